Background: an optimization exercise with open tools, aiming at small area. Do not read the settings as production practice.
Where RTL was checked, it was by simulation tests only, not by an equivalence proof against the original.
Runs are listed by start time; runs that overlapped did not see each other's results, and the first one shown may already differ from the original design.
Not every run is shown, and edits may drop behaviour that the tests do not exercise.
The RTL of runs 13 and 14 was laid out without a check of its function.
The clock input has no modelled driver; a real chip could not lean on it and would need a root buffer or a full tree.
Power is estimated from default activity; no workload was simulated.

### run.sh
#!/bin/bash
# synth_recipe.tcl (not shown) runs the flow's synth.tcl, then flattens the netlist and writes it again
# the make line also repeats each setting of config.mk as NAME=value (left out here)
make -C /OpenROAD-flow-scripts/flow DESIGN_CONFIG=/design/flow/config.mk WORK_HOME=/design/flow/orfs CLKGATE_MAP_FILE= SYNTH_SCRIPT=/design/flow/synth_recipe.tcl finish
### config.mk
export PLATFORM = sky130hd
export DESIGN_NAME = top
export DESIGN_NICKNAME = top
export VERILOG_FILES = /design/flow/design.v
export SDC_FILE = /design/flow/constraint.sdc
export NUM_CORES = 4
export LEC_CHECK = 0
export CAP_MARGIN = 20
export CORE_MARGIN = 2
export CORE_UTILIZATION = 40
export SLEW_MARGIN = 20
### constraint.sdc
create_clock -name core_clock -period 10.0 [get_ports {MAX10_CLK1_50}]
set_input_delay 2.0000 -clock core_clock [delete_from_list [all_inputs] [get_ports {MAX10_CLK1_50}]]
set_output_delay 2.0000 -clock core_clock [all_outputs]
set_load 0.01 [all_outputs]
### design.v
module countdown_timer #(parameter CLK_FREQ = 50_000_000) (
    input           clk,
    input           rst_n,   
    input           PB0_flag,
    input           PB1_flag,
    output logic    PB0_read,    
    output logic    PB1_read,    
    output  [7:0]   tmr_out_sec,
    output  [7:0]   tmr_out_min,
    output logic    finish_flag
);
enum logic [3:0] {
    IDLE,
    INCREMENT,
    ACTIVE,
    DECREMENT,
    FINISH
} current_state, next_state;
logic [7:0] tmr_sec;
logic [7:0] tmr_min;
logic [31:0] counter;
logic decrement_flag;
always_ff @( posedge clk or negedge rst_n ) begin
    if (!rst_n) begin
        current_state <= IDLE;   
    end else begin
        current_state <= next_state;
    end
end
always_comb begin : next_state_logic
    PB0_read = 0;  
    PB1_read = 0;
    next_state = current_state;
    unique case (current_state)
        IDLE : begin
            if (PB0_flag) begin  
                next_state = INCREMENT;
                PB0_read = 1;
            end else if (PB1_flag) begin     
                next_state = ACTIVE;
                PB1_read = 1;
            end else begin   
                next_state = IDLE;
            end
        end
        INCREMENT : next_state = IDLE;   
        ACTIVE : begin
            if (PB1_flag) begin
                next_state = IDLE;
                PB1_read = 1;
            end else if (tmr_out_min == 0 && tmr_out_sec == 0) begin
                next_state = FINISH;
            end else if (decrement_flag) begin
                next_state = DECREMENT;
            end else begin
                next_state = ACTIVE;
            end
        end
        DECREMENT : next_state = ACTIVE;
        FINISH : begin
            if (PB0_flag) begin
                next_state = INCREMENT;
                PB0_read = 1;
            end else if (PB1_flag) begin
                next_state = IDLE;
                PB1_read = 1;
            end else begin
                next_state = FINISH;
            end
        end
    endcase
end : next_state_logic
always_ff @( posedge clk or negedge rst_n ) begin : timer_logic
    if (!rst_n) begin
        finish_flag <= 0;
        counter <= 0;
        decrement_flag <= 0;
        tmr_sec <= 0;
        tmr_min <= 0;
    end else
    unique case (current_state)
        IDLE : begin
            finish_flag <= 0;
            counter <= 0;
        end
        INCREMENT : begin
            finish_flag <= 0;
            if(tmr_min == 99) begin
                tmr_min <= 0;
            end else begin
                tmr_min <= tmr_min + 1;
            end
        end
        ACTIVE : begin
            if(counter == (CLK_FREQ-2)) begin   
                decrement_flag <= 1;
                counter <= 1;    
            end else begin
                counter <= counter + 1;
            end
        end
        DECREMENT : begin
            if(tmr_sec == 0) begin   
                tmr_sec <= 59;
                tmr_min <= tmr_min - 1;
            end else begin
                tmr_sec <= tmr_sec - 1;
            end
            decrement_flag <= 0;
        end
        FINISH : begin
            finish_flag <= 1;
        end
    endcase
end : timer_logic
assign tmr_out_min = tmr_min;
assign tmr_out_sec = tmr_sec;
endmodule
module LED_blinker #(parameter MAX_COUNT_1Hz = 25_000_000) (
	input 	clk,
	input 	enable,
	input	rst_n,
	output	led
);
logic [31:0] count;
logic toggle;
always_ff @( posedge clk or negedge rst_n ) begin		
	if(!rst_n) begin
		toggle <= 0;
		count <= 0;
	end else if(count == MAX_COUNT_1Hz-1) begin
		toggle <= !toggle;
		count <= 0;
	end else begin
		count <= count + 1;
	end
end
assign led = toggle & enable;
endmodule
module bin_to_bcd #(
	parameter BIN_WIDTH = 8,
	parameter DEC_DEGITS = 3
)(                                         
	input	[BIN_WIDTH-1:0] 		bin,
	output	[(DEC_DEGITS*4)-1:0]	out
);
logic [(DEC_DEGITS*4)-1:0] bcd;
logic [3:0] bin_index;
logic [2:0] dec_index;
logic [3:0] dec_val;
always_comb begin
	bcd = 0;
	for(bin_index = 0; bin_index < BIN_WIDTH; bin_index = bin_index + 1) begin
		bcd = {bcd[0+:((DEC_DEGITS*4)-1)], bin[BIN_WIDTH-bin_index-1+:1]};
		if(bin_index < BIN_WIDTH-1) begin
			for(dec_index = 0; dec_index < DEC_DEGITS; dec_index = dec_index + 1) begin
				dec_val = bcd[(dec_index*4)+:4];
				if(dec_val > 4) begin
					bcd[(dec_index*4)+:4] = dec_val + 3;
				end
			end
		end
	end
end
assign out = bcd;
endmodule
module PB_state (
	input clk,
	input rst_n,
	input PB0,
	input PB1,
	input PB0_read,
	input PB1_read,
	output logic PB0_flag,
	output logic PB1_flag
);
logic PB0_old, PB1_old;
always_ff @( posedge clk or negedge rst_n ) begin
	if (!rst_n) begin
		PB0_old <= 0;
		PB1_old <= 0;
		PB0_flag <= 0;
		PB1_flag <= 0;
	end else begin
		PB0_old <= PB0;
		PB1_old <= PB1;
		if(PB0_old == 1 && PB0 == 0) begin
			PB0_flag <= 1;
		end else if (PB0_read == 1) begin
			PB0_flag <= 0;
		end
		if(PB1_old == 1 && PB1 == 0) begin
			PB1_flag <= 1;
		end else if (PB1_read == 1) begin
			PB1_flag <= 0;
		end
	end
end
endmodule
module sev_seg_decoder (
	input		 	dp,
	input 	[3:0]	bcd,
	output	[7:0]	sev_seg
);
logic [6:0] val;
always_comb begin
	case(bcd)
		4'b0000 : val = 7'b1000000;
		4'b0001 : val = 7'b1111001;
		4'b0010 : val = 7'b0100100;			 
		4'b0011 : val = 7'b0110000;			 
		4'b0100 : val = 7'b0011001;			 
		4'b0101 : val = 7'b0010010;			 
		4'b0110 : val = 7'b0000010;			 
		4'b0111 : val = 7'b1111000;			 
		4'b1000 : val = 7'b0000000;			 
		4'b1001 : val = 7'b0010000;			 
		4'b1010 : val = 7'b0001000;			 
		4'b1011 : val = 7'b0000000;			 
		4'b1100 : val = 7'b1000110;			
		4'b1101 : val = 7'b1000000;
		4'b1110 : val = 7'b0000110;
		4'b1111 : val = 7'b0001110;
	endcase
end
assign sev_seg = {~dp, val};
endmodule
module top #(parameter CLK_FREQ = 10_000) (
	input 			MAX10_CLK1_50,
	input			SW0,	 
	input	[1:0]	KEY,
	output 	[7:0]	HEX0,
	output 	[7:0]	HEX1,
	output 	[7:0]	HEX2,
	output 	[7:0]	HEX3,
	output	[9:0]	LEDR
);
wire
	PB0_read,	 
	PB1_read,	 
	finish_flag, 
	led,		 
	PB0_flag,	 
	PB1_flag;	 
wire [7:0] tmr_out_min;
wire [7:0] tmr_out_sec;
wire [11:0] tmr_out_min_bcd;
wire [11:0] tmr_out_sec_bcd;
wire rst_n = ~SW0;	 
countdown_timer #(.CLK_FREQ(CLK_FREQ)) timer(
	.*,
	.clk(MAX10_CLK1_50)
);
bin_to_bcd bcd_encoder_sec(
	.bin(tmr_out_sec),
	.out(tmr_out_sec_bcd)
);
bin_to_bcd bcd_encoder_min(
	.bin(tmr_out_min),
	.out(tmr_out_min_bcd)
);
LED_blinker #(.MAX_COUNT_1Hz(CLK_FREQ/2)) blinker(
	.*,
	.clk(MAX10_CLK1_50),
	.enable(finish_flag)
);
sev_seg_decoder sec_0(
	.bcd(tmr_out_sec_bcd[3:0]),
	.sev_seg(HEX0),
	.dp(1'b0)
);
sev_seg_decoder sec_1(
	.bcd(tmr_out_sec_bcd[7:4]),
	.sev_seg(HEX1),
	.dp(1'b0)
);
sev_seg_decoder min_0(
	.bcd(tmr_out_min_bcd[3:0]),
	.sev_seg(HEX2),
	.dp(1'b1)
);
sev_seg_decoder min_1(
	.bcd(tmr_out_min_bcd[7:4]),
	.sev_seg(HEX3),
	.dp(1'b0)
);
PB_state read_PBs(
	.*,
	.clk(MAX10_CLK1_50),
	.PB0(KEY[0]),
	.PB1(KEY[1])
);
assign LEDR = {10{led}};
endmodule
==> results of run 1 <==
area by class of cell:
class                      count  area (um^2)
fill                        1856        10400
multi-input combinational    751         4910
sequential                    90         2250
timing repair buffer          46          448
tap                          234          293
clock buffer                  12          256
inverter                      39          148
clock inverter                 4         26.3
state kept, by name, summed over array words and instances (netlist names):
register / flops
blinker.count: 32
read_PBs.PB1_flag: 1
timer.decrement_flag: 1
read_PBs.PB1_old: 1
read_PBs.PB0_old: 1
timer.tmr_min: 8
timer.counter: 32
timer.tmr_sec: 8
read_PBs.PB0_flag: 1
timer.finish_flag: 1
blinker.toggle: 1
timer.current_state: 3
worst register-to-register path: cells and delay by family (launching register included):
kind	cells	cell delay, ns
compound gates	2	0.37
fa+ha+maj	1	0.24
buf+inv	1	0.47
flops	1	0.62
simple gates	3	1.13
worst max path at each step:
| stage | startpoint | endpoint | slack [ns] |
|---|---|---|---|
| 2_1_floorplan | timer.tmr_sec[5] | HEX1[6] | 3.39 |
| 3_3_place_gp | timer.tmr_sec[5] | HEX1[6] | 1.88 |
| 3_5_place_dp | timer.tmr_sec[5] | HEX1[6] | 1.72 |
| 4_1_cts | timer.tmr_sec[5] | HEX1[6] | 1.34 |
| 5_1_grt | timer.tmr_sec[5] | HEX1[6] | 0.82 |
| 6_report | timer.tmr_sec[5] | HEX1[6] | 1.32 |
per-layer routing:
metal	share of wire [%]	up-vias	global-route usage, %
met5	0	-	0
met4	0.55	0	2.37
met3	2.9	7	3.20
met2	46	79	26.6
met1	51	3188	23.8
li1	-	3422	-
cell usage in the layout, fill, tap and decap left out, drive strengths merged, types with 15 or more instances in the layout:
master,count
inv,36
a31oi,15
a21oi,55
xor2,19
xnor2,32
and3,24
dfrtp,90
o21ai,93
ha,32
o31ai,16
nand3,44
nand2,105
clkdlybuf4s50,41
nor2,68
nand4,15
nor3,25
logic make-up (layout without fill, tap and decap cells):
| logic type | Yosys count | count (layout) |
|---|---|---|
| AO/OA/AOI/OAI | 284 | 284 |
| XOR/XNOR | 52 | 52 |
| adder cells (fa/ha/maj) | 32 | 32 |
| buffers and inverters | 105 | 101 |
| flip-flops | 90 | 90 |
| multiplexers | 12 | 12 |
| other | 2 | 4 |
| AND/OR/NAND/NOR | 367 | 367 |
stage by stage:
stage | worst slack (ns) | instance area (um^2) | total power, mW
2_1_floorplan | 3.39 | 7650 | 2.27
3_3_place_gp | 1.88 | 8050 | 2.99
3_5_place_dp | 1.72 | 8050 | 2.99
4_1_cts | 1.34 | 8340 | 3.32
5_1_grt | 0.818 | 8340 | 3.62
6_report | 1.32 | 8340 | 3.31
where the power goes:
| part | total, mW | switching, mW | internal [mW] |
|---|---|---|---|
| registers | 0.526 | 0.124 | 0.402 |
| logic | 2.46 | 1.35 | 1.11 |
| clock network | 0.321 | 0.140 | 0.182 |
==> results.yml, run 1 <==
place:
  placed_cells: 1160
  numPortBuffers: 41
  gp_congestion: 0.788
  hpwlAfterDp_mm: 11.4
critical_path:
  critical_path_depth: 22
  crit_fanout: 12
  critical_path.reg2reg.endpoint: "timer.tmr_min[5]"
  timing.critical_path.required_ns: 8.00
  crit-reg2reg-launch: "timer.tmr_sec[1]"
  end_kind: "primary output"
  slowest_stage: "sky130_fd_sc_hd__mux2i_1"
  criticalPathCategory: "reg2out"
  rrSetupSlack_ns: 7.05
  critical-path-top-cell-by-count: "sky130_fd_sc_hd__ha_1"
  r2r.worst_path.cells: 7
  crit_family: "adder cells"
  critPathBufInv: 4
  worstSetupStartpointType: "flip-flop"
  crit_path_max_incr_delay_ns: 0.84
  cp_cell_instances: "inv_1 > ha_1 > inv_1 > ha_1 > nor2_2 > nor2_4 > mux2i_1 > o31ai_2 > nand2_1 > nand2_1 > ha_1 > xnor3_1 > ha_1 > o31ai_4 > xnor2_2 > inv_1 > ha_1 > nand2b_1 > a2111oi_0 > a311oi_1 > nand2_1 > clkdlybuf4s50_1"
  worstPathArrival_ns: 6.68
floorplanning:
  core_um2: 18700
  die_width_um: 142
  die_area_um2: 20200
  floorplan.initialDensity_pct: 40.9
  fp-row-count: 50
  die_height_um: 142
  num_io_pins: 46
synth:
  netlist-cell-type-count: 101
  netlist.top_cell.by_area: "sky130_fd_sc_hd__dfrtp_1"
  synth_fa_ha_area_share_pct: 5.24
  synthesis.area_um2: 7650
  main_combinational_cell_family_by_area_after_synthesis: "simple AND/OR/NAND/NOR gates"
  synth-compound-area-share_pct: 25.1
  synth-seq-area-share_pct: 29.5
  post_synth_mux_area_share_pct: 1.78
  main_synth_ff_type: "sky130_fd_sc_hd__dfrtp_1"
  yosysWarnings: 5
  yosys_register_bits: 90
  syn_avg_cell_area_um2: 8.10
  synth.top_cell.area_share_pct: 29.5
  post-synth-top-count-cell: "sky130_fd_sc_hd__nand2_1"
  netlist_top_cells_count: "sky130_fd_sc_hd__nand2_1, sky130_fd_sc_hd__dfrtp_1, sky130_fd_sc_hd__o21ai_0, sky130_fd_sc_hd__nor2_1, sky130_fd_sc_hd__a21oi_1"
  synth_edf_count: 0
  async_flop_share_pct: 100
  fraction_of_synthesized_cell_area_in_xor_and_xnor_cells_pct: 6.68
  synthTopCellsByArea: "sky130_fd_sc_hd__dfrtp_1, sky130_fd_sc_hd__o21ai_0, sky130_fd_sc_hd__ha_1, sky130_fd_sc_hd__nand2_1, sky130_fd_sc_hd__xnor2_1"
  postSynthCellCount: 944
  synth-simple-area-share_pct: 25.2
global_routing:
  global_route_wire_length_before_repair_mm: 28.5
  overflow: 0
  gr-usage-all-layers_pct: 16.6
  grt_max_degree: 75
  number_of_global_route_vias_before_repair: 5981
  initial_antenna_violation_count: 0
timing:
  slew_viol_final: 0
  maxClockFrequency_mhz: 115
  finalCriticalPeriod_ns: 8.68
  final_setup_tns_ns: 0
  timing_worst_slew_pin_value_ns: 1.06
  grt_setup_unrepaired: "no"
  finalCritPeriodShare_pct: 86.8
  slew_headroom_pct: 29.3
  final_count_of_hold_timing_violations: 0
  clock_skew_ns: 0.00977
  fin_worst_hold_slack_ns: 0.465
  setup_viol: 0
drt:
  detailedRoute.firstIterationViolations: 514
  route.detailed.wl_per_inst_um: 14.1
  antenna_left: 0
  total_vias_in_the_final_route: 6696
  drt-pass1-iter-count: 4
  routed_via_density: 5.69
  routed_wire_length_mm: 16.6
  drc_violations: 0
layout:
  finish.utilization_pct: 44.6
  synthToLayoutAreaGrowth_pct: 9.00
  nNetsFinal: 973
  drive_gt1_share_pct: 7.96
  n_antenna_cell: 0
  instances_no_fill: 1176
clock_network:
  ctsHoldBuffers: 0
  cts_sinks: 90
  clkSlewWorstSetupHoldPaths_ns: 0.06
  post_cts.repair.setup_buffers: 0
  tritoncts.num_buffers: 9
  cts.path.max_buffers: 2
  cts_tree: "done"
  clock_tree.htree_level_count: 3
  cts_root_buffer: "sky130_fd_sc_hd__clkbuf_16"
  cts.repair.resized: 0
  clkLatencyLatePin_ns: 0.35
pwr:
  peakVddDrop_mv: 0.286
  power_leakage_nw: 3.37
  cellPowerDensity_nw_per_um2: 397
flow_run:
  max_cap_violations: 0
min_path:
  worst_hold_path_type: "reg2reg"
  worst_hold_path.num_cells: 1
  min-delay-start: "blinker.toggle"
  whs_endpoint: "blinker.toggle"
outcome:
  run_status: "finished clean"
==> run 2: changes to the inputs <==
==> design.v (replaced) <==
module countdown_timer (
	input              clk,
	input              rst_n,
	input              PB0_flag,
	input              PB1_flag,
	output logic       PB0_read,
	output logic       PB1_read,
	output logic [3:0] sec0,     
	output logic [2:0] sec1,     
	output logic [3:0] min0,     
	output logic [3:0] min1,     
	output logic       finish_flag
);
localparam logic [2:0] IDLE = 3'd0, INCREMENT = 3'd1, ACTIVE = 3'd2,
                       DECREMENT = 3'd3, FINISH = 3'd4;
logic [2:0] state, next_state;
logic       decrement_flag;
logic [13:0] cnt;
wire last = ~cnt[13] & ~cnt[12] & ~cnt[11] & cnt[10] & cnt[9] & ~cnt[8] &
            ~cnt[7] & ~cnt[6] & ~cnt[5] & cnt[4] & ~cnt[3] & cnt[1];
wire is_zero = (sec0 == 4'd0) && (sec1 == 3'd0) && (min0 == 4'd0) && (min1 == 4'd0);
always_ff @(posedge clk or negedge rst_n) begin
	if (!rst_n) state <= IDLE;
	else        state <= next_state;
end
always_comb begin
	PB0_read   = 1'b0;
	PB1_read   = 1'b0;
	next_state = state;
	case (state)
		IDLE: begin
			if (PB0_flag) begin
				next_state = INCREMENT;
				PB0_read   = 1'b1;
			end else if (PB1_flag) begin
				next_state = ACTIVE;
				PB1_read   = 1'b1;
			end
		end
		INCREMENT: next_state = IDLE;
		ACTIVE: begin
			if (PB1_flag) begin
				next_state = IDLE;
				PB1_read   = 1'b1;
			end else if (is_zero) begin
				next_state = FINISH;
			end else if (decrement_flag) begin
				next_state = DECREMENT;
			end
		end
		DECREMENT: next_state = ACTIVE;
		FINISH: begin
			if (PB0_flag) begin
				next_state = INCREMENT;
				PB0_read   = 1'b1;
			end else if (PB1_flag) begin
				next_state = IDLE;
				PB1_read   = 1'b1;
			end
		end
		default: begin
			next_state = 3'bxxx;
			PB0_read   = 1'bx;
			PB1_read   = 1'bx;
		end
	endcase
end
always_ff @(posedge clk) begin
	if (state == IDLE || last) cnt <= {decrement_flag, 13'd0};
	else                       cnt <= {cnt[12:0], ~(cnt[13] ^ cnt[12])};
end
always_ff @(posedge clk or negedge rst_n) begin
	if (!rst_n) begin
		finish_flag    <= 1'b0;
		decrement_flag <= 1'b0;
		sec0 <= 4'd0;
		sec1 <= 3'd0;
		min0 <= 4'd0;
		min1 <= 4'd0;
	end else begin
		case (state)
			IDLE: finish_flag <= 1'b0;
			INCREMENT: begin
				finish_flag <= 1'b0;
				if (min0 == 4'd9) begin
					min0 <= 4'd0;
					min1 <= (min1 == 4'd9) ? 4'd0 : min1 + 4'd1;
				end else begin
					min0 <= min0 + 4'd1;
				end
			end
			ACTIVE: if (last) decrement_flag <= 1'b1;
			DECREMENT: begin
				decrement_flag <= 1'b0;
				if (sec0 != 4'd0) begin
					sec0 <= sec0 - 4'd1;
				end else begin
					sec0 <= 4'd9;
					if (sec1 != 3'd0) begin
						sec1 <= sec1 - 3'd1;
					end else begin
						sec1 <= 3'd5;
						if (min0 != 4'd0) begin
							min0 <= min0 - 4'd1;
						end else begin
							min0 <= 4'd9;
							min1 <= min1 - 4'd1;
						end
					end
				end
			end
			FINISH: finish_flag <= 1'b1;
			default: ;
		endcase
	end
end
endmodule
module LED_blinker (
	input  clk,
	input  enable,
	input  rst_n,
	output led
);
localparam logic [12:0] START = 13'd5825;    
logic [12:0] lf;
logic        toggle;
wire last = ~lf[12] & lf[11] & ~lf[10] & ~lf[7] & lf[6] & lf[5] & ~lf[4] &
            ~lf[3] & ~lf[2] & ~lf[0];
always_ff @(posedge clk or negedge rst_n) begin
	if (!rst_n) begin
		lf     <= START;
		toggle <= 1'b0;
	end else begin
		lf     <= {lf[11:0], lf[0] ^ lf[12] ^ last};
		toggle <= toggle ^ last;
	end
end
assign led = toggle & enable;
endmodule
module PB_state (
	input        clk,
	input        rst_n,
	input        PB0,
	input        PB1,
	input        PB0_read,
	input        PB1_read,
	output logic PB0_flag,
	output logic PB1_flag
);
logic PB0_old, PB1_old;
always_ff @(posedge clk or negedge rst_n) begin
	if (!rst_n) begin
		PB0_old  <= 1'b0;
		PB1_old  <= 1'b0;
		PB0_flag <= 1'b0;
		PB1_flag <= 1'b0;
	end else begin
		PB0_old  <= PB0;
		PB1_old  <= PB1;
		PB0_flag <= (PB0_old & ~PB0) | (PB0_flag & ~PB0_read);
		PB1_flag <= (PB1_old & ~PB1) | (PB1_flag & ~PB1_read);
	end
end
endmodule
module sev_seg_decoder (
	input        [3:0] bcd,
	output logic [6:0] seg
);
always_comb begin
	case (bcd)
		4'd0:    seg = 7'b1000000;
		4'd1:    seg = 7'b1111001;
		4'd2:    seg = 7'b0100100;
		4'd3:    seg = 7'b0110000;
		4'd4:    seg = 7'b0011001;
		4'd5:    seg = 7'b0010010;
		4'd6:    seg = 7'b0000010;
		4'd7:    seg = 7'b1111000;
		4'd8:    seg = 7'b0000000;
		4'd9:    seg = 7'b0010000;
		default: seg = 7'bxxxxxxx;
	endcase
end
endmodule
module top (
	input        MAX10_CLK1_50,
	input        SW0,	 
	input  [1:0] KEY,
	output [7:0] HEX0,
	output [7:0] HEX1,
	output [7:0] HEX2,
	output [7:0] HEX3,
	output [9:0] LEDR
);
wire rst_n = ~SW0;
wire PB0_read, PB1_read, PB0_flag, PB1_flag, finish_flag, led;
wire [3:0] sec0, min0, min1;
wire [2:0] sec1;
countdown_timer timer (
	.clk(MAX10_CLK1_50), .rst_n, .PB0_flag, .PB1_flag, .PB0_read, .PB1_read,
	.sec0, .sec1, .min0, .min1, .finish_flag
);
PB_state read_PBs (
	.clk(MAX10_CLK1_50), .rst_n, .PB0(KEY[0]), .PB1(KEY[1]),
	.PB0_read, .PB1_read, .PB0_flag, .PB1_flag
);
LED_blinker blinker (
	.clk(MAX10_CLK1_50), .rst_n, .enable(finish_flag), .led
);
sev_seg_decoder sec_0 (.bcd(sec0),         .seg(HEX0[6:0]));
sev_seg_decoder sec_1 (.bcd({1'b0, sec1}), .seg(HEX1[6:0]));
sev_seg_decoder min_0 (.bcd(min0),         .seg(HEX2[6:0]));
sev_seg_decoder min_1 (.bcd(min1),         .seg(HEX3[6:0]));
assign HEX0[7] = 1'b1;
assign HEX1[7] = 1'b1;
assign HEX2[7] = 1'b0;
assign HEX3[7] = 1'b1;
assign LEDR = {10{led}};
endmodule
--- a/config.mk
+++ b/config.mk
@@ -5,6 +5,7 @@
 export SDC_FILE = /design/flow/constraint.sdc
 export NUM_CORES = 4
 export LEC_CHECK = 0
+export ABC_AREA = 1
 export CAP_MARGIN = 20
 export CORE_MARGIN = 2
 export CORE_UTILIZATION = 40
==> results.yml, run 2 <==
outcome:
  run_status: "finished clean"
synth:
  main_combinational_cell_family_by_area_after_synthesis: "simple AND/OR/NAND/NOR gates"
  fraction_of_synthesized_cell_area_in_xor_and_xnor_cells_pct: 1.53
  post_synth_mux_area_share_pct: 0
  postSynthCellCount: 352
  main_synth_ff_type: "sky130_fd_sc_hd__dfrtp_1"
  netlist_top_cells_count: "sky130_fd_sc_hd__nand2_1, sky130_fd_sc_hd__inv_1, sky130_fd_sc_hd__nor2_1, sky130_fd_sc_hd__dfrtp_1, sky130_fd_sc_hd__o21ai_0"
  async_flop_share_pct: 73.1
  synthTopCellsByArea: "sky130_fd_sc_hd__dfrtp_1, sky130_fd_sc_hd__dfxtp_1, sky130_fd_sc_hd__ha_1, sky130_fd_sc_hd__nand2_1, sky130_fd_sc_hd__inv_1"
  yosysWarnings: 4
  yosys_register_bits: 52
  netlist-cell-type-count: 35
  synth-compound-area-share_pct: 9.34
  synth_edf_count: 0
  synth-seq-area-share_pct: 43.4
  synth.top_cell.area_share_pct: 28.1
  synth_fa_ha_area_share_pct: 8.77
  synth-simple-area-share_pct: 23.6
  post-synth-top-count-cell: "sky130_fd_sc_hd__nand2_1"
  netlist.top_cell.by_area: "sky130_fd_sc_hd__dfrtp_1"
  synthesis.area_um2: 2850
  syn_avg_cell_area_um2: 8.11
layout:
  regMostFlops: "timer.cnt"
  commonest_non_fill_non_tap_cell_in_the_layout: "sky130_fd_sc_hd__nand2_1"
  layout_common_cells: "sky130_fd_sc_hd__nand2_1, sky130_fd_sc_hd__inv_1, sky130_fd_sc_hd__nor2_1"
  final-seq-area_um2: 1240
  nNetsFinal: 407
  reg.largest.list: "timer.cnt (14), blinker.lf (13)"
  n_antenna_cell: 0
  largest_register_ff_count: 14
  drive_gt1_share_pct: 9.64
  area_used_by_multi_input_combinational_logic_um2: 1250
  filler_cell_count: 692
  synthToLayoutAreaGrowth_pct: 16.8
pwr:
  cellPowerDensity_nw_per_um2: 298
  peakVddDrop_mv: 0.139
  design_power_total_mw: 0.994
  power_leakage_nw: 1.54
floorplanning:
  die_width_um: 88.5
  fp-row-count: 30
  core_um2: 6830
  die_height_um: 88.5
  die_area_um2: 7830
  num_io_pins: 46
  floorplan.initialDensity_pct: 41.8
critical_path:
  startpoint: "timer.sec1[0]"
  worstPathArrival_ns: 1.95
  worstSetupStartpointType: "flip-flop"
  end_kind: "primary output"
  crit_fanout: 5
  timing.critical_path.required_ns: 8.00
  crit-reg2reg-launch: "timer.min0[0]"
  criticalPathCategory: "reg2out"
drt:
  antenna_left: 0
  detailedRoute.firstIterationViolations: 73
  routed_via_density: 4.54
  routed_wire_length_mm: 5.00
  drc_violations: 0
  route.detailed.wl_per_inst_um: 10.4
  drt-pass1-iter-count: 4
  total_vias_in_the_final_route: 2180
min_path:
  min-delay-start: "blinker.lf[9]"
  worst_hold_path_type: "reg2reg"
clock_network:
  cts_tree: "done"
  clock_tree.htree_level_count: 2
  cts_sinks: 52
  cts.repair.resized: 0
  clkSlewWorstSetupHoldPaths_ns: 0.10
  post_cts.repair.setup_buffers: 0
  clkLatencyLatePin_ns: 0.31
  tritoncts.num_buffers: 5
  cts.path.max_buffers: 2
  ctsHoldBuffers: 0
  cts_root_buffer: "sky130_fd_sc_hd__clkbuf_8"
global_routing:
  grt_max_degree: 39
  number_of_global_route_vias_before_repair: 2002
  gr-usage-all-layers_pct: 14.3
  global_route_wire_length_before_repair_mm: 8.90
  initial_antenna_violation_count: 0
  overflow: 0
timing:
  setup_viol: 0
  finalCriticalPeriod_ns: 3.95
  clock_skew_ns: 0.00914
  final_count_of_hold_timing_violations: 0
  grt_setup_unrepaired: "no"
  layout_setup_ws_ns: 6.05
  slew_viol_final: 0
  finalCritPeriodShare_pct: 39.5
  maxClockFrequency_mhz: 253
  final_setup_tns_ns: 0
  fin_worst_hold_slack_ns: 0.361
flow_run:
  max_cap_violations: 0
place:
  numPortBuffers: 41
  hpwlAfterDp_mm: 3.78
  detailedPlace.worstSlack_ns: 6.38
  gp_congestion: 0.816
## run 2: final cells by class
| type | instances | area share (%) |
|---|---|---|
| Clock buffer | 5 | 2.06 |
| Clock inverter | 3 | 0.750 |
| Inverter | 56 | 6.45 |
| Multi-Input combinational cell | 226 | 37.4 |
| Sequential cell | 52 | 37.1 |
| Tap cell | 96 | 3.60 |
| Timing Repair Buffer | 42 | 12.5 |
## run 2: worst paths after layout
path,to,slack (ns),cells past startpoint
setup / recovery,HEX1[5],6.05,5
hold reg to reg,blinker.lf[10],0.36,0
max in group asynchronous,blinker.lf[7],7.55,3
min in group asynchronous,blinker.lf[11],2.10,3
setup reg to reg,timer.state[1],8.32,9
hold / removal,blinker.lf[10],0.36,0
## run 2: worst max-delay path, cell delays in order, from the launching register on
cell and delay (ns):
sky130_fd_sc_hd__dfrtp_1 0.43, sky130_fd_sc_hd__inv_1 0.11, sky130_fd_sc_hd__ha_1 0.22, sky130_fd_sc_hd__or2_2 0.28, sky130_fd_sc_hd__nand2_1 0.07, sky130_fd_sc_hd__clkdlybuf4s50_1 0.53
## run 2: through the flow
step / std cells / instance area [um^2] / utilization (%)
6_report: 480 / 3330 / 48.8
3_5_place_dp: 472 / 3240 / 47.4
3_3_place_gp: 472 / 3240 / 47.4
5_1_grt: 480 / 3330 / 48.8
2_1_floorplan: 354 / 2860 / -
4_1_cts: 480 / 3330 / 48.8
## run 2: layer usage
metal	vias to the layer above	global-route usage, %	wire (um)
met3	4	2.99	146
met2	31	21.7	2180
li1	1156	-	-
met5	-	0	0
met1	989	20.5	2620
met4	0	4.55	60
## run 2: power breakdown
group / switching (mW) / internal, mW / leakage (nW) / total, mW
clock network: 0.0713 / 0.0511 / 0.0452 / 0.122
registers: 0.0615 / 0.259 / 0.589 / 0.321
logic: 0.298 / 0.253 / 0.902 / 0.550
## run 2: cell families (layout without fill, tap and decap cells)
kind of cell / after synthesis / after routing
adder cells (fa/ha/maj): 20 / 20
XOR/XNOR: 5 / 5
buffers and inverters: 76 / 106
AO/OA/AOI/OAI: 50 / 50
AND/OR/NAND/NOR: 147 / 147
flip-flops: 52 / 52
other: 2 / 4
==> run 3: changes to the inputs <==
--- a/config.mk
+++ b/config.mk
@@ -5,7 +5,6 @@
 export SDC_FILE = /design/flow/constraint.sdc
 export NUM_CORES = 4
 export LEC_CHECK = 0
-export ABC_AREA = 1
 export CAP_MARGIN = 20
 export CORE_MARGIN = 2
 export CORE_UTILIZATION = 40
==> results.yml, run 3 <==
critical_path:
  criticalPathCategory: "reg2out"
  crit-reg2reg-launch: "timer.min0[0]"
  startpoint: "timer.min1[0]"
  timing.critical_path.required_ns: 8.00
  end_kind: "primary output"
  worstPathArrival_ns: 2.07
  worstSetupStartpointType: "flip-flop"
  crit_fanout: 8
floorplanning:
  die_area_um2: 7970
  floorplan.initialDensity_pct: 40.7
  num_io_pins: 46
  die_height_um: 89.3
  die_width_um: 89.3
  fp-row-count: 31
  core_um2: 7140
synth:
  main_synth_ff_type: "sky130_fd_sc_hd__dfrtp_1"
  synthTopCellsByArea: "sky130_fd_sc_hd__dfrtp_1, sky130_fd_sc_hd__dfxtp_1, sky130_fd_sc_hd__ha_1, sky130_fd_sc_hd__dfstp_2, sky130_fd_sc_hd__a21oi_1"
  synthesis.area_um2: 2910
  syn_avg_cell_area_um2: 9.32
  synth_edf_count: 0
  netlist.top_cell.by_area: "sky130_fd_sc_hd__dfrtp_1"
  synth.top_cell.area_share_pct: 27.5
  netlist-cell-type-count: 54
  synth-seq-area-share_pct: 42.6
  post-synth-top-count-cell: "sky130_fd_sc_hd__dfrtp_1"
  netlist_top_cells_count: "sky130_fd_sc_hd__dfrtp_1, sky130_fd_sc_hd__nor2_1, sky130_fd_sc_hd__inv_1, sky130_fd_sc_hd__a21oi_1, sky130_fd_sc_hd__ha_1"
  yosysWarnings: 4
  postSynthCellCount: 312
  yosys_register_bits: 52
  async_flop_share_pct: 73.1
drt:
  routed_wire_length_mm: 5.42
  drt-pass1-iter-count: 4
  detailedRoute.firstIterationViolations: 113
  antenna_left: 0
  routed_via_density: 4.96
  drc_violations: 0
  total_vias_in_the_final_route: 2157
  route.detailed.wl_per_inst_um: 12.5
clock_network:
  clock_tree.htree_level_count: 2
  clkSlewWorstSetupHoldPaths_ns: 0.09
  cts_tree: "done"
  ctsHoldBuffers: 0
  cts.repair.resized: 0
  tritoncts.num_buffers: 5
  post_cts.repair.setup_buffers: 0
  cts_sinks: 52
  cts_root_buffer: "sky130_fd_sc_hd__clkbuf_8"
  cts.path.max_buffers: 2
  clkLatencyLatePin_ns: 0.29
pwr:
  cellPowerDensity_nw_per_um2: 280
  peakVddDrop_mv: 0.0999
  power_leakage_nw: 1.46
  design_power_total_mw: 0.944
timing:
  maxClockFrequency_mhz: 246
  final_count_of_hold_timing_violations: 0
  finalCritPeriodShare_pct: 40.7
  slew_headroom_pct: 52.4
  clock_skew_ns: 0.00423
  slew_viol_final: 0
  finalCriticalPeriod_ns: 4.07
  setup_viol: 0
  timing_worst_slew_pin_value_ns: 0.713
  final_setup_tns_ns: 0
  grt_setup_unrepaired: "no"
global_routing:
  number_of_global_route_vias_before_repair: 1888
  initial_antenna_violation_count: 0
  global_route_wire_length_before_repair_mm: 8.88
  gr-usage-all-layers_pct: 14.1
  grt_max_degree: 39
  overflow: 0
layout:
  nNetsFinal: 359
  commonest_non_fill_non_tap_cell_in_the_layout: "sky130_fd_sc_hd__clkdlybuf4s50_1"
  regMostFlops: "timer.cnt"
  reg.largest.list: "timer.cnt (14), blinker.lf (13)"
  largest_register_ff_count: 14
  synthToLayoutAreaGrowth_pct: 16.1
  layout_common_cells: "sky130_fd_sc_hd__clkdlybuf4s50_1, sky130_fd_sc_hd__dfrtp_1, sky130_fd_sc_hd__nor2_1"
  drive_gt1_share_pct: 7.14
  n_antenna_cell: 0
min_path:
  worst_hold_path_type: "reg2reg"
  min-delay-start: "blinker.lf[9]"
outcome:
  run_status: "finished clean"
place:
  gp_congestion: 0.801
  numPortBuffers: 41
  hpwlAfterDp_mm: 3.96
flow_run:
  max_cap_violations: 0
## run 3: cell types whose count changed after synthesis, sizes merged, moves of 7 or more
cell    before  now
nand2       60   16
inv         56   22
nor2        52   28
and2         0   15
o21ai       30   16
nand3       19    7
a21oi       12   21
clkbuf       0    8
nand2b       0    7
nor3b        1    8
## run 3: per-stage QoR
step                instances  area, um^2  hold slack [ns]  setup slack [ns]  utilization, %
floorplan                 314        2920            0.331              6.79               -
global placement          427        3290            0.346              6.29            46.1
detailed placement        427        3290            0.340              6.25            46.1
CTS                       435        3370            0.362              5.92            47.3
global route              435        3370            0.363              5.78            47.3
finish                    435        3370            0.359              5.93            47.3
## run 3: metal layers
layer	up-vias	wire [um]	global-route usage, %
met5	-	0	0
li1	1108	-	-
met1	998	2650	19.2
met3	4	192	2.77
met2	47	2520	23.2
met4	0	62	3.26
## run 3: final timing paths
kind | to | slack [ns] | cells after the start
worst max-delay path | HEX3[3] | 5.93 | 6
worst min-delay path | blinker.lf[10] | 0.36 | 0
worst max register to register | timer.min1[1] | 7.68 | 6
worst min register to register | blinker.lf[10] | 0.36 | 0
max in group asynchronous | blinker.lf[9] | 7.53 | 3
min in group asynchronous | timer.min0[2] | 2.11 | 3
## run 3: layout make-up
type / count / area (um^2)
Clock inverter: 2 / 15.0
Tap cell: 99 / 124
Clock buffer: 6 / 72.6
Fill cell: 701 / 3760
Sequential cell: 52 / 1240
Timing Repair Buffer: 42 / 418
Inverter: 22 / 82.6
Multi-Input combinational cell: 212 / 1420
## run 3: power breakdown
| part | internal (mW) | switching, mW |
|---|---|---|
| clock | 0.0501 | 0.0655 |
| combinational | 0.252 | 0.249 |
| sequential | 0.251 | 0.0769 |
| total | 0.553 | 0.391 |
## run 3: cells by family after synthesis
group                    synth area share (%)
multiplexers                             2.93
other                                   0.258
adder cells (fa/ha/maj)                  8.61
buffers and inverters                    8.69
AND/OR/NAND/NOR                          22.5
XOR/XNOR                                0.301
AO/OA/AOI/OAI                            14.1
flip-flops                               42.6
## run 3: worst max-delay path, stage by stage (launching register included)
cell,delay [ns]
sky130_fd_sc_hd__dfrtp_1,0.46
sky130_fd_sc_hd__inv_1,0.15
sky130_fd_sc_hd__ha_1,0.35
sky130_fd_sc_hd__inv_1,0.08
sky130_fd_sc_hd__nand2_1,0.05
sky130_fd_sc_hd__a21oi_1,0.14
sky130_fd_sc_hd__clkdlybuf4s50_1,0.55
==> run 4: changes to the inputs <==
==> design.v (replaced) <==
module countdown_timer (
	input              clk,
	input              rst_n,
	input              PB0_flag,
	input              PB1_flag,
	output logic       PB0_read,
	output logic       PB1_read,
	output logic [6:0] seg_sec0,
	output logic [6:0] seg_sec1,
	output logic [6:0] seg_min0,
	output logic [6:0] seg_min1,
	output logic       finish_flag
);
localparam logic [2:0] IDLE = 3'd0, INCREMENT = 3'd1, ACTIVE = 3'd2, DECREMENT = 3'd3, FINISH = 3'd4;
logic [2:0] state, next_state;
logic       decrement_flag;
logic       z_s0, z_s1, z_m0, z_m1, n_m0;
logic [13:0] cnt;
wire last = ~cnt[13] & ~cnt[12] & ~cnt[11] & cnt[10] & cnt[9] & ~cnt[8] &
            ~cnt[7] & ~cnt[6] & ~cnt[5] & cnt[4] & ~cnt[3] & cnt[1];
wire is_zero = z_s0 & z_s1 & z_m0 & z_m1;
always_ff @(posedge clk or negedge rst_n) begin
	if (!rst_n) state <= IDLE;
	else        state <= next_state;
end
always_comb begin
	PB0_read   = 1'b0;
	PB1_read   = 1'b0;
	next_state = state;
	case (state)
		IDLE: begin
			if (PB0_flag) begin
				next_state = INCREMENT;
				PB0_read   = 1'b1;
			end else if (PB1_flag) begin
				next_state = ACTIVE;
				PB1_read   = 1'b1;
			end
		end
		INCREMENT: next_state = IDLE;
		ACTIVE: begin
			if (PB1_flag) begin
				next_state = IDLE;
				PB1_read   = 1'b1;
			end else if (is_zero) begin
				next_state = FINISH;
			end else if (decrement_flag) begin
				next_state = DECREMENT;
			end
		end
		DECREMENT: next_state = ACTIVE;
		FINISH: begin
			if (PB0_flag) begin
				next_state = INCREMENT;
				PB0_read   = 1'b1;
			end else if (PB1_flag) begin
				next_state = IDLE;
				PB1_read   = 1'b1;
			end
		end
		default: begin
			next_state = 'x;
			PB0_read   = 1'bx;
			PB1_read   = 1'bx;
		end
	endcase
end
always_ff @(posedge clk) begin
	if (state == IDLE || last) cnt <= {decrement_flag, 13'd0};
	else                       cnt <= {cnt[12:0], ~(cnt[13] ^ cnt[12])};
end
always_ff @(posedge clk or negedge rst_n) begin
	if (!rst_n) begin
		finish_flag    <= 1'b0;
		decrement_flag <= 1'b0;
	end else begin
		if (state == IDLE || state == INCREMENT) finish_flag <= 1'b0;
		else if (state == FINISH)                finish_flag <= 1'b1;
		if (state == DECREMENT)                  decrement_flag <= 1'b0;
		else if (state == ACTIVE && last)        decrement_flag <= 1'b1;
	end
end
wire dec = (state == DECREMENT);
wire inc = (state == INCREMENT);
wire b0  = dec & z_s0;           
wire b1  = b0 & z_s1;            
wire b2  = b1 & z_m0;            
wire c0  = inc & n_m0;           
digit_sec0 sec0 (.clk, .rst_n, .dn(dec),          .seg(seg_sec0), .is0(z_s0));
digit_sec1 sec1 (.clk, .rst_n, .dn(b0),           .seg(seg_sec1), .is0(z_s1));
digit_min0 min0 (.clk, .rst_n, .up(inc), .dn(b1), .seg(seg_min0), .is0(z_m0), .is9(n_m0));
digit_min1 min1 (.clk, .rst_n, .up(c0),  .dn(b2), .seg(seg_min1), .is0(z_m1), .is9());
endmodule
module LED_blinker (
	input  clk,
	input  enable,
	input  rst_n,
	output led
);
localparam logic [12:0] START = 13'd5825;    
logic [12:0] lf;
logic        toggle;
wire last = ~lf[12] & lf[11] & ~lf[10] & ~lf[7] & lf[6] & lf[5] & ~lf[4] &
            ~lf[3] & ~lf[2] & ~lf[0];
always_ff @(posedge clk or negedge rst_n) begin
	if (!rst_n) begin
		lf     <= START;
		toggle <= 1'b0;
	end else begin
		lf     <= {lf[11:0], lf[0] ^ lf[12] ^ last};
		toggle <= toggle ^ last;
	end
end
assign led = toggle & enable;
endmodule
module digit_min0 (
	input              clk,
	input              rst_n,
	input              up,       
	input              dn,       
	output logic [6:0] seg,      
	output logic       is0,
	output logic       is9
);
logic [3:0] q;
logic [3:0] q_dn;
logic [3:0] q_up;
assign q_dn[0] = ~q[0];
assign q_up[0] = ~q[0];
assign q_dn[1] = (~q[0] & q[3]) | (q[0] & q[1]) | (~q[0] & ~q[1] & q[2]);
assign q_up[1] = (q[0] & ~q[1] & ~q[3]) | (~q[0] & q[1]);
assign q_dn[2] = (~q[0] & q[3]) | (q[0] & q[2]) | (q[1] & q[2]);
assign q_up[2] = (q[0] & q[1] & ~q[2]) | (~q[1] & q[2]) | (~q[0] & q[2]);
assign q_dn[3] = (~q[0] & ~q[1] & ~q[2] & ~q[3]) | (q[0] & q[3]);
assign q_up[3] = (~q[0] & q[3]) | (q[0] & q[1] & q[2]);
assign seg[0] = (q[0] & ~q[1] & ~q[2] & ~q[3]) | (~q[0] & ~q[1] & q[2]);
assign seg[1] = (q[0] & ~q[1] & q[2]) | (~q[0] & q[1] & q[2]);
assign seg[2] = (~q[0] & q[1] & ~q[2]);
assign seg[3] = (q[0] & ~q[1] & ~q[2] & ~q[3]) | (~q[0] & ~q[1] & q[2]) | (q[0] & q[1] & q[2]);
assign seg[4] = q[0] | (~q[1] & q[2]);
assign seg[5] = (q[0] & ~q[2] & ~q[3]) | (q[1] & ~q[2]) | (q[0] & q[1]);
assign seg[6] = (~q[1] & ~q[2] & ~q[3]) | (q[0] & q[1] & q[2]);
assign is0 = (~q[0] & ~q[1] & ~q[2] & ~q[3]);
assign is9 = (q[0] & q[3]);
always_ff @(posedge clk or negedge rst_n) begin
	if (!rst_n)   q <= 4'b0000;
	else if (up) q <= q_up;
	else if (dn) q <= q_dn;
end
endmodule
module digit_min1 (
	input              clk,
	input              rst_n,
	input              up,       
	input              dn,       
	output logic [6:0] seg,      
	output logic       is0,
	output logic       is9
);
logic [3:0] q;
logic [3:0] q_dn;
logic [3:0] q_up;
assign q_dn[0] = ~q[0];
assign q_up[0] = ~q[0];
assign q_dn[1] = (~q[0] & q[3]) | (q[0] & q[1]) | (~q[0] & ~q[1] & q[2]);
assign q_up[1] = (q[0] & ~q[1] & ~q[3]) | (~q[0] & q[1]);
assign q_dn[2] = (~q[0] & q[3]) | (q[0] & q[2]) | (q[1] & q[2]);
assign q_up[2] = (q[0] & q[1] & ~q[2]) | (~q[1] & q[2]) | (~q[0] & q[2]);
assign q_dn[3] = (~q[0] & ~q[1] & ~q[2] & ~q[3]) | (q[0] & q[3]);
assign q_up[3] = (~q[0] & q[3]) | (q[0] & q[1] & q[2]);
assign seg[0] = (q[0] & ~q[1] & ~q[2] & ~q[3]) | (~q[0] & ~q[1] & q[2]);
assign seg[1] = (q[0] & ~q[1] & q[2]) | (~q[0] & q[1] & q[2]);
assign seg[2] = (~q[0] & q[1] & ~q[2]);
assign seg[3] = (q[0] & ~q[1] & ~q[2] & ~q[3]) | (~q[0] & ~q[1] & q[2]) | (q[0] & q[1] & q[2]);
assign seg[4] = q[0] | (~q[1] & q[2]);
assign seg[5] = (q[0] & ~q[2] & ~q[3]) | (q[1] & ~q[2]) | (q[0] & q[1]);
assign seg[6] = (~q[1] & ~q[2] & ~q[3]) | (q[0] & q[1] & q[2]);
assign is0 = (~q[0] & ~q[1] & ~q[2] & ~q[3]);
assign is9 = (q[0] & q[3]);
always_ff @(posedge clk or negedge rst_n) begin
	if (!rst_n)   q <= 4'b0000;
	else if (up) q <= q_up;
	else if (dn) q <= q_dn;
end
endmodule
module PB_state (
	input        clk,
	input        rst_n,
	input        PB0,
	input        PB1,
	input        PB0_read,
	input        PB1_read,
	output logic PB0_flag,
	output logic PB1_flag
);
logic PB0_old, PB1_old;
always_ff @(posedge clk or negedge rst_n) begin
	if (!rst_n) begin
		PB0_old  <= 1'b0;
		PB1_old  <= 1'b0;
		PB0_flag <= 1'b0;
		PB1_flag <= 1'b0;
	end else begin
		PB0_old  <= PB0;
		PB1_old  <= PB1;
		PB0_flag <= (PB0_old & ~PB0) | (PB0_flag & ~PB0_read);
		PB1_flag <= (PB1_old & ~PB1) | (PB1_flag & ~PB1_read);
	end
end
endmodule
module digit_sec0 (
	input              clk,
	input              rst_n,
	input              dn,       
	output logic [6:0] seg,      
	output logic       is0
);
logic [3:0] q;
logic [3:0] q_dn;
assign q_dn[0] = ~q[0];
assign q_dn[1] = (~q[0] & q[3]) | (q[0] & q[1]) | (~q[0] & ~q[1] & q[2]);
assign q_dn[2] = (~q[0] & q[3]) | (q[0] & q[2]) | (q[1] & q[2]);
assign q_dn[3] = (~q[0] & ~q[1] & ~q[2] & ~q[3]) | (q[0] & q[3]);
assign seg[0] = (q[0] & ~q[1] & ~q[2] & ~q[3]) | (~q[0] & ~q[1] & q[2]);
assign seg[1] = (q[0] & ~q[1] & q[2]) | (~q[0] & q[1] & q[2]);
assign seg[2] = (~q[0] & q[1] & ~q[2]);
assign seg[3] = (q[0] & ~q[1] & ~q[2] & ~q[3]) | (~q[0] & ~q[1] & q[2]) | (q[0] & q[1] & q[2]);
assign seg[4] = q[0] | (~q[1] & q[2]);
assign seg[5] = (q[0] & ~q[2] & ~q[3]) | (q[1] & ~q[2]) | (q[0] & q[1]);
assign seg[6] = (~q[1] & ~q[2] & ~q[3]) | (q[0] & q[1] & q[2]);
assign is0 = (~q[0] & ~q[1] & ~q[2] & ~q[3]);
always_ff @(posedge clk or negedge rst_n) begin
	if (!rst_n)   q <= 4'b0000;
	else if (dn) q <= q_dn;
end
endmodule
module digit_sec1 (
	input              clk,
	input              rst_n,
	input              dn,       
	output logic [6:0] seg,      
	output logic       is0
);
logic [2:0] q;
logic [2:0] q_dn;
assign q_dn[0] = ~q[0];
assign q_dn[1] = (q[0] & q[1]) | (~q[0] & q[2]);
assign q_dn[2] = (~q[0] & ~q[1] & ~q[2]) | (q[0] & q[2]);
assign seg[0] = (q[0] & ~q[1] & ~q[2]) | (~q[0] & q[2]);
assign seg[1] = (q[0] & q[2]);
assign seg[2] = (~q[0] & q[1]);
assign seg[3] = (q[0] & ~q[1] & ~q[2]) | (~q[0] & q[2]);
assign seg[4] = q[0] | q[2];
assign seg[5] = (q[0] & ~q[2]) | q[1];
assign seg[6] = (~q[1] & ~q[2]);
assign is0 = (~q[0] & ~q[1] & ~q[2]);
always_ff @(posedge clk or negedge rst_n) begin
	if (!rst_n)   q <= 3'b000;
	else if (dn) q <= q_dn;
end
endmodule
module top (
	input        MAX10_CLK1_50,
	input        SW0,	 
	input  [1:0] KEY,
	output [7:0] HEX0,
	output [7:0] HEX1,
	output [7:0] HEX2,
	output [7:0] HEX3,
	output [9:0] LEDR
);
wire rst_n = ~SW0;
wire PB0_read, PB1_read, PB0_flag, PB1_flag, finish_flag, led;
countdown_timer timer (
	.clk(MAX10_CLK1_50), .rst_n, .PB0_flag, .PB1_flag, .PB0_read, .PB1_read,
	.seg_sec0(HEX0[6:0]), .seg_sec1(HEX1[6:0]), .seg_min0(HEX2[6:0]),
	.seg_min1(HEX3[6:0]), .finish_flag
);
PB_state read_PBs (
	.clk(MAX10_CLK1_50), .rst_n, .PB0(KEY[0]), .PB1(KEY[1]),
	.PB0_read, .PB1_read, .PB0_flag, .PB1_flag
);
LED_blinker blinker (
	.clk(MAX10_CLK1_50), .rst_n, .enable(finish_flag), .led
);
assign HEX0[7] = 1'b1;
assign HEX1[7] = 1'b1;
assign HEX2[7] = 1'b0;
assign HEX3[7] = 1'b1;
assign LEDR = {10{led}};
endmodule
==> flow/run.sh (new file) <==
#!/bin/bash
# Layout flow: the standard flow (standard.sh), with two changes:
#  1. after the standard synthesis, its combinational logic is mapped again
#     by remap.ys (Yosys + abc.script, an area-oriented ABC script); every
#     register cell of the standard synthesis is kept unchanged
#  2. port buffers use the smallest buffer cell
# Logs: synth_make.log and flow_make.log (make), remap.log (Yosys),
# orfs/logs/ (each ORFS step).
set -euo pipefail
here=$(pwd)
res=$here/orfs/results/sky130hd/top/base
lib=$FLOW_HOME/platforms/sky130hd/lib/sky130_fd_sc_hd__tt_025C_1v80.lib
yosys_bin=$(command -v yosys || echo "$FLOW_HOME/../tools/install/yosys/bin/yosys")

bash standard.sh synth > "$here/synth_make.log" 2>&1
cp "$res/1_2_yosys.v" "$here/std_1_2_yosys.v"

sed -e "s#@LIB@#$lib#g" -e "s#@IN@#$here/std_1_2_yosys.v#" \
    -e "s#@OUT@#$here/remap_1_2_yosys.v#" -e "s#@ABC@#$here/flow/abc.script#" \
    flow/remap.ys > "$here/remap_run.ys"
if "$yosys_bin" -l "$here/remap.log" -q "$here/remap_run.ys" > /dev/null 2>&1; then
  regs() { grep -oE 'sky130_fd_sc_hd__(df|edf|sdf)[a-z0-9_]* [^ ]+' "$1" | sort; }
  if [[ "$(regs "$here/std_1_2_yosys.v")" == "$(regs "$here/remap_1_2_yosys.v")" ]]; then
    cp "$here/remap_1_2_yosys.v" "$res/1_2_yosys.v"
    rm -f "$res/1_synth.odb" "$res/1_synth.sdc"
    echo "remapped netlist in use" >> "$here/remap.log"
  else
    echo "registers differ: standard netlist kept" >> "$here/remap.log"
  fi
fi

bash standard.sh BUFFER_PORTS_ARGS="-buffer_cell sky130_fd_sc_hd__buf_1" finish \
  > "$here/flow_make.log" 2>&1
==> flow/abc.script (new file) <==
strash
&get -n
&deepsyn -T 20
&put
dch -f
&get -n
&nf -R 1000
&put
topo
stime -c
==> flow/remap.ys (new file) <==
# Re-map the combinational logic of the standard synthesis's netlist with
# this flow's ABC script; every register cell is kept as it is (same
# instance, same cell), so the registers match the standard synthesis.
read_liberty -ignore_miss_func @LIB@
read_verilog @IN@
hierarchy -top top
setattr -mod -set keep_hierarchy 1 sky130_fd_sc_hd__df* sky130_fd_sc_hd__edf* sky130_fd_sc_hd__sdf*
flatten
opt_clean -purge
abc -script @ABC@ -liberty @LIB@ -dont_use sky130_fd_sc_hd__lpflow_bleeder_1 -dont_use sky130_fd_sc_hd__lpflow_clkbufkapwr_1 -dont_use sky130_fd_sc_hd__lpflow_clkbufkapwr_16 -dont_use sky130_fd_sc_hd__lpflow_clkbufkapwr_2 -dont_use sky130_fd_sc_hd__lpflow_clkbufkapwr_4 -dont_use sky130_fd_sc_hd__lpflow_clkbufkapwr_8 -dont_use sky130_fd_sc_hd__lpflow_clkinvkapwr_1 -dont_use sky130_fd_sc_hd__lpflow_clkinvkapwr_16 -dont_use sky130_fd_sc_hd__lpflow_clkinvkapwr_2 -dont_use sky130_fd_sc_hd__lpflow_clkinvkapwr_4 -dont_use sky130_fd_sc_hd__lpflow_clkinvkapwr_8 -dont_use sky130_fd_sc_hd__lpflow_decapkapwr_12 -dont_use sky130_fd_sc_hd__lpflow_decapkapwr_3 -dont_use sky130_fd_sc_hd__lpflow_decapkapwr_4 -dont_use sky130_fd_sc_hd__lpflow_decapkapwr_6 -dont_use sky130_fd_sc_hd__lpflow_decapkapwr_8 -dont_use sky130_fd_sc_hd__lpflow_inputiso0n_1 -dont_use sky130_fd_sc_hd__lpflow_inputiso0p_1 -dont_use sky130_fd_sc_hd__lpflow_inputiso1n_1 -dont_use sky130_fd_sc_hd__lpflow_inputiso1p_1 -dont_use sky130_fd_sc_hd__lpflow_inputisolatch_1 -dont_use sky130_fd_sc_hd__lpflow_isobufsrc_1 -dont_use sky130_fd_sc_hd__lpflow_isobufsrc_16 -dont_use sky130_fd_sc_hd__lpflow_isobufsrc_2 -dont_use sky130_fd_sc_hd__lpflow_isobufsrc_4 -dont_use sky130_fd_sc_hd__lpflow_isobufsrc_8 -dont_use sky130_fd_sc_hd__lpflow_isobufsrckapwr_16 -dont_use sky130_fd_sc_hd__lpflow_lsbuf_lh_hl_isowell_tap_1 -dont_use sky130_fd_sc_hd__lpflow_lsbuf_lh_hl_isowell_tap_2 -dont_use sky130_fd_sc_hd__lpflow_lsbuf_lh_hl_isowell_tap_4 -dont_use sky130_fd_sc_hd__lpflow_lsbuf_lh_isowell_4 -dont_use sky130_fd_sc_hd__lpflow_lsbuf_lh_isowell_tap_1 -dont_use sky130_fd_sc_hd__lpflow_lsbuf_lh_isowell_tap_2 -dont_use sky130_fd_sc_hd__lpflow_lsbuf_lh_isowell_tap_4 -dont_use sky130_fd_sc_hd__probe_p_8 -dont_use sky130_fd_sc_hd__probec_p_8  -D 10000
opt_clean -purge
splitnets
opt_clean -purge
hilomap -singleton -hicell sky130_fd_sc_hd__conb_1 HI -locell sky130_fd_sc_hd__conb_1 LO
insbuf -buf sky130_fd_sc_hd__buf_4 A X
rename -hide w:_*
opt_clean -purge
select top
write_verilog -noattr -nohex -nodec -selected @OUT@
==> standard.sh (new file) <==
#!/bin/bash
# synth_recipe.tcl (not shown) runs the flow's synth.tcl, then flattens the netlist and writes it again
# the make line also repeats each setting of config.mk as NAME=value (left out here)
make -C /OpenROAD-flow-scripts/flow DESIGN_CONFIG=/design/flow/config.mk WORK_HOME=/design/flow/orfs CLKGATE_MAP_FILE= SYNTH_SCRIPT=/design/flow/synth_recipe.tcl "${@:-finish}"
removed: run.sh
==> results.yml, run 4 <==
outcome:
  run_status: "finished clean"
layout:
  drive_gt1_share_pct: 5.41
  instances_no_fill: 331
  n_antenna_cell: 0
  synthToLayoutAreaGrowth_pct: 11.9
  nNetsFinal: 262
  largest_register_ff_count: 14
  commonest_non_fill_non_tap_cell_in_the_layout: "sky130_fd_sc_hd__buf_1"
  reg.largest.list: "timer.cnt (14), blinker.lf (13)"
  layout_common_cells: "sky130_fd_sc_hd__buf_1, sky130_fd_sc_hd__dfrtp_1, sky130_fd_sc_hd__nand2_1, sky130_fd_sc_hd__nor2_1"
  postLayoutCellArea_um2: 2490
  regMostFlops: "timer.cnt"
clock_network:
  cts_sinks: 52
  clkLatencyLatePin_ns: 0.29
  cts_root_buffer: "sky130_fd_sc_hd__clkbuf_8"
  cts.repair.resized: 0
  post_cts.repair.setup_buffers: 0
  cts_tree: "done"
  clock_tree.htree_level_count: 2
  tritoncts.num_buffers: 5
  ctsHoldBuffers: 0
  cts.path.max_buffers: 2
  clkSlewWorstSetupHoldPaths_ns: 0.09
critical_path:
  crit_family: "flip-flops"
  crit_path_max_incr_delay_ns: 0.45
  cp_cell_instances: "nor3_1 > mux2_1 > a31oi_1 > o21ai_0 > buf_1"
  crit_fanout: 7
  rrSetupSlack_ns: 7.21
  worstSetupStartpointType: "flip-flop"
  worstPathArrival_ns: 1.76
  criticalPathCategory: "reg2out"
  timing.critical_path.required_ns: 8.00
  critPathBufInv: 1
  end_kind: "primary output"
  slowest_stage: "sky130_fd_sc_hd__dfrtp_1"
drt:
  total_vias_in_the_final_route: 1575
  drt-pass1-iter-count: 2
  routed_wire_length_mm: 3.73
  drc_violations: 0
  antenna_left: 0
  route.detailed.wl_per_inst_um: 11.3
  routed_via_density: 4.76
  detailedRoute.firstIterationViolations: 35
synth:
  yosysWarnings: 7
  synthesis.area_um2: 2220
  syn_avg_cell_area_um2: 10.1
  postSynthCellCount: 221
place:
  hpwlAfterDp_mm: 2.70
  numPortBuffers: 41
  gp_congestion: 0.758
  post_dp_cell_area_um2: 2380
  placed_cells: 323
timing:
  grt_setup_unrepaired: "no"
  slew_headroom_pct: 43.7
  fin_worst_hold_slack_ns: 0.362
  slew_viol_final: 0
  setup_viol: 0
  timing_worst_slew_pin_value_ns: 0.838
  finalCriticalPeriod_ns: 3.76
  clock_skew_ns: 0.00487
  final_setup_tns_ns: 0
  final_count_of_hold_timing_violations: 0
  finalCritPeriodShare_pct: 37.6
  maxClockFrequency_mhz: 266
global_routing:
  grt_max_degree: 39
  number_of_global_route_vias_before_repair: 1367
  initial_antenna_violation_count: 0
  gr-usage-all-layers_pct: 12.7
  overflow: 0
  global_route_wire_length_before_repair_mm: 6.25
floorplanning:
  num_io_pins: 46
  floorplan.initialDensity_pct: 40.9
  core_um2: 5440
  die_area_um2: 6170
  die_width_um: 78.5
  fp-row-count: 27
  die_height_um: 78.5
pwr:
  peakVddDrop_mv: 0.126
  design_power_total_mw: 0.731
  power_leakage_nw: 1.06
  cellPowerDensity_nw_per_um2: 294
min_path:
  worst_hold_path_type: "reg2reg"
flow_run:
  max_cap_violations: 0
## run 4: report_power, final
group / leakage, nW / internal, mW / switching [mW]
clock network: 0.0558 / 0.0756 / 0.0651
logic: 0.407 / 0.108 / 0.163
registers: 0.593 / 0.255 / 0.0641
total: 1.06 / 0.439 / 0.293
## run 4: per-stage QoR
stage / setup slack, ns / utilization (%)
6_report: 6.24 / 45.7
5_1_grt: 6.12 / 45.7
4_1_cts: 6.24 / 45.7
3_5_place_dp: 6.58 / 43.7
3_3_place_gp: 6.62 / 43.7
2_1_floorplan: 6.67 / -
## run 4: path summary, 6_finish.rpt
path,start,depth (start not counted),endpoint
setup / recovery,timer.min0.q[3],5,HEX2[5]
hold / removal,blinker.lf[1],0,blinker.lf[2]
setup reg to reg,timer.state[1],8,timer.min1.q[3]
hold reg to reg,blinker.lf[1],0,blinker.lf[2]
max in group asynchronous,SW0,3,blinker.lf[10]
min in group asynchronous,SW0,3,blinker.lf[8]
## run 4: metal layers
metal  GRT usage (%)  wire length [um]  vias up  part of all wire (%)
li1                -                 -      815                     -
met1            17.5              1830      733                    49
met2            19.9              1740       25                    47
met3            3.22               127        2                   3.4
met4            3.68                24        0                  0.64
met5               0                 0        -                     0
## run 4: area by class of cell
| class | count | area (um^2) |
|---|---|---|
| Multi-Input combinational cell | 147 | 848 |
| Timing Repair Buffer | 42 | 161 |
| Fill cell | 531 | 2950 |
| Inverter | 10 | 37.5 |
| Clock buffer | 6 | 72.6 |
| Clock inverter | 2 | 38.8 |
| Sequential cell | 52 | 1240 |
| Tap cell | 72 | 90.1 |
==> run 5: changes to the inputs <==
--- a/flow/run.sh
+++ b/flow/run.sh
@@ -29,5 +29,6 @@
   fi
 fi
 
-bash standard.sh BUFFER_PORTS_ARGS="-buffer_cell sky130_fd_sc_hd__buf_1" finish \
+bash standard.sh BUFFER_PORTS_ARGS="-buffer_cell sky130_fd_sc_hd__buf_1" \
+  CTS_ARGS="-sink_clustering_enable -repair_clock_nets -dont_use_dummy_load" finish \
   > "$here/flow_make.log" 2>&1
==> results.yml, run 5 <==
layout:
  drive_gt1_share_pct: 4.69
  regMostFlops: "timer.cnt"
  commonest_non_fill_non_tap_cell_in_the_layout: "sky130_fd_sc_hd__buf_1"
  reg.largest.list: "timer.cnt (14), blinker.lf (13)"
  n_antenna_cell: 0
  synthToLayoutAreaGrowth_pct: 10.0
  nNetsFinal: 262
  layout_common_cells: "sky130_fd_sc_hd__buf_1, sky130_fd_sc_hd__dfrtp_1, sky130_fd_sc_hd__nand2_1, sky130_fd_sc_hd__nor2_1"
  largest_register_ff_count: 14
synth:
  yosysWarnings: 7
  syn_avg_cell_area_um2: 10.1
  postSynthCellCount: 221
  synthesis.area_um2: 2220
global_routing:
  number_of_global_route_vias_before_repair: 1372
  gr-usage-all-layers_pct: 12.8
  initial_antenna_violation_count: 0
  grt_max_degree: 39
  overflow: 0
  global_route_wire_length_before_repair_mm: 6.28
timing:
  clock_skew_ns: 0.0261
  finalCritPeriodShare_pct: 37.2
  maxClockFrequency_mhz: 269
  slew_headroom_pct: 44.5
  slew_viol_final: 0
  finalCriticalPeriod_ns: 3.72
  setup_viol: 0
  final_count_of_hold_timing_violations: 0
  final_setup_tns_ns: 0
  timing_worst_slew_pin_value_ns: 0.826
  layout_setup_ws_ns: 6.28
  grt_setup_unrepaired: "no"
floorplanning:
  core_um2: 5440
  floorplan.initialDensity_pct: 40.9
  num_io_pins: 46
  die_area_um2: 6170
  fp-row-count: 27
  die_width_um: 78.5
  die_height_um: 78.5
pwr:
  design_power_total_mw: 0.693
  cellPowerDensity_nw_per_um2: 283
  clockPowerShare_pct: 14.9
  pwr-share-seq_pct: 46.0
  switching_share_pct: 41.1
  p_sw_mw: 0.285
  p_int_mw: 0.408
  power_leakage_nw: 1.04
  pwr-share-comb_pct: 39.1
  peakVddDrop_mv: 0.110
place:
  hpwlAfterDp_mm: 2.70
  numPortBuffers: 41
  detailedPlace.worstSlack_ns: 6.58
  gp_congestion: 0.758
critical_path:
  crit_fanout: 7
  critical_path.reg2reg.endpoint: "timer.min1.q[3]"
  criticalPathCategory: "reg2out"
  crit-reg2reg-launch: "timer.state[1]"
  r2r.worst_path.cells: 8
  timing.critical_path.required_ns: 8.00
  worstPathArrival_ns: 1.72
  end_kind: "primary output"
  worstSetupStartpointType: "flip-flop"
  rrSetupSlack_ns: 7.19
  startpoint: "timer.min0.q[3]"
  crit_path_end: "HEX2[5]"
drt:
  drc_violations: 0
  routed_via_density: 4.82
  drt-pass1-iter-count: 6
  routed_wire_length_mm: 3.71
  antenna_left: 0
  detailedRoute.firstIterationViolations: 28
  total_vias_in_the_final_route: 1581
  route.detailed.wl_per_inst_um: 11.3
outcome:
  run_status: "finished clean"
clock_network:
  tritoncts.num_buffers: 5
  cts_sinks: 52
  clkSlewWorstSetupHoldPaths_ns: 0.09
  ctsHoldBuffers: 0
  cts.path.max_buffers: 2
  cts_root_buffer: "sky130_fd_sc_hd__clkbuf_8"
  cts.repair.resized: 0
  cts_tree: "done"
  post_cts.repair.setup_buffers: 0
  clock_tree.htree_level_count: 2
  clkLatencyLatePin_ns: 0.30
min_path:
  worst_hold_path_type: "reg2reg"
  min-delay-start: "blinker.lf[1]"
flow_run:
  max_cap_violations: 0
[run 5: cell count changes in the layout (fill, tap and decap cells not counted)]
cell,delta
sky130_fd_sc_hd__bufinv_16,-1
sky130_fd_sc_hd__clkbuf_1,-1
sky130_fd_sc_hd__inv_6,-1
[run 5: metrics by stage]
| step | cells | area [um^2] | utilization, % | hold slack [ns] |
|---|---|---|---|---|
| 6_report | 328 | 2440 | 45.0 | 0.362 |
| 5_1_grt | 328 | 2440 | 45.0 | 0.373 |
| 4_1_cts | 328 | 2440 | 45.0 | 0.367 |
| 3_5_place_dp | 323 | 2380 | 43.7 | 0.341 |
| 3_3_place_gp | 323 | 2380 | 43.7 | 0.337 |
| 2_1_floorplan | 223 | 2230 | - | 0.331 |
[run 5: worst min path at each step]
| stage | to | depth (start not counted) |
|---|---|---|
| 2_1_floorplan | blinker.lf[2] | 0 |
| 3_3_place_gp | blinker.lf[2] | 0 |
| 3_5_place_dp | blinker.lf[2] | 0 |
| 4_1_cts | blinker.lf[2] | 0 |
| 5_1_grt | blinker.lf[7] | 0 |
| 6_report | blinker.lf[2] | 0 |
[run 5: critical path, stage by stage, from the launching register on]
cell and delay, ns:
sky130_fd_sc_hd__dfrtp_1 0.44, sky130_fd_sc_hd__nor3_1 0.41, sky130_fd_sc_hd__mux2_1 0.22, sky130_fd_sc_hd__a31oi_1 0.06, sky130_fd_sc_hd__o21ai_0 0.16, sky130_fd_sc_hd__buf_1 0.16
[run 5: power by group through the flow]
stage                     sequential (mW)  clock, mW  combinational, mW
after global placement              0.321          0              0.271
after global routing                0.330      0.117              0.308
final                               0.319      0.103              0.271
after detailed placement            0.323          0              0.273
after CTS                           0.319      0.107              0.275
after floorplan                     0.306          0              0.203
[run 5: cell type report]
type,count,area (um^2)
flip-flops and latches,52,1240
multi-input cells,147,848
clock buffers,5,68.8
fillers,535,2990
well taps,72,90.1
repair buffers,42,161
inverters,10,37.5
[run 5: routing by layer]
layer	vias to the layer above	GRT usage, %	share of wire, %	wire, um
met5	-	0	0	0
met4	0	4.21	1.0	38
met3	5	3.22	3.9	146
met2	33	20.0	46	1730
met1	729	17.4	49	1800
li1	814	-	-	-
==> run 6: changes to the inputs <==
--- a/flow/run.sh
+++ b/flow/run.sh
@@ -30,5 +30,5 @@
 fi
 
 bash standard.sh BUFFER_PORTS_ARGS="-buffer_cell sky130_fd_sc_hd__buf_1" \
-  CTS_ARGS="-sink_clustering_enable -repair_clock_nets -dont_use_dummy_load" finish \
+  CTS_ARGS="-sink_clustering_enable -repair_clock_nets -dont_use_dummy_load -buf_list sky130_fd_sc_hd__clkbuf_8" finish \
   > "$here/flow_make.log" 2>&1
==> results.yml, run 6 <==
flow_run:
  max_cap_violations: 0
drt:
  route.detailed.wl_per_inst_um: 11.3
  drt-pass1-iter-count: 6
  drc_violations: 0
  antenna_left: 0
  detailedRoute.firstIterationViolations: 28
  routed_wire_length_mm: 3.71
  routed_via_density: 4.82
  total_vias_in_the_final_route: 1581
clock_network:
  clkLatencyLatePin_ns: 0.30
  clock_tree.htree_level_count: 2
  tritoncts.num_buffers: 5
  cts_root_buffer: "sky130_fd_sc_hd__clkbuf_8"
  cts.repair.resized: 0
  ctsHoldBuffers: 0
  clkSlewWorstSetupHoldPaths_ns: 0.09
  cts_sinks: 52
  post_cts.repair.setup_buffers: 0
  cts.path.max_buffers: 2
  cts_tree: "done"
pwr:
  power_leakage_nw: 1.04
  peakVddDrop_mv: 0.110
  cellPowerDensity_nw_per_um2: 283
critical_path:
  critical_path.reg2reg.endpoint: "timer.min1.q[3]"
  rrSetupSlack_ns: 7.19
  startpoint: "timer.min0.q[3]"
  crit_fanout: 7
  worstPathArrival_ns: 1.72
  end_kind: "primary output"
  timing.critical_path.required_ns: 8.00
  crit-reg2reg-launch: "timer.state[1]"
  r2r.worst_path.cells: 8
  crit_path_end: "HEX2[5]"
  worstSetupStartpointType: "flip-flop"
  criticalPathCategory: "reg2out"
timing:
  layout_setup_ws_ns: 6.28
  clock_skew_ns: 0.0261
  finalCriticalPeriod_ns: 3.72
  finalCritPeriodShare_pct: 37.2
  final_count_of_hold_timing_violations: 0
  timing_worst_slew_pin_value_ns: 0.826
  setup_viol: 0
  slew_viol_final: 0
  maxClockFrequency_mhz: 269
  final_setup_tns_ns: 0
  slew_headroom_pct: 44.5
  grt_setup_unrepaired: "no"
floorplanning:
  core_um2: 5440
  num_io_pins: 46
  floorplan.initialDensity_pct: 40.9
  die_area_um2: 6170
  fp-row-count: 27
  die_height_um: 78.5
  die_width_um: 78.5
synth:
  yosysWarnings: 7
  postSynthCellCount: 221
  synthesis.area_um2: 2220
  syn_avg_cell_area_um2: 10.1
layout:
  drive_gt1_share_pct: 4.69
  regMostFlops: "timer.cnt"
  largest_register_ff_count: 14
  reg.largest.list: "timer.cnt (14), blinker.lf (13)"
  n_antenna_cell: 0
  synthToLayoutAreaGrowth_pct: 10.0
  commonest_non_fill_non_tap_cell_in_the_layout: "sky130_fd_sc_hd__buf_1"
  nNetsFinal: 262
  layout_common_cells: "sky130_fd_sc_hd__buf_1, sky130_fd_sc_hd__dfrtp_1, sky130_fd_sc_hd__nand2_1, sky130_fd_sc_hd__nor2_1"
global_routing:
  number_of_global_route_vias_before_repair: 1372
  gr-usage-all-layers_pct: 12.8
  initial_antenna_violation_count: 0
  global_route_wire_length_before_repair_mm: 6.28
  overflow: 0
  grt_max_degree: 39
place:
  gp_congestion: 0.758
  detailedPlace.worstSlack_ns: 6.58
  numPortBuffers: 41
  hpwlAfterDp_mm: 2.70
min_path:
  min-delay-start: "blinker.lf[1]"
  worst_hold_path_type: "reg2reg"
outcome:
  run_status: "finished clean"
[run 6: through the flow]
stage / instance area, um^2 / hold slack, ns / power [mW] / cells / utilization (%)
2_1_floorplan: 2230 / 0.331 / 0.510 / 223 / -
3_3_place_gp: 2380 / 0.337 / 0.592 / 323 / 43.7
3_5_place_dp: 2380 / 0.341 / 0.596 / 323 / 43.7
4_1_cts: 2440 / 0.367 / 0.700 / 328 / 45.0
5_1_grt: 2440 / 0.373 / 0.755 / 328 / 45.0
6_report: 2440 / 0.362 / 0.693 / 328 / 45.0
[run 6: worst min path at each step]
stage	end	cells after the start
detailed placement	blinker.lf[2]	0
finish	blinker.lf[2]	0
global route	blinker.lf[7]	0
global placement	blinker.lf[2]	0
CTS	blinker.lf[2]	0
floorplan	blinker.lf[2]	0
[run 6: where the power goes]
group / switching, mW / internal, mW / total, mW / leakage [nW]
Sequential: 0.0639 / 0.255 / 0.319 / 0.593
Clock: 0.0578 / 0.0452 / 0.103 / 0.0359
Combinational: 0.163 / 0.108 / 0.271 / 0.407
[run 6: metal layers]
metal	routed length [um]	vias up	GRT usage, %	part of all wire [%]
met5	0	-	0	0
met2	1730	33	20.0	46
met1	1800	729	17.4	49
li1	-	814	-	-
met4	38	0	4.21	1.0
met3	146	5	3.22	3.9
[run 6: area by class of cell]
class                      instances  area (um^2)
clock buffer                       5         68.8
tap                               72         90.1
fill                             535         2990
timing repair buffer              42          161
sequential                        52         1240
multi-input combinational        147          848
inverter                          10         37.5
[run 6: worst max-delay path: stages, from the launching register on]
cell	delay (ns)
sky130_fd_sc_hd__dfrtp_1	0.44
sky130_fd_sc_hd__nor3_1	0.41
sky130_fd_sc_hd__mux2_1	0.22
sky130_fd_sc_hd__a31oi_1	0.06
sky130_fd_sc_hd__o21ai_0	0.16
sky130_fd_sc_hd__buf_1	0.16
==> run 7: changes to the inputs <==
--- a/flow/run.sh
+++ b/flow/run.sh
@@ -30,5 +30,5 @@
 fi
 
 bash standard.sh BUFFER_PORTS_ARGS="-buffer_cell sky130_fd_sc_hd__buf_1" \
-  CTS_ARGS="-sink_clustering_enable -repair_clock_nets -dont_use_dummy_load -buf_list sky130_fd_sc_hd__clkbuf_8" finish \
+  CTS_ARGS="-sink_clustering_enable -repair_clock_nets -dont_use_dummy_load -buf_list {sky130_fd_sc_hd__clkbuf_4 sky130_fd_sc_hd__clkbuf_8}" finish \
   > "$here/flow_make.log" 2>&1
==> results.yml, run 7 <==
clock_network:
  clkLatencyLatePin_ns: 0.30
  tritoncts.num_buffers: 5
  cts_root_buffer: "sky130_fd_sc_hd__clkbuf_8"
  cts.path.max_buffers: 2
  post_cts.repair.setup_buffers: 0
  cts_sinks: 52
  clkSlewWorstSetupHoldPaths_ns: 0.09
  ctsHoldBuffers: 0
  cts.repair.resized: 0
  cts_tree: "done"
  clock_tree.htree_level_count: 2
layout:
  synthToLayoutAreaGrowth_pct: 10.0
  nNetsFinal: 262
  regMostFlops: "timer.cnt"
  commonest_non_fill_non_tap_cell_in_the_layout: "sky130_fd_sc_hd__buf_1"
  largest_register_ff_count: 14
  instances_no_fill: 328
  n_antenna_cell: 0
  reg.largest.list: "timer.cnt (14), blinker.lf (13)"
  drive_gt1_share_pct: 4.69
  layout_common_cells: "sky130_fd_sc_hd__buf_1, sky130_fd_sc_hd__dfrtp_1, sky130_fd_sc_hd__nand2_1, sky130_fd_sc_hd__nor2_1"
critical_path:
  timing.critical_path.required_ns: 8.00
  critical_path.reg2reg.endpoint: "timer.min1.q[3]"
  end_kind: "primary output"
  crit-reg2reg-launch: "timer.state[1]"
  worstPathArrival_ns: 1.72
  criticalPathCategory: "reg2out"
  r2r.worst_path.cells: 8
  crit_fanout: 7
  crit_path_end: "HEX2[5]"
  rrSetupSlack_ns: 7.19
  worstSetupStartpointType: "flip-flop"
  startpoint: "timer.min0.q[3]"
floorplanning:
  floorplan.initialDensity_pct: 40.9
  die_height_um: 78.5
  fp-row-count: 27
  die_width_um: 78.5
  core_um2: 5440
  die_area_um2: 6170
  num_io_pins: 46
global_routing:
  gr-usage-all-layers_pct: 12.8
  global_route_wire_length_before_repair_mm: 6.28
  overflow: 0
  grt_max_degree: 39
  initial_antenna_violation_count: 0
  number_of_global_route_vias_before_repair: 1372
timing:
  final_count_of_hold_timing_violations: 0
  slew_headroom_pct: 44.5
  setup_viol: 0
  final_setup_tns_ns: 0
  timing_worst_slew_pin_value_ns: 0.826
  finalCritPeriodShare_pct: 37.2
  clock_skew_ns: 0.0261
  slew_viol_final: 0
  grt_setup_unrepaired: "no"
  maxClockFrequency_mhz: 269
  finalCriticalPeriod_ns: 3.72
place:
  gp_congestion: 0.758
  hpwlAfterDp_mm: 2.70
  numPortBuffers: 41
  placed_cells: 323
synth:
  syn_avg_cell_area_um2: 10.1
  postSynthCellCount: 221
  yosysWarnings: 7
  synthesis.area_um2: 2220
flow_run:
  max_cap_violations: 0
drt:
  drt-pass1-iter-count: 6
  detailedRoute.firstIterationViolations: 28
  routed_via_density: 4.82
  routed_wire_length_mm: 3.71
  drc_violations: 0
  antenna_left: 0
  route.detailed.wl_per_inst_um: 11.3
  total_vias_in_the_final_route: 1581
outcome:
  run_status: "finished clean"
pwr:
  design_power_total_mw: 0.693
  peakVddDrop_mv: 0.110
  cellPowerDensity_nw_per_um2: 283
  power_leakage_nw: 1.04
min_path:
  worst_hold_path_type: "reg2reg"
  min-delay-start: "blinker.lf[1]"
run 7: cell counts in the layout (fill, tap and decap cells not counted):
No cell type changed its count.
run 7: metrics by stage:
step	instance area (um^2)	utilization (%)	hold WS [ns]	worst slack [ns]
2_1_floorplan	2230	-	0.331	6.67
3_3_place_gp	2380	43.7	0.337	6.62
3_5_place_dp	2380	43.7	0.341	6.58
4_1_cts	2440	45.0	0.367	6.27
5_1_grt	2440	45.0	0.373	6.15
6_report	2440	45.0	0.362	6.28
run 7: critical path: stages (launching register included):
cell,delay [ns]
sky130_fd_sc_hd__dfrtp_1,0.44
sky130_fd_sc_hd__nor3_1,0.41
sky130_fd_sc_hd__mux2_1,0.22
sky130_fd_sc_hd__a31oi_1,0.06
sky130_fd_sc_hd__o21ai_0,0.16
sky130_fd_sc_hd__buf_1,0.16
run 7: routing by layer:
| metal | part of all wire (%) | global-route usage (%) | up-vias |
|---|---|---|---|
| met5 | 0 | 0 | - |
| met3 | 3.9 | 3.22 | 5 |
| met1 | 49 | 17.4 | 729 |
| met4 | 1.0 | 4.21 | 0 |
| met2 | 46 | 20.0 | 33 |
| li1 | - | - | 814 |
run 7: cell type report:
cell class                      instances  area, um^2
Timing Repair Buffer                   42         161
Clock buffer                            5        68.8
Tap cell                               72        90.1
Fill cell                             535        2990
Multi-Input combinational cell        147         848
Sequential cell                        52        1240
Inverter                               10        37.5
run 7: worst min-delay path by stage:
stage / slack (ns) / cells past startpoint / endpoint
2_1_floorplan: 0.33 / 0 / blinker.lf[2]
3_3_place_gp: 0.34 / 0 / blinker.lf[2]
3_5_place_dp: 0.34 / 0 / blinker.lf[2]
4_1_cts: 0.37 / 0 / blinker.lf[2]
5_1_grt: 0.37 / 0 / blinker.lf[7]
6_report: 0.36 / 0 / blinker.lf[2]
run 7: power breakdown:
part / switching (mW) / internal [mW]
logic: 0.163 / 0.108
registers: 0.0639 / 0.255
clock network: 0.0578 / 0.0452
==> run 8: changes to the inputs <==
--- a/design.v
+++ b/design.v
@@ -11,7 +11,7 @@
 	output logic [6:0] seg_min1,
 	output logic       finish_flag
 );
-localparam logic [2:0] IDLE = 3'd0, INCREMENT = 3'd1, ACTIVE = 3'd2, DECREMENT = 3'd3, FINISH = 3'd4;
+localparam logic [2:0] IDLE0 = 3'd0, IDLE1 = 3'd4, INC0 = 3'd1, INC1 = 3'd5, FIN0 = 3'd2, FIN1 = 3'd6, ACTIVE = 3'd3, DECREMENT = 3'd7;
 logic [2:0] state, next_state;
 logic       decrement_flag;
 logic       z_s0, z_s1, z_m0, z_m1, n_m0;
@@ -19,8 +19,13 @@
 wire last = ~cnt[13] & ~cnt[12] & ~cnt[11] & cnt[10] & cnt[9] & ~cnt[8] &
             ~cnt[7] & ~cnt[6] & ~cnt[5] & cnt[4] & ~cnt[3] & cnt[1];
 wire is_zero = z_s0 & z_s1 & z_m0 & z_m1;
-always_ff @(posedge clk or negedge rst_n) begin
-	if (!rst_n) state <= IDLE;
+wire idle = (state == IDLE0) || (state == IDLE1);
+wire inc  = (state == INC0)  || (state == INC1);
+wire fin  = (state == FIN0)  || (state == FIN1);
+wire dec  = (state == DECREMENT);
+assign finish_flag = (state == IDLE1) || (state == INC1) || (state == FIN1);
+always_ff @(posedge clk or negedge rst_n) begin
+	if (!rst_n) state <= IDLE0;
 	else        state <= next_state;
 end
 always_comb begin
@@ -28,34 +33,38 @@
 	PB1_read   = 1'b0;
 	next_state = state;
 	case (state)
-		IDLE: begin
+		IDLE0, IDLE1: begin
 			if (PB0_flag) begin
-				next_state = INCREMENT;
+				next_state = INC0;
 				PB0_read   = 1'b1;
 			end else if (PB1_flag) begin
 				next_state = ACTIVE;
 				PB1_read   = 1'b1;
+			end else begin
+				next_state = IDLE0;
 			end
 		end
-		INCREMENT: next_state = IDLE;
+		INC0, INC1: next_state = IDLE0;
 		ACTIVE: begin
 			if (PB1_flag) begin
-				next_state = IDLE;
+				next_state = IDLE0;
 				PB1_read   = 1'b1;
 			end else if (is_zero) begin
-				next_state = FINISH;
+				next_state = FIN0;
 			end else if (decrement_flag) begin
 				next_state = DECREMENT;
 			end
 		end
 		DECREMENT: next_state = ACTIVE;
-		FINISH: begin
+		FIN0, FIN1: begin
 			if (PB0_flag) begin
-				next_state = INCREMENT;
+				next_state = INC1;
 				PB0_read   = 1'b1;
 			end else if (PB1_flag) begin
-				next_state = IDLE;
+				next_state = IDLE1;
 				PB1_read   = 1'b1;
+			end else begin
+				next_state = FIN1;
 			end
 		end
 		default: begin
@@ -66,22 +75,14 @@
 	endcase
 end
 always_ff @(posedge clk) begin
-	if (state == IDLE || last) cnt <= {decrement_flag, 13'd0};
-	else                       cnt <= {cnt[12:0], ~(cnt[13] ^ cnt[12])};
-end
-always_ff @(posedge clk or negedge rst_n) begin
-	if (!rst_n) begin
-		finish_flag    <= 1'b0;
-		decrement_flag <= 1'b0;
-	end else begin
-		if (state == IDLE || state == INCREMENT) finish_flag <= 1'b0;
-		else if (state == FINISH)                finish_flag <= 1'b1;
-		if (state == DECREMENT)                  decrement_flag <= 1'b0;
-		else if (state == ACTIVE && last)        decrement_flag <= 1'b1;
-	end
-end
-wire dec = (state == DECREMENT);
-wire inc = (state == INCREMENT);
+	if (idle || last) cnt <= {decrement_flag, 13'd0};
+	else              cnt <= {cnt[12:0], ~(cnt[13] ^ cnt[12])};
+end
+always_ff @(posedge clk or negedge rst_n) begin
+	if (!rst_n)                              decrement_flag <= 1'b0;
+	else if (dec)                            decrement_flag <= 1'b0;
+	else if (state == ACTIVE && last)        decrement_flag <= 1'b1;
+end
 wire b0  = dec & z_s0;           
 wire b1  = b0 & z_s1;            
 wire b2  = b1 & z_m0;            
==> flow/run.sh (replaced) <==
#!/bin/bash
# Layout flow: the standard flow (standard.sh), with these changes:
#  1. after the standard synthesis, its combinational logic is mapped again
#     by remap.ys (Yosys + abc.script, an area-oriented ABC script, run with
#     four seeds; the smallest result is used); every register cell of the
#     standard synthesis is kept unchanged, with its name and cell type, and
#     Yosys proves each result equivalent to the standard netlist (equiv.ys)
#  2. port buffers use the smallest buffer cell
#  3. clock tree synthesis without dummy loads
# Logs: synth_make.log and flow_make.log (make), remap_*.log (Yosys),
# orfs/logs/ (each ORFS step).
set -euo pipefail
here=$(pwd)
res=$here/orfs/results/sky130hd/top/base
lib=$FLOW_HOME/platforms/sky130hd/lib/sky130_fd_sc_hd__tt_025C_1v80.lib
yosys_bin=$(command -v yosys || echo "$FLOW_HOME/../tools/install/yosys/bin/yosys")

bash standard.sh synth > "$here/synth_make.log" 2>&1
cp "$res/1_2_yosys.v" "$here/std_1_2_yosys.v"

regs() { grep -oE 'sky130_fd_sc_hd__(df|edf|sdf)[a-z0-9_]* [^ ]+' "$1" | sort; }
remap() {  # $1 = seed
  local s=$1
  sed -e "s#@T@#40#" -e "s#@SEED@#$s#" flow/abc.script > "$here/remap_$s.abc"
  sed -e "s#@LIB@#$lib#g" -e "s#@IN@#$here/std_1_2_yosys.v#" \
      -e "s#@OUT@#$here/remap_$s.v#" -e "s#@ABC@#$here/remap_$s.abc#" \
      flow/remap.ys > "$here/remap_$s.ys"
  "$yosys_bin" -l "$here/remap_$s.log" -q "$here/remap_$s.ys" > /dev/null 2>&1 || return 0
  "$yosys_bin" -q -l "$here/remap_${s}_area.log" -p "read_liberty -lib $lib; read_verilog $here/remap_$s.v; hierarchy -top top; stat -liberty $lib" > /dev/null 2>&1 || return 0
  sed -e "s#@LIB@#$lib#g" -e "s#@GOLD@#$here/std_1_2_yosys.v#" -e "s#@GATE@#$here/remap_$s.v#" \
      flow/equiv.ys > "$here/equiv_$s.ys"
  "$yosys_bin" -l "$here/equiv_$s.log" -q "$here/equiv_$s.ys" > /dev/null 2>&1 && touch "$here/remap_${s}_proven"
  return 0
}
for s in 1 2 3 4; do remap $s & done
wait
best=""; best_area=""
for s in 1 2 3 4; do
  [[ -f "$here/remap_${s}_proven" ]] || continue
  [[ "$(regs "$here/std_1_2_yosys.v")" == "$(regs "$here/remap_$s.v")" ]] || continue
  a=$(grep "Chip area" "$here/remap_${s}_area.log" | awk '{print $NF}')
  echo "seed $s: area $a" >> "$here/remap_choice.log"
  if [[ -z "$best" ]] || awk "BEGIN{exit !($a < $best_area)}"; then best=$s; best_area=$a; fi
done
if [[ -n "$best" ]]; then
  cp "$here/remap_$best.v" "$res/1_2_yosys.v"
  rm -f "$res/1_synth.odb" "$res/1_synth.sdc"
  echo "using seed $best" >> "$here/remap_choice.log"
else
  echo "no usable remap: standard netlist kept" >> "$here/remap_choice.log"
fi

bash standard.sh BUFFER_PORTS_ARGS="-buffer_cell sky130_fd_sc_hd__buf_1" \
  CTS_ARGS="-sink_clustering_enable -repair_clock_nets -dont_use_dummy_load" \
  finish > "$here/flow_make.log" 2>&1
==> flow/abc.script (replaced) <==
strash
&get -n
&deepsyn -T @T@ -S @SEED@
&put
dch -f
&get -n
&nf -R 1000
&put
topo
stime -c
==> flow/equiv.ys (new file) <==
# Proves that the re-mapped netlist does what the standard synthesis's does.
read_liberty -ignore_miss_func @LIB@
read_verilog @GOLD@
rename top gold
read_verilog @GATE@
rename top gate
flatten gold gate
opt_clean
async2sync
equiv_make gold gate equiv
hierarchy -top equiv
equiv_simple -seq 5
equiv_induct -seq 5
equiv_status -assert
==> results.yml, run 8 <==
clock_network:
  tritoncts.num_buffers: 5
  cts.repair.resized: 0
  cts_tree: "done"
  post_cts.repair.setup_buffers: 0
  ctsHoldBuffers: 0
  clkSlewWorstSetupHoldPaths_ns: 0.06
  cts.path.max_buffers: 2
  cts_root_buffer: "sky130_fd_sc_hd__clkbuf_8"
  clkLatencyLatePin_ns: 0.30
  clock_tree.htree_level_count: 2
  cts_sinks: 51
critical_path:
  crit_family: "simple AND/OR/NAND/NOR gates"
  worstPathArrival_ns: 1.65
  crit_fanout: 6
  startpoint: "timer.min1.q[2]"
  slowest_stage: "sky130_fd_sc_hd__dfrtp_1"
  crit-reg2reg-launch: "timer.state[1]"
  cp_cell_instances: "or2_0 > a21boi_0 > nand2_1 > nand2_1 > buf_1"
  end_kind: "primary output"
  critical-path-top-cell-by-count: "sky130_fd_sc_hd__nand2_1"
  timing.critical_path.required_ns: 8.00
  crit_path_max_incr_delay_ns: 0.42
  critPathBufInv: 1
  criticalPathCategory: "reg2out"
  worstSetupStartpointType: "flip-flop"
timing:
  maxClockFrequency_mhz: 274
  clock_skew_ns: 0.0194
  finalCritPeriodShare_pct: 36.5
  finalCriticalPeriod_ns: 3.65
  slew_viol_final: 0
  final_count_of_hold_timing_violations: 0
  setup_viol: 0
  slew_headroom_pct: 61.2
  grt_setup_unrepaired: "no"
  timing_worst_slew_pin_value_ns: 0.582
  final_setup_tns_ns: 0
pwr:
  design_power_total_mw: 0.697
  power_leakage_nw: 1.04
  p_int_mw: 0.408
  p_sw_mw: 0.289
  clockPowerShare_pct: 14.8
  switching_share_pct: 41.4
  pwr-share-comb_pct: 39.5
  pwr-share-seq_pct: 45.7
  peakVddDrop_mv: 0.166
  cellPowerDensity_nw_per_um2: 292
drt:
  routed_via_density: 4.74
  detailedRoute.firstIterationViolations: 100
  total_vias_in_the_final_route: 1542
  route.detailed.wl_per_inst_um: 11.4
  drt-pass1-iter-count: 4
  drc_violations: 0
  routed_wire_length_mm: 3.69
  antenna_left: 0
floorplanning:
  die_height_um: 77.7
  die_area_um2: 6030
  core_um2: 5170
  num_io_pins: 46
  floorplan.initialDensity_pct: 42.0
  die_width_um: 77.7
  fp-row-count: 26
synth:
  syn_avg_cell_area_um2: 9.87
  yosysWarnings: 7
  synthesis.area_um2: 2170
  postSynthCellCount: 220
layout:
  nNetsFinal: 261
  regMostFlops: "timer.cnt"
  drive_gt1_share_pct: 4.71
  finish.utilization_pct: 46.2
  synthToLayoutAreaGrowth_pct: 10.1
  n_antenna_cell: 0
  reg.largest.list: "timer.cnt (14), blinker.lf (13)"
  layout_common_cells: "sky130_fd_sc_hd__buf_1, sky130_fd_sc_hd__dfrtp_1, sky130_fd_sc_hd__nand2_1, sky130_fd_sc_hd__nor2_1, sky130_fd_sc_hd__dfxtp_1"
  largest_register_ff_count: 14
  commonest_non_fill_non_tap_cell_in_the_layout: "sky130_fd_sc_hd__buf_1"
place:
  hpwlAfterDp_mm: 2.66
  gp_congestion: 0.790
  numPortBuffers: 41
global_routing:
  grt_max_degree: 38
  number_of_global_route_vias_before_repair: 1423
  gr-usage-all-layers_pct: 13.6
  global_route_wire_length_before_repair_mm: 6.53
  initial_antenna_violation_count: 0
  overflow: 0
min_path:
  min-delay-start: "blinker.lf[1]"
  worst_hold_path_type: "reg2reg"
flow_run:
  max_cap_violations: 0
outcome:
  run_status: "finished clean"
run 8: path summary, 6_finish.rpt:
path / end / slack (ns) / depth (start not counted)
max: HEX3[5] / 6.35 / 5
min: blinker.lf[2] / 0.35 / 0
max reg2reg: timer.min0.q[1] / 7.78 / 8
min reg2reg: blinker.lf[2] / 0.35 / 0
max in group asynchronous: blinker.lf[0] / 7.88 / 3
min in group asynchronous: read_PBs.PB0_old / 1.75 / 3
run 8: worst register-to-register path: cells and delay by family, from the launching register on:
kind               cells  cell delay, ns
and+or+nand+nor        7            1.48
DFF                    1            0.49
AOI/OAI and AO/OA      1            0.14
run 8: layout make-up:
| type | instances | area, um^2 |
|---|---|---|
| Sequential cell | 51 | 1210 |
| Clock buffer | 5 | 68.8 |
| Timing Repair Buffer | 42 | 161 |
| Multi-Input combinational cell | 145 | 815 |
| Inverter | 12 | 45.0 |
| Tap cell | 70 | 87.6 |
| Fill cell | 517 | 2780 |
run 8: power groups by stage:
| stage | Clock [mW] | Combinational, mW | Sequential [mW] |
|---|---|---|---|
| after floorplan | 0 | 0.206 | 0.305 |
| after global placement | 0 | 0.277 | 0.322 |
| after detailed placement | 0 | 0.277 | 0.322 |
| after CTS | 0.108 | 0.279 | 0.319 |
| after global routing | 0.118 | 0.316 | 0.330 |
| final | 0.103 | 0.276 | 0.319 |
run 8: through the flow:
stage / setup slack, ns / cell area (um^2) / hold slack (ns) / cells
detailed placement: 6.64 / 2320 / 0.336 / 320
finish: 6.35 / 2390 / 0.348 / 325
floorplan: 6.67 / 2180 / 0.331 / 222
CTS: 6.33 / 2390 / 0.351 / 325
global route: 6.13 / 2390 / 0.359 / 325
global placement: 6.69 / 2320 / 0.334 / 320
run 8: per-layer routing:
| metal | vias up | global-route usage (%) | part of all wire (%) |
|---|---|---|---|
| met5 | - | 0 | 0 |
| met4 | 0 | 5.89 | 1.9 |
| met3 | 7 | 3.60 | 4.5 |
| met2 | 31 | 19.0 | 41 |
| met1 | 709 | 19.7 | 52 |
| li1 | 795 | - | - |
==> run 9: changes to the inputs <==
==> design.v: back to that of run 4 <==
==> results.yml, run 9 <==
min_path:
  whs_endpoint: "blinker.lf[10]"
  worst_hold_path.num_cells: 0
  min-delay-start: "blinker.lf[9]"
  worst_hold_path_type: "reg2reg"
pwr:
  peakVddDrop_mv: 0.111
  design_power_total_mw: 0.697
  power_leakage_nw: 1.03
  cellPowerDensity_nw_per_um2: 287
place:
  hpwlAfterDp_mm: 2.73
  detailedPlace.worstSlack_ns: 6.49
  numPortBuffers: 41
  gp_congestion: 0.770
layout:
  n_antenna_cell: 0
  regMostFlops: "timer.cnt"
  synthToLayoutAreaGrowth_pct: 10.1
  finish.utilization_pct: 45.0
  largest_register_ff_count: 14
  nNetsFinal: 264
  reg.largest.list: "timer.cnt (14), blinker.lf (13)"
  drive_gt1_share_pct: 4.65
  filler_cell_count: 532
  commonest_non_fill_non_tap_cell_in_the_layout: "sky130_fd_sc_hd__buf_1"
  layout_common_cells: "sky130_fd_sc_hd__buf_1, sky130_fd_sc_hd__dfrtp_1, sky130_fd_sc_hd__nand2_1"
clock_network:
  tritoncts.num_buffers: 5
  cts_sinks: 52
  post_cts.repair.setup_buffers: 0
  cts.repair.resized: 0
  clock_tree.htree_level_count: 2
  ctsHoldBuffers: 0
  clkLatencyLatePin_ns: 0.29
  cts_tree: "done"
  cts.path.max_buffers: 2
  cts_root_buffer: "sky130_fd_sc_hd__clkbuf_8"
  clkSlewWorstSetupHoldPaths_ns: 0.08
drt:
  route.detailed.wl_per_inst_um: 11.4
  routed_via_density: 4.82
  drc_violations: 0
  detailedRoute.firstIterationViolations: 77
  drt-pass1-iter-count: 4
  routed_wire_length_mm: 3.76
  total_vias_in_the_final_route: 1590
  antenna_left: 0
critical_path:
  end_kind: "primary output"
  critical_path.reg2reg.endpoint: "timer.min1.q[3]"
  crit_path_max_incr_delay_ns: 0.50
  cp_cell_instances: "xnor2_1 > nand2_1 > nand2b_1 > nand3_1 > a21oi_1 > buf_1"
  criticalPathCategory: "reg2out"
  rrSetupSlack_ns: 6.99
  worstSetupStartpointType: "flip-flop"
  slowest_stage: "sky130_fd_sc_hd__dfrtp_1"
  timing.critical_path.required_ns: 8.00
  r2r.worst_path.cells: 11
  crit-reg2reg-launch: "timer.state[1]"
  startpoint: "timer.min1.q[0]"
  worstPathArrival_ns: 1.86
  crit_fanout: 10
floorplanning:
  fp-row-count: 27
  die_area_um2: 6130
  floorplan.initialDensity_pct: 40.9
  core_um2: 5410
  die_height_um: 78.3
  num_io_pins: 46
  die_width_um: 78.3
timing:
  final_count_of_hold_timing_violations: 0
  finalCritPeriodShare_pct: 38.6
  grt_setup_unrepaired: "no"
  maxClockFrequency_mhz: 259
  layout_setup_ws_ns: 6.14
  finalCriticalPeriod_ns: 3.86
  setup_viol: 0
  clock_skew_ns: 0.0130
  slew_headroom_pct: 38.8
  slew_viol_final: 0
  timing_worst_slew_pin_value_ns: 0.910
  final_setup_tns_ns: 0
outcome:
  run_status: "finished clean"
flow_run:
  max_cap_violations: 0
global_routing:
  global_route_wire_length_before_repair_mm: 6.62
  number_of_global_route_vias_before_repair: 1424
  gr-usage-all-layers_pct: 13.4
  grt_max_degree: 39
  initial_antenna_violation_count: 0
  overflow: 0
synth:
  synthesis.area_um2: 2210
  postSynthCellCount: 223
  yosysWarnings: 7
  syn_avg_cell_area_um2: 9.91
## run 9: where the power goes
group	internal, mW	total [mW]	switching (mW)
Clock	0.0452	0.104	0.0586
Sequential	0.257	0.320	0.0634
Combinational	0.109	0.273	0.165
## run 9: critical path: cells and delay by family, from the launching register on
kind | cells | cell delay [ns]
simple gates | 3 | 0.40
compound gates | 1 | 0.22
xor+xnor | 1 | 0.27
buf+inv | 1 | 0.17
flops | 1 | 0.50
## run 9: final cells by class
type	count	area (um^2)	share of cell area, %
timing repair buffer	42	161	6.64
multi-input combinational	147	828	34.1
inverter	12	45.0	1.85
tap	72	90.1	3.70
clock buffer	5	68.8	2.83
sequential	52	1240	50.9
## run 9: worst max path at each step
stage	to	slack [ns]	cells past startpoint
finish	HEX3[0]	6.14	6
global route	HEX3[0]	5.93	6
CTS	HEX3[0]	6.16	6
detailed placement	HEX3[0]	6.49	6
global placement	HEX3[0]	6.56	6
floorplan	HEX3[0]	6.65	5
## run 9: stage by stage
step	hold slack (ns)	cells	cell area, um^2
global placement	0.333	325	2360
finish	0.359	330	2430
detailed placement	0.337	325	2360
global route	0.364	330	2430
CTS	0.362	330	2430
floorplan	0.331	225	2220
## run 9: metal layers
metal	routed length (um)	GRT usage (%)	vias to the layer above	share of wire, %
met3	182	4.02	6	4.8
li1	-	-	813	-
met5	0	0	-	0
met4	48	4.21	0	1.3
met2	1670	20.9	34	44
met1	1860	17.9	737	49
==> run 10: changes to the inputs <==
==> design.v: back to that of run 8 <==
==> flow/run.sh (replaced) <==
#!/bin/bash
# Layout flow: the standard flow (standard.sh), with these changes:
#  1. after the standard synthesis, its combinational logic is mapped again
#     (remap.ys: Yosys + an area-oriented ABC script, abc_amap.script or
#     abc_nf.script). Three rounds of four runs (two ABC seeds x two mappers)
#     each start from the smallest netlist so far. Every register cell of the
#     standard synthesis is kept unchanged (name and cell type), and Yosys
#     proves each result equivalent to the standard netlist (equiv.ys); the
#     smallest proven netlist is used.
#  2. port buffers use the smallest buffer cell
#  3. clock tree synthesis without dummy loads
# Logs: synth_make.log and flow_make.log (make), remap/*.log (Yosys runs),
# remap/choice.log (areas), orfs/logs/ (each ORFS step).
set -euo pipefail
here=$(pwd)
res=$here/orfs/results/sky130hd/top/base
lib=$FLOW_HOME/platforms/sky130hd/lib/sky130_fd_sc_hd__tt_025C_1v80.lib
yosys_bin=$(command -v yosys || echo "$FLOW_HOME/../tools/install/yosys/bin/yosys")
rd=$here/remap
mkdir -p "$rd"

bash standard.sh synth > "$here/synth_make.log" 2>&1
std=$here/std_1_2_yosys.v
cp "$res/1_2_yosys.v" "$std"

regs() { grep -oE 'sky130_fd_sc_hd__(df|edf|sdf)[a-z0-9_]* [^ ]+' "$1" | sort; }
area() { grep "Chip area" "$1" | awk '{print $NF}'; }
std_regs=$(regs "$std")

job() {  # $1 = input netlist, $2 = tag, $3 = seed, $4 = mapper
  local in=$1 t=$2 s=$3 m=$4
  sed -e "s#@T@#40#" -e "s#@SEED@#$s#" "flow/abc_$m.script" > "$rd/$t.abc"
  sed -e "s#@LIB@#$lib#g" -e "s#@IN@#$in#" -e "s#@OUT@#$rd/$t.v#" -e "s#@ABC@#$rd/$t.abc#" \
      flow/remap.ys > "$rd/$t.ys"
  "$yosys_bin" -l "$rd/$t.log" -q "$rd/$t.ys" > /dev/null 2>&1 || return 0
  "$yosys_bin" -q -l "$rd/${t}_area.log" \
    -p "read_liberty -lib $lib; read_verilog $rd/$t.v; hierarchy -top top; stat -liberty $lib" \
    > /dev/null 2>&1 || return 0
  sed -e "s#@LIB@#$lib#g" -e "s#@GOLD@#$std#" -e "s#@GATE@#$rd/$t.v#" flow/equiv.ys > "$rd/${t}_equiv.ys"
  "$yosys_bin" -l "$rd/${t}_equiv.log" -q "$rd/${t}_equiv.ys" > /dev/null 2>&1 && touch "$rd/${t}.proven"
  return 0
}

best=""; best_area=""
cur=$std
for r in 1 2 3; do
  tags=()
  for s in $((2*r-1)) $((2*r)); do
    for m in amap nf; do
      t="r${r}_s${s}_$m"; tags+=("$t")
      job "$cur" "$t" "$s" "$m" &
    done
  done
  wait
  for t in "${tags[@]}"; do
    [[ -f "$rd/$t.proven" ]] || continue
    [[ "$(regs "$rd/$t.v")" == "$std_regs" ]] || continue
    a=$(area "$rd/${t}_area.log")
    echo "$t: area $a" >> "$rd/choice.log"
    if [[ -z "$best" ]] || awk "BEGIN{exit !($a < $best_area)}"; then best=$t; best_area=$a; fi
  done
  [[ -n "$best" ]] && cur=$rd/$best.v
done

if [[ -n "$best" ]]; then
  cp "$rd/$best.v" "$res/1_2_yosys.v"
  rm -f "$res/1_synth.odb" "$res/1_synth.sdc"
  echo "using $best" >> "$rd/choice.log"
else
  echo "no usable remap: standard netlist kept" >> "$rd/choice.log"
fi

bash standard.sh BUFFER_PORTS_ARGS="-buffer_cell sky130_fd_sc_hd__buf_1" \
  CTS_ARGS="-sink_clustering_enable -repair_clock_nets -dont_use_dummy_load -sink_clustering_size 30 -sink_clustering_max_diameter 300" \
  finish > "$here/flow_make.log" 2>&1
==> flow/abc_amap.script (new file) <==
strash
&get -n
&deepsyn -T @T@ -S @SEED@
&put
dch -f
amap
topo
stime -c
==> flow/abc_nf.script (new file) <==
strash
&get -n
&deepsyn -T @T@ -S @SEED@
&put
dch -f
&get -n
&nf -R 1000
&put
topo
stime -c
removed: flow/abc.script
==> results.yml, run 10 <==
global_routing:
  overflow: 0
  initial_antenna_violation_count: 0
  gr-usage-all-layers_pct: 13.5
  grt_max_degree: 38
  global_route_wire_length_before_repair_mm: 6.51
  number_of_global_route_vias_before_repair: 1479
layout:
  largest_register_ff_count: 14
  commonest_non_fill_non_tap_cell_in_the_layout: "sky130_fd_sc_hd__buf_1"
  drive_gt1_share_pct: 4.48
  n_antenna_cell: 0
  synthToLayoutAreaGrowth_pct: 10.3
  filler_cell_count: 513
  nNetsFinal: 274
  regMostFlops: "timer.cnt"
  reg.largest.list: "timer.cnt (14), blinker.lf (13)"
  layout_common_cells: "sky130_fd_sc_hd__buf_1, sky130_fd_sc_hd__clkinv_1, sky130_fd_sc_hd__nor2_1"
pwr:
  switching_share_pct: 42.8
  power_leakage_nw: 0.968
  cellPowerDensity_nw_per_um2: 300
  pwr-share-comb_pct: 43.4
  clockPowerShare_pct: 14.4
  pwr-share-seq_pct: 42.2
  peakVddDrop_mv: 0.0952
  p_int_mw: 0.405
  p_sw_mw: 0.303
timing:
  slew_headroom_pct: 64.6
  timing_worst_slew_pin_value_ns: 0.528
  clock_skew_ns: 0.0182
  finalCriticalPeriod_ns: 3.77
  grt_setup_unrepaired: "no"
  setup_viol: 0
  slew_viol_final: 0
  maxClockFrequency_mhz: 265
  layout_setup_ws_ns: 6.23
  final_count_of_hold_timing_violations: 0
  finalCritPeriodShare_pct: 37.7
  final_setup_tns_ns: 0
floorplanning:
  floorplan.initialDensity_pct: 41.6
  num_io_pins: 46
  fp-row-count: 26
  die_area_um2: 5950
  core_um2: 5140
  die_height_um: 77.1
  die_width_um: 77.1
drt:
  drt-pass1-iter-count: 4
  detailedRoute.firstIterationViolations: 115
  routed_wire_length_mm: 3.86
  route.detailed.wl_per_inst_um: 11.4
  routed_via_density: 4.78
  total_vias_in_the_final_route: 1614
  antenna_left: 0
  drc_violations: 0
clock_network:
  tritoncts.num_buffers: 5
  cts_tree: "done"
  clock_tree.htree_level_count: 2
  clkSlewWorstSetupHoldPaths_ns: 0.09
  cts_root_buffer: "sky130_fd_sc_hd__clkbuf_8"
  cts.repair.resized: 0
  cts.path.max_buffers: 2
  cts_sinks: 51
  clkLatencyLatePin_ns: 0.29
  post_cts.repair.setup_buffers: 0
  ctsHoldBuffers: 0
critical_path:
  end_kind: "primary output"
  crit_fanout: 3
  worstSetupStartpointType: "flip-flop"
  rrSetupSlack_ns: 6.85
  worstPathArrival_ns: 1.77
  criticalPathCategory: "reg2out"
  timing.critical_path.required_ns: 8.00
flow_run:
  max_cap_violations: 0
outcome:
  run_status: "finished clean"
synth:
  postSynthCellCount: 233
  yosysWarnings: 7
  synthesis.area_um2: 2140
  syn_avg_cell_area_um2: 9.18
place:
  hpwlAfterDp_mm: 2.92
  numPortBuffers: 41
  gp_congestion: 0.793
  detailedPlace.worstSlack_ns: 6.55
min_path:
  worst_hold_path_type: "reg2reg"
-- run 10: cell types whose count changed in the layout (fill, tap and decap cells not counted), sizes merged, moves of 4 or more --
cell / change
nor2: +14
nand3: -6
xnor2: -4
o21ai: +6
o22ai: +5
nand2b: -4
nand2: -11
clkinv: +27
and2: -10
-- run 10: metal layers --
| layer | up-vias | GRT usage, % | part of all wire, % |
|---|---|---|---|
| met5 | - | 0 | 0 |
| met4 | 0 | 4.82 | 0.88 |
| met3 | 4 | 2.71 | 4.0 |
| met2 | 31 | 22.3 | 48 |
| met1 | 745 | 17.5 | 47 |
| li1 | 834 | - | - |
-- run 10: stage by stage --
step	utilization, %	hold WS [ns]	power, mW	instance area (um^2)	instances
finish	45.9	0.357	0.707	2360	338
global route	45.9	0.371	0.769	2360	338
CTS	45.9	0.362	0.713	2360	338
detailed placement	44.6	0.342	0.608	2290	333
global placement	44.6	0.337	0.607	2290	333
floorplan	-	0.331	0.516	2150	235
-- run 10: critical path: stages (launching register included) --
cell,delay [ns]
sky130_fd_sc_hd__dfrtp_1,0.41
sky130_fd_sc_hd__nor3_1,0.42
sky130_fd_sc_hd__clkinv_1,0.16
sky130_fd_sc_hd__a21oi_1,0.20
sky130_fd_sc_hd__or2_0,0.14
sky130_fd_sc_hd__buf_1,0.15
-- run 10: worst paths after layout --
path | startpoint | endpoint | depth (start not counted)
min in group asynchronous | SW0 | timer.sec0.q[2] | 3
max in group asynchronous | SW0 | blinker.lf[0] | 3
min reg2reg | blinker.lf[8] | blinker.lf[9] | 0
max reg2reg | timer.state[0] | timer.min1.q[3] | 16
max | timer.min0.q[3] | HEX2[3] | 5
min | blinker.lf[8] | blinker.lf[9] | 0
-- run 10: power groups by stage --
stage / Clock, mW / Combinational (mW) / Sequential (mW)
4_1_cts: 0.107 / 0.308 / 0.298
6_report: 0.102 / 0.307 / 0.299
3_3_place_gp: 0 / 0.306 / 0.301
2_1_floorplan: 0 / 0.224 / 0.291
5_1_grt: 0.114 / 0.348 / 0.306
3_5_place_dp: 0 / 0.307 / 0.301
-- run 10: area by class of cell --
type,instances,area (um^2),area share (%)
repair buffers,42,161,6.84
well taps,70,87.6,3.71
clock buffers,5,68.8,2.92
flip-flops and latches,51,1210,51.4
multi-input cells,131,682,28.9
inverters,39,146,6.20
==> run 11: changes to the inputs <==
--- a/flow/run.sh
+++ b/flow/run.sh
@@ -71,5 +71,5 @@
 fi
 
 bash standard.sh BUFFER_PORTS_ARGS="-buffer_cell sky130_fd_sc_hd__buf_1" \
-  CTS_ARGS="-sink_clustering_enable -repair_clock_nets -dont_use_dummy_load -sink_clustering_size 30 -sink_clustering_max_diameter 300" \
+  CTS_ARGS="-sink_clustering_enable -repair_clock_nets -dont_use_dummy_load" \
   finish > "$here/flow_make.log" 2>&1
==> results.yml, run 11 <==
synth:
  yosysWarnings: 7
  postSynthCellCount: 233
  syn_avg_cell_area_um2: 9.18
  synthesis.area_um2: 2140
layout:
  largest_register_ff_count: 14
  postLayoutCellArea_um2: 2360
  drive_gt1_share_pct: 4.48
  commonest_non_fill_non_tap_cell_in_the_layout: "sky130_fd_sc_hd__buf_1"
  layout_common_cells: "sky130_fd_sc_hd__buf_1, sky130_fd_sc_hd__clkinv_1, sky130_fd_sc_hd__nor2_1"
  regMostFlops: "timer.cnt"
  nNetsFinal: 274
  filler_cell_count: 513
  n_antenna_cell: 0
  instances_no_fill: 338
  finish.utilization_pct: 45.9
  reg.largest.list: "timer.cnt (14), blinker.lf (13)"
  synthToLayoutAreaGrowth_pct: 10.3
clock_network:
  cts.repair.resized: 0
  ctsHoldBuffers: 0
  tritoncts.num_buffers: 5
  post_cts.repair.setup_buffers: 0
  cts_tree: "done"
  clkSlewWorstSetupHoldPaths_ns: 0.09
  clkLatencyLatePin_ns: 0.29
  cts.path.max_buffers: 2
  cts_sinks: 51
  clock_tree.htree_level_count: 2
  cts_root_buffer: "sky130_fd_sc_hd__clkbuf_8"
global_routing:
  initial_antenna_violation_count: 0
  gr-usage-all-layers_pct: 13.5
  global_route_wire_length_before_repair_mm: 6.51
  number_of_global_route_vias_before_repair: 1479
  overflow: 0
  grt_max_degree: 38
critical_path:
  worstPathArrival_ns: 1.77
  worstSetupStartpointType: "flip-flop"
  end_kind: "primary output"
  crit_fanout: 3
  criticalPathCategory: "reg2out"
  timing.critical_path.required_ns: 8.00
drt:
  route.detailed.wl_per_inst_um: 11.4
  detailedRoute.firstIterationViolations: 115
  routed_wire_length_mm: 3.86
  drt-pass1-iter-count: 4
  total_vias_in_the_final_route: 1614
  routed_via_density: 4.78
  drc_violations: 0
  antenna_left: 0
flow_run:
  max_cap_violations: 0
place:
  gp_congestion: 0.793
  placed_cells: 333
  post_dp_cell_area_um2: 2290
  hpwlAfterDp_mm: 2.92
  numPortBuffers: 41
floorplanning:
  floorplan.initialDensity_pct: 41.6
  core_um2: 5140
  die_width_um: 77.1
  fp-row-count: 26
  die_area_um2: 5950
  die_height_um: 77.1
  num_io_pins: 46
timing:
  setup_viol: 0
  final_count_of_hold_timing_violations: 0
  clock_skew_ns: 0.0182
  timing_worst_slew_pin_value_ns: 0.528
  slew_viol_final: 0
  maxClockFrequency_mhz: 265
  finalCriticalPeriod_ns: 3.77
  final_setup_tns_ns: 0
  slew_headroom_pct: 64.6
  finalCritPeriodShare_pct: 37.7
  grt_setup_unrepaired: "no"
outcome:
  run_status: "finished clean"
pwr:
  cellPowerDensity_nw_per_um2: 300
  power_leakage_nw: 0.968
  peakVddDrop_mv: 0.0952
min_path:
  worst_hold_path_type: "reg2reg"
## run 11: cell type report
| class | instances | area, um^2 | area share (%) |
|---|---|---|---|
| flip-flops and latches | 51 | 1210 | 51.4 |
| multi-input cells | 131 | 682 | 28.9 |
| repair buffers | 42 | 161 | 6.84 |
| inverters | 39 | 146 | 6.20 |
| well taps | 70 | 87.6 | 3.71 |
| clock buffers | 5 | 68.8 | 2.92 |
## run 11: critical path, cell delays in order, from the launching register on
cell and delay (ns):
sky130_fd_sc_hd__dfrtp_1 0.41, sky130_fd_sc_hd__nor3_1 0.42, sky130_fd_sc_hd__clkinv_1 0.16, sky130_fd_sc_hd__a21oi_1 0.20
sky130_fd_sc_hd__or2_0 0.14, sky130_fd_sc_hd__buf_1 0.15
## run 11: per-layer routing
layer | vias up | share of wire (%) | global-route usage [%]
li1 | 834 | - | -
met2 | 31 | 48 | 22.3
met1 | 745 | 47 | 17.5
met4 | 0 | 0.88 | 4.82
met5 | - | 0 | 0
met3 | 4 | 4.0 | 2.71
## run 11: per-stage QoR
stage               power (mW)  setup WS, ns  hold WS (ns)
floorplan                0.516          6.68         0.331
global placement         0.607          6.49         0.337
detailed placement       0.608          6.55         0.342
CTS                      0.713          6.20         0.362
global route             0.769          6.05         0.371
finish                   0.707          6.23         0.357
## run 11: power by group
part	internal (mW)	total [mW]	leakage [nW]	switching, mW
sequential	0.256	0.299	0.577	0.0429
combinational	0.104	0.307	0.354	0.203
clock	0.0452	0.102	0.0359	0.0569
total	0.405	0.707	0.968	0.303
## run 11: path summary, 6_finish.rpt
| path | slack, ns | cells after the start | start | end |
|---|---|---|---|---|
| min reg2reg | 0.36 | 0 | blinker.lf[8] | blinker.lf[9] |
| max reg2reg | 6.85 | 16 | timer.state[0] | timer.min1.q[3] |
| max in group asynchronous | 7.89 | 3 | SW0 | blinker.lf[0] |
| max | 6.23 | 5 | timer.min0.q[3] | HEX2[3] |
| min in group asynchronous | 1.76 | 3 | SW0 | timer.sec0.q[2] |
| min | 0.36 | 0 | blinker.lf[8] | blinker.lf[9] |
==> run 12: changes to the inputs <==
--- a/design.v
+++ b/design.v
@@ -98,17 +98,17 @@
 	input  rst_n,
 	output led
 );
-localparam logic [12:0] START = 13'd5825;    
+localparam logic [12:0] START = 13'd2160;    
 logic [12:0] lf;
 logic        toggle;
-wire last = ~lf[12] & lf[11] & ~lf[10] & ~lf[7] & lf[6] & lf[5] & ~lf[4] &
-            ~lf[3] & ~lf[2] & ~lf[0];
+wire last = lf[12] & lf[10] & ~lf[9] & ~lf[7] & ~lf[6] & lf[5] & lf[3] &
+            ~lf[2] & ~lf[1] & ~lf[0];
 always_ff @(posedge clk or negedge rst_n) begin
 	if (!rst_n) begin
 		lf     <= START;
 		toggle <= 1'b0;
 	end else begin
-		lf     <= {lf[11:0], lf[0] ^ lf[12] ^ last};
+		lf     <= {lf[11:0], ~(lf[3] ^ lf[12]) ^ last};
 		toggle <= toggle ^ last;
 	end
 end
--- a/flow/run.sh
+++ b/flow/run.sh
@@ -1,16 +1,13 @@
 #!/bin/bash
 # Layout flow: the standard flow (standard.sh), with these changes:
 #  1. after the standard synthesis, its combinational logic is mapped again
-#     (remap.ys: Yosys + an area-oriented ABC script, abc_amap.script or
-#     abc_nf.script). Three rounds of four runs (two ABC seeds x two mappers)
-#     each start from the smallest netlist so far. Every register cell of the
+#     (remap.ys: Yosys + an area-oriented ABC script, abc_amap.script).
+#     Three rounds of four runs (four ABC seeds) each start from the smallest
+#     netlist so far. Every register cell of the
 #     standard synthesis is kept unchanged (name and cell type), and Yosys
 #     proves each result equivalent to the standard netlist (equiv.ys); the
 #     smallest proven netlist is used.
 #  2. port buffers use the smallest buffer cell
-#  3. clock tree synthesis without dummy loads
-# Logs: synth_make.log and flow_make.log (make), remap/*.log (Yosys runs),
-# remap/choice.log (areas), orfs/logs/ (each ORFS step).
 set -euo pipefail
 here=$(pwd)
 res=$here/orfs/results/sky130hd/top/base
@@ -45,11 +42,9 @@
 cur=$std
 for r in 1 2 3; do
   tags=()
-  for s in $((2*r-1)) $((2*r)); do
-    for m in amap nf; do
-      t="r${r}_s${s}_$m"; tags+=("$t")
-      job "$cur" "$t" "$s" "$m" &
-    done
+  for s in $((4*r-3)) $((4*r-2)) $((4*r-1)) $((4*r)); do
+    t="r${r}_s${s}"; tags+=("$t")
+    job "$cur" "$t" "$s" amap &
   done
   wait
   for t in "${tags[@]}"; do
@@ -72,4 +67,5 @@
 
 bash standard.sh BUFFER_PORTS_ARGS="-buffer_cell sky130_fd_sc_hd__buf_1" \
   CTS_ARGS="-sink_clustering_enable -repair_clock_nets -dont_use_dummy_load" \
+  POST_CTS_TCL="$here/flow/post_cts.tcl" \
   finish > "$here/flow_make.log" 2>&1
==> flow/post_cts.tcl (new file) <==
set block [ord::get_db_block]
set clk_port_net [[$block findBTerm MAX10_CLK1_50] getNet]
set root ""
foreach it [$clk_port_net getITerms] {
  set inst [$it getInst]
  if {[string match sky130_fd_sc_hd__clkbuf_* [[$inst getMaster] getName]]} { set root $inst }
}
set rootnet [[$root findITerm X] getNet]
set leaves {}
foreach it [$rootnet getITerms] { if {[$it getInst] != $root} { lappend leaves $it } }
puts "root [$root getName] drives [llength $leaves] pins"
if {[llength $leaves] + [llength [$clk_port_net getITerms]] - 1 <= 4} {
  foreach it $leaves { $it disconnect; $it connect $clk_port_net }
  foreach it [$root getITerms] { $it disconnect }
  odb::dbInst_destroy $root
  odb::dbNet_destroy $rootnet
  puts "root buffer removed; the clock port drives [llength [$clk_port_net getITerms]] pins"
}
removed: flow/abc_nf.script
==> results.yml, run 12 <==
outcome:
  run_status: "finished clean"
global_routing:
  global_route_wire_length_before_repair_mm: 6.76
  overflow: 0
  gr-usage-all-layers_pct: 14.0
  grt_max_degree: 38
  initial_antenna_violation_count: 0
  number_of_global_route_vias_before_repair: 1428
critical_path:
  worstPathArrival_ns: 1.67
  worstSetupStartpointType: "flip-flop"
  rrSetupSlack_ns: 7.05
  r2r.worst_path.cells: 15
  crit_fanout: 5
  crit-reg2reg-launch: "timer.state[0]"
  criticalPathCategory: "reg2out"
  timing.critical_path.required_ns: 8.00
  critical_path.reg2reg.endpoint: "timer.min1.q[2]"
  end_kind: "primary output"
place:
  post_dp_cell_area_um2: 2280
  numPortBuffers: 41
  gp_congestion: 0.918
  detailedPlace.worstSlack_ns: 6.52
  hpwlAfterDp_mm: 2.84
  placed_cells: 333
clock_network:
  clkSlewWorstSetupHoldPaths_ns: 0.08
  cts_sinks: 51
  clkLatencyLatePin_ns: 0.15
layout:
  nNetsFinal: 273
  regMostFlops: "timer.cnt"
  reg.largest.list: "timer.cnt (14), blinker.lf (13)"
  synthToLayoutAreaGrowth_pct: 9.70
  instances_no_fill: 337
  largest_register_ff_count: 14
  postLayoutCellArea_um2: 2330
  drive_gt1_share_pct: 3.37
  n_antenna_cell: 0
  commonest_non_fill_non_tap_cell_in_the_layout: "sky130_fd_sc_hd__buf_1"
  layout_common_cells: "sky130_fd_sc_hd__buf_1, sky130_fd_sc_hd__clkinv_1, sky130_fd_sc_hd__dfrtp_1"
  finish.utilization_pct: 45.7
pwr:
  peakVddDrop_mv: 0.143
  power_leakage_nw: 0.943
  cellPowerDensity_nw_per_um2: 293
timing:
  grt_setup_unrepaired: "no"
  finalCriticalPeriod_ns: 3.67
  slew_headroom_pct: 58.3
  slew_viol_final: 0
  timing_worst_slew_pin_value_ns: 0.624
  maxClockFrequency_mhz: 272
  clock_skew_ns: 0.0154
  finalCritPeriodShare_pct: 36.7
  setup_viol: 0
  final_count_of_hold_timing_violations: 0
  final_setup_tns_ns: 0
  layout_setup_ws_ns: 6.33
floorplanning:
  die_height_um: 76.9
  die_width_um: 76.9
  core_um2: 5110
  num_io_pins: 46
  floorplan.initialDensity_pct: 41.7
  die_area_um2: 5920
  fp-row-count: 26
drt:
  total_vias_in_the_final_route: 1577
  drt-pass1-iter-count: 4
  routed_wire_length_mm: 3.88
  detailedRoute.firstIterationViolations: 106
  route.detailed.wl_per_inst_um: 11.5
  drc_violations: 0
  routed_via_density: 4.68
  antenna_left: 0
min_path:
  whs_endpoint: "blinker.lf[5]"
  worst_hold_path.num_cells: 0
  min-delay-start: "blinker.lf[4]"
  worst_hold_path_type: "reg2reg"
flow_run:
  max_cap_violations: 0
synth:
  postSynthCellCount: 233
  yosysWarnings: 7
  syn_avg_cell_area_um2: 9.13
  synthesis.area_um2: 2130
==> run 12: changes by cell type in the layout (fill, tap and decap cells not counted), moves of 3 or more <==
cell / before / now
sky130_fd_sc_hd__nand2_1: 14 / 17
sky130_fd_sc_hd__nand3_1: 1 / 4
sky130_fd_sc_hd__o21ai_0: 19 / 23
sky130_fd_sc_hd__nor3_1: 10 / 6
==> run 12: metal layers <==
| metal | vias to the layer above | track usage (%) | share of wire [%] |
|---|---|---|---|
| met4 | 0 | 4.91 | 0.82 |
| met3 | 2 | 2.59 | 4.0 |
| met5 | - | 0 | 0 |
| met1 | 713 | 20.4 | 53 |
| li1 | 827 | - | - |
| met2 | 35 | 20.7 | 42 |
==> run 12: worst max path at each step <==
stage,from,endpoint,slack [ns],depth (start not counted)
3_3_place_gp,timer.min1.q[0],HEX3[0],6.57,6
5_1_grt,timer.min1.q[0],HEX3[0],6.11,6
3_5_place_dp,timer.min0.q[1],HEX2[5],6.52,5
6_report,timer.min1.q[0],HEX3[0],6.33,6
2_1_floorplan,timer.min1.q[0],HEX3[0],6.50,5
==> run 12: area by class of cell <==
| cell class | count | area (um^2) |
|---|---|---|
| Multi-Input combinational cell | 132 | 677 |
| Fill cell | 515 | 2770 |
| Sequential cell | 51 | 1210 |
| Clock buffer | 4 | 55.1 |
| Tap cell | 70 | 87.6 |
| Inverter | 38 | 143 |
| Timing Repair Buffer | 42 | 161 |
==> run 12: where the power goes <==
group	internal [mW]	total, mW	switching (mW)
clock network	0.0367	0.0876	0.0509
registers	0.256	0.292	0.0356
logic	0.101	0.304	0.203
==> run 12: critical path, cell delays in order, from the launching register on <==
cell                       delay [ns]
sky130_fd_sc_hd__dfrtp_1         0.42
sky130_fd_sc_hd__o21ai_0         0.25
sky130_fd_sc_hd__clkinv_1        0.14
sky130_fd_sc_hd__o21ai_0         0.25
sky130_fd_sc_hd__a32oi_1         0.15
sky130_fd_sc_hd__nor2b_1         0.15
sky130_fd_sc_hd__buf_1           0.16
==> run 12: through the flow <==
stage               hold slack [ns]  power [mW]
floorplan                     0.331       0.509
global placement              0.336       0.600
detailed placement            0.340       0.600
global route                  0.370       0.743
finish                        0.356       0.683
==> run 13: changes to the inputs <==
--- a/design.v
+++ b/design.v
@@ -11,7 +11,7 @@
 	output logic [6:0] seg_min1,
 	output logic       finish_flag
 );
-localparam logic [2:0] IDLE0 = 3'd0, IDLE1 = 3'd4, INC0 = 3'd1, INC1 = 3'd5, FIN0 = 3'd2, FIN1 = 3'd6, ACTIVE = 3'd3, DECREMENT = 3'd7;
+localparam logic [2:0] IDLE0 = 3'd0, INC0 = 3'd1, ACTIVE = 3'd2, DECREMENT = 3'd3, IDLE1 = 3'd4, INC1 = 3'd5, FIN0 = 3'd6, FIN1 = 3'd7;
 logic [2:0] state, next_state;
 logic       decrement_flag;
 logic       z_s0, z_s1, z_m0, z_m1, n_m0;
==> results.yml, run 13 <==
floorplanning:
  num_io_pins: 46
  core_um2: 5140
  die_height_um: 77.0
  die_area_um2: 5930
  fp-row-count: 26
  floorplan.initialDensity_pct: 41.5
  die_width_um: 77.0
clock_network:
  clkSlewWorstSetupHoldPaths_ns: 0.09
  cts_sinks: 51
  clkLatencyLatePin_ns: 0.15
global_routing:
  use_met3_pct: 3.76
  grt_util_met2_pct: 20.3
  grt_max_degree: 38
  initial_antenna_violation_count: 0
  number_of_global_route_vias_before_repair: 1495
  overflow: 0
  grt.busiest_layer: "met1"
  global_route_wire_length_before_repair_mm: 6.64
  gr-usage-all-layers_pct: 13.7
  globalRouteMet1Util_pct: 20.3
place:
  hpwlAfterDp_mm: 2.85
  placed_cells: 337
  numPortBuffers: 41
  gp_congestion: 0.790
layout:
  regMostFlops: "timer.cnt"
  area_used_by_multi_input_combinational_logic_um2: 666
  synthToLayoutAreaGrowth_pct: 9.68
  instances_no_fill: 341
  filler_cell_count: 534
  largest_register_ff_count: 14
  final-seq-area_um2: 1210
  layout_common_cells: "sky130_fd_sc_hd__clkinv_1, sky130_fd_sc_hd__buf_1, sky130_fd_sc_hd__nor2_1"
  n_antenna_cell: 0
  reg.largest.list: "timer.cnt (14), blinker.lf (13)"
  drive_gt1_share_pct: 3.32
  nNetsFinal: 277
  commonest_non_fill_non_tap_cell_in_the_layout: "sky130_fd_sc_hd__clkinv_1"
timing:
  setup_viol: 0
  finalCritPeriodShare_pct: 38.4
  clock_skew_ns: 0.0221
  grt_setup_unrepaired: "no"
  slew_viol_final: 0
  final_setup_tns_ns: 0
  maxClockFrequency_mhz: 260
  final_count_of_hold_timing_violations: 0
  finalCriticalPeriod_ns: 3.84
  timing_worst_slew_pin_value_ns: 0.623
  slew_headroom_pct: 58.4
  fin_worst_hold_slack_ns: 0.357
outcome:
  run_status: "finished clean"
min_path:
  min-delay-start: "blinker.lf[8]"
  whs_endpoint: "blinker.lf[9]"
  worst_hold_path.num_cells: 0
  worst_hold_path_type: "reg2reg"
critical_path:
  worstSetupStartpointType: "flip-flop"
  worstPathArrival_ns: 1.84
  critical_path.reg2reg.endpoint: "timer.min1.q[3]"
  crit-reg2reg-launch: "timer.state[1]"
  crit_fanout: 4
  r2r.worst_path.cells: 14
  crit_path_max_incr_delay_ns: 0.37
  cp_cell_instances: "clkinv_1 > nor2_1 > clkinv_1 > nand2_1 > o22ai_1 > o22ai_1 > clkinv_1 > o21ai_0 > buf_1"
  rrSetupSlack_ns: 6.97
  crit_family: "buffers and inverters"
  timing.critical_path.required_ns: 8.00
  critPathBufInv: 4
  end_kind: "primary output"
  criticalPathCategory: "reg2out"
  slowest_stage: "sky130_fd_sc_hd__dfrtp_1"
  critical-path-top-cell-by-count: "sky130_fd_sc_hd__clkinv_1"
synth:
  postSynthCellCount: 237
  yosysWarnings: 7
  synthesis.area_um2: 2130
  syn_avg_cell_area_um2: 9.00
pwr:
  cellPowerDensity_nw_per_um2: 287
  peakVddDrop_mv: 0.135
  power_leakage_nw: 0.929
drt:
  routed_wire_length_mm: 3.74
  total_vias_in_the_final_route: 1619
  route.detailed.wl_per_inst_um: 11.0
  antenna_left: 0
  routed_via_density: 4.75
  drc_violations: 0
  detailedRoute.firstIterationViolations: 45
  drt-pass1-iter-count: 4
flow_run:
  max_cap_violations: 0
run 13: layer usage:
metal / part of all wire (%) / wire length (um)
met1: 54 / 2010
met5: 0 / 0
met4: 0.83 / 31
met3: 4.5 / 168
met2: 41 / 1530
run 13: worst max path at each step:
stage                    startpoint      end  slack, ns  cells after the start
global placement    timer.sec0.q[2]  HEX0[6]       6.40                      9
detailed placement  timer.sec0.q[2]  HEX0[6]       6.35                      9
global route        timer.sec0.q[2]  HEX0[6]       5.97                      9
finish              timer.sec0.q[2]  HEX0[6]       6.16                      9
floorplan           timer.sec0.q[2]  HEX0[6]       6.26                      8
run 13: cell type report:
type / count / share of cell area (%)
Timing Repair Buffer: 42 / 6.90
Sequential cell: 51 / 51.8
Clock buffer: 4 / 2.35
Tap cell: 70 / 3.75
Inverter: 42 / 6.74
Multi-Input combinational cell: 132 / 28.5
run 13: worst register-to-register path, stage by stage (launching register included):
cell and delay (ns):
sky130_fd_sc_hd__dfrtp_1 0.42, sky130_fd_sc_hd__clkinv_1 0.16, sky130_fd_sc_hd__nor2_1 0.26, sky130_fd_sc_hd__nand2_1 0.15
sky130_fd_sc_hd__nor2_1 0.19, sky130_fd_sc_hd__clkinv_1 0.18, sky130_fd_sc_hd__nor2_1 0.17, sky130_fd_sc_hd__clkinv_1 0.09
sky130_fd_sc_hd__nor2_1 0.21, sky130_fd_sc_hd__nand2_1 0.13, sky130_fd_sc_hd__nor2_1 0.20, sky130_fd_sc_hd__clkinv_1 0.16
sky130_fd_sc_hd__nor2_1 0.19, sky130_fd_sc_hd__o22ai_1 0.18, sky130_fd_sc_hd__o32ai_1 0.26
run 13: power by group:
group | leakage [nW] | switching [mW] | internal, mW | total [mW]
Clock | 0.0288 | 0.0496 | 0.0367 | 0.0863
Combinational | 0.333 | 0.199 | 0.0980 | 0.297
Sequential | 0.568 | 0.0388 | 0.248 | 0.287
Total | 0.929 | 0.287 | 0.383 | 0.671
run 13: through the flow:
stage          total power, mW  util, %  setup WS, ns  cell area [um^2]
6_report                 0.671     45.5          6.16              2340
2_1_floorplan            0.500        -          6.26              2140
3_3_place_gp             0.589     44.4          6.40              2280
3_5_place_dp             0.590     44.4          6.35              2280
5_1_grt                  0.732     45.5          5.97              2340
==> run 14: changes to the inputs <==
--- a/design.v
+++ b/design.v
@@ -11,7 +11,7 @@
 	output logic [6:0] seg_min1,
 	output logic       finish_flag
 );
-localparam logic [2:0] IDLE0 = 3'd0, INC0 = 3'd1, ACTIVE = 3'd2, DECREMENT = 3'd3, IDLE1 = 3'd4, INC1 = 3'd5, FIN0 = 3'd6, FIN1 = 3'd7;
+localparam logic [2:0] IDLE0 = 3'd0, IDLE1 = 3'd4, INC0 = 3'd1, INC1 = 3'd5, FIN0 = 3'd2, FIN1 = 3'd6, ACTIVE = 3'd3, DECREMENT = 3'd7;
 logic [2:0] state, next_state;
 logic       decrement_flag;
 logic       z_s0, z_s1, z_m0, z_m1, n_m0;
@@ -244,17 +244,17 @@
 );
 logic [2:0] q;
 logic [2:0] q_dn;
-assign q_dn[0] = ~q[0];
-assign q_dn[1] = (q[0] & q[1]) | (~q[0] & q[2]);
-assign q_dn[2] = (~q[0] & ~q[1] & ~q[2]) | (q[0] & q[2]);
-assign seg[0] = (q[0] & ~q[1] & ~q[2]) | (~q[0] & q[2]);
-assign seg[1] = (q[0] & q[2]);
-assign seg[2] = (~q[0] & q[1]);
-assign seg[3] = (q[0] & ~q[1] & ~q[2]) | (~q[0] & q[2]);
-assign seg[4] = q[0] | q[2];
-assign seg[5] = (q[0] & ~q[2]) | q[1];
-assign seg[6] = (~q[1] & ~q[2]);
-assign is0 = (~q[0] & ~q[1] & ~q[2]);
+assign q_dn[0] = (~q[0] & q[1] & ~q[2]) | (~q[1] & q[2]);
+assign q_dn[1] = ~q[2] | ~q[1];
+assign q_dn[2] = (q[0] & ~q[2]) | (~q[0] & q[2]);
+assign seg[0] = q[0];
+assign seg[1] = (~q[0] & q[1] & ~q[2]);
+assign seg[2] = (~q[1] & q[2]);
+assign seg[3] = q[0];
+assign seg[4] = q[1];
+assign seg[5] = q[2];
+assign seg[6] = (~q[1] & ~q[2]) | (q[0] & q[2]);
+assign is0 = (~q[1] & ~q[2]);
 always_ff @(posedge clk or negedge rst_n) begin
 	if (!rst_n)   q <= 3'b000;
 	else if (dn) q <= q_dn;
==> results.yml, run 14 <==
outcome:
  run_status: "finished clean"
global_routing:
  initial_antenna_violation_count: 0
  overflow: 0
  number_of_global_route_vias_before_repair: 1474
  grt_max_degree: 38
  gr-usage-all-layers_pct: 12.6
  global_route_wire_length_before_repair_mm: 6.66
critical_path:
  worstSetupStartpointType: "flip-flop"
  startpoint: "timer.min0.q[0]"
  cp_cell_instances: "nand2b_1 > o32ai_1 > buf_1"
  rrSetupSlack_ns: 8.14
  timing.critical_path.required_ns: 8.00
  crit-reg2reg-launch: "timer.sec0.q[2]"
  end_kind: "primary output"
  crit_fanout: 19
  slowest_stage: "sky130_fd_sc_hd__dfrtp_1"
  crit_path_max_incr_delay_ns: 0.74
  worstPathArrival_ns: 1.47
  criticalPathCategory: "reg2out"
timing:
  clock_skew_ns: 0.0122
  finalCriticalPeriod_ns: 3.47
  slew_headroom_pct: 59.4
  timing_worst_slew_pin_value_ns: 0.609
  final_count_of_hold_timing_violations: 0
  grt_setup_unrepaired: "no"
  finalCritPeriodShare_pct: 34.7
  maxClockFrequency_mhz: 288
  setup_viol: 0
  slew_viol_final: 0
  final_setup_tns_ns: 0
place:
  numPortBuffers: 41
  gp_congestion: 0.729
  post_dp_cell_area_um2: 2510
  placed_cells: 338
  hpwlAfterDp_mm: 2.89
floorplanning:
  die_height_um: 82.1
  die_area_um2: 6740
  fp-row-count: 28
  die_width_um: 82.1
  core_um2: 5920
  floorplan.initialDensity_pct: 41.2
  num_io_pins: 46
layout:
  instances_no_fill: 342
  nNetsFinal: 274
  postLayoutCellArea_um2: 2570
  regMostFlops: "timer.cnt"
  n_antenna_cell: 0
  largest_register_ff_count: 14
  reg.largest.list: "timer.cnt (14), blinker.lf (13)"
  layout_common_cells: "sky130_fd_sc_hd__buf_1, sky130_fd_sc_hd__dfrtp_1, sky130_fd_sc_hd__nor2_1"
  commonest_non_fill_non_tap_cell_in_the_layout: "sky130_fd_sc_hd__buf_1"
  drive_gt1_share_pct: 5.99
  synthToLayoutAreaGrowth_pct: 5.23
synth:
  netlist-cell-type-count: 50
  async_flop_share_pct: 72.5
  synthesis.area_um2: 2440
  yosys_register_bits: 51
  synthTopCellsByArea: "sky130_fd_sc_hd__dfrtp_1, sky130_fd_sc_hd__dfxtp_1, sky130_fd_sc_hd__buf_4, sky130_fd_sc_hd__dfstp_2, sky130_fd_sc_hd__nor2_1"
  main_synth_ff_type: "sky130_fd_sc_hd__dfrtp_1"
  syn_avg_cell_area_um2: 9.73
  postSynthCellCount: 251
  synth.top_cell.area_share_pct: 33.8
  yosysWarnings: 7
  netlist_top_cells_count: "sky130_fd_sc_hd__dfrtp_1, sky130_fd_sc_hd__nor2_1, sky130_fd_sc_hd__inv_1, sky130_fd_sc_hd__buf_4, sky130_fd_sc_hd__nand2_1"
  synth-seq-area-share_pct: 49.6
  post-synth-top-count-cell: "sky130_fd_sc_hd__dfrtp_1"
  netlist.top_cell.by_area: "sky130_fd_sc_hd__dfrtp_1"
  synth_edf_count: 0
drt:
  routed_wire_length_mm: 4.03
  route.detailed.wl_per_inst_um: 11.8
  routed_via_density: 5.03
  antenna_left: 0
  drt-pass1-iter-count: 4
  detailedRoute.firstIterationViolations: 53
  total_vias_in_the_final_route: 1719
  drc_violations: 0
min_path:
  worst_hold_path_type: "reg2reg"
  min-delay-start: "blinker.lf[4]"
pwr:
  peakVddDrop_mv: 0.124
  power_leakage_nw: 1.08
  cellPowerDensity_nw_per_um2: 280
clock_network:
  clkSlewWorstSetupHoldPaths_ns: 0.08
  cts_sinks: 51
  clkLatencyLatePin_ns: 0.14
flow_run:
  max_cap_violations: 0
[run 14: report_power, final]
| group | switching [mW] | total [mW] | internal, mW |
|---|---|---|---|
| clock | 0.0478 | 0.0844 | 0.0366 |
| combinational | 0.163 | 0.287 | 0.124 |
| sequential | 0.0990 | 0.347 | 0.248 |
[run 14: through the flow]
stage / utilization [%] / worst slack (ns) / power [mW] / hold slack, ns
after floorplan: - / 6.83 / 0.569 / 0.331
after global placement: 42.5 / 6.78 / 0.635 / 0.334
after detailed placement: 42.5 / 6.72 / 0.642 / 0.336
after global routing: 43.4 / 6.42 / 0.785 / 0.364
final: 43.4 / 6.53 / 0.719 / 0.359
[run 14: path summary, 6_finish.rpt]
path | to | cells after the start
worst max-delay path | HEX2[3] | 3
worst min-delay path | blinker.lf[5] | 0
worst max register to register | timer.min1.q[1] | 4
worst min register to register | blinker.lf[5] | 0
max in group asynchronous | blinker.lf[11] | 3
min in group asynchronous | blinker.lf[1] | 3
[run 14: cells by family (layout without fill, tap and decap cells)]
kind of cell / Yosys count / count (layout) / synth area share (%)
other cells: 2 / 4 / 0.308
fa+ha+maj: 1 / 1 / 0.512
compound gates: 43 / 43 / 11.7
simple gates: 90 / 90 / 21.4
buf+inv: 48 / 62 / 10.3
mux: 8 / 8 / 3.38
xor+xnor: 8 / 8 / 2.87
flops: 51 / 51 / 49.6
[run 14: worst max-delay path: cells and delay by family, from the launching register on]
kind / cells / cell delay, ns
and+or+nand+nor: 1 / 0.14
AOI/OAI and AO/OA: 1 / 0.26
DFF: 1 / 0.74
buffers and inverters: 1 / 0.19
[run 14: area by class of cell]
class                      count  area (um^2)
clock buffer                   4         55.1
inverter                      16         60.1
timing repair buffer          42          161
multi-input combinational    154          987
fill                         597         3350
tap                           75         93.8
sequential                    51         1210
[run 14: metal layers]
layer | track usage, % | routed length [um]
met2 | 19.3 | 1860
met1 | 17.9 | 2010
met4 | 3.50 | 25
met3 | 2.93 | 133
met5 | 0 | 0
==> run 15: changes to the inputs <==
--- a/design.v
+++ b/design.v
@@ -126,25 +126,25 @@
 logic [3:0] q;
 logic [3:0] q_dn;
 logic [3:0] q_up;
-assign q_dn[0] = ~q[0];
-assign q_up[0] = ~q[0];
-assign q_dn[1] = (~q[0] & q[3]) | (q[0] & q[1]) | (~q[0] & ~q[1] & q[2]);
-assign q_up[1] = (q[0] & ~q[1] & ~q[3]) | (~q[0] & q[1]);
-assign q_dn[2] = (~q[0] & q[3]) | (q[0] & q[2]) | (q[1] & q[2]);
-assign q_up[2] = (q[0] & q[1] & ~q[2]) | (~q[1] & q[2]) | (~q[0] & q[2]);
-assign q_dn[3] = (~q[0] & ~q[1] & ~q[2] & ~q[3]) | (q[0] & q[3]);
-assign q_up[3] = (~q[0] & q[3]) | (q[0] & q[1] & q[2]);
-assign seg[0] = (q[0] & ~q[1] & ~q[2] & ~q[3]) | (~q[0] & ~q[1] & q[2]);
-assign seg[1] = (q[0] & ~q[1] & q[2]) | (~q[0] & q[1] & q[2]);
-assign seg[2] = (~q[0] & q[1] & ~q[2]);
-assign seg[3] = (q[0] & ~q[1] & ~q[2] & ~q[3]) | (~q[0] & ~q[1] & q[2]) | (q[0] & q[1] & q[2]);
-assign seg[4] = q[0] | (~q[1] & q[2]);
-assign seg[5] = (q[0] & ~q[2] & ~q[3]) | (q[1] & ~q[2]) | (q[0] & q[1]);
-assign seg[6] = (~q[1] & ~q[2] & ~q[3]) | (q[0] & q[1] & q[2]);
-assign is0 = (~q[0] & ~q[1] & ~q[2] & ~q[3]);
-assign is9 = (q[0] & q[3]);
-always_ff @(posedge clk or negedge rst_n) begin
-	if (!rst_n)   q <= 4'b0000;
+assign q_dn[0] = (q[0] & ~q[3]) | (~q[0] & ~q[1] & q[3]);
+assign q_up[0] = q[1];
+assign q_dn[1] = q[0];
+assign q_up[1] = q[2];
+assign q_dn[2] = q[1];
+assign q_up[2] = q[3];
+assign q_dn[3] = q[2];
+assign q_up[3] = (q[0] & ~q[1]) | (~q[0] & q[1]) | (~q[1] & q[2] & q[3]);
+assign seg[0] = (~q[0] & q[1]);
+assign seg[1] = (q[0] & q[2]);
+assign seg[2] = (q[0] & ~q[2] & q[3]);
+assign seg[3] = (q[1] & ~q[2]) | (~q[0] & q[1]);
+assign seg[4] = ~((q[2] & ~q[3]) | (q[0] & ~q[1]));
+assign seg[5] = (q[1] & ~q[2]) | (~q[1] & q[2] & q[3]) | (q[0] & ~q[2] & q[3]);
+assign seg[6] = (q[1] & ~q[2]) | (~q[0] & ~q[3]);
+assign is0 = (~q[0] & ~q[1] & ~q[3]);
+assign is9 = (~q[0] & ~q[2] & q[3]);
+always_ff @(posedge clk or negedge rst_n) begin
+	if (!rst_n)   q <= 4'b0100;
 	else if (up) q <= q_up;
 	else if (dn) q <= q_dn;
 end
@@ -161,25 +161,25 @@
 logic [3:0] q;
 logic [3:0] q_dn;
 logic [3:0] q_up;
-assign q_dn[0] = ~q[0];
-assign q_up[0] = ~q[0];
-assign q_dn[1] = (~q[0] & q[3]) | (q[0] & q[1]) | (~q[0] & ~q[1] & q[2]);
-assign q_up[1] = (q[0] & ~q[1] & ~q[3]) | (~q[0] & q[1]);
-assign q_dn[2] = (~q[0] & q[3]) | (q[0] & q[2]) | (q[1] & q[2]);
-assign q_up[2] = (q[0] & q[1] & ~q[2]) | (~q[1] & q[2]) | (~q[0] & q[2]);
-assign q_dn[3] = (~q[0] & ~q[1] & ~q[2] & ~q[3]) | (q[0] & q[3]);
-assign q_up[3] = (~q[0] & q[3]) | (q[0] & q[1] & q[2]);
-assign seg[0] = (q[0] & ~q[1] & ~q[2] & ~q[3]) | (~q[0] & ~q[1] & q[2]);
-assign seg[1] = (q[0] & ~q[1] & q[2]) | (~q[0] & q[1] & q[2]);
-assign seg[2] = (~q[0] & q[1] & ~q[2]);
-assign seg[3] = (q[0] & ~q[1] & ~q[2] & ~q[3]) | (~q[0] & ~q[1] & q[2]) | (q[0] & q[1] & q[2]);
-assign seg[4] = q[0] | (~q[1] & q[2]);
-assign seg[5] = (q[0] & ~q[2] & ~q[3]) | (q[1] & ~q[2]) | (q[0] & q[1]);
-assign seg[6] = (~q[1] & ~q[2] & ~q[3]) | (q[0] & q[1] & q[2]);
-assign is0 = (~q[0] & ~q[1] & ~q[2] & ~q[3]);
-assign is9 = (q[0] & q[3]);
-always_ff @(posedge clk or negedge rst_n) begin
-	if (!rst_n)   q <= 4'b0000;
+assign q_dn[0] = (q[0] & ~q[3]) | (~q[0] & ~q[1] & q[3]);
+assign q_up[0] = q[1];
+assign q_dn[1] = q[0];
+assign q_up[1] = q[2];
+assign q_dn[2] = q[1];
+assign q_up[2] = q[3];
+assign q_dn[3] = q[2];
+assign q_up[3] = (q[0] & ~q[1]) | (~q[0] & q[1]) | (~q[1] & q[2] & q[3]);
+assign seg[0] = (~q[0] & q[1]);
+assign seg[1] = (q[0] & q[2]);
+assign seg[2] = (q[0] & ~q[2] & q[3]);
+assign seg[3] = (q[1] & ~q[2]) | (~q[0] & q[1]);
+assign seg[4] = ~((q[2] & ~q[3]) | (q[0] & ~q[1]));
+assign seg[5] = (q[1] & ~q[2]) | (~q[1] & q[2] & q[3]) | (q[0] & ~q[2] & q[3]);
+assign seg[6] = (q[1] & ~q[2]) | (~q[0] & ~q[3]);
+assign is0 = (~q[0] & ~q[1] & ~q[3]);
+assign is9 = (~q[0] & ~q[2] & q[3]);
+always_ff @(posedge clk or negedge rst_n) begin
+	if (!rst_n)   q <= 4'b0100;
 	else if (up) q <= q_up;
 	else if (dn) q <= q_dn;
 end
@@ -218,20 +218,20 @@
 );
 logic [3:0] q;
 logic [3:0] q_dn;
-assign q_dn[0] = ~q[0];
-assign q_dn[1] = (~q[0] & q[3]) | (q[0] & q[1]) | (~q[0] & ~q[1] & q[2]);
-assign q_dn[2] = (~q[0] & q[3]) | (q[0] & q[2]) | (q[1] & q[2]);
-assign q_dn[3] = (~q[0] & ~q[1] & ~q[2] & ~q[3]) | (q[0] & q[3]);
-assign seg[0] = (q[0] & ~q[1] & ~q[2] & ~q[3]) | (~q[0] & ~q[1] & q[2]);
-assign seg[1] = (q[0] & ~q[1] & q[2]) | (~q[0] & q[1] & q[2]);
-assign seg[2] = (~q[0] & q[1] & ~q[2]);
-assign seg[3] = (q[0] & ~q[1] & ~q[2] & ~q[3]) | (~q[0] & ~q[1] & q[2]) | (q[0] & q[1] & q[2]);
-assign seg[4] = q[0] | (~q[1] & q[2]);
-assign seg[5] = (q[0] & ~q[2] & ~q[3]) | (q[1] & ~q[2]) | (q[0] & q[1]);
-assign seg[6] = (~q[1] & ~q[2] & ~q[3]) | (q[0] & q[1] & q[2]);
-assign is0 = (~q[0] & ~q[1] & ~q[2] & ~q[3]);
-always_ff @(posedge clk or negedge rst_n) begin
-	if (!rst_n)   q <= 4'b0000;
+assign q_dn[0] = (~q[2] & ~q[3]) | (~q[1] & ~q[3]) | (~q[1] & ~q[2]) | (~q[0] & q[3]);
+assign q_dn[1] = q[0];
+assign q_dn[2] = q[1];
+assign q_dn[3] = q[2];
+assign seg[0] = (q[0] & ~q[2] & q[3]);
+assign seg[1] = (~q[0] & ~q[2]) | (~q[1] & ~q[3]);
+assign seg[2] = (~q[0] & ~q[1]);
+assign seg[3] = (q[0] & q[3]);
+assign seg[4] = (q[0] & q[3]) | (q[2] & ~q[3]);
+assign seg[5] = (~q[0] & ~q[3]) | (~q[1] & q[3]);
+assign seg[6] = (~q[2] & ~q[3]) | (q[0] & ~q[1] & q[3]);
+assign is0 = (~q[2] & ~q[3]);
+always_ff @(posedge clk or negedge rst_n) begin
+	if (!rst_n)   q <= 4'b0011;
 	else if (dn) q <= q_dn;
 end
 endmodule
@@ -244,17 +244,17 @@
 );
 logic [2:0] q;
 logic [2:0] q_dn;
-assign q_dn[0] = (~q[0] & q[1] & ~q[2]) | (~q[1] & q[2]);
-assign q_dn[1] = ~q[2] | ~q[1];
-assign q_dn[2] = (q[0] & ~q[2]) | (~q[0] & q[2]);
-assign seg[0] = q[0];
-assign seg[1] = (~q[0] & q[1] & ~q[2]);
-assign seg[2] = (~q[1] & q[2]);
-assign seg[3] = q[0];
-assign seg[4] = q[1];
-assign seg[5] = q[2];
-assign seg[6] = (~q[1] & ~q[2]) | (q[0] & q[2]);
-assign is0 = (~q[1] & ~q[2]);
+assign q_dn[0] = (~q[1] & q[2]) | (q[0] & q[1]);
+assign q_dn[1] = (q[0] & q[2]) | (~q[0] & ~q[1]);
+assign q_dn[2] = ~q[0];
+assign seg[0] = (q[0] & ~q[1]) | (~q[1] & q[2]);
+assign seg[1] = (~q[0] & q[1]);
+assign seg[2] = (q[1] & ~q[2]);
+assign seg[3] = (q[0] & ~q[1]) | (~q[1] & q[2]);
+assign seg[4] = (q[0] & ~q[1]) | q[2];
+assign seg[5] = q[0];
+assign seg[6] = (~q[1] & ~q[2]);
+assign is0 = (~q[0] & ~q[2]);
 always_ff @(posedge clk or negedge rst_n) begin
 	if (!rst_n)   q <= 3'b000;
 	else if (dn) q <= q_dn;
==> results.yml, run 15 <==
timing:
  final_setup_tns_ns: 0
  final_count_of_hold_timing_violations: 0
  timing_worst_slew_pin_value_ns: 0.513
  maxClockFrequency_mhz: 295
  slew_viol_final: 0
  finalCriticalPeriod_ns: 3.39
  slew_headroom_pct: 65.7
  finalCritPeriodShare_pct: 33.9
  grt_setup_unrepaired: "no"
  setup_viol: 0
  clock_skew_ns: 0.00662
critical_path:
  r2r.worst_path.cells: 10
  crit_path_end: "LEDR[7]"
  worstPathArrival_ns: 1.39
  end_kind: "primary output"
  slowest_stage: "sky130_fd_sc_hd__dfrtp_1"
  critical-path-top-cell-by-count: "sky130_fd_sc_hd__nor2_1"
  startpoint: "timer.state[0]"
  criticalPathCategory: "reg2out"
  rrSetupSlack_ns: 7.78
  worstSetupStartpointType: "flip-flop"
  crit_path_max_incr_delay_ns: 0.42
  crit-reg2reg-launch: "timer.state[0]"
  timing.critical_path.required_ns: 8.00
  crit_fanout: 10
  critical_path.reg2reg.endpoint: "timer.min1.q[3]"
  cp_cell_instances: "clkinv_1 > nor2_1 > nor2_1 > buf_1"
layout:
  postLayoutCellArea_um2: 2310
  nNetsFinal: 272
  layout_common_cells: "sky130_fd_sc_hd__nor2_1, sky130_fd_sc_hd__buf_1, sky130_fd_sc_hd__clkinv_1"
  regMostFlops: "timer.cnt"
  largest_register_ff_count: 14
  finish.utilization_pct: 45.3
  reg.largest.list: "timer.cnt (14), blinker.lf (13), timer.sec0.q (4)"
  drive_gt1_share_pct: 4.89
  n_antenna_cell: 0
  synthToLayoutAreaGrowth_pct: 9.40
global_routing:
  number_of_global_route_vias_before_repair: 1405
  gr-usage-all-layers_pct: 13.2
  initial_antenna_violation_count: 0
  global_route_wire_length_before_repair_mm: 6.27
  overflow: 0
  grt_max_degree: 38
synth:
  syn_avg_cell_area_um2: 9.08
  synthesis.area_um2: 2120
  yosysWarnings: 7
  postSynthCellCount: 233
drt:
  drc_violations: 0
  antenna_left: 0
  routed_via_density: 4.78
  drt-pass1-iter-count: 5
  routed_wire_length_mm: 3.74
  detailedRoute.firstIterationViolations: 98
  route.detailed.wl_per_inst_um: 11.1
  total_vias_in_the_final_route: 1605
floorplanning:
  fp-row-count: 26
  floorplan.initialDensity_pct: 41.4
  die_height_um: 76.7
  die_area_um2: 5890
  num_io_pins: 46
  core_um2: 5110
  die_width_um: 76.7
place:
  gp_congestion: 0.793
  hpwlAfterDp_mm: 2.79
  post_dp_cell_area_um2: 2260
  numPortBuffers: 41
outcome:
  run_status: "finished clean"
pwr:
  cellPowerDensity_nw_per_um2: 285
  peakVddDrop_mv: 0.131
  power_leakage_nw: 0.921
clock_network:
  cts_sinks: 51
  clkSlewWorstSetupHoldPaths_ns: 0.08
  clkLatencyLatePin_ns: 0.14
flow_run:
  max_cap_violations: 0
min_path:
  worst_hold_path_type: "reg2reg"
[run 15: worst max-delay path: cells and delay by family (launching register included)]
kind,cells,cell delay (ns)
simple gates,2,0.51
buf+inv,2,0.32
flops,1,0.42
[run 15: area by class of cell]
type	instances	area (um^2)
repair buffers	42	161
inverters	39	146
multi-input cells	130	648
clock buffers	4	55.1
fillers	509	2790
well taps	70	87.6
flip-flops and latches	51	1220
[run 15: how the worst min path moves through the flow]
stage	from	end	slack [ns]	cells after the start
after floorplan	blinker.lf[8]	blinker.lf[9]	0.33	0
after global placement	blinker.lf[8]	blinker.lf[9]	0.34	0
after detailed placement	blinker.lf[8]	blinker.lf[9]	0.34	0
after global routing	blinker.lf[4]	blinker.lf[5]	0.36	0
final	blinker.lf[4]	blinker.lf[5]	0.35	0
[run 15: metal layers]
metal | up-vias | track usage [%] | part of all wire [%]
met3 | 4 | 3.18 | 4.5
met1 | 737 | 18.8 | 51
li1 | 822 | - | -
met2 | 42 | 19.8 | 43
met5 | - | 0 | 0
met4 | 0 | 4.36 | 0.86
[run 15: through the flow]
| stage | hold WS [ns] | power [mW] | std cells | setup slack (ns) |
|---|---|---|---|---|
| finish | 0.351 | 0.659 | 336 | 6.61 |
| global placement | 0.339 | 0.576 | 332 | 6.82 |
| global route | 0.358 | 0.713 | 336 | 6.48 |
| detailed placement | 0.342 | 0.579 | 332 | 6.78 |
| floorplan | 0.331 | 0.501 | 235 | 6.78 |
[run 15: power by group]
part | switching (mW) | internal (mW) | leakage (nW) | total (mW)
clock | 0.0488 | 0.0367 | 0.0288 | 0.0854
combinational | 0.169 | 0.0917 | 0.334 | 0.261
sequential | 0.0520 | 0.261 | 0.558 | 0.313
==> run 16: changes to the inputs <==
--- a/flow/run.sh
+++ b/flow/run.sh
@@ -5,9 +5,12 @@
 #     Three rounds of four runs (four ABC seeds) each start from the smallest
 #     netlist so far. Every register cell of the
 #     standard synthesis is kept unchanged (name and cell type), and Yosys
-#     proves each result equivalent to the standard netlist (equiv.ys); the
+#     proves each result equivalent to the standard netlist (cutregs.py cuts
+#     the registers out of both, equiv.ys compares the logic by SAT); the
 #     smallest proven netlist is used.
-#  2. port buffers use the smallest buffer cell
+#     The tie-high and tie-low cells are merged into one cell (mergeties.py).
+#  2. port buffers use the smallest buffer cell; tie cells are not split
+#     per load
 set -euo pipefail
 here=$(pwd)
 res=$here/orfs/results/sky130hd/top/base
@@ -23,6 +26,7 @@
 regs() { grep -oE 'sky130_fd_sc_hd__(df|edf|sdf)[a-z0-9_]* [^ ]+' "$1" | sort; }
 area() { grep "Chip area" "$1" | awk '{print $NF}'; }
 std_regs=$(regs "$std")
+python3 flow/cutregs.py "$std" "$rd/std_cut.v" || true
 
 job() {  # $1 = input netlist, $2 = tag, $3 = seed, $4 = mapper
   local in=$1 t=$2 s=$3 m=$4
@@ -30,10 +34,12 @@
   sed -e "s#@LIB@#$lib#g" -e "s#@IN@#$in#" -e "s#@OUT@#$rd/$t.v#" -e "s#@ABC@#$rd/$t.abc#" \
       flow/remap.ys > "$rd/$t.ys"
   "$yosys_bin" -l "$rd/$t.log" -q "$rd/$t.ys" > /dev/null 2>&1 || return 0
+  python3 flow/mergeties.py "$rd/$t.v" || return 0
   "$yosys_bin" -q -l "$rd/${t}_area.log" \
     -p "read_liberty -lib $lib; read_verilog $rd/$t.v; hierarchy -top top; stat -liberty $lib" \
     > /dev/null 2>&1 || return 0
-  sed -e "s#@LIB@#$lib#g" -e "s#@GOLD@#$std#" -e "s#@GATE@#$rd/$t.v#" flow/equiv.ys > "$rd/${t}_equiv.ys"
+  python3 flow/cutregs.py "$rd/$t.v" "$rd/${t}_cut.v" || return 0
+  sed -e "s#@LIB@#$lib#g" -e "s#@GOLD@#$rd/std_cut.v#" -e "s#@GATE@#$rd/${t}_cut.v#" flow/equiv.ys > "$rd/${t}_equiv.ys"
   "$yosys_bin" -l "$rd/${t}_equiv.log" -q "$rd/${t}_equiv.ys" > /dev/null 2>&1 && touch "$rd/${t}.proven"
   return 0
 }
@@ -68,4 +74,5 @@
 bash standard.sh BUFFER_PORTS_ARGS="-buffer_cell sky130_fd_sc_hd__buf_1" \
   CTS_ARGS="-sink_clustering_enable -repair_clock_nets -dont_use_dummy_load" \
   POST_CTS_TCL="$here/flow/post_cts.tcl" \
+  SKIP_REPAIR_TIE_FANOUT=1 \
   finish > "$here/flow_make.log" 2>&1
==> flow/cutregs.py (new file) <==
#!/usr/bin/env python3
"""Cut every register cell out of a Yosys-written gate netlist: its output
becomes an input port and each of its other pins an output port, named after
the register's instance name, so two netlists with the same registers can be
compared as combinational logic.  usage: cutregs.py IN.v OUT.v"""
import re, sys, hashlib
src = open(sys.argv[1]).read()
inst_re = re.compile(r'(sky130_fd_sc_hd__(?:df|edf|sdf)\w*)\s+(\\\S+\s|[^\s(]+)\s*\((.*?)\);', re.S)
ins, outs, assigns = [], [], []
def key(name):
    return "r" + hashlib.sha1(name.strip().encode()).hexdigest()[:12]
def repl(m):
    cell, name, body = m.group(1), m.group(2), m.group(3)
    k = key(name)
    for pin, net in re.findall(r'\.(\w+)\(([^()]*)\)', body):
        net = net.strip()
        if not net:
            continue
        if net.startswith("\\"):
            net += " "   # an escaped name ends at white space
        if pin in ("Q", "Q_N"):
            p = f"{k}_{pin}"; ins.append(p); assigns.append(f"  assign {net} = {p};")
        else:
            p = f"{k}_{pin}"; outs.append(p); assigns.append(f"  assign {p} = {net};")
    return ""
body = inst_re.sub(repl, src)
m = re.search(r'module\s+top\s*\((.*?)\);', body, re.S)
ports = m.group(1).strip()
newports = ports + "".join(", " + p for p in ins + outs)
decl = "".join(f"\n  input {p};" for p in ins) + "".join(f"\n  output {p};" for p in outs)
body = body[:m.start()] + f"module top({newports});" + decl + body[m.end():]
body = body.replace("endmodule", "\n".join(assigns) + "\nendmodule", 1)
open(sys.argv[2], "w").write(body)
==> flow/equiv.ys (replaced) <==
# Proves that a re-mapped netlist does what the standard synthesis's does.
# Both have the same register cells (same instances), so cutregs.py has cut
# every register into an input (its output pin) and outputs (its other
# pins); the two combinational netlists are then compared by SAT.
read_liberty -ignore_miss_func @LIB@
read_verilog @GOLD@
rename top gold
read_verilog @GATE@
rename top gate
flatten gold gate
opt_clean
miter -equiv -flatten -make_assert -ignore_gold_x gold gate miter
hierarchy -top miter
sat -verify -prove-asserts miter
==> flow/mergeties.py (new file) <==
#!/usr/bin/env python3
"""Merge the tie-high and tie-low cells of a Yosys-written netlist into one
sky130_fd_sc_hd__conb_1 (it has both a HI and a LO output).
usage: mergeties.py NETLIST.v (rewritten in place)"""
import re, sys
f = sys.argv[1]
s = open(f).read()
cell = re.compile(r'  sky130_fd_sc_hd__conb_1 (\S+) \(\s*\.(HI|LO)\(([^()]*)\)\s*\);\n')
ties = cell.findall(s)
hi = [t for t in ties if t[1] == "HI"]
lo = [t for t in ties if t[1] == "LO"]
if len(hi) == 1 and len(lo) == 1:
    s = cell.sub("", s)
    merged = (f"  sky130_fd_sc_hd__conb_1 {hi[0][0]} (\n    .HI({hi[0][2]}),\n"
              f"    .LO({lo[0][2]})\n  );\n")
    s = s.replace("endmodule", merged + "endmodule", 1)
    open(f, "w").write(s)
==> results.yml, run 16 <==
floorplanning:
  floorplan.initialDensity_pct: 41.4
  core_um2: 5110
  die_height_um: 76.7
  fp-row-count: 26
  die_area_um2: 5880
  die_width_um: 76.7
  num_io_pins: 46
global_routing:
  grt_util_met2_pct: 22.7
  use_met3_pct: 2.94
  global_route_wire_length_before_repair_mm: 6.76
  initial_antenna_violation_count: 0
  number_of_global_route_vias_before_repair: 1547
  overflow: 0
  gr-usage-all-layers_pct: 14.1
  grt_max_degree: 38
  globalRouteMet1Util_pct: 18.3
  grt.busiest_layer: "met2"
critical_path:
  worstSetupStartpointType: "flip-flop"
  criticalPathCategory: "reg2out"
  crit_fanout: 10
  timing.critical_path.required_ns: 8.00
  cp_cell_instances: "clkinv_1 > nor2_1 > nor2_1 > buf_1"
  critical-path-top-cell-by-count: "sky130_fd_sc_hd__nor2_1"
  slowest_stage: "sky130_fd_sc_hd__dfrtp_1"
  crit_path_max_incr_delay_ns: 0.41
  worstPathArrival_ns: 1.34
  end_kind: "primary output"
timing:
  finalCriticalPeriod_ns: 3.34
  finalCritPeriodShare_pct: 33.4
  grt_setup_unrepaired: "no"
  setup_viol: 0
  final_count_of_hold_timing_violations: 0
  slew_viol_final: 0
  clock_skew_ns: 0.0206
  fin_worst_hold_slack_ns: 0.341
  final_setup_tns_ns: 0
  maxClockFrequency_mhz: 300
layout:
  postLayoutCellArea_um2: 2300
  filler_cell_count: 529
  nNetsFinal: 270
  largest_register_ff_count: 14
  layout_common_cells: "sky130_fd_sc_hd__nor2_1, sky130_fd_sc_hd__buf_1, sky130_fd_sc_hd__clkinv_1"
  regMostFlops: "timer.cnt"
  n_antenna_cell: 0
  reg.largest.list: "timer.cnt (14), blinker.lf (13), timer.sec0.q (4)"
  finish.utilization_pct: 45.1
  synthToLayoutAreaGrowth_pct: 9.06
  drive_gt1_share_pct: 4.94
flow_run:
  max_cap_violations: 0
drt:
  antenna_left: 0
  routed_via_density: 4.73
  total_vias_in_the_final_route: 1576
  drt-pass1-iter-count: 4
  routed_wire_length_mm: 3.66
  drc_violations: 0
  detailedRoute.firstIterationViolations: 117
  route.detailed.wl_per_inst_um: 11.0
clock_network:
  clkLatencyLatePin_ns: 0.15
  clkSlewWorstSetupHoldPaths_ns: 0.09
  cts_sinks: 51
min_path:
  worst_hold_path_type: "reg2reg"
synth:
  synthesis.area_um2: 2110
  syn_avg_cell_area_um2: 9.10
  postSynthCellCount: 232
  yosysWarnings: 7
place:
  post_dp_cell_area_um2: 2250
  gp_congestion: 0.782
  hpwlAfterDp_mm: 2.76
  numPortBuffers: 41
pwr:
  power_leakage_nw: 0.911
  peakVddDrop_mv: 0.140
  cellPowerDensity_nw_per_um2: 285
outcome:
  run_status: "finished clean"
run 16: worst max-delay path: cells and delay by family, from the launching register on:
kind / cells / cell delay, ns
buf+inv: 2 / 0.32
flops: 1 / 0.41
simple gates: 2 / 0.48
run 16: path summary, 6_finish.rpt:
check	slack, ns	endpoint	from	depth (start not counted)
min in group asynchronous	1.89	blinker.lf[7]	SW0	3
worst max register to register	7.73	timer.min1.q[2]	timer.state[0]	11
worst min-delay path	0.34	blinker.lf[6]	blinker.lf[5]	0
max in group asynchronous	7.73	timer.min1.q[2]	SW0	3
worst max-delay path	6.66	LEDR[5]	timer.state[0]	4
worst min register to register	0.34	blinker.lf[6]	blinker.lf[5]	0
run 16: through the flow:
step	worst slack, ns	instances	power [mW]
3_5_place_dp	6.79	329	0.578
2_1_floorplan	6.78	232	0.501
5_1_grt	6.48	333	0.721
3_3_place_gp	6.84	329	0.576
6_report	6.66	333	0.656
run 16: layout make-up:
| class | count | area, um^2 | share of cell area, % |
|---|---|---|---|
| flip-flops and latches | 51 | 1220 | 52.8 |
| multi-input cells | 127 | 637 | 27.6 |
| repair buffers | 42 | 161 | 7.01 |
| inverters | 39 | 146 | 6.36 |
| well taps | 70 | 87.6 | 3.80 |
| clock buffers | 4 | 55.1 | 2.39 |
run 16: power by group:
part | switching (mW) | total [mW] | internal, mW | leakage, nW
clock network | 0.0491 | 0.0858 | 0.0367 | 0.0288
registers | 0.0501 | 0.311 | 0.261 | 0.558
logic | 0.167 | 0.259 | 0.0918 | 0.324
total | 0.267 | 0.656 | 0.390 | 0.911
run 16: per-layer routing:
| metal | up-vias | share of wire (%) | wire, um |
|---|---|---|---|
| met5 | - | 0 | 0 |
| met4 | 0 | 1.9 | 68 |
| li1 | 814 | - | - |
| met2 | 36 | 45 | 1660 |
| met1 | 720 | 48 | 1780 |
| met3 | 6 | 4.3 | 156 |
==> run 17: changes to the inputs <==
--- a/flow/post_cts.tcl
+++ b/flow/post_cts.tcl
@@ -16,3 +16,69 @@
   odb::dbNet_destroy $rootnet
   puts "root buffer removed; the clock port drives [llength [$clk_port_net getITerms]] pins"
 }
+
+set leaves {}
+foreach it [$clk_port_net getITerms] {
+  set inst [$it getInst]
+  if {[string match sky130_fd_sc_hd__clkbuf_* [[$inst getMaster] getName]]} { lappend leaves $inst }
+}
+proc max_clock_pin_slew {} {
+  estimate_parasitics -placement
+  set worst 0
+  foreach p [get_pins -hierarchical */CLK] {
+    set sl [get_property $p slew_max]
+    if {$sl > $worst} { set worst $sl }
+  }
+  return $worst
+}
+
+if {[llength $leaves] == 4} {
+  set min 1e9
+  set victim ""
+  foreach l $leaves {
+    set n [llength [[[$l findITerm X] getNet] getITerms]]
+    if {$n < $min} { set min $n; set victim $l }
+  }
+  set vname [$victim getName]
+  set vmaster [$victim getMaster]
+  set vloc [$victim getLocation]
+  set vorient [$victim getOrient]
+  set vnet [[$victim findITerm X] getNet]
+  set vnetname [$vnet getName]
+  set moved {}
+  foreach it [$vnet getITerms] {
+    if {[$it getInst] == $victim} continue
+    lassign [[$it getInst] getLocation] sx sy
+    set best ""
+    set bd 1e18
+    foreach l $leaves {
+      if {$l == $victim} continue
+      lassign [$l getLocation] lx ly
+      set d [expr {abs($lx - $sx) + abs($ly - $sy)}]
+      if {$d < $bd} { set bd $d; set best $l }
+    }
+    $it disconnect
+    $it connect [[$best findITerm X] getNet]
+    lappend moved $it
+  }
+  foreach it [$victim getITerms] { $it disconnect }
+  odb::dbInst_destroy $victim
+  odb::dbNet_destroy $vnet
+  set slew [max_clock_pin_slew]
+  if {$slew > 0.115} {
+    # too slow a clock edge: put the leaf buffer back as it was
+    set b [odb::dbInst_create $block $vmaster $vname]
+    $b setOrient $vorient
+    $b setLocation {*}$vloc
+    $b setPlacementStatus PLACED
+    set n [odb::dbNet_create $block $vnetname]
+    $n setSigType CLOCK
+    [$b findITerm A] connect $clk_port_net
+    [$b findITerm X] connect $n
+    foreach it $moved { $it disconnect; $it connect $n }
+    global_connect
+    puts "kept leaf clock buffer $vname (estimated clock pin slew $slew ns with it removed)"
+  } else {
+    puts "removed leaf clock buffer $vname ([llength $moved] sinks moved; estimated clock pin slew $slew ns)"
+  }
+}
==> results.yml, run 17 <==
drt:
  total_vias_in_the_final_route: 1559
  antenna_left: 0
  drc_violations: 0
  routed_via_density: 4.72
  route.detailed.wl_per_inst_um: 11.0
  drt-pass1-iter-count: 4
  routed_wire_length_mm: 3.64
  detailedRoute.firstIterationViolations: 85
layout:
  largest_register_ff_count: 14
  regMostFlops: "timer.cnt"
  commonest_non_fill_non_tap_cell_in_the_layout: "sky130_fd_sc_hd__nor2_1"
  layout_common_cells: "sky130_fd_sc_hd__nor2_1, sky130_fd_sc_hd__buf_1, sky130_fd_sc_hd__clkinv_1"
  filler_cell_count: 516
  n_antenna_cell: 0
  reg.largest.list: "timer.cnt (14), blinker.lf (13), timer.sec0.q (4)"
  synthToLayoutAreaGrowth_pct: 8.41
  drive_gt1_share_pct: 4.62
  nNetsFinal: 267
timing:
  final_setup_tns_ns: 0
  grt_setup_unrepaired: "no"
  final_count_of_hold_timing_violations: 0
  maxClockFrequency_mhz: 293
  finalCritPeriodShare_pct: 34.2
  clock_skew_ns: 0.0153
  slew_viol_final: 0
  finalCriticalPeriod_ns: 3.42
  setup_viol: 0
pwr:
  pwr-share-seq_pct: 52.4
  clockPowerShare_pct: 14.3
  cellPowerDensity_nw_per_um2: 236
  pwr-share-comb_pct: 33.3
  peakVddDrop_mv: 0.128
  power_leakage_nw: 0.905
  p_sw_mw: 0.202
  design_power_total_mw: 0.540
  p_int_mw: 0.337
  switching_share_pct: 37.5
clock_network:
  cts_sinks: 51
  clkLatencyLatePin_ns: 0.16
  clkSlewWorstSetupHoldPaths_ns: 0.10
synth:
  postSynthCellCount: 230
  synthesis.area_um2: 2110
  yosysWarnings: 7
  syn_avg_cell_area_um2: 9.19
floorplanning:
  num_io_pins: 46
  die_width_um: 76.7
  core_um2: 5110
  floorplan.initialDensity_pct: 41.4
  fp-row-count: 26
  die_area_um2: 5880
  die_height_um: 76.7
critical_path:
  worstSetupStartpointType: "flip-flop"
  crit_fanout: 10
  end_kind: "primary output"
  worstPathArrival_ns: 1.42
  criticalPathCategory: "reg2out"
  timing.critical_path.required_ns: 8.00
  rrSetupSlack_ns: 8.05
global_routing:
  grt_max_degree: 38
  overflow: 0
  initial_antenna_violation_count: 0
  global_route_wire_length_before_repair_mm: 6.31
  gr-usage-all-layers_pct: 13.0
  number_of_global_route_vias_before_repair: 1396
outcome:
  run_status: "finished clean"
place:
  numPortBuffers: 41
  hpwlAfterDp_mm: 2.75
  gp_congestion: 0.821
min_path:
  worst_hold_path_type: "reg2reg"
flow_run:
  max_cap_violations: 0
## run 17: worst max-delay path, stage by stage (launching register included)
cell                       delay (ns)
sky130_fd_sc_hd__dfrtp_1         0.40
sky130_fd_sc_hd__clkinv_1        0.13
sky130_fd_sc_hd__nor2_1          0.19
sky130_fd_sc_hd__clkinv_1        0.12
sky130_fd_sc_hd__and3_1          0.26
sky130_fd_sc_hd__buf_1           0.16
## run 17: metrics by stage
stage / instance area [um^2] / util, % / setup WS [ns] / hold WS (ns) / std cells
5_1_grt: 2290 / 44.9 / 6.36 / 0.372 / 330
3_3_place_gp: 2250 / 44.0 / 6.83 / 0.335 / 327
6_report: 2290 / 44.9 / 6.58 / 0.364 / 330
2_1_floorplan: 2110 / - / 6.75 / 0.331 / 230
3_5_place_dp: 2250 / 44.0 / 6.76 / 0.345 / 327
## run 17: per-layer routing
layer | vias to the layer above | track usage [%] | routed length (um)
met5 | - | 0 | 0
met4 | 0 | 4.55 | 53
met3 | 5 | 2.59 | 168
met2 | 29 | 19.9 | 1590
met1 | 711 | 18.5 | 1830
li1 | 814 | - | -
## run 17: power by group through the flow
stage | logic (mW) | registers, mW | clock network (mW)
global route | 0.206 | 0.288 | 0.0902
detailed placement | 0.183 | 0.286 | 0
global placement | 0.182 | 0.285 | 0
floorplan | 0.140 | 0.277 | 0
finish | 0.180 | 0.283 | 0.0772
## run 17: path summary, 6_finish.rpt
kind | cells past startpoint | end | start
max in group asynchronous | 3 | timer.sec0.q[1] | SW0
min reg2reg | 0 | blinker.lf[5] | blinker.lf[4]
max reg2reg | 9 | timer.min1.q[3] | timer.state[0]
max | 5 | LEDR[5] | timer.state[0]
min in group asynchronous | 3 | blinker.lf[0] | SW0
min | 0 | blinker.lf[5] | blinker.lf[4]
## run 17: cell type report, clock buffers not listed
type / count / area (um^2) / area share (%)
flip-flops and latches: 51 / 1220 / 53.1
multi-input cells: 126 / 642 / 28.0
repair buffers: 42 / 161 / 7.05
inverters: 38 / 143 / 6.23
well taps: 70 / 87.6 / 3.82
==> run 18: changes to the inputs <==
--- a/flow/run.sh
+++ b/flow/run.sh
@@ -8,7 +8,8 @@
 #     proves each result equivalent to the standard netlist (cutregs.py cuts
 #     the registers out of both, equiv.ys compares the logic by SAT); the
 #     smallest proven netlist is used.
-#     The tie-high and tie-low cells are merged into one cell (mergeties.py).
+#     postmap.py merges the tie-high and tie-low cells into one cell and gives
+#     the inverter that drives the registers' reset pins a 2x cell.
 #  2. port buffers use the smallest buffer cell; tie cells are not split
 #     per load
 set -euo pipefail
@@ -34,7 +35,7 @@
   sed -e "s#@LIB@#$lib#g" -e "s#@IN@#$in#" -e "s#@OUT@#$rd/$t.v#" -e "s#@ABC@#$rd/$t.abc#" \
       flow/remap.ys > "$rd/$t.ys"
   "$yosys_bin" -l "$rd/$t.log" -q "$rd/$t.ys" > /dev/null 2>&1 || return 0
-  python3 flow/mergeties.py "$rd/$t.v" || return 0
+  python3 flow/postmap.py "$rd/$t.v" || return 0
   "$yosys_bin" -q -l "$rd/${t}_area.log" \
     -p "read_liberty -lib $lib; read_verilog $rd/$t.v; hierarchy -top top; stat -liberty $lib" \
     > /dev/null 2>&1 || return 0
==> flow/postmap.py (new file) <==
#!/usr/bin/env python3
"""Small clean-ups of a re-mapped netlist (Yosys-written), in place:
 - merge the tie-high and tie-low cells into one sky130_fd_sc_hd__conb_1
   (it has both a HI and a LO output);
 - the inverter that drives the registers' asynchronous reset/set pins gets
   the cell sky130_fd_sc_hd__inv_2 (same area as the 1x inverter, twice the
   drive).
usage: postmap.py NETLIST.v"""
import re, sys
f = sys.argv[1]
s = open(f).read()

cell = re.compile(r'  sky130_fd_sc_hd__conb_1 (\S+) \(\s*\.(HI|LO)\(([^()]*)\)\s*\);\n')
ties = cell.findall(s)
hi = [t for t in ties if t[1] == "HI"]
lo = [t for t in ties if t[1] == "LO"]
if len(hi) == 1 and len(lo) == 1:
    s = cell.sub("", s)
    merged = (f"  sky130_fd_sc_hd__conb_1 {hi[0][0]} (\n    .HI({hi[0][2]}),\n"
              f"    .LO({lo[0][2]})\n  );\n")
    s = s.replace("endmodule", merged + "endmodule", 1)

inst = re.compile(r'(sky130_fd_sc_hd__\w+)(\s+(?:\\\S+\s|[^\s(]+)\s*\()(.*?)\);', re.S)
count = {}
for m in inst.finditer(s):
    for pin, net in re.findall(r'\.(\w+)\(([^()]*)\)', m.group(3)):
        if pin in ("RESET_B", "SET_B"):
            count[net.strip()] = count.get(net.strip(), 0) + 1
if count:
    rnet = max(count, key=count.get)
    def swap(m):
        if m.group(1) in ("sky130_fd_sc_hd__clkinv_1", "sky130_fd_sc_hd__inv_1") and \
           re.search(r'\.Y\(\s*' + re.escape(rnet) + r'\s*\)', m.group(3)):
            return "sky130_fd_sc_hd__inv_2" + m.group(2) + m.group(3) + ");"
        return m.group(0)
    s = inst.sub(swap, s)
open(f, "w").write(s)
removed: flow/mergeties.py
==> results.yml, run 18 <==
timing:
  timing_worst_slew_pin_value_ns: 0.731
  slew_headroom_pct: 51.2
  finalCriticalPeriod_ns: 3.34
  maxClockFrequency_mhz: 299
  fin_worst_hold_slack_ns: 0.354
  final_setup_tns_ns: 0
  grt_setup_unrepaired: "no"
  final_count_of_hold_timing_violations: 0
  clock_skew_ns: 0.0206
  slew_viol_final: 0
  finalCritPeriodShare_pct: 33.4
  setup_viol: 0
drt:
  drc_violations: 0
  routed_via_density: 4.72
  antenna_left: 0
  detailedRoute.firstIterationViolations: 70
  total_vias_in_the_final_route: 1568
  route.detailed.wl_per_inst_um: 11.3
  drt-pass1-iter-count: 4
  routed_wire_length_mm: 3.74
layout:
  filler_cell_count: 529
  regMostFlops: "timer.cnt"
  postLayoutCellArea_um2: 2300
  layout_common_cells: "sky130_fd_sc_hd__nor2_1, sky130_fd_sc_hd__buf_1, sky130_fd_sc_hd__clkinv_1"
  reg.largest.list: "timer.cnt (14), blinker.lf (13), timer.sec0.q (4)"
  synthToLayoutAreaGrowth_pct: 8.71
  n_antenna_cell: 0
  nNetsFinal: 269
  largest_register_ff_count: 14
  drive_gt1_share_pct: 4.96
critical_path:
  criticalPathCategory: "reg2out"
  worstPathArrival_ns: 1.34
  end_kind: "primary output"
  crit_fanout: 10
  timing.critical_path.required_ns: 8.00
  worstSetupStartpointType: "flip-flop"
synth:
  yosysWarnings: 7
  syn_avg_cell_area_um2: 9.10
  synthesis.area_um2: 2110
  postSynthCellCount: 232
floorplanning:
  floorplan.initialDensity_pct: 41.4
  die_width_um: 76.7
  fp-row-count: 26
  num_io_pins: 46
  die_height_um: 76.7
  core_um2: 5110
  die_area_um2: 5880
clock_network:
  clkLatencyLatePin_ns: 0.15
  clkSlewWorstSetupHoldPaths_ns: 0.09
  cts_sinks: 51
outcome:
  run_status: "finished clean"
global_routing:
  grt.busiest_layer: "met2"
  grt_util_met2_pct: 23.0
  grt_max_degree: 38
  overflow: 0
  globalRouteMet1Util_pct: 18.2
  global_route_wire_length_before_repair_mm: 6.74
  gr-usage-all-layers_pct: 14.0
  initial_antenna_violation_count: 0
  use_met3_pct: 3.65
  number_of_global_route_vias_before_repair: 1518
place:
  post_dp_cell_area_um2: 2240
  gp_congestion: 0.748
  numPortBuffers: 41
  hpwlAfterDp_mm: 2.79
pwr:
  power_leakage_nw: 0.909
  cellPowerDensity_nw_per_um2: 287
  peakVddDrop_mv: 0.140
min_path:
  worst_hold_path_type: "reg2reg"
flow_run:
  max_cap_violations: 0
[run 18: worst paths after layout]
path	startpoint	end	slack [ns]	cells after the start
setup / recovery	timer.state[0]	LEDR[9]	6.66	4
hold / removal	blinker.lf[5]	blinker.lf[6]	0.35	0
setup reg to reg	timer.state[0]	timer.min1.q[3]	7.73	10
hold reg to reg	blinker.lf[5]	blinker.lf[6]	0.35	0
max in group asynchronous	SW0	async pin	7.57	2
min in group asynchronous	SW0	blinker.lf[10]	1.94	2
[run 18: through the flow]
step                power (mW)  utilization [%]  instances  setup slack [ns]
global route             0.718             45.0        332              6.52
detailed placement       0.578             43.9        328              6.77
floorplan                0.501                -        232              6.78
finish                   0.660             45.0        332              6.66
global placement         0.575             43.9        328              6.85
[run 18: area by class of cell, clock buffers not listed]
class	count	area (um^2)	share of cell area (%)
plain buffers	1	13.8	0.599
inverters	39	146	6.38
multi-input cells	127	637	27.7
flip-flops and latches	51	1220	53.0
well taps	70	87.6	3.81
repair buffers	41	154	6.70
[run 18: metal layers]
layer | wire (um) | share of wire (%)
met3 | 175 | 4.7
met1 | 1790 | 48
met5 | 0 | 0
met2 | 1720 | 46
met4 | 44 | 1.2
[run 18: where the power goes]
part / internal (mW) / switching [mW]
registers: 0.261 / 0.0502
clock network: 0.0367 / 0.0509
logic: 0.0916 / 0.169
[run 18: critical path: stages (launching register included)]
cell                       delay [ns]
sky130_fd_sc_hd__dfrtp_1         0.41
sky130_fd_sc_hd__clkinv_1        0.12
sky130_fd_sc_hd__nor2_1          0.09
sky130_fd_sc_hd__nor2_1          0.39
sky130_fd_sc_hd__buf_1           0.20
==> run 19: changes to the inputs <==
==> flow/post_cts.tcl (replaced) <==
set block [ord::get_db_block]
set clk_port_net [[$block findBTerm MAX10_CLK1_50] getNet]
set root ""
foreach it [$clk_port_net getITerms] {
  set inst [$it getInst]
  if {[string match sky130_fd_sc_hd__clkbuf_* [[$inst getMaster] getName]]} { set root $inst }
}
set rootnet [[$root findITerm X] getNet]
set leaves {}
foreach it [$rootnet getITerms] { if {[$it getInst] != $root} { lappend leaves $it } }
puts "root [$root getName] drives [llength $leaves] pins"
if {[llength $leaves] + [llength [$clk_port_net getITerms]] - 1 <= 4} {
  foreach it $leaves { $it disconnect; $it connect $clk_port_net }
  foreach it [$root getITerms] { $it disconnect }
  odb::dbInst_destroy $root
  odb::dbNet_destroy $rootnet
  puts "root buffer removed; the clock port drives [llength [$clk_port_net getITerms]] pins"
}

set leaves {}
foreach it [$clk_port_net getITerms] {
  set inst [$it getInst]
  if {[string match sky130_fd_sc_hd__clkbuf_* [[$inst getMaster] getName]]} { lappend leaves $inst }
}
proc max_clock_pin_slew {} {
  estimate_parasitics -placement
  set worst 0
  foreach p [get_pins -hierarchical */CLK] {
    set sl [get_property $p slew_max]
    if {$sl > $worst} { set worst $sl }
  }
  return $worst
}

# sinks of leaf buffer $victim, each with the nearest other leaf buffer
proc spread_plan {victim leaves} {
  set plan {}
  foreach it [[[$victim findITerm X] getNet] getITerms] {
    if {[$it getInst] == $victim} continue
    lassign [[$it getInst] getLocation] sx sy
    set best ""
    set bd 1e18
    foreach l $leaves {
      if {$l == $victim} continue
      lassign [$l getLocation] lx ly
      set d [expr {abs($lx - $sx) + abs($ly - $sy)}]
      if {$d < $bd} { set bd $d; set best $l }
    }
    lappend plan [list $it $best]
  }
  return $plan
}
proc move_sinks {plan victim back} {
  set vnet [[$victim findITerm X] getNet]
  foreach p $plan {
    lassign $p it to
    $it disconnect
    if {$back} { $it connect $vnet } else { $it connect [[$to findITerm X] getNet] }
  }
}

if {[llength $leaves] == 4} {
  # try each leaf buffer: move its sinks to the nearest other leaves and
  # estimate the clock pin slew; then move them back
  set best_victim ""
  set best_slew 1e9
  foreach v $leaves {
    set plan [spread_plan $v $leaves]
    move_sinks $plan $v 0
    set slew [max_clock_pin_slew]
    move_sinks $plan $v 1
    puts "without leaf [$v getName]: estimated clock pin slew $slew ns"
    if {$slew < $best_slew} { set best_slew $slew; set best_victim $v }
  }
  if {$best_slew <= 0.122} {
    set plan [spread_plan $best_victim $leaves]
    move_sinks $plan $best_victim 0
    set vnet [[$best_victim findITerm X] getNet]
    foreach it [$best_victim getITerms] { $it disconnect }
    puts "removed leaf clock buffer [$best_victim getName] ([llength $plan] sinks moved)"
    odb::dbInst_destroy $best_victim
    odb::dbNet_destroy $vnet
  } else {
    puts "kept all four leaf clock buffers"
  }
  set slew [max_clock_pin_slew]
  puts "estimated clock pin slew now $slew ns"
}
==> results.yml, run 19 <==
outcome:
  run_status: "finished clean"
critical_path:
  worstSetupStartpointType: "flip-flop"
  crit-reg2reg-launch: "timer.state[0]"
  crit_fanout: 10
  r2r.worst_path.cells: 10
  timing.critical_path.required_ns: 8.00
  critical_path.reg2reg.endpoint: "timer.min1.q[3]"
  worstPathArrival_ns: 1.34
  end_kind: "primary output"
  rrSetupSlack_ns: 7.73
  criticalPathCategory: "reg2out"
drt:
  antenna_left: 0
  detailedRoute.firstIterationViolations: 88
  routed_via_density: 4.69
  drt-pass1-iter-count: 4
  total_vias_in_the_final_route: 1554
  route.detailed.wl_per_inst_um: 11.2
  drc_violations: 0
  routed_wire_length_mm: 3.71
timing:
  finalCritPeriodShare_pct: 33.4
  final_setup_tns_ns: 0
  finalCriticalPeriod_ns: 3.34
  final_count_of_hold_timing_violations: 0
  slew_viol_final: 0
  setup_viol: 0
  maxClockFrequency_mhz: 299
  timing_worst_slew_pin_value_ns: 0.737
  slew_headroom_pct: 50.8
  grt_setup_unrepaired: "no"
  fin_worst_hold_slack_ns: 0.327
  clock_skew_ns: 0.0351
layout:
  layout_common_cells: "sky130_fd_sc_hd__nor2_1, sky130_fd_sc_hd__buf_1, sky130_fd_sc_hd__clkinv_1"
  nNetsFinal: 268
  synthToLayoutAreaGrowth_pct: 8.06
  largest_register_ff_count: 14
  reg.largest.list: "timer.cnt (14), blinker.lf (13), timer.sec0.q (4)"
  drive_gt1_share_pct: 4.60
  n_antenna_cell: 0
  regMostFlops: "timer.cnt"
synth:
  yosysWarnings: 7
  syn_avg_cell_area_um2: 9.10
  synthesis.area_um2: 2110
  postSynthCellCount: 232
pwr:
  power_leakage_nw: 0.902
  peakVddDrop_mv: 0.140
  cellPowerDensity_nw_per_um2: 285
floorplanning:
  fp-row-count: 26
  floorplan.initialDensity_pct: 41.4
  die_height_um: 76.7
  die_width_um: 76.7
  num_io_pins: 46
  core_um2: 5110
  die_area_um2: 5880
global_routing:
  global_route_wire_length_before_repair_mm: 6.72
  initial_antenna_violation_count: 0
  overflow: 0
  grt_max_degree: 38
  number_of_global_route_vias_before_repair: 1509
  gr-usage-all-layers_pct: 13.7
clock_network:
  cts_sinks: 51
  clkSlewWorstSetupHoldPaths_ns: 0.12
  clkLatencyLatePin_ns: 0.17
place:
  gp_congestion: 0.748
  numPortBuffers: 41
  hpwlAfterDp_mm: 2.79
min_path:
  whs_endpoint: "blinker.lf[6]"
  worst_hold_path.num_cells: 0
  min-delay-start: "blinker.lf[5]"
  worst_hold_path_type: "reg2reg"
flow_run:
  max_cap_violations: 0
[run 19: worst max-delay path, cell delays in order, from the launching register on]
cell and delay, ns:
sky130_fd_sc_hd__dfrtp_1 0.41, sky130_fd_sc_hd__clkinv_1 0.12, sky130_fd_sc_hd__nor2_1 0.09, sky130_fd_sc_hd__nor2_1 0.39, sky130_fd_sc_hd__buf_1 0.20
[run 19: cell type report]
cell class | count | area (um^2)
multi-input cells | 127 | 637
well taps | 70 | 87.6
inverters | 39 | 146
flip-flops and latches | 51 | 1220
repair buffers | 41 | 154
fillers | 532 | 2830
clock buffers | 3 | 41.3
[run 19: worst max-delay path by stage]
stage	start	to	slack [ns]	depth (start not counted)
finish	timer.state[0]	LEDR[9]	6.66	4
global route	timer.state[1]	LEDR[0]	6.50	4
detailed placement	timer.state[0]	LEDR[9]	6.77	4
global placement	timer.state[0]	LEDR[1]	6.85	4
floorplan	timer.state[0]	LEDR[1]	6.78	4
[run 19: metrics by stage]
stage               setup WS, ns  cells  area (um^2)  utilization [%]  power (mW)
global placement            6.85    328         2240             43.9       0.575
floorplan                   6.78    232         2110                -       0.501
finish                      6.66    331         2280             44.7       0.650
global route                6.50    331         2280             44.7       0.709
detailed placement          6.77    328         2240             43.9       0.578
[run 19: routing by layer]
layer / part of all wire [%] / global-route usage, %
met1: 49 / 18.3
met2: 46 / 22.7
met3: 4.1 / 2.59
met4: 1.2 / 4.00
met5: 0 / 0
[run 19: where the power goes]
| part | total [mW] | internal, mW | switching, mW |
|---|---|---|---|
| combinational | 0.260 | 0.0915 | 0.169 |
| clock | 0.0784 | 0.0279 | 0.0505 |
| sequential | 0.311 | 0.261 | 0.0504 |
| total | 0.650 | 0.381 | 0.270 |
==> run 20: changes to the inputs <==
--- a/design.v
+++ b/design.v
@@ -129,22 +129,22 @@
 assign q_dn[0] = (q[0] & ~q[3]) | (~q[0] & ~q[1] & q[3]);
 assign q_up[0] = q[1];
 assign q_dn[1] = q[0];
-assign q_up[1] = q[2];
-assign q_dn[2] = q[1];
-assign q_up[2] = q[3];
-assign q_dn[3] = q[2];
-assign q_up[3] = (q[0] & ~q[1]) | (~q[0] & q[1]) | (~q[1] & q[2] & q[3]);
+assign q_up[1] = ~q[2];
+assign q_dn[2] = ~q[1];
+assign q_up[2] = ~q[3];
+assign q_dn[3] = ~q[2];
+assign q_up[3] = (q[0] & ~q[1]) | (~q[0] & q[1]) | (~q[1] & ~q[2] & q[3]);
 assign seg[0] = (~q[0] & q[1]);
-assign seg[1] = (q[0] & q[2]);
-assign seg[2] = (q[0] & ~q[2] & q[3]);
-assign seg[3] = (q[1] & ~q[2]) | (~q[0] & q[1]);
-assign seg[4] = ~((q[2] & ~q[3]) | (q[0] & ~q[1]));
-assign seg[5] = (q[1] & ~q[2]) | (~q[1] & q[2] & q[3]) | (q[0] & ~q[2] & q[3]);
-assign seg[6] = (q[1] & ~q[2]) | (~q[0] & ~q[3]);
-assign is0 = (~q[0] & ~q[1] & ~q[3]);
-assign is9 = (~q[0] & ~q[2] & q[3]);
-always_ff @(posedge clk or negedge rst_n) begin
-	if (!rst_n)   q <= 4'b0100;
+assign seg[1] = (q[0] & ~q[2]);
+assign seg[2] = (q[0] & q[2] & q[3]);
+assign seg[3] = (~q[0] & q[1]) | (q[1] & q[2]);
+assign seg[4] = ~((~q[2] & ~q[3]) | (q[0] & ~q[1]));
+assign seg[5] = (~q[1] & ~q[2] & q[3]) | (q[1] & q[2]) | (q[0] & q[2] & q[3]);
+assign seg[6] = (q[1] & q[2]) | (~q[0] & ~q[3]);
+assign is0 = (~q[1] & ~q[2] & ~q[3]);
+assign is9 = (~q[0] & q[2] & q[3]);
+always_ff @(posedge clk or negedge rst_n) begin
+	if (!rst_n)   q <= 4'b0000;
 	else if (up) q <= q_up;
 	else if (dn) q <= q_dn;
 end
@@ -164,22 +164,22 @@
 assign q_dn[0] = (q[0] & ~q[3]) | (~q[0] & ~q[1] & q[3]);
 assign q_up[0] = q[1];
 assign q_dn[1] = q[0];
-assign q_up[1] = q[2];
-assign q_dn[2] = q[1];
-assign q_up[2] = q[3];
-assign q_dn[3] = q[2];
-assign q_up[3] = (q[0] & ~q[1]) | (~q[0] & q[1]) | (~q[1] & q[2] & q[3]);
+assign q_up[1] = ~q[2];
+assign q_dn[2] = ~q[1];
+assign q_up[2] = ~q[3];
+assign q_dn[3] = ~q[2];
+assign q_up[3] = (q[0] & ~q[1]) | (~q[0] & q[1]) | (~q[1] & ~q[2] & q[3]);
 assign seg[0] = (~q[0] & q[1]);
-assign seg[1] = (q[0] & q[2]);
-assign seg[2] = (q[0] & ~q[2] & q[3]);
-assign seg[3] = (q[1] & ~q[2]) | (~q[0] & q[1]);
-assign seg[4] = ~((q[2] & ~q[3]) | (q[0] & ~q[1]));
-assign seg[5] = (q[1] & ~q[2]) | (~q[1] & q[2] & q[3]) | (q[0] & ~q[2] & q[3]);
-assign seg[6] = (q[1] & ~q[2]) | (~q[0] & ~q[3]);
-assign is0 = (~q[0] & ~q[1] & ~q[3]);
-assign is9 = (~q[0] & ~q[2] & q[3]);
-always_ff @(posedge clk or negedge rst_n) begin
-	if (!rst_n)   q <= 4'b0100;
+assign seg[1] = (q[0] & ~q[2]);
+assign seg[2] = (q[0] & q[2] & q[3]);
+assign seg[3] = (~q[0] & q[1]) | (q[1] & q[2]);
+assign seg[4] = ~((~q[2] & ~q[3]) | (q[0] & ~q[1]));
+assign seg[5] = (~q[1] & ~q[2] & q[3]) | (q[1] & q[2]) | (q[0] & q[2] & q[3]);
+assign seg[6] = (q[1] & q[2]) | (~q[0] & ~q[3]);
+assign is0 = (~q[1] & ~q[2] & ~q[3]);
+assign is9 = (~q[0] & q[2] & q[3]);
+always_ff @(posedge clk or negedge rst_n) begin
+	if (!rst_n)   q <= 4'b0000;
 	else if (up) q <= q_up;
 	else if (dn) q <= q_dn;
 end
@@ -218,20 +218,20 @@
 );
 logic [3:0] q;
 logic [3:0] q_dn;
-assign q_dn[0] = (~q[2] & ~q[3]) | (~q[1] & ~q[3]) | (~q[1] & ~q[2]) | (~q[0] & q[3]);
+assign q_dn[0] = (~q[0] & ~q[1] & q[3]) | (~q[0] & q[2] & q[3]) | (~q[1] & q[2] & ~q[3]);
 assign q_dn[1] = q[0];
-assign q_dn[2] = q[1];
+assign q_dn[2] = ~q[1];
 assign q_dn[3] = q[2];
-assign seg[0] = (q[0] & ~q[2] & q[3]);
-assign seg[1] = (~q[0] & ~q[2]) | (~q[1] & ~q[3]);
-assign seg[2] = (~q[0] & ~q[1]);
-assign seg[3] = (q[0] & q[3]);
-assign seg[4] = (q[0] & q[3]) | (q[2] & ~q[3]);
-assign seg[5] = (~q[0] & ~q[3]) | (~q[1] & q[3]);
-assign seg[6] = (~q[2] & ~q[3]) | (q[0] & ~q[1] & q[3]);
+assign seg[0] = (~q[0] & ~q[2] & q[3]);
+assign seg[1] = (q[0] & ~q[2]) | (q[1] & ~q[3]);
+assign seg[2] = (q[0] & q[1]);
+assign seg[3] = (~q[0] & q[3]);
+assign seg[4] = (~q[0] & q[3]) | (q[2] & ~q[3]);
+assign seg[5] = (q[0] & ~q[3]) | (q[1] & q[3]);
+assign seg[6] = (~q[2] & ~q[3]) | (~q[0] & q[1] & q[3]);
 assign is0 = (~q[2] & ~q[3]);
 always_ff @(posedge clk or negedge rst_n) begin
-	if (!rst_n)   q <= 4'b0011;
+	if (!rst_n)   q <= 4'b0000;
 	else if (dn) q <= q_dn;
 end
 endmodule
==> results.yml, run 20 <==
drt:
  drt-pass1-iter-count: 4
  routed_via_density: 4.76
  total_vias_in_the_final_route: 1567
  antenna_left: 0
  detailedRoute.firstIterationViolations: 72
  route.detailed.wl_per_inst_um: 11.4
  drc_violations: 0
  routed_wire_length_mm: 3.74
layout:
  regMostFlops: "timer.cnt"
  layout_common_cells: "sky130_fd_sc_hd__nor2_1, sky130_fd_sc_hd__buf_1, sky130_fd_sc_hd__dfrtp_1"
  drive_gt1_share_pct: 3.09
  synthToLayoutAreaGrowth_pct: 8.13
  largest_register_ff_count: 14
  nNetsFinal: 266
  finish.utilization_pct: 44.6
  reg.largest.list: "timer.cnt (14), blinker.lf (13), timer.sec0.q (4)"
  n_antenna_cell: 0
  commonest_non_fill_non_tap_cell_in_the_layout: "sky130_fd_sc_hd__nor2_1"
synth:
  postSynthCellCount: 230
  syn_avg_cell_area_um2: 9.10
  synthesis.area_um2: 2090
  yosysWarnings: 7
flow_run:
  max_cap_violations: 0
clock_network:
  clkSlewWorstSetupHoldPaths_ns: 0.10
  clkLatencyLatePin_ns: 0.16
  cts_sinks: 51
critical_path:
  slowest_stage: "sky130_fd_sc_hd__dfrtp_1"
  end_kind: "primary output"
  criticalPathCategory: "reg2out"
  worstPathArrival_ns: 1.36
  worstSetupStartpointType: "flip-flop"
  critical-path-top-cell-by-count: "sky130_fd_sc_hd__nor2_1"
  crit_path_max_incr_delay_ns: 0.42
  crit_fanout: 10
  timing.critical_path.required_ns: 8.00
  cp_cell_instances: "clkinv_1 > nor2_1 > nor2_1 > buf_1"
outcome:
  run_status: "finished clean"
pwr:
  design_power_total_mw: 0.643
  clockPowerShare_pct: 11.9
  p_int_mw: 0.373
  switching_share_pct: 41.9
  peakVddDrop_mv: 0.137
  pwr-share-comb_pct: 40.8
  power_leakage_nw: 0.918
  cellPowerDensity_nw_per_um2: 284
  pwr-share-seq_pct: 47.3
  p_sw_mw: 0.270
place:
  gp_congestion: 0.873
  hpwlAfterDp_mm: 2.80
  numPortBuffers: 41
global_routing:
  gr-usage-all-layers_pct: 13.3
  initial_antenna_violation_count: 0
  grt_max_degree: 38
  overflow: 0
  global_route_wire_length_before_repair_mm: 6.40
  number_of_global_route_vias_before_repair: 1375
floorplanning:
  die_area_um2: 5820
  core_um2: 5070
  num_io_pins: 46
  fp-row-count: 26
  floorplan.initialDensity_pct: 41.2
  die_width_um: 76.3
  die_height_um: 76.3
min_path:
  worst_hold_path_type: "reg2reg"
timing:
  final_count_of_hold_timing_violations: 0
  timing_worst_slew_pin_value_ns: 0.753
  grt_setup_unrepaired: "no"
  final_setup_tns_ns: 0
  maxClockFrequency_mhz: 298
  fin_worst_hold_slack_ns: 0.358
  finalCriticalPeriod_ns: 3.36
  slew_headroom_pct: 49.7
  slew_viol_final: 0
  clock_skew_ns: 0.0144
  finalCritPeriodShare_pct: 33.6
  setup_viol: 0
## run 20: worst paths after layout
kind | from | to | slack, ns | depth (start not counted)
setup / recovery | timer.state[0] | LEDR[5] | 6.64 | 4
hold / removal | blinker.lf[8] | blinker.lf[9] | 0.36 | 0
setup reg to reg | timer.state[0] | timer.min1.q[1] | 7.74 | 8
hold reg to reg | blinker.lf[8] | blinker.lf[9] | 0.36 | 0
max in group asynchronous | SW0 | blinker.lf[3] | 7.56 | 2
min in group asynchronous | SW0 | blinker.toggle | 1.94 | 2
## run 20: power by group through the flow
stage | registers, mW | clock network (mW) | logic [mW]
5_1_grt | 0.313 | 0.0869 | 0.301
2_1_floorplan | 0.295 | 0 | 0.197
3_5_place_dp | 0.307 | 0 | 0.265
3_3_place_gp | 0.308 | 0 | 0.263
6_report | 0.304 | 0.0763 | 0.262
## run 20: per-layer routing
layer	GRT usage, %	up-vias	part of all wire (%)
met2	19.5	40	45
li1	-	804	-
met4	3.27	0	0.83
met3	2.84	2	4.8
met1	20.0	721	49
met5	0	-	0
## run 20: per-stage QoR
| step | setup WS [ns] | std cells | area (um^2) |
|---|---|---|---|
| 2_1_floorplan | 6.79 | 230 | 2090 |
| 3_3_place_gp | 6.88 | 326 | 2220 |
| 3_5_place_dp | 6.83 | 326 | 2220 |
| 5_1_grt | 6.52 | 329 | 2260 |
| 6_report | 6.64 | 329 | 2260 |
## run 20: worst max-delay path: cells and delay by family (launching register included)
family                 cells  cell delay, ns
DFF                        1            0.42
buffers and inverters      2            0.30
and+or+nand+nor            2            0.47
## run 20: layout make-up
type                       instances  area (um^2)
fill                             517         2810
timing repair buffer              41          154
clock buffer                       3         41.3
tap                               70         87.6
inverter                          32          120
sequential                        51         1210
multi-input combinational        132          648

[static timing again, ports no longer ideal]
The results above use ideal ports. As a check the final layouts listed here were re-extracted and re-timed, cells and wires unchanged. Step 1 assumes that a clkbuf_16 drives the clock port and a buf_2 every other input. Step 2, shift: input delay + t, output delay - t, t = (earliest + latest rising clock arrival at the registers) / 2. This alone moves slack from input paths to output paths. a / b / c = ideal ports / drivers / drivers and shift; a / b = the first two.
run	shift t [ns]	setup WS [ns]	slew at the worst register clock pin (ns)
run 1	0.379	1.317 / 1.279 / 1.658	0.07 / 0.07
run 2	0.329	6.053 / 6.026 / 6.354	0.10 / 0.10
run 3	0.317	5.927 / 5.900 / 6.217	0.09 / 0.09
run 4	0.318	6.243 / 6.217 / 6.534	0.09 / 0.09
run 5	0.310	6.279 / 6.252 / 6.562	0.09 / 0.09
run 6	0.310	6.279 / 6.252 / 6.562	0.09 / 0.09
run 7	0.310	6.279 / 6.252 / 6.562	0.09 / 0.09
run 8	0.318	6.354 / 6.326 / 6.644	0.09 / 0.09
run 9	0.314	6.141 / 6.116 / 6.430	0.09 / 0.09
run 10	0.310	6.227 / 6.202 / 6.512	0.09 / 0.09
run 11	0.310	6.227 / 6.202 / 6.512	0.09 / 0.09
run 12	0.193	6.326 / 6.275 / 6.468	0.09 / 0.09
run 13	0.189	6.159 / 6.108 / 6.297	0.09 / 0.09
run 14	0.190	6.532 / 6.480 / 6.669	0.08 / 0.08
run 15	0.192	6.612 / 6.560 / 6.752	0.08 / 0.08
run 16	0.194	6.662 / 6.608 / 6.802	0.09 / 0.09
run 17	0.199	6.582 / 6.537 / 6.736	0.11 / 0.11
run 18	0.195	6.656 / 6.602 / 6.797	0.09 / 0.09
run 19	0.197	6.659 / 6.614 / 6.811	0.12 / 0.12
run 20	0.199	6.641 / 6.596 / 6.795	0.10 / 0.10
After both steps every run listed still meets setup and hold.
